From an optimization exercise on the open Yosys and OpenROAD flow, aimed at small area; shortcuts taken in it are not production practice.
RTL that was checked went through simulation tests only; none was proved equivalent to the original.
The runs stand in the order in which they began. Some may have run side by side, so a run need not build on the results above it, and the first need not be the original design.
The series may have gaps, and a smaller design here may also do less where the tests do not look.
For runs 4 to 8, only the layout was checked, not whether the RTL still works.
Power and IR drop assume default switching activity.

$ cat flow/config.mk
export PLATFORM = sky130hd
export DESIGN_NAME = C10LP_TOP
export DESIGN_NICKNAME = C10LP_TOP
export VERILOG_FILES = /design/flow/design.v
export SDC_FILE = /design/flow/constraint.sdc
export NUM_CORES = 4
export LEC_CHECK = 0
export CAP_MARGIN = 20
export CORE_MARGIN = 2
export CORE_UTILIZATION = 40
export SLEW_MARGIN = 20
$ cat flow/constraint.sdc
create_clock -name core_clock -period 20.0 [get_ports {SYS_CLK50M}]
set_input_delay 4.0000 -clock core_clock [delete_from_list [all_inputs] [get_ports {SYS_CLK50M}]]
set_output_delay 4.0000 -clock core_clock [all_outputs]
set_load 0.01 [all_outputs]
$ cat flow/design.v
module debouncer 
(
	input 		noisy,
	input 		clock,
	output reg 	debounced
);
reg [7:0] shiftreg;
always @ (posedge clock) 
begin
	shiftreg[7:0] <= {shiftreg[6:0], noisy};
	if (shiftreg[7:0] == 8'b00000000) 
	begin
		debounced <= 1'b1;
	end 
	else if (shiftreg[7:0] == 8'b11111111) 
	begin
		debounced <= 1'b0;
	end 
	else 
	begin
		debounced <= debounced;
	end
end
endmodule
module RXMajority3Filter
(
	input clockIN,
	input rxIN,
	output wire rxOUT
);
reg [2:0] rxLock;
assign rxOUT = (rxLock[0] & rxLock[1]) | (rxLock[0] & rxLock[2]) | (rxLock[1] & rxLock[2]);
always @(posedge clockIN)
begin
	rxLock <= {rxIN, rxLock[2:1]};
end
endmodule
module UART_RX
#(
	parameter CLOCK_FREQUENCY = 50_000_000,
	parameter BAUD_RATE       = 9600
)
(
	input  clockIN,
	input  RxResetIN,
	input  rxIN, 
	output wire rxIdleOUT,
	output wire rxReadyOUT,
	output wire [7:0] rxDataOUT
);
localparam HALF_BAUD_CLK_REG_VALUE = (CLOCK_FREQUENCY / BAUD_RATE / 2 - 1);
localparam HALF_BAUD_CLK_REG_SIZE  = $clog2(HALF_BAUD_CLK_REG_VALUE);
reg [HALF_BAUD_CLK_REG_SIZE-1:0] rxClkCounter;
reg rxBaudClk;
reg [9:0] rxReg;
wire rx;
wire rxBaudTick = ~(rx & rxIdleOUT) & (rxClkCounter == 0) & ~rxBaudClk;
assign rxIdleOUT      = ~rxReg[0];
assign rxReadyOUT     = rxReg[9] & rxIdleOUT;
assign rxDataOUT[7:0] = rxReg[8:1];
RXMajority3Filter rxFilter
(
	.clockIN(clockIN),
	.rxIN(rxIN),
	.rxOUT(rx)
);
always @(posedge clockIN) 
begin : rx_clock_generate
	if(rx & rxIdleOUT) 
	begin
		rxClkCounter <= HALF_BAUD_CLK_REG_VALUE;
		rxBaudClk    <= 0;
	end
	else if(rxClkCounter == 0) 
	begin
		rxClkCounter <= HALF_BAUD_CLK_REG_VALUE;
		rxBaudClk    <= ~rxBaudClk;
	end
	else 
	begin
		rxClkCounter <= rxClkCounter - 1'b1;
	end
end
always @(posedge clockIN) 
begin : rx_receive
	if(RxResetIN) begin
		rxReg <= 10'h000;
	end
	else if(rxBaudTick) begin
		if(~rxIdleOUT) begin
			rxReg <= {rx, rxReg[9:1]};
		end
		else if(~rx) begin
			rxReg <= 10'h1FF;
		end
	end
end
endmodule
module LedDataSelector
(
	input wire clock,
	input wire reset,
	input wire [7:0] UART_Rx,
	input wire UART_RxReady,
	output reg [31:0] LED0_Data,
	output reg [31:0] LED0_Addr,
	output reg LED0_Write,
	output reg [31:0] LED1_Data,
	output reg [31:0] LED1_Addr,
	output reg LED1_Write
);
localparam STATE_RX_0_BYTE   = 3'd0;
localparam STATE_RX_OTHER	= 3'd1;
reg [2:0] current_state;
reg [4:0] current_byte;
reg UART_RxReady_q;
wire UART_RxFire = UART_RxReady & ~UART_RxReady_q;
always @(posedge clock)
	UART_RxReady_q <= UART_RxReady;
reg [31:0] LED_Data;
reg [31:0] LED_Addr;
always @(posedge clock)
begin
	if(reset) 
	begin
		LED0_Data <= 32'd0;
		LED0_Addr <= 32'd0;
		LED1_Data <= 32'd0;
		LED1_Addr <= 32'd0;
		LED0_Write <= 1'b0;
		LED1_Write <= 1'b0;
		current_state <= STATE_RX_0_BYTE;
	end
	else if(UART_RxFire)
	begin
		case (current_state)	
		STATE_RX_0_BYTE:
		begin
			current_byte <= 1;
			LED0_Write <= 1'b0;
			LED1_Write <= 1'b0;
			LED_Addr <= {24'd0, UART_Rx[7:0]};
			current_state <= STATE_RX_OTHER;	
		end
		STATE_RX_OTHER:
		begin
			if(UART_RxReady)
			begin
				case (current_byte)
				1:
					LED_Addr <= {16'd0, UART_Rx[7:0], LED_Addr[7:0]};
				2:
					LED_Addr <= {8'd0, UART_Rx[7:0], LED_Addr[15:0]};
				3:
					LED_Addr <= {UART_Rx[7:0], LED_Addr[23:0]};
				4:
					LED_Data <= {24'd0, UART_Rx[7:0]};
				5:
					LED_Data <= {16'd0, UART_Rx[7:0], LED_Data[7:0]};
				6:
					LED_Data <= {8'd0, UART_Rx[7:0], LED_Data[15:0]};
				7:
				begin
					LED_Data = {UART_Rx[7:0], LED_Data[23:0]};
					if(LED_Addr[31] == 1'b1)
					begin
						LED_Addr[31] = 1'b0;
						LED1_Data <= LED_Data;
						LED1_Addr <= LED_Addr;
						LED1_Write <= 1'b1;
					end
					else
					begin
						LED0_Data <= LED_Data;
						LED0_Addr <= LED_Addr;
						LED0_Write <= 1'b1;
					end
					current_state <= STATE_RX_0_BYTE;					
				end
				endcase  
				current_byte <= current_byte + 1;
			end
		end
		endcase  
	end
end
endmodule
module RAM_2P
#(
	parameter ADDR_WIDTH = 32,  
	parameter DATA_WIDTH = 32 	 
)
(
	input [DATA_WIDTH-1:0] data_a, data_b,
	input [$clog2(ADDR_WIDTH):0] addr_a, addr_b,  
	input we_a, we_b, 
	input clock,
	output reg [DATA_WIDTH-1:0] rd_a, rd_b
);
localparam integer ADDR_POINTER_WIDTH = $clog2(ADDR_WIDTH);
reg [DATA_WIDTH-1:0] ram[ADDR_WIDTH-1:0];
always @ (posedge clock)
begin
	if (we_a) 
	begin
		ram[addr_a] <= data_a;
		rd_a <= data_a;
	end
	else 
	begin
		rd_a <= ram[addr_a];
	end
end
always @ (posedge clock)
begin
	if (we_b)
	begin
		ram[addr_b] <= data_b;
		rd_b <= data_b;
	end
	else
	begin
		rd_b <= ram[addr_b];
	end
end
endmodule
module WS2812
#(
	parameter LEDS_NUM = 3,  
	parameter PREPARE_LATCH_DELAY = 10,  
	parameter CLOCK_FRQ = 50_000_000   
)
(
	input wire clock,
	input wire reset,
	input wire [31:0] color_rgb,  
	output reg new_data_req,
	output reg [LED_ADDR_WIDTH-1:0] current_ledN,
	output reg ws_data
);
localparam integer CLOCK_CYCLE_COUNT 	= CLOCK_FRQ / 800_000;
localparam integer T0H_CYCLE_COUNT     = (CLOCK_CYCLE_COUNT * 35 + 50) / 100;  
localparam integer T1H_CYCLE_COUNT     = (CLOCK_CYCLE_COUNT * 90 + 50) / 100;  
localparam integer RESET_CYCLE_COUNT   = 600 * CLOCK_CYCLE_COUNT;  
localparam integer LED_ADDR_WIDTH 		= $clog2(LEDS_NUM);
localparam integer CLK_COUNTER_WIDTH 	= $clog2(RESET_CYCLE_COUNT);
localparam STATE_RESET    = 3'd0;
localparam STATE_PREPARE_LATCH = 3'd1;
localparam STATE_LATCH    = 3'd2;
localparam STATE_PREPARE_TRANSMIT = 3'd3;
localparam STATE_TRANSMIT = 3'd4;
localparam STATE_SEND_RESET   = 3'd5;
reg [CLK_COUNTER_WIDTH-1:0] clk_counter;
reg [2:0] current_state;
reg [1:0] current_color;
reg [2:0] current_bit;
reg [7:0] led_red;
reg [7:0] led_green;
reg [7:0] led_blue;
reg [7:0] led_current_color;
always @ (posedge clock)
begin
	if (reset) 
	begin
		ws_data <= 0;
		current_state <= STATE_RESET;
	end
	else 
	begin
		case (current_state)	
		STATE_RESET:
		begin
			ws_data <= 0;
			clk_counter <= 0;
			current_ledN <= 0;
			current_state <= STATE_PREPARE_LATCH;
		end
		STATE_PREPARE_LATCH:
		begin
			new_data_req <= 1;
			if(clk_counter >= PREPARE_LATCH_DELAY)
				current_state <= STATE_LATCH;
			else
				clk_counter <= clk_counter + 1'b1;
		end
		STATE_LATCH:
		begin
			new_data_req <= 0;
			led_red <= color_rgb[7:0];
			led_green <= color_rgb[15:8];
			led_blue <= color_rgb[23:16];
			current_color <= 0;  
			current_state <= STATE_PREPARE_TRANSMIT;
		end
		STATE_PREPARE_TRANSMIT:
		begin
			clk_counter <= 0;
			current_bit <= 3'd7;
			if(current_color == 2'd0)  
				led_current_color <= led_green;
			else if(current_color == 2'd1)  
				led_current_color <= led_red;
			else if(current_color == 2'd2)  
				led_current_color <= led_blue;
			current_state <= STATE_TRANSMIT;
		end
		STATE_TRANSMIT:		
		begin		
			if(led_current_color[current_bit] == 1'b1 && clk_counter >= T1H_CYCLE_COUNT)
				ws_data <= 0;
			else if(led_current_color[current_bit] == 1'b0 && clk_counter >= T0H_CYCLE_COUNT)
				ws_data <= 0;	
			else
				ws_data <= 1;
			if(clk_counter >= CLOCK_CYCLE_COUNT)
			begin
				clk_counter <= 0;
				if(current_bit == 3'd0)
				begin
					if(current_color == 2)
					begin
						if(current_ledN == LEDS_NUM)
							current_state <= STATE_SEND_RESET;
						else
						begin  
							current_ledN <= current_ledN + 1'd1;
							current_color <= 0;  
							clk_counter <= 0;
							current_state <= STATE_PREPARE_LATCH;
						end
					end
					else
					begin
						current_color <= current_color + 1'b1;
						current_state <= STATE_PREPARE_TRANSMIT;
					end
				end
				else
					current_bit <= current_bit - 1'b1;
			end
			else
				clk_counter <= clk_counter + 1'b1;
		end
		STATE_SEND_RESET:
		begin
			if(clk_counter < RESET_CYCLE_COUNT)
			begin
				clk_counter <= clk_counter + 1'b1;
				ws_data <= 0;
			end
			else
				current_state <= STATE_RESET;
		end
		endcase  
	end
end
endmodule
module SK6812RGBW
#(
	parameter LEDS_NUM = 3,  
	parameter PREPARE_LATCH_DELAY = 10,  
	parameter CLOCK_FRQ = 50_000_000   
)
(
	input wire clock,
	input wire reset,
	input wire [31:0] color_rgbw,  
	output reg new_data_req,
	output reg [LED_ADDR_WIDTH-1:0] current_ledN,
	output reg ws_data
);
localparam integer CLOCK_CYCLE_COUNT 	= CLOCK_FRQ / 800_000;
localparam integer T0H_CYCLE_COUNT     = (CLOCK_CYCLE_COUNT * 35 + 50) / 100;  
localparam integer T1H_CYCLE_COUNT     = (CLOCK_CYCLE_COUNT * 90 + 50) / 100;  
localparam integer RESET_CYCLE_COUNT   = 600 * CLOCK_CYCLE_COUNT;  
localparam integer LED_ADDR_WIDTH 		= $clog2(LEDS_NUM);
localparam integer CLK_COUNTER_WIDTH 	= $clog2(RESET_CYCLE_COUNT);
localparam STATE_RESET    = 3'd0;
localparam STATE_PREPARE_LATCH = 3'd1;
localparam STATE_LATCH    = 3'd2;
localparam STATE_PREPARE_TRANSMIT = 3'd3;
localparam STATE_TRANSMIT = 3'd4;
localparam STATE_SEND_RESET   = 3'd5;
reg [CLK_COUNTER_WIDTH-1:0] clk_counter;
reg [2:0] current_state;
reg [2:0] current_color;
reg [2:0] current_bit;
reg [7:0] led_red;
reg [7:0] led_green;
reg [7:0] led_blue;
reg [7:0] led_white;
reg [7:0] led_current_color;
always @ (posedge clock)
begin
	if (reset) 
	begin
		ws_data <= 0;
		current_state <= STATE_RESET;
	end
	else 
	begin
		case (current_state)	
		STATE_RESET:
		begin
			ws_data <= 0;
			clk_counter <= 0;
			current_ledN <= 0;
			current_state <= STATE_PREPARE_LATCH;
		end
		STATE_PREPARE_LATCH:
		begin
			new_data_req <= 1;
			if(clk_counter >= PREPARE_LATCH_DELAY)
				current_state <= STATE_LATCH;
			else
				clk_counter <= clk_counter + 1'b1;
		end
		STATE_LATCH:
		begin
			new_data_req <= 0;
			led_red <= color_rgbw[7:0];
			led_green <= color_rgbw[15:8];
			led_blue <= color_rgbw[23:16];
			led_white <= color_rgbw[31:24];
			current_color <= 0;  
			current_state <= STATE_PREPARE_TRANSMIT;
		end
		STATE_PREPARE_TRANSMIT:
		begin
			clk_counter <= 0;
			current_bit <= 3'd7;
			if(current_color == 2'd0)  
				led_current_color <= led_green;
			else if(current_color == 2'd1)  
				led_current_color <= led_red;
			else if(current_color == 2'd2)  
				led_current_color <= led_blue;
			else if(current_color == 2'd3)  
				led_current_color <= led_white;
			current_state <= STATE_TRANSMIT;
		end
		STATE_TRANSMIT:		
		begin		
			if(led_current_color[current_bit] == 1'b1 && clk_counter >= T1H_CYCLE_COUNT)
				ws_data <= 0;
			else if(led_current_color[current_bit] == 1'b0 && clk_counter >= T0H_CYCLE_COUNT)
				ws_data <= 0;	
			else
				ws_data <= 1;
			if(clk_counter >= CLOCK_CYCLE_COUNT)
			begin
				clk_counter <= 0;
				if(current_bit == 3'd0)
				begin
					if(current_color == 2'd3)
					begin
						if(current_ledN == LEDS_NUM)
							current_state <= STATE_SEND_RESET;
						else
						begin  
							current_ledN <= current_ledN + 1'd1;
							current_color <= 0;  
							clk_counter <= 0;
							current_state <= STATE_PREPARE_LATCH;
						end
					end
					else
					begin
						current_color <= current_color + 1'b1;
						current_state <= STATE_PREPARE_TRANSMIT;
					end
				end
				else
					current_bit <= current_bit - 1'b1;
			end
			else
				clk_counter <= clk_counter + 1'b1;
		end
		STATE_SEND_RESET:
		begin
			if(clk_counter < RESET_CYCLE_COUNT)
			begin
				clk_counter <= clk_counter + 1'b1;
				ws_data <= 0;
			end
			else
				current_state <= STATE_RESET;
		end
		endcase  
	end
end
endmodule
module C10LP_TOP
(
	input SYS_CLK50M,
	input USER_PB0,
	input GPIO1,
	output ARDUINO_IO12,
	output ARDUINO_IO13
);
wire reset;
wire [31:0] ws_led_color;
wire [1:0] ws_led_addr;  
wire [31:0] sk_led_color;
wire [1:0] sk_led_addr;
wire [31:0] ws_led_color_new;
wire [31:0] ws_led_addr_new;
wire ws_led_write_new;
wire [31:0] sk_led_color_new;
wire [31:0] sk_led_addr_new;
wire sk_led_write_new;
wire [7:0] uart_rx;
wire uart_rx_ready;
wire uart_rx_idle;
wire ws_new_data_req;
wire sk_new_data_req;
debouncer db
(
	.noisy(USER_PB0),
	.clock(SYS_CLK50M),
	.debounced(reset)
);
WS2812
#(
	.LEDS_NUM(3),
	.CLOCK_FRQ(50_000_000)
) ws
(
	.clock(SYS_CLK50M),
	.reset(reset),
	.color_rgb(ws_led_color),
	.current_ledN(ws_led_addr),
	.new_data_req(ws_new_data_req),
	.ws_data(ARDUINO_IO12)
);
SK6812RGBW
#(
	.LEDS_NUM(3),
	.CLOCK_FRQ(50_000_000)
) sk
(
	.clock(SYS_CLK50M),
	.reset(reset),
	.color_rgbw(sk_led_color),
	.current_ledN(sk_led_addr),
	.new_data_req(sk_new_data_req),
	.ws_data(ARDUINO_IO13)
);
RAM_2P ram_ws
(
	.clock(SYS_CLK50M),
	.rd_a(),
	.rd_b(ws_led_color),
	.addr_b({4'd0, ws_led_addr}),
	.data_a(ws_led_color_new),
	.data_b(32'd0),
	.addr_a({3'd0, ws_led_addr_new[2:0]}),
	.we_a(ws_led_write_new),
	.we_b(1'b0)
);
RAM_2P ram_sk
(
	.clock(SYS_CLK50M),
	.rd_a(),
	.rd_b(sk_led_color),
	.addr_b({4'd0, sk_led_addr}),
	.data_a(sk_led_color_new),
	.data_b(32'd0),
	.addr_a({3'd0, sk_led_addr_new[2:0]}),
	.we_a(sk_led_write_new),
	.we_b(1'b0)
);
UART_RX
#(
	.BAUD_RATE(921600),
	.CLOCK_FREQUENCY(50_000_000)
) uart_rx_i
(
	.clockIN(SYS_CLK50M),
	.RxResetIN(reset),
	.rxIN(GPIO1),
	.rxIdleOUT(uart_rx_idle),
	.rxReadyOUT(uart_rx_ready),
	.rxDataOUT(uart_rx)
);
LedDataSelector lds
(
	.clock(SYS_CLK50M),
	.reset(reset),
	.UART_Rx(uart_rx),
	.UART_RxReady(uart_rx_ready),
	.LED0_Data(ws_led_color_new),
	.LED0_Addr(ws_led_addr_new),
	.LED0_Write(ws_led_write_new),
	.LED1_Data(sk_led_color_new),
	.LED1_Addr(sk_led_addr_new),
	.LED1_Write(sk_led_write_new)
);
endmodule
$ cat flow/run.sh
#!/bin/bash
# synth_recipe.tcl (not shown) runs the flow's synth.tcl, then flattens the netlist and writes it again
# the make line also repeats each setting of config.mk as NAME=value (left out here)
make -C /OpenROAD-flow-scripts/flow DESIGN_CONFIG=/design/flow/config.mk WORK_HOME=/design/flow/orfs CLKGATE_MAP_FILE= SYNTH_SCRIPT=/design/flow/synth_recipe.tcl finish
==> results of run 1 <==
-- layout make-up --
| cell class | count | area (um^2) | share of cell area, % |
|---|---|---|---|
| flip-flops and latches | 534 | 14460 | 63.57 |
| multi-input cells | 731 | 5215 | 22.93 |
| clock buffers | 66 | 1468 | 6.453 |
| well taps | 664 | 830.8 | 3.653 |
| clock inverters | 36 | 424.2 | 1.865 |
| repair buffers | 26 | 205.2 | 0.9022 |
| inverters | 38 | 142.6 | 0.6272 |
-- metal layers --
layer	wire length, um	track usage (%)
met1	17270	20.31
met2	17760	24.25
met3	1130	2.340
met4	746	4.512
met5	0	0
-- layout by cell type (no fill, tap or decap), types with 4 or more instances in the layout --
cell / n
o21ai_0: 29
nand2_1: 184
inv_1: 37
o22ai_1: 9
edfxtp_1: 376
clkdlybuf4s50_1: 4
nand2b_1: 5
ha_1: 28
xnor2_1: 21
nor2b_1: 10
o22a_1: 8
clkbuf_16: 55
or4_1: 5
buf_4: 22
a211oi_1: 4
clkbuf_1: 6
mux2i_1: 10
o31ai_1: 5
clkbuf_8: 5
clkinv_2: 15
nand3_1: 20
nor2_1: 82
nor3_1: 14
o31a_1: 4
nor4_1: 5
and2_1: 17
a21oi_1: 97
nand4_1: 7
nor3b_1: 7
clkinv_1: 7
dfxtp_1: 157
and3_1: 27
xor2_1: 15
mux4_2: 60
bufinv_16: 8
-- per-stage QoR --
| stage | instance area [um^2] | utilization (%) | setup WS (ns) | hold WS, ns | instances |
|---|---|---|---|---|---|
| 2_1_floorplan | 20020 | - | 15.64 | 0.3259 | 1370 |
| 3_3_place_gp | 20840 | 42.39 | 15.13 | 0.3307 | 1993 |
| 3_5_place_dp | 20840 | 42.40 | 15.13 | 0.3427 | 1993 |
| 4_1_cts | 22730 | 46.25 | 14.47 | 0.3556 | 2095 |
| 5_1_grt | 22740 | 46.27 | 14.46 | 0.3664 | 2095 |
| 6_report | 22740 | 46.27 | 14.52 | 0.3495 | 2095 |
-- logic make-up (layout without fill, tap and decap cells) --
logic type | count (synthesis) | in the layout
adders and majority gates | 29 | 29
AOI/OAI and AO/OA | 186 | 186
and+or+nand+nor | 410 | 410
buffers and inverters | 105 | 166
DFF | 534 | 534
xor gates and xnor gates | 36 | 36
muxes | 70 | 70
-- how the worst max path moves through the flow --
stage          startpoint      endpoint  slack [ns]  cells after the start
6_report       ws.ws_data  ARDUINO_IO12       14.52                      1
5_1_grt        ws.ws_data  ARDUINO_IO12       14.46                      1
4_1_cts        ws.ws_data  ARDUINO_IO12       14.47                      1
3_5_place_dp   ws.ws_data  ARDUINO_IO12       15.13                      1
3_3_place_gp   ws.ws_data  ARDUINO_IO12       15.13                      1
2_1_floorplan  ws.ws_data  ARDUINO_IO12       15.64                      0
-- state kept, by name, summed over array words and instances (netlist names), 4 cells and up --
| name | count |
|---|---|
| sk.clk_counter | 16 |
| db.shiftreg | 8 |
| ws.led_red | 8 |
| sk.led_white | 8 |
| uart_rx_i.rxClkCounter | 5 |
| ws.led_blue | 8 |
| sk.led_current_color | 8 |
| sk.led_blue | 8 |
| ram_ws.rd_b | 24 |
| lds.LED_Data | 24 |
| ws.led_current_color | 8 |
| lds.LED_Addr | 4 |
| ram_sk.ram | 128 |
| lds.LED0_Data | 24 |
| ws.clk_counter | 16 |
| sk.led_red | 8 |
| sk.led_green | 8 |
| uart_rx_i.rxReg | 10 |
| ram_sk.rd_b | 32 |
| lds.current_byte | 5 |
| lds.LED1_Data | 32 |
| ram_ws.ram | 96 |
| ws.led_green | 8 |
==> run summary, run 1 <==
- I/O pins: 5
- Worst-path clk slew: 0.06 ns
- Tcrit/Tclk final: 27.38%
- # nets final: 1416
- Synth Area in Simple Gates: 9.658%
- FMAX: 182.6 MHz
- Vias post-DR: 10580
- Hold Path Depth: 0
- Mean Syn Cell Area: 14.61 um^2
- CTS tree: built
- Worst R2R Path Depth: 6
- Synth Area in XOR/XNOR: 1.575%
- Crit Path Class: flip-flop to primary output
- Reg-to-Reg Start: sk.current_color[1]
- Longest Clk Path Bufs: 3
- Critical path, cell by cell: clkdlybuf4s50_1
- Top Family by Delay on Critical Path: buffers and inverters
- Compound-Gate Fraction of Synth Area: 5.495%
- Clock skew: 0.03358 ns
- Port Buf Inserts: 4
- Worst skew pair latency: 0.60 ns
- ANT nets after route: 0
- Starting Density: 40.72%
- Synth cell count leaders: edfxtp_1 (376), nand2_1 (184), dfxtp_1 (158)
- Yosys Warn Count: 7
- Final Routed Wirelength: 36910 um
- Largest area contributor in the netlist: edfxtp_1
- Critical Path AT: 1.48 ns
- Synth Area in Adders: 1.800%
- Routability Congestion: 0.8078
- Post-synthesis cell count: 1370
- Worst Path Required: 16.00 ns
- CTS hold repair buffers: 0
- Initial drt markers: 695
- Hold Path Origin: db.shiftreg[5]
- Async S/R FF share, synth: 0%
- Hold crit path type: flip-flop to flip-flop
- Max-Cap Viols: 0
- Global route overflow: 0
- Global-route wire length before repair: 59310 um
- Drt wl/cell: 17.62 um
- Run status: no timing/DRC/antenna violations
- Initial antenna violation count: 1
- Mux cell area share after synthesis: 7.251%
- Ys flop type: edfxtp_1
- Clock sink count: 534
- Reg2reg end: sk.led_current_color[1]
- Count leader, synth: edfxtp_1
- Root Driver: clkbuf_16
- Worst Hold End: db.shiftreg[6]
- DPL Wire Length: 21820 um
- Post-synth net total: 1401
- Critical Path End Type: primary output
- Number of H-tree levels: 2
- Worst setup SP type: flip-flop
- RSZ-0062 raised after global routing: false
- Die height: 227.7 um
- Setup TNS: 0 ns
- Drt drc: 0
- Full die area: 0.05185 mm^2
- GRT Resource Usage Total: 14.77%
- Placement row count: 81
- TritonCTS buffer count: 54
- Filler Cells Inserted: 4301
- Endpoints failing setup: 0
- Number of global-route vias before repair: 10760
- Largest net degree at the start of global routing: 69
- Yosys reg bits: 534
- Worst-path fanout max: 3
- Core area: 0.04915 mm^2
- Postcts setup bufs: 0
- Slew Limit Fails: 0
- Post-synth EDFFs: 376
- Synth cell types: 63
- CTS resizes: 0
- Proportion of layout cells with a drive suffix above 1: 13.63%
- Max_slew headroom: 33.32%
- Area grow syn2layout: 13.63%
- Minimum clock period: 5.476 ns
- Largest cells by area after synthesis: edfxtp_1 (56%), dfxtp_1 (16%), mux4_2 (6.8%)
- Slew @ Worst Pin: 0.9926 ns
- DIE WIDTH: 227.7 um
- Worst path bufs/invs: 1
- Routed vias/inst: 5.048
- Top-area cell type share of the netlist area: 56.41%
- Final hold violation count: 0
- Max incr delay on CP: 0.54 ns
- Diode count: 0
- Sequential area share after synthesis: 72.21%
- FF-to-FF setup slack: 17.16 ns
- Drt pass-1 iters: 5
- Synthesized area: 0.02002 mm^2
- Largest family of logic cells by synthesized area: simple AND/OR/NAND/NOR gates
- Crit-path slowest cell: clkdlybuf4s50_1
Power of run 1 is not shown: the default activity estimate is doubtful for this run.
==> inputs of run 2 (changes only) <==
==> flow/design.v (replaced) <==
module debouncer
(
	input 		noisy,
	input 		clock,
	output reg 	debounced
);
reg       last;
reg [2:0] run;    
always @ (posedge clock)
begin
	last <= noisy;
	if (noisy != last)
		run <= 3'd0;
	else if (run != 3'd7)
		run <= run + 3'd1;
	if (run == 3'd7)
		debounced <= ~last;
end
endmodule
module RXMajority3Filter
(
	input clockIN,
	input rxIN,
	output wire rxOUT
);
reg [2:0] rxLock;
assign rxOUT = (rxLock[0] & rxLock[1]) | (rxLock[0] & rxLock[2]) | (rxLock[1] & rxLock[2]);
always @(posedge clockIN)
begin
	rxLock <= {rxIN, rxLock[2:1]};
end
endmodule
module UART_RX
#(
	parameter CLOCK_FREQUENCY = 50_000_000,
	parameter BAUD_RATE       = 921600
)
(
	input  clockIN,
	input  RxResetIN,
	input  rxIN,
	output wire rxFireOUT,
	output wire [7:0] rxDataOUT
);
localparam HALF_BAUD_CLK_REG_VALUE = (CLOCK_FREQUENCY / BAUD_RATE / 2 - 1);
localparam HALF_BAUD_CLK_REG_SIZE  = $clog2(HALF_BAUD_CLK_REG_VALUE);
reg [HALF_BAUD_CLK_REG_SIZE-1:0] rxClkCounter;
reg rxBaudClk;
reg [9:0] rxReg;
wire rx;
wire rxIdle = ~rxReg[0];
wire rxBaudTick = ~(rx & rxIdle) & (rxClkCounter == 0) & ~rxBaudClk;
assign rxFireOUT = rxReg[9] & rxIdle & rxBaudClk & (rxClkCounter == HALF_BAUD_CLK_REG_VALUE);
assign rxDataOUT = rxReg[8:1];
RXMajority3Filter rxFilter
(
	.clockIN(clockIN),
	.rxIN(rxIN),
	.rxOUT(rx)
);
always @(posedge clockIN)
begin
	if(rx & rxIdle)
	begin
		rxClkCounter <= HALF_BAUD_CLK_REG_VALUE;
		rxBaudClk    <= 0;
	end
	else if(rxClkCounter == 0)
	begin
		rxClkCounter <= HALF_BAUD_CLK_REG_VALUE;
		rxBaudClk    <= ~rxBaudClk;
	end
	else
		rxClkCounter <= rxClkCounter - 1'b1;
end
always @(posedge clockIN)
begin
	if(RxResetIN)
		rxReg <= 10'h000;
	else if(rxBaudTick)
	begin
		if(~rxIdle)
			rxReg <= {rx, rxReg[9:1]};
		else if(~rx)
			rxReg <= 10'h1FF;
	end
end
endmodule
module LedDataSelector
(
	input wire clock,
	input wire reset,
	input wire [7:0] UART_Rx,
	input wire UART_RxFire,
	output reg        wr,
	output reg        addr31,
	output reg [2:0]  addr,
	output reg [7:0]  red,
	output reg [7:0]  green,
	output reg [7:0]  blue,
	output reg [7:0]  white
);
reg [2:0] byte_idx;
always @(posedge clock)
begin
	wr <= UART_RxFire & (byte_idx == 3'd7) & ~reset;
	if (reset)
		byte_idx <= 3'd0;
	else if (UART_RxFire)
	begin
		byte_idx <= byte_idx + 3'd1;
		case (byte_idx)
		3'd0: addr   <= UART_Rx[2:0];
		3'd3: addr31 <= UART_Rx[7];
		3'd4: red    <= UART_Rx;
		3'd5: green  <= UART_Rx;
		3'd6: blue   <= UART_Rx;
		3'd7: white  <= UART_Rx;
		default: ;
		endcase
	end
end
endmodule
module RAM_2P
#(
	parameter WIDTH = 32
)
(
	input clock,
	input reset,
	input we,                     
	input [1:0] waddr,
	input [WIDTH-1:0] wdata,      
	input [1:0] rd_led,           
	input [4:0] rd_idx,           
	input win,                    
	input led_end,                
	output rd_bit
);
reg [WIDTH-1:0] ram [0:3];
reg pend;
wire blk    = we & win & ~led_end & ~reset & (waddr == rd_led);
wire commit = pend & (~win | led_end | reset);
always @(posedge clock)
	pend <= blk | (pend & ~commit);
genvar k;
generate
for (k = 0; k < 4; k = k + 1) begin : g_ent
	always @(posedge clock)
		if ((we & ~blk & (waddr == k)) | (commit & (rd_led == k)))
			ram[k] <= wdata;
end
endgenerate
wire [WIDTH-1:0] cur = ram[rd_led];
assign rd_bit = cur[rd_idx];
endmodule
module WS2812
#(
	parameter NBITS = 24,
	parameter [5:0] T_CNT = 6'd35,   
	parameter [4:0] T_IDX = 5'd8,
	parameter [1:0] T_LED = 2'd0,
	parameter [2:0] T_EXT = 3'd6
)
(
	input wire clock,
	input wire reset,
	input wire bit_val,
	output reg [1:0] led,
	output reg [4:0] idx,
	output wire win,
	output wire led_end,
	output reg ws_data
);
reg gap, pre;
reg [5:0] cnt;
reg [2:0] ext;
wire bit_end = ~pre & (cnt == 6'd62);
wire col_end = bit_end & (idx[2:0] == 3'd7);
wire led_last = col_end & (idx == NBITS - 1);
wire term = gap & ~pre & (cnt == T_CNT) & (idx == T_IDX) & (led == T_LED) & (ext == T_EXT);
assign win = ~gap & (~pre | (cnt >= 6'd61));
assign led_end = led_last & ~gap;
always @(posedge clock)
begin
	if (reset)
	begin
		ws_data <= 1'b0;
		gap <= 1'b0;
		pre <= 1'b1;
		cnt <= 6'd50;
		idx <= 5'd0;
		led <= 2'd0;
	end
	else
	begin
		ws_data <= ~gap & ~pre & (bit_val ? (cnt < 6'd56) : (cnt < 6'd22));
		if (term)
		begin
			gap <= 1'b0;
			pre <= 1'b1;
			cnt <= 6'd51;
			idx <= 5'd0;
			led <= 2'd0;
		end
		else if (pre)
		begin
			cnt <= cnt + 6'd1;
			if (cnt == 6'd62)
				pre <= 1'b0;
		end
		else if (led_last)
		begin
			idx <= 5'd0;
			led <= led + 2'd1;
			pre <= 1'b1;
			cnt <= 6'd51;
			if (led == 2'd3)
			begin
				gap <= 1'b1;
				ext <= gap ? ext + 3'd1 : 3'd0;
			end
		end
		else if (col_end)
		begin
			idx <= idx + 5'd1;
			cnt <= 6'd63;
		end
		else if (bit_end)
		begin
			idx <= idx + 5'd1;
			cnt <= 6'd0;
		end
		else
			cnt <= cnt + 6'd1;
	end
end
endmodule
module SK6812RGBW
(
	input wire clock,
	input wire reset,
	input wire bit_val,
	output wire [1:0] led,
	output wire [4:0] idx,
	output wire win,
	output wire led_end,
	output wire ws_data
);
WS2812 #(.NBITS(32), .T_CNT(6'd44), .T_IDX(5'd9), .T_LED(2'd2), .T_EXT(3'd4)) ser
(
	.clock(clock),
	.reset(reset),
	.bit_val(bit_val),
	.led(led),
	.idx(idx),
	.win(win),
	.led_end(led_end),
	.ws_data(ws_data)
);
endmodule
module C10LP_TOP
(
	input SYS_CLK50M,
	input USER_PB0,
	input GPIO1,
	output ARDUINO_IO12,
	output ARDUINO_IO13
);
wire reset;
wire [7:0] uart_rx;
wire uart_rx_fire;
wire wr, addr31;
wire [2:0] addr;
wire [7:0] red, green, blue, white;
wire [31:0] grbw = {green, red, blue, white};
wire [31:0] tx_data;
genvar i;
generate
for (i = 0; i < 32; i = i + 1) begin : g_rev
	assign tx_data[i] = grbw[31 - i];
end
endgenerate
wire [1:0] ws_led, sk_led;
wire [4:0] ws_idx, sk_idx;
wire ws_win, sk_win, ws_led_end, sk_led_end, ws_bit, sk_bit;
debouncer db
(
	.noisy(USER_PB0),
	.clock(SYS_CLK50M),
	.debounced(reset)
);
UART_RX uart_rx_i
(
	.clockIN(SYS_CLK50M),
	.RxResetIN(reset),
	.rxIN(GPIO1),
	.rxFireOUT(uart_rx_fire),
	.rxDataOUT(uart_rx)
);
LedDataSelector lds
(
	.clock(SYS_CLK50M),
	.reset(reset),
	.UART_Rx(uart_rx),
	.UART_RxFire(uart_rx_fire),
	.wr(wr),
	.addr31(addr31),
	.addr(addr),
	.red(red),
	.green(green),
	.blue(blue),
	.white(white)
);
RAM_2P #(.WIDTH(24)) ram_ws
(
	.clock(SYS_CLK50M),
	.reset(reset),
	.we(wr & ~addr31 & ~addr[2]),
	.waddr(addr[1:0]),
	.wdata(tx_data[23:0]),
	.rd_led(ws_led),
	.rd_idx(ws_idx),
	.win(ws_win),
	.led_end(ws_led_end),
	.rd_bit(ws_bit)
);
RAM_2P #(.WIDTH(32)) ram_sk
(
	.clock(SYS_CLK50M),
	.reset(reset),
	.we(wr & addr31 & ~addr[2]),
	.waddr(addr[1:0]),
	.wdata(tx_data),
	.rd_led(sk_led),
	.rd_idx(sk_idx),
	.win(sk_win),
	.led_end(sk_led_end),
	.rd_bit(sk_bit)
);
WS2812 ws
(
	.clock(SYS_CLK50M),
	.reset(reset),
	.bit_val(ws_bit),
	.led(ws_led),
	.idx(ws_idx),
	.win(ws_win),
	.led_end(ws_led_end),
	.ws_data(ARDUINO_IO12)
);
SK6812RGBW sk
(
	.clock(SYS_CLK50M),
	.reset(reset),
	.bit_val(sk_bit),
	.led(sk_led),
	.idx(sk_idx),
	.win(sk_win),
	.led_end(sk_led_end),
	.ws_data(ARDUINO_IO13)
);
endmodule
==> run 2 against run 1 <==
Compared with the run above: cell area decreased by 35%; non-clock buffer count decreased by 7; highest routed layer unchanged; cell count decreased by 35%; sequential cell count down 206; routed wire length down 25%; utilization shrank 0.26 points; synthesized cell count is 36% lower; worst setup slack better by 0.12 ns; first-iteration DRC count is 11% higher; still clean; sequential share of layout area down 1.5 points; clock-buffer cell count decreased by 19; critical path depth unchanged.
==> run summary, run 2 <==
- Top-area cell type share of the netlist area: 61.19% (+4.8 points)
- Port Buf Inserts: 4 (unchanged)
- Top Family by Delay on Critical Path: buffers and inverters
- Starting Density: 40.48% (-0.24 points)
- Synth Area in XOR/XNOR: 1.671% (+0.096 points)
- Final hold violation count: 0 (unchanged)
- FF-to-FF setup slack: 16.52 ns (-0.64 ns)
- Crit Path Class: flip-flop to primary output
- Filler Cells Inserted: 2845 (-34%)
- Synthesized area: 0.01310 mm^2 (-35%)
- Compound-Gate Fraction of Synth Area: 8.451% (+3.0 points)
- CTS resizes: 0 (unchanged)
- Setup TNS: 0 ns (unchanged)
- FMAX: 186.7 MHz (+2.2%)
- Area grow syn2layout: 13.67% (about the same)
- Full die area: 0.03422 mm^2 (-34%)
- Proportion of layout cells with a drive suffix above 1: 10.72% (-2.9 points)
- Longest Clk Path Bufs: 3 (unchanged)
- Die height: 185.0 um (-19%)
- Critical Path End Type: primary output
- DIE WIDTH: 185.0 um (-19%)
- Count leader, synth: edfxtp_1
- Synth Area in Simple Gates: 9.110% (-0.55 points)
- Global route overflow: 0 (unchanged)
- Critical Path AT: 1.36 ns (-0.12 ns)
- Peak supply drop: 0.06573 mV
- Root Driver: clkbuf_16
- Post-synth net total: 923 (-34%)
- Largest family of logic cells by synthesized area: simple AND/OR/NAND/NOR gates
- Number of global-route vias before repair: 7430 (-31%)
- # placed instances: 1291 (-35%)
- Post-synth EDFFs: 267 (-29%)
- Hold Path Depth: 0 (unchanged)
- Worst Hold End: uart_rx_i.rxFilter.rxLock[0]
- Worst path bufs/invs: 1 (unchanged)
- Largest net degree at the start of global routing: 34 (-51%)
- CTS tree: built
- GRT Resource Usage Total: 16.62% (+1.9 points)
- Minimum clock period: 5.356 ns (-0.1196 ns)
- Critical path, cell by cell: clkdlybuf4s50_1
- Initial drt markers: 769 (+11%)
- Initial antenna violation count: 0 (-1)
- Largest area contributor in the netlist: edfxtp_1
- Post-synthesis cell count: 880 (-36%)
- Global-route wire length before repair: 43630 um (-26%)
- Cell area power density: 94.14 mW/mm^2
- Tcrit/Tclk final: 26.78% (-0.60 points)
- Routability Congestion: 0.7852 (-2.8%)
- Most flops, register: ram_sk.ram
- Area after DPL: 0.01364 mm^2 (-35%)
- Most common cell after layout, fill and taps aside: edfxtp_1
- I/O pins: 5 (unchanged)
- ANT nets after route: 0 (unchanged)
- Worst setup margin: 14.64 ns (+0.1196 ns)
- Commonest non-fill, non-tap cells in the layout: edfxtp_1 (267), dfxtp_1 (61), nor2_1 (59)
- Max reg flops: 128 (unchanged)
- Number of H-tree levels: 2 (unchanged)
- Worst setup SP type: flip-flop
- CTS hold repair buffers: 0 (unchanged)
- Reg-to-Reg Start: sk.ser.idx[1]
- Yosys reg bits: 328 (-39%)
- Core area: 0.03237 mm^2 (-34%)
- Vias post-DR: 7420 (-30%)
- Ys flop type: edfxtp_1
- Largest regs: ram_sk.ram x128, ram_ws.ram x96, uart_rx_i.rxReg x10
- Drt pass-1 iters: 8 (+3)
- Slew @ Worst Pin: 1.214 ns (+0.2213 ns)
- Final Routed Wirelength: 27560 um (-25%)
- Synth Area in Adders: 3.896% (+2.1 points)
- Postcts setup bufs: 0 (unchanged)
- Worst-path fanout max: 1 (-2)
- Drt wl/cell: 20.33 um (+15%)
- Clock sink count: 328 (-39%)
- Yosys Warn Count: 10 (+3)
- Routed vias/inst: 5.472 (+8.4%)
- Post-Layout Cell Count: 1356 (-35%)
- Hold crit path type: flip-flop to flip-flop
- DPL Wire Length: 16880 um (-23%)
- Async S/R FF share, synth: 0% (unchanged)
- Hold Path Origin: uart_rx_i.rxFilter.rxLock[1]
- Synth cell count leaders: edfxtp_1 (267), dfxtp_1 (61), nor2_1 (59)
- Diode count: 0 (unchanged)
- Worst R2R Path Depth: 9 (+3)
- Endpoints failing setup: 0 (unchanged)
- Max-Cap Viols: 0 (unchanged)
- Design Area, Final: 0.01489 mm^2 (-35%)
- Sequential area share after synthesis: 70.51% (-1.7 points)
- Largest cells by area after synthesis: edfxtp_1 (61%), dfxtp_1 (9.3%), ha_1 (3.8%)
- RSZ-0062 raised after global routing: false
- Crit-path slowest cell: clkdlybuf4s50_1
- Synth cell types: 63 (unchanged)
- Worst-path clk slew: 0.06 ns (about the same)
- Max incr delay on CP: 0.53 ns (about the same)
- Reg2reg end: ram_sk.ram[3][0]
- Clock skew: 0.01726 ns (-0.01632 ns)
- Run status: no timing/DRC/antenna violations
- Slew Limit Fails: 0 (unchanged)
- Worst skew pair latency: 0.51 ns (-0.09 ns)
- Placement row count: 66 (-19%)
- DP Worst Slack: 15.05 ns (-0.08880 ns)
- Mux cell area share after synthesis: 3.715% (-3.5 points)
- Finished Core Util: 46.01% (-0.26 points)
- Mean Syn Cell Area: 14.89 um^2 (+1.9%)
- Worst Path Required: 16.00 ns (about the same)
- Leakage: 0.004843 uW
- TritonCTS buffer count: 34 (-37%)
- # nets final: 931 (-34%)
- Drt drc: 0 (unchanged)
- Max_slew headroom: 18.38% (-15 points)
[run 2: changes by cell type after synthesis, moves of 38 or more]
cell / previous run / this run
a21oi_1: 97 / 25
a222oi_1: 0 / 40
clkbuf_1: 53 / 15
dfxtp_1: 158 / 61
edfxtp_1: 376 / 267
mux4_2: 60 / 14
nand2_1: 184 / 56
[run 2: logic make-up (layout without fill, tap and decap cells)]
kind of cell    after synthesis  count (layout)
buf+inv                      73             107
compound gates              142             142
flops                       328             328
fa+ha+maj                    41              41
xor+xnor                     25              25
mux                          31              31
simple gates                240             240
[run 2: where the power goes]
part / internal (uW) / total (uW) / switching, uW
Combinational: 5.17 / 10.4 / 5.21
Clock: 400 / 658 / 258
Sequential: 731 / 734 / 2.90
[run 2: area by class of cell]
cell class / count / area [um^2] / share of cell area, %
timing repair buffer: 19 / 212.7 / 1.428
clock inverter: 15 / 178.9 / 1.201
inverter: 26 / 97.59 / 0.6552
clock buffer: 47 / 993.5 / 6.670
tap: 442 / 553.0 / 3.713
multi-input combinational: 479 / 3620 / 24.30
sequential: 328 / 9239 / 62.03
[run 2: worst max-delay path by stage]
| stage | from | endpoint | slack (ns) | depth (start not counted) |
|---|---|---|---|---|
| finish | sk.ser.ws_data | ARDUINO_IO13 | 14.64 | 1 |
| CTS | sk.ser.ws_data | ARDUINO_IO13 | 14.62 | 1 |
| global route | sk.ser.ws_data | ARDUINO_IO13 | 14.60 | 1 |
| floorplan | USER_PB0 | db.run[0] | 15.63 | 2 |
| detailed placement | USER_PB0 | db.run[2] | 15.05 | 3 |
| global placement | USER_PB0 | db.run[1] | 15.08 | 3 |
[run 2: stage by stage]
stage,hold WS [ns],total power (uW)
final,0.3577,1402
after detailed placement,0.3435,758.9
after floorplan,0.3344,756.2
after global placement,0.3398,758.5
after CTS,0.3579,1413
after global routing,0.3608,1441
[run 2: layer usage]
layer,part of all wire (%),up-vias,track usage (%)
li1,-,3429,-
met5,0,-,0
met1,45,3780,23.38
met2,48,168,26.95
met3,4.5,43,2.261
met4,2.1,0,5.048
[run 2: worst reg2reg max path, delay by kind of cell, from the launching register on]
kind,cells,cell delay (ns)
and+or+nand+nor,3,0.49
adders and majority gates,2,0.46
buffers and inverters,2,0.51
AOI/OAI and AO/OA,2,1.47
DFF,1,0.29
==> inputs of run 3 (changes only) <==
==> flow/design.v (replaced) <==
module debouncer
(
	input 		noisy,
	input 		clock,
	output reg 	debounced
);
reg       last;
reg [2:0] run;    
always @ (posedge clock)
begin
	last <= noisy;
	if (noisy != last)
		run <= 3'd0;
	else if (run != 3'd7)
		run <= run + 3'd1;
	if (run == 3'd7)
		debounced <= ~last;
end
endmodule
module RXMajority3Filter
(
	input clockIN,
	input rxIN,
	output wire rxOUT
);
reg [2:0] rxLock;
assign rxOUT = (rxLock[0] & rxLock[1]) | (rxLock[0] & rxLock[2]) | (rxLock[1] & rxLock[2]);
always @(posedge clockIN)
begin
	rxLock <= {rxIN, rxLock[2:1]};
end
endmodule
module UART_RX
#(
	parameter CLOCK_FREQUENCY = 50_000_000,
	parameter BAUD_RATE       = 921600
)
(
	input  clockIN,
	input  RxResetIN,
	input  rxIN,
	output reg  rxFireOUT,
	output reg  rxBitOUT,
	output reg  [3:0] rxBitsOUT
);
localparam HALF_BAUD_CLK_REG_VALUE = (CLOCK_FREQUENCY / BAUD_RATE / 2 - 1);
localparam HALF_BAUD_CLK_REG_SIZE  = $clog2(HALF_BAUD_CLK_REG_VALUE);
reg [HALF_BAUD_CLK_REG_SIZE-1:0] rxClkCounter;
reg rxBaudClk;
wire rx;
wire rxIdle = (rxBitsOUT == 4'd15);
wire rxBaudTick = ~(rx & rxIdle) & (rxClkCounter == 0) & ~rxBaudClk;
RXMajority3Filter rxFilter
(
	.clockIN(clockIN),
	.rxIN(rxIN),
	.rxOUT(rx)
);
always @(posedge clockIN)
begin
	if(rx & rxIdle)
	begin
		rxClkCounter <= HALF_BAUD_CLK_REG_VALUE;
		rxBaudClk    <= 0;
	end
	else if(rxClkCounter == 0)
	begin
		rxClkCounter <= HALF_BAUD_CLK_REG_VALUE;
		rxBaudClk    <= ~rxBaudClk;
	end
	else
		rxClkCounter <= rxClkCounter - 1'b1;
end
always @(posedge clockIN)
begin
	rxFireOUT <= rxBaudTick & (rxBitsOUT == 4'd0) & rx & ~RxResetIN;
	if(RxResetIN)
		rxBitsOUT <= 4'd15;
	else if(rxBaudTick)
	begin
		rxBitOUT <= rx;
		if(rxIdle)
			rxBitsOUT <= 4'd8;
		else
			rxBitsOUT <= rxBitsOUT - 4'd1;
	end
end
endmodule
module LedDataSelector
(
	input wire clock,
	input wire reset,
	input wire [4:0] phase,
	input wire UART_RxFire,
	input wire UART_RxBit,
	input wire [3:0] UART_RxBits,
	input wire [1:0] ws_led,
	input wire ws_win,
	input wire ws_led_end,
	input wire [1:0] sk_led,
	input wire sk_win,
	input wire sk_led_end,
	output wire [3:0] wd,        
	output wire [3:0] ws_we,     
	output wire [3:0] sk_we
);
reg [2:0] byte_idx;
reg [2:0] addr;
reg addr31;
reg wr;
reg [7:0] cb [0:3];
wire rx_data = ~UART_RxBits[3];            
wire slot_now = (phase[2:0] == UART_RxBits[2:0]);
genvar c;
generate
for (c = 0; c < 4; c = c + 1) begin : g_cb
	localparam [2:0] BYTE = (c == 0) ? 3'd5 : (c == 1) ? 3'd4 : (c == 2) ? 3'd6 : 3'd7;
	wire ins = rx_data & slot_now & (byte_idx == BYTE);
	always @(posedge clock)
		cb[c] <= {cb[c][0], cb[c][7:2], ins ? UART_RxBit : cb[c][1]};
	assign wd[c] = cb[c][1];
end
endgenerate
always @(posedge clock)
begin
	wr <= UART_RxFire & (byte_idx == 3'd7) & ~reset;
	if (reset)
		byte_idx <= 3'd0;
	else if (UART_RxFire)
		byte_idx <= byte_idx + 3'd1;
	if (byte_idx == 3'd0 && UART_RxBits == 4'd7) addr[0] <= UART_RxBit;
	if (byte_idx == 3'd0 && UART_RxBits == 4'd6) addr[1] <= UART_RxBit;
	if (byte_idx == 3'd0 && UART_RxBits == 4'd5) addr[2] <= UART_RxBit;
	if (byte_idx == 3'd3 && UART_RxBits == 4'd0) addr31 <= UART_RxBit;
end
reg pend, ch, sw_on, sw_half;
reg [1:0] tgt;
wire wr_ok   = wr & ~addr[2];    
wire a_win   = addr31 ? sk_win : ws_win;
wire a_end   = addr31 ? sk_led_end : ws_led_end;
wire [1:0] a_led = addr31 ? sk_led : ws_led;
wire blk     = wr_ok & a_win & ~a_end & ~reset & (a_led == addr[1:0]);
wire c_win   = ch ? sk_win : ws_win;
wire c_end   = ch ? sk_led_end : ws_led_end;
wire commit  = pend & (~c_win | c_end | reset);
wire start   = (wr_ok & ~blk) | commit;
always @(posedge clock)
begin
	if (wr_ok)
	begin
		tgt <= addr[1:0];
		ch <= addr31;
	end
	pend <= blk | (pend & ~commit);
	if (start)
	begin
		sw_on <= 1'b1;
		sw_half <= 1'b0;
	end
	else if (sw_on && phase[2:0] == 3'd7)
	begin
		if (sw_half)
			sw_on <= 1'b0;
		sw_half <= 1'b1;
	end
end
wire [1:0] wtap = tgt - phase[4:3];
wire [3:0] tap_sel = 4'd1 << wtap;
assign ws_we = (sw_on & ~ch) ? tap_sel : 4'd0;
assign sk_we = (sw_on & ch) ? tap_sel : 4'd0;
endmodule
module RAM_2P
(
	input clock,
	input [3:0] we,       
	input wd,
	output [3:0] tap
);
reg [31:0] q;
wire [31:0] nxt = {q[0], q[31:1]};
genvar t;
generate
for (t = 0; t < 4; t = t + 1) begin : g_tap
	assign tap[t] = we[t] ? wd : nxt[8*t];
end
endgenerate
always @(posedge clock)
	q <= {nxt[31:25], tap[3], nxt[23:17], tap[2], nxt[15:9], tap[1], nxt[7:1], tap[0]};
endmodule
module WS2812
#(
	parameter NCOL = 3,
	parameter NBITS = 8 * NCOL,
	parameter [5:0] T_CNT = 6'd35,   
	parameter [4:0] T_IDX = 5'd8,
	parameter [1:0] T_LED = 2'd0,
	parameter [2:0] T_EXT = 3'd6
)
(
	input wire clock,
	input wire reset,
	input wire [4:0] phase,
	input wire [4*NCOL-1:0] taps,    
	output reg [1:0] led,
	output reg [4:0] idx,
	output wire win,
	output wire led_end,
	output reg ws_data
);
reg gap, pre;
reg bit_val;    
wire [1:0] rtap = led - phase[4:3];
wire [3:0] col_taps = taps[4*idx[4:3] +: 4];
always @(posedge clock)
	if (phase[2:0] == idx[2:0])
		bit_val <= col_taps[rtap];
reg [5:0] cnt;
reg [2:0] ext;
wire bit_end = ~pre & (cnt == 6'd62);
wire col_end = bit_end & (idx[2:0] == 3'd7);
wire led_last = col_end & (idx == NBITS - 1);
wire term = gap & ~pre & (cnt == T_CNT) & (idx == T_IDX) & (led == T_LED) & (ext == T_EXT);
assign win = ~gap & (~pre | (cnt >= 6'd61));
assign led_end = led_last & ~gap;
always @(posedge clock)
begin
	if (reset)
	begin
		ws_data <= 1'b0;
		gap <= 1'b0;
		pre <= 1'b1;
		cnt <= 6'd50;
		idx <= 5'd0;
		led <= 2'd0;
	end
	else
	begin
		ws_data <= ~gap & ~pre & (bit_val ? (cnt < 6'd56) : (cnt < 6'd22));
		if (term)
		begin
			gap <= 1'b0;
			pre <= 1'b1;
			cnt <= 6'd51;
			idx <= 5'd0;
			led <= 2'd0;
		end
		else if (pre)
		begin
			cnt <= cnt + 6'd1;
			if (cnt == 6'd62)
				pre <= 1'b0;
		end
		else if (led_last)
		begin
			idx <= 5'd0;
			led <= led + 2'd1;
			pre <= 1'b1;
			cnt <= 6'd51;
			if (led == 2'd3)
			begin
				gap <= 1'b1;
				ext <= gap ? ext + 3'd1 : 3'd0;
			end
		end
		else if (col_end)
		begin
			idx <= idx + 5'd1;
			cnt <= 6'd63;
		end
		else if (bit_end)
		begin
			idx <= idx + 5'd1;
			cnt <= 6'd0;
		end
		else
			cnt <= cnt + 6'd1;
	end
end
endmodule
module SK6812RGBW
(
	input wire clock,
	input wire reset,
	input wire [4:0] phase,
	input wire [15:0] taps,
	output wire [1:0] led,
	output wire win,
	output wire led_end,
	output wire ws_data
);
WS2812 #(.NCOL(4), .T_CNT(6'd44), .T_IDX(5'd9), .T_LED(2'd2), .T_EXT(3'd4)) ser
(
	.clock(clock),
	.reset(reset),
	.phase(phase),
	.taps(taps),
	.led(led),
	.idx(),
	.win(win),
	.led_end(led_end),
	.ws_data(ws_data)
);
endmodule
module C10LP_TOP
(
	input SYS_CLK50M,
	input USER_PB0,
	input GPIO1,
	output ARDUINO_IO12,
	output ARDUINO_IO13
);
wire reset;
reg [4:0] phase;
always @(posedge SYS_CLK50M)
	phase <= phase + 5'd1;
wire rx_fire, rx_bit;
wire [3:0] rx_bits;
wire [3:0] wd, ws_we, sk_we;
wire [1:0] ws_led, sk_led;
wire ws_win, sk_win, ws_led_end, sk_led_end;
wire [11:0] ws_taps;
wire [15:0] sk_taps;
debouncer db
(
	.noisy(USER_PB0),
	.clock(SYS_CLK50M),
	.debounced(reset)
);
UART_RX uart_rx_i
(
	.clockIN(SYS_CLK50M),
	.RxResetIN(reset),
	.rxIN(GPIO1),
	.rxFireOUT(rx_fire),
	.rxBitOUT(rx_bit),
	.rxBitsOUT(rx_bits)
);
LedDataSelector lds
(
	.clock(SYS_CLK50M),
	.reset(reset),
	.phase(phase),
	.UART_RxFire(rx_fire),
	.UART_RxBit(rx_bit),
	.UART_RxBits(rx_bits),
	.ws_led(ws_led),
	.ws_win(ws_win),
	.ws_led_end(ws_led_end),
	.sk_led(sk_led),
	.sk_win(sk_win),
	.sk_led_end(sk_led_end),
	.wd(wd),
	.ws_we(ws_we),
	.sk_we(sk_we)
);
genvar c;
generate
for (c = 0; c < 3; c = c + 1) begin : g_ws
	RAM_2P ram (.clock(SYS_CLK50M), .we(ws_we), .wd(wd[c]), .tap(ws_taps[4*c +: 4]));
end
for (c = 0; c < 4; c = c + 1) begin : g_sk
	RAM_2P ram (.clock(SYS_CLK50M), .we(sk_we), .wd(wd[c]), .tap(sk_taps[4*c +: 4]));
end
endgenerate
WS2812 ws
(
	.clock(SYS_CLK50M),
	.reset(reset),
	.phase(phase),
	.taps(ws_taps),
	.led(ws_led),
	.idx(),
	.win(ws_win),
	.led_end(ws_led_end),
	.ws_data(ARDUINO_IO12)
);
SK6812RGBW sk
(
	.clock(SYS_CLK50M),
	.reset(reset),
	.phase(phase),
	.taps(sk_taps),
	.led(sk_led),
	.win(sk_win),
	.led_end(sk_led_end),
	.ws_data(ARDUINO_IO13)
);
endmodule
==> run 3 against run 2 <==
Compared with the run above: clock skew about the same; routed wire length decreased by 46%; power decreased by 6.3%; still clean on timing, DRC and antenna; non-clock buffer count decreased by 15; synthesized cell count decreased by 13%; clock power decreased by 5.2%; die area decreased by 23%; sequential cell count increased by 7; cell area decreased by 23%.
==> run summary, run 3 <==
- Run status: no timing/DRC/antenna violations
- Longest Clk Path Bufs: 3 (unchanged)
- Async S/R FF share, synth: 0% (unchanged)
- # nets final: 827 (-11%)
- Clock network power share: 47.5% (+0.6 points)
- ANT nets after route: 0 (unchanged)
- DIE WIDTH: 162.2 um (-12%)
- Critical path, cell by cell: clkdlybuf4s50_1
- Drt wl/cell: 13.10 um (-36%)
- Area after DPL: 0.01038 mm^2 (-24%)
- Global-route wire length before repair: 24380 um (-44%)
- Area grow syn2layout: 15.26%
- Diode count: 0 (unchanged)
- Full die area: 0.02630 mm^2 (-23%)
- Worst skew pair latency: 0.50 ns (about the same)
- Routed vias/inst: 4.459 (-19%)
- Placement row count: 57 (-14%)
- Root Driver: clkbuf_16
- Cell area power density: 113.9 mW/mm^2 (+21%)
- Top-area cell type share of the netlist area: 63.61% (+2.4 points)
- Max incr delay on CP: 0.52 ns (about the same)
- Critical Path AT: 1.32 ns (-0.04 ns)
- Core area: 0.02446 mm^2 (-24%)
- Initial antenna violation count: 0 (unchanged)
- Tcrit/Tclk final: 26.61% (-0.17 points)
- Yosys Warn Count: 9 (-1)
- Worst-path clk slew: 0.06 ns (about the same)
- RSZ-0062 raised after global routing: false
- Endpoints failing setup: 0 (unchanged)
- Sequential area share after synthesis: 68.71% (-1.8 points)
- FMAX: 187.9 MHz (+0.66%)
- Psw: 254.6 uW (-4.3%)
- Global route overflow: 0 (unchanged)
- Setup TNS: 0 ns (unchanged)
- Max-Cap Viols: 0 (unchanged)
- Post-synth EDFFs: 17 (-94%)
- Final hold slack: 0.3107 ns (-0.04699 ns)
- Yosys reg bits: 335 (+2.1%)
- Vias post-DR: 5061 (-32%)
- Largest area contributor in the netlist: dfxtp_1
- Post-synthesis cell count: 763 (-13%)
- Max_slew headroom: 47.63% (+29 points)
- TritonCTS buffer count: 34 (unchanged)
- CTS hold repair buffers: 0 (unchanged)
- Port Buf Inserts: 4 (unchanged)
- Synth cell types: 66 (+4.8%)
- Synthesized area: 0.01001 mm^2 (-24%)
- Initial drt markers: 297 (-61%)
- Drt pass-1 iters: 4 (-4)
- Most flops, register: g_sk.ram.q
- Largest regs: g_sk.ram.q x128, g_ws.ram.q x96, lds.cb x32
- Sw frac: 19.38% (+0.40 points)
- Filler Cells Inserted: 2139 (-25%)
- Crit-path slowest cell: clkdlybuf4s50_1
- Number of H-tree levels: 2 (unchanged)
- Worst-path fanout max: 1 (unchanged)
- Starting Density: 40.91% (+0.44 points)
- Most common cell after layout, fill and taps aside: dfxtp_1
- Largest net degree at the start of global routing: 21 (-38%)
- Synth cell count leaders: dfxtp_1 (318), nand2_1 (43), nor2_1 (42)
- CTS resizes: 0 (unchanged)
- Postcts setup bufs: 0 (unchanged)
- Largest cells by area after synthesis: dfxtp_1 (64%), edfxtp_1 (5.1%), ha_1 (4.8%)
- Count leader, synth: dfxtp_1
- Max reg flops: 128 (unchanged)
- Crit Path Class: flip-flop to primary output
- Drt drc: 0 (unchanged)
- DPL Wire Length: 9659 um (-43%)
- FF-to-FF setup slack: 17.28 ns (+0.76 ns)
- Slew @ Worst Pin: 0.7856 ns (-0.4283 ns)
- Post-synth net total: 804 (-13%)
- Worst path bufs/invs: 1 (unchanged)
- Minimum clock period: 5.321 ns (-0.03500 ns)
- Die height: 162.2 um (-12%)
- Clock skew: 0.01762 ns (+0.0003610 ns)
- Routability Congestion: 0.7970 (+1.5%)
- Peak supply drop: 0.05434 mV (-17%)
- GRT Resource Usage Total: 11.69% (-4.9 points)
- Slew Limit Fails: 0 (unchanged)
- Top Family by Delay on Critical Path: buffers and inverters
- P_int: 1059 uW (-6.8%)
- Critical Path End Type: primary output
- Design Area, Final: 0.01154 mm^2 (-23%)
- Seq pwr share: 51.7% (-0.6 points)
- CTS tree: built
- Mean Syn Cell Area: 13.12 um^2 (-12%)
- Gate power share: 0.8% (about the same)
- Commonest non-fill, non-tap cells in the layout: dfxtp_1 (318), nand2_1 (43), nor2_1 (42)
- Ys flop type: dfxtp_1
- Final Routed Wirelength: 14870 um (-46%)
- Leakage: 0.004623 uW (-4.5%)
- Worst setup SP type: flip-flop
- Proportion of layout cells with a drive suffix above 1: 12.70% (+2.0 points)
- Number of global-route vias before repair: 4816 (-35%)
- Worst Path Required: 16.00 ns (about the same)
- I/O pins: 5 (unchanged)
- Final hold violation count: 0 (unchanged)
- Clock sink count: 335 (+2.1%)
- Hold crit path type: flip-flop to flip-flop
run 3: per-layer routing:
metal | wire length [um] | vias up | global-route usage (%)
met5 | 0 | - | 0
met4 | 368 | 0 | 5.189
met3 | 507 | 29 | 2.809
met2 | 6048 | 61 | 16.19
met1 | 7947 | 2343 | 17.23
li1 | - | 2628 | -
run 3: cell families after synthesis:
| logic type | synth area share [%] |
|---|---|
| mux | 6.688 |
| compound gates | 3.651 |
| buf+inv | 1.888 |
| fa+ha+maj | 4.851 |
| flops | 68.71 |
| simple gates | 10.00 |
| xor+xnor | 4.213 |
run 3: layout make-up:
cell class / instances / area, um^2 / share of cell area, %
multi-input cells: 380 / 2943 / 25.51
well taps: 324 / 405.4 / 3.514
clock inverters: 10 / 67.56 / 0.5857
repair buffers: 4 / 40.04 / 0.3471
inverters: 31 / 116.4 / 1.009
clock buffers: 51 / 1087 / 9.425
flip-flops and latches: 335 / 6877 / 59.61
run 3: stage by stage:
step / total power [uW] / worst slack [ns] / util [%] / cells
2_1_floorplan: 702.5 / 15.63 / - / 763
3_3_place_gp: 704.7 / 15.10 / 42.44 / 1074
3_5_place_dp: 705.2 / 15.09 / 42.44 / 1074
4_1_cts: 1332 / 14.66 / 47.16 / 1135
5_1_grt: 1360 / 14.64 / 47.16 / 1135
6_report: 1314 / 14.68 / 47.16 / 1135
run 3: power groups by stage:
stage / logic (uW) / registers [uW] / clock network (uW)
2_1_floorplan: 8.91 / 694 / 0
3_3_place_gp: 10.2 / 695 / 0
3_5_place_dp: 10.6 / 695 / 0
4_1_cts: 10.6 / 680 / 641
5_1_grt: 12.3 / 680 / 668
6_report: 10.4 / 680 / 624
run 3: path summary, 6_finish.rpt:
check        cells after the start             start                to
max                              1        ws.ws_data      ARDUINO_IO12
min                              0  g_ws[2].ram.q[2]  g_ws[2].ram.q[1]
max reg2reg                      8         ws.led[0]        ws.bit_val
min reg2reg                      0  g_ws[2].ram.q[2]  g_ws[2].ram.q[1]
==> inputs of run 4 (changes only) <==
--- a/flow/design.v
+++ b/flow/design.v
@@ -102,6 +102,9 @@
 	input wire sk_led_end,
 	output wire [3:0] wd,        
-	output wire [3:0] ws_we,     
-	output wire [3:0] sk_we
+	output wire ws_we,           
+	output wire sk_we,
+	output wire ws_by,           
+	output wire sk_by,
+	output wire [1:0] by_led
 );
 reg [2:0] byte_idx;
@@ -145,4 +148,5 @@
 wire commit  = pend & (~c_win | c_end | reset);
 wire start   = (wr_ok & ~blk) | commit;
+wire at_last = (phase == {tgt, 3'd7});
 always @(posedge clock)
 begin
@@ -158,5 +162,5 @@
 		sw_half <= 1'b0;
 	end
-	else if (sw_on && phase[2:0] == 3'd7)
+	else if (sw_on && at_last)
 	begin
 		if (sw_half)
@@ -165,26 +169,24 @@
 	end
 end
-wire [1:0] wtap = tgt - phase[4:3];
-wire [3:0] tap_sel = 4'd1 << wtap;
-assign ws_we = (sw_on & ~ch) ? tap_sel : 4'd0;
-assign sk_we = (sw_on & ch) ? tap_sel : 4'd0;
+wire sw_here = sw_on & (phase[4:3] == tgt);
+assign ws_we = sw_here & ~ch;
+assign sk_we = sw_here & ch;
+assign ws_by = sw_on & ~ch;
+assign sk_by = sw_on & ch;
+assign by_led = tgt;
 endmodule
 module RAM_2P
 (
 	input clock,
-	input [3:0] we,       
+	input we,
 	input wd,
-	output [3:0] tap
+	output tap0,
+	output tap2
 );
 reg [31:0] q;
-wire [31:0] nxt = {q[0], q[31:1]};
-genvar t;
-generate
-for (t = 0; t < 4; t = t + 1) begin : g_tap
-	assign tap[t] = we[t] ? wd : nxt[8*t];
-end
-endgenerate
+assign tap0 = we ? wd : q[1];
+assign tap2 = q[17];
 always @(posedge clock)
-	q <= {nxt[31:25], tap[3], nxt[23:17], tap[2], nxt[15:9], tap[1], nxt[7:1], tap[0]};
+	q <= {q[0], q[31:2], tap0};
 endmodule
 module WS2812
@@ -201,5 +203,8 @@
 	input wire reset,
 	input wire [4:0] phase,
-	input wire [4*NCOL-1:0] taps,    
+	input wire [2*NCOL-1:0] taps,    
+	input wire [NCOL-1:0] wd,        
+	input wire by,                   
+	input wire [1:0] by_led,
 	output reg [1:0] led,
 	output reg [4:0] idx,
@@ -210,9 +215,8 @@
 reg gap, pre;
 reg bit_val;    
-wire [1:0] rtap = led - phase[4:3];
-wire [3:0] col_taps = taps[4*idx[4:3] +: 4];
+wire [1:0] col_taps = taps[2*idx[4:3] +: 2];
 always @(posedge clock)
-	if (phase[2:0] == idx[2:0])
-		bit_val <= col_taps[rtap];
+	if (phase[3:0] == {led[0], idx[2:0]})
+		bit_val <= (by && by_led == led) ? wd[idx[4:3]] : col_taps[phase[4] ^ led[1]];
 reg [5:0] cnt;
 reg [2:0] ext;
@@ -283,5 +287,8 @@
 	input wire reset,
 	input wire [4:0] phase,
-	input wire [15:0] taps,
+	input wire [7:0] taps,
+	input wire [3:0] wd,
+	input wire by,
+	input wire [1:0] by_led,
 	output wire [1:0] led,
 	output wire win,
@@ -295,4 +302,7 @@
 	.phase(phase),
 	.taps(taps),
+	.wd(wd),
+	.by(by),
+	.by_led(by_led),
 	.led(led),
 	.idx(),
@@ -316,9 +326,11 @@
 wire rx_fire, rx_bit;
 wire [3:0] rx_bits;
-wire [3:0] wd, ws_we, sk_we;
+wire [3:0] wd;
+wire ws_we, sk_we, ws_by, sk_by;
+wire [1:0] by_led;
 wire [1:0] ws_led, sk_led;
 wire ws_win, sk_win, ws_led_end, sk_led_end;
-wire [11:0] ws_taps;
-wire [15:0] sk_taps;
+wire [5:0] ws_taps;
+wire [7:0] sk_taps;
 debouncer db
 (
@@ -352,13 +364,16 @@
 	.wd(wd),
 	.ws_we(ws_we),
-	.sk_we(sk_we)
+	.sk_we(sk_we),
+	.ws_by(ws_by),
+	.sk_by(sk_by),
+	.by_led(by_led)
 );
 genvar c;
 generate
 for (c = 0; c < 3; c = c + 1) begin : g_ws
-	RAM_2P ram (.clock(SYS_CLK50M), .we(ws_we), .wd(wd[c]), .tap(ws_taps[4*c +: 4]));
+	RAM_2P ram (.clock(SYS_CLK50M), .we(ws_we), .wd(wd[c]), .tap0(ws_taps[2*c]), .tap2(ws_taps[2*c+1]));
 end
 for (c = 0; c < 4; c = c + 1) begin : g_sk
-	RAM_2P ram (.clock(SYS_CLK50M), .we(sk_we), .wd(wd[c]), .tap(sk_taps[4*c +: 4]));
+	RAM_2P ram (.clock(SYS_CLK50M), .we(sk_we), .wd(wd[c]), .tap0(sk_taps[2*c]), .tap2(sk_taps[2*c+1]));
 end
 endgenerate
@@ -369,4 +384,7 @@
 	.phase(phase),
 	.taps(ws_taps),
+	.wd(wd[2:0]),
+	.by(ws_by),
+	.by_led(by_led),
 	.led(ws_led),
 	.idx(),
@@ -381,4 +399,7 @@
 	.phase(phase),
 	.taps(sk_taps),
+	.wd(wd),
+	.by(sk_by),
+	.by_led(by_led),
 	.led(sk_led),
 	.win(sk_win),
--- a/flow/config.mk
+++ b/flow/config.mk
@@ -9,3 +9,5 @@
 export CORE_MARGIN = 2
 export CORE_UTILIZATION = 40
+export CTS_BUF_LIST = sky130_fd_sc_hd__clkbuf_4
+export CTS_CLUSTER_SIZE = 30
 export SLEW_MARGIN = 20
==> run 4 against run 3 <==
Compared with the run above: sequential share of layout area increased by 4.3 points; sequential power about the same; clock power decreased by 19%; register-to-register slack better by 0.25 ns; still clean on timing, DRC and antenna; sequential cell count did not move; global-route usage is 0.18 points higher.
==> run summary, run 4 <==
- Run status: no timing/DRC/antenna violations
- Worst-path clk slew: 0.07 ns (about the same)
- Hold Path Depth: 0 (unchanged)
- Setup TNS: 0 ns (unchanged)
- Max_slew headroom: 42.95% (-4.7 points)
- Crit-path slowest cell: clkdlybuf4s50_1
- CTS tree: built
- Final hold slack: 0.3042 ns (-0.006542 ns)
- Worst setup margin: 14.52 ns (-0.1552 ns)
- Number of H-tree levels: 3 (+1)
- I/O pins: 5 (unchanged)
- Max-Cap Viols: 0 (unchanged)
- Clock sink count: 335 (unchanged)
- Critical Path End Type: primary output
- Yosys Warn Count: 9 (unchanged)
- DPL Wire Length: 8895 um (-7.9%)
- Slew Limit Fails: 0 (unchanged)
- Full die area: 0.02495 mm^2 (-5.1%)
- Proportion of layout cells with a drive suffix above 1: 17.53% (+4.8 points)
- Synth Area in XOR/XNOR: 4.065% (-0.15 points)
- Minimum clock period: 5.476 ns (+0.1552 ns)
- Post-synthesis cell count: 709 (-7.1%)
- Reg-to-Reg Start: sk.ser.idx[0]
- Placement row count: 56 (-1.8%)
- Largest family of logic cells by synthesized area: simple AND/OR/NAND/NOR gates
- Worst-path fanout max: 1 (unchanged)
- Post-Layout Cell Count: 1147 (+1.1%)
- Worst setup SP type: flip-flop
- Final Routed Wirelength: 13970 um (-6.1%)
- Count leader, synth: dfxtp_1
- GRT Resource Usage Total: 11.87% (+0.18 points)
- Die height: 158.0 um (-2.6%)
- Max reg flops: 128 (unchanged)
- Worst Path Required: 16.00 ns (about the same)
- WP depth: 1 (unchanged)
- Post-synth EDFFs: 17 (unchanged)
- Leakage: 0.004428 uW (-4.2%)
- Slew @ Worst Pin: 0.8487 ns (+0.06311 ns)
- Worst R2R Path Depth: 7 (-1)
- Tcrit/Tclk final: 27.38% (+0.78 points)
- CTS resizes: 0 (unchanged)
- Most flops, register: g_sk.ram.q
- Mean Syn Cell Area: 13.37 um^2 (+1.9%)
- Critical Path AT: 1.48 ns (+0.16 ns)
- Compound-Gate Fraction of Synth Area: 4.184% (+0.53 points)
- Commonest non-fill, non-tap cells in the layout: dfxtp_1 (318), clkbuf_4 (116), nor2_1 (40)
- Initial antenna violation count: 1 (+1)
- Drt wl/cell: 12.18 um (-7.0%)
- Top-area cell type share of the netlist area: 67.15% (+3.5 points)
- Postcts setup bufs: 0 (unchanged)
- Initial drt markers: 208 (-30%)
- Cell area power density: 110.6 mW/mm^2 (-2.9%)
- TritonCTS buffer count: 82 (+140%)
- Post-synth net total: 746 (-7.2%)
- FF-to-FF setup slack: 17.53 ns (+0.25 ns)
- Port Buf Inserts: 4 (unchanged)
- Max incr delay on CP: 0.53 ns (about the same)
- # nets final: 816 (-1.3%)
- Routed vias/inst: 4.407 (-1.2%)
- Largest net degree at the start of global routing: 16 (-24%)
- Critical Path Start: ws.ws_data
- Yosys reg bits: 335 (unchanged)
- Async S/R FF share, synth: 0% (unchanged)
- Most common cell after layout, fill and taps aside: dfxtp_1
- Largest area contributor in the netlist: dfxtp_1
- Endpoints failing setup: 0 (unchanged)
- Global route overflow: 0 (unchanged)
- Synth cell count leaders: dfxtp_1 (318), nor2_1 (40), ha_1 (34)
- Synth Area in Adders: 4.593% (-0.26 points)
- Number of global-route vias before repair: 5119 (+6.3%)
- Routability Congestion: 0.8108 (+1.7%)
- Clock skew: 0.03039 ns (+0.01277 ns)
- Crit Path Class: flip-flop to primary output
- Drt pass-1 iters: 4 (unchanged)
- Ys flop type: dfxtp_1
- Largest cells by area after synthesis: dfxtp_1 (67%), edfxtp_1 (5.4%), ha_1 (4.5%)
- ANT nets after route: 0 (unchanged)
- DP Worst Slack: 15.08 ns (-0.007200 ns)
- Longest Clk Path Bufs: 3 (unchanged)
- CTS hold repair buffers: 0 (unchanged)
- Starting Density: 40.51% (-0.40 points)
- Largest regs: g_sk.ram.q x128, g_ws.ram.q x96, lds.cb x32
- Finished Core Util: 46.00% (-1.2 points)
- Global-route wire length before repair: 23300 um (-4.4%)
- FF/Latch Area: 0.006877 mm^2 (unchanged)
- FMAX: 182.6 MHz (-2.8%)
- Drt drc: 0 (unchanged)
- Area grow syn2layout: 13.54%
- Synth Area in Simple Gates: 9.225% (-0.78 points)
- Final hold violation count: 0 (unchanged)
- Reg2reg end: sk.ser.ext[2]
- DIE WIDTH: 158.0 um (-2.6%)
- Core area: 0.02340 mm^2 (-4.3%)
- Vias post-DR: 5055 (-0.12%)
- Multi-input gate area: 0.002396 mm^2 (-19%)
- Filler Cells Inserted: 2156 (+0.79%)
- Peak supply drop: 0.03924 mV (-28%)
- Root Driver: clkbuf_4
- Sequential area share after synthesis: 72.54% (+3.8 points)
- Synthesized area: 0.009480 mm^2 (-5.3%)
- RSZ-0062 raised after global routing: false
- # placed instances: 1014 (-5.6%)
- Worst path bufs/invs: 1 (unchanged)
- Worst skew pair latency: 0.64 ns (+0.14 ns)
- Hold crit path type: flip-flop to flip-flop
- Top Family by Delay on Critical Path: buffers and inverters
- Critical path, cell by cell: clkdlybuf4s50_1
- CP Capture Point: ARDUINO_IO12
- Mux cell area share after synthesis: 3.207% (-3.5 points)
- Synth cell types: 57 (-14%)
[run 4: cell types whose count changed in the layout (fill, tap and decap cells not counted), sizes merged, moves of 6 or more]
| cell | delta |
|---|---|
| a21oi | -7 |
| clkbuf | +65 |
| mux2 | -18 |
| nand2 | -11 |
| nor2 | -6 |
| nor3 | -7 |
| xor2 | +6 |
[run 4: cell families after synthesis]
family,count (synthesis)
DFF,335
and+or+nand+nor,162
AOI/OAI and AO/OA,63
buffers and inverters,46
xor gates and xnor gates,44
adders and majority gates,35
muxes,24
[run 4: area by class of cell]
cell class              count  share of cell area [%]
flip-flops and latches    335                   63.88
multi-input cells         328                   22.26
clock buffers             116                   8.090
well taps                 319                   3.708
inverters                  28                  0.9764
clock inverters            16                  0.6858
repair buffers              4                  0.3720
diodes                      1                 0.02325
[run 4: where the power goes]
group | internal [uW] | switching [uW] | total (uW) | leakage [uW]
Sequential | 675 | 2.74 | 678 | 0.00273
Clock | 265 | 239 | 504 | 0.000575
Combinational | 4.57 | 4.41 | 8.98 | 0.00112
[run 4: how the worst min path moves through the flow]
| stage | from | endpoint |
|---|---|---|
| after floorplan | g_sk[0].ram.q[11] | g_sk[0].ram.q[10] |
| after global placement | lds.cb[3][2] | lds.cb[3][1] |
| after detailed placement | g_ws[1].ram.q[6] | g_ws[1].ram.q[5] |
| after CTS | g_sk[0].ram.q[15] | g_sk[0].ram.q[14] |
| after global routing | g_sk[0].ram.q[15] | g_sk[0].ram.q[14] |
| final | g_sk[0].ram.q[15] | g_sk[0].ram.q[14] |
[run 4: metal layers]
metal	GRT usage, %	share of wire [%]
met5	0	0
met4	7.079	2.8
met3	4.626	4.9
met2	17.27	44
met1	14.89	48
[run 4: through the flow]
step | area, um^2 | total power (uW)
floorplan | 9480 | 699.5
global placement | 9817 | 700.7
detailed placement | 9817 | 702.2
CTS | 10760 | 1216
global route | 10760 | 1251
finish | 10760 | 1191
==> inputs of run 5 (changes only) <==
--- a/flow/config.mk
+++ b/flow/config.mk
@@ -9,5 +9,5 @@
 export CORE_MARGIN = 2
 export CORE_UTILIZATION = 40
-export CTS_BUF_LIST = sky130_fd_sc_hd__clkbuf_4
-export CTS_CLUSTER_SIZE = 30
+export CTS_BUF_LIST = sky130_fd_sc_hd__clkbuf_2
+export CTS_CLUSTER_SIZE = 20
 export SLEW_MARGIN = 20
==> run 5 against run 4 <==
Compared with the run above: still clean on timing, DRC and antenna; via count fell by 0.51%; worst setup slack got worse by 0.15 ns; sequential cell count unchanged; critical endpoint is now ARDUINO_IO13.
==> run summary, run 5 <==
- Run status: no timing/DRC/antenna violations
- Sequential area share after synthesis: 72.54% (unchanged)
- I/O pins: 5 (unchanged)
- FMAX: 177.8 MHz (-2.6%)
- Drt drc: 0 (unchanged)
- Worst setup SP type: flip-flop
- Global route overflow: 0 (unchanged)
- Initial antenna violation count: 1 (unchanged)
- Cell area power density: 106.4 mW/mm^2 (-3.9%)
- Synth cell count leaders: dfxtp_1 (318), nor2_1 (40), ha_1 (34)
- RSZ-0062 raised after global routing: false
- Area grow syn2layout: 11.44%
- Ys flop type: dfxtp_1
- Minimum clock period: 5.623 ns (+0.1466 ns)
- Worst Path Required: 16.00 ns (about the same)
- Critical path, cell by cell: clkdlybuf4s50_1
- Worst path bufs/invs: 1 (unchanged)
- Async S/R FF share, synth: 0% (unchanged)
- Max reg flops: 128 (unchanged)
- Tcrit/Tclk final: 28.11% (+0.73 points)
- Global-route wire length before repair: 23650 um (+1.5%)
- ANT nets after route: 0 (unchanged)
- Endpoints failing setup: 0 (unchanged)
- Most flops, register: g_sk.ram.q
- Placement row count: 56 (unchanged)
- Top Family by Delay on Critical Path: buffers and inverters
- Max-Cap Viols: 0 (unchanged)
- Clock sink count: 335 (unchanged)
- Mean Syn Cell Area: 13.37 um^2 (unchanged)
- Root Driver: clkbuf_2
- Critical Path End Type: primary output
- Slew Limit Fails: 0 (unchanged)
- Largest net degree at the start of global routing: 16 (unchanged)
- Yosys Warn Count: 9 (unchanged)
- Full die area: 0.02495 mm^2 (unchanged)
- Final Routed Wirelength: 14240 um (+1.9%)
- Longest Clk Path Bufs: 3 (unchanged)
- Slew @ Worst Pin: 0.8592 ns (+0.01046 ns)
- Routability Congestion: 0.8108 (unchanged)
- Largest regs: g_sk.ram.q x128, g_ws.ram.q x96, lds.cb x32
- Die height: 158.0 um (unchanged)
- Largest cells by area after synthesis: dfxtp_1 (67%), edfxtp_1 (5.4%), ha_1 (4.5%)
- Commonest non-fill, non-tap cells in the layout: dfxtp_1 (318), clkbuf_2 (115), nor2_1 (40)
- Peak supply drop: 0.03625 mV (-7.6%)
- Synthesized area: 0.009480 mm^2 (unchanged)
- # nets final: 813 (-0.37%)
- Core area: 0.02340 mm^2 (unchanged)
- Number of H-tree levels: 3 (unchanged)
- Synth Area in XOR/XNOR: 4.065% (unchanged)
- Starting Density: 40.51% (unchanged)
- Crit-path slowest cell: clkdlybuf4s50_1
- Worst-path clk slew: 0.11 ns (+0.04 ns)
- Setup TNS: 0 ns (unchanged)
- Routed vias/inst: 4.369 (-0.86%)
- Post-synth net total: 746 (unchanged)
- Largest family of logic cells by synthesized area: simple AND/OR/NAND/NOR gates
- Clock skew: 0.03343 ns (+0.003038 ns)
- Crit Path Class: flip-flop to primary output
- Max incr delay on CP: 0.53 ns (about the same)
- Final hold violation count: 0 (unchanged)
- Finished Core Util: 45.15% (-0.85 points)
- Post-synthesis cell count: 709 (unchanged)
- Worst skew pair latency: 0.79 ns (+0.15 ns)
- CTS resizes: 0 (unchanged)
- TritonCTS buffer count: 79 (-3.7%)
- Initial drt markers: 174 (-16%)
- Hold crit path type: flip-flop to flip-flop
- Leakage: 0.004413 uW (-0.35%)
- Synth Area in Simple Gates: 9.225% (unchanged)
- GRT Resource Usage Total: 12.06% (+0.19 points)
- Synth Area in Adders: 4.593% (unchanged)
- Mux cell area share after synthesis: 3.207% (unchanged)
- Postcts setup bufs: 0 (unchanged)
- DPL Wire Length: 8895 um (unchanged)
- CTS tree: built
- Number of global-route vias before repair: 5146 (+0.53%)
- Worst-path fanout max: 1 (unchanged)
- DIE WIDTH: 158.0 um (unchanged)
- Filler Cells Inserted: 2179 (+1.1%)
- Top-area cell type share of the netlist area: 67.15% (unchanged)
- Yosys reg bits: 335 (unchanged)
- Port Buf Inserts: 4 (unchanged)
- Drt wl/cell: 12.37 um (+1.6%)
- Drt pass-1 iters: 4 (unchanged)
- Most common cell after layout, fill and taps aside: dfxtp_1
- Vias post-DR: 5029 (-0.51%)
- CTS hold repair buffers: 0 (unchanged)
- Count leader, synth: dfxtp_1
- Max_slew headroom: 42.72% (-0.23 points)
- Post-synth EDFFs: 17 (unchanged)
- Critical Path AT: 1.62 ns (+0.14 ns)
- Synth cell types: 57 (unchanged)
- Proportion of layout cells with a drive suffix above 1: 17.45% (-0.084 points)
- Largest area contributor in the netlist: dfxtp_1
- Final hold slack: 0.3100 ns (+0.005826 ns)
- Compound-Gate Fraction of Synth Area: 4.184% (unchanged)
[run 5: cell count changes in the layout (fill, tap and decap cells not counted), sizes merged]
cell / previous run / this run
clkbuf: 116 / 115
inv: 30 / 29
clkinv: 13 / 16
bufinv: 0 / 3
[run 5: area by class of cell]
cell class              instances  area [um^2]  area share, %
well taps                     319        399.1          3.778
inverters                      28        105.1         0.9948
multi-input cells             328         2396          22.68
clock buffers                 115        575.6          5.448
flip-flops and latches        335         6877          65.09
diodes                          1        2.502        0.02369
repair buffers                  4        40.04         0.3790
clock inverters                21        170.2          1.611
[run 5: final timing paths]
check,depth (start not counted),from,slack (ns),end
setup reg to reg,7,sk.ser.idx[0],17.53,sk.ser.ext[2]
hold reg to reg,0,g_sk[2].ram.q[15],0.31,g_sk[2].ram.q[14]
setup / recovery,1,sk.ser.ws_data,14.38,ARDUINO_IO13
hold / removal,0,g_sk[2].ram.q[15],0.31,g_sk[2].ram.q[14]
[run 5: kinds of logic after synthesis]
| group | after synthesis |
|---|---|
| multiplexers | 24 |
| AND/OR/NAND/NOR | 162 |
| buffers and inverters | 46 |
| AO/OA/AOI/OAI | 63 |
| adder cells (fa/ha/maj) | 35 |
| flip-flops | 335 |
| XOR/XNOR | 44 |
[run 5: metrics by stage]
step	worst slack, ns	total power [uW]	instances	cell area [um^2]
2_1_floorplan	15.63	699.5	709	9480
3_3_place_gp	15.10	700.7	1014	9817
3_5_place_dp	15.08	702.2	1014	9817
4_1_cts	14.24	1147	1150	10560
5_1_grt	14.19	1183	1151	10570
6_report	14.38	1124	1151	10570
[run 5: per-layer routing]
| layer | part of all wire, % | up-vias | global-route usage [%] |
|---|---|---|---|
| li1 | - | 2549 | - |
| met4 | 3.0 | 0 | 7.465 |
| met3 | 4.9 | 38 | 4.353 |
| met5 | 0 | - | 0 |
| met2 | 44 | 87 | 17.70 |
| met1 | 48 | 2355 | 15.11 |
[run 5: report_power, final]
group	internal (uW)	switching, uW	total [uW]
sequential	675	2.75	678
clock	192	245	437
combinational	4.57	4.41	8.98
==> inputs of run 6 (changes only) <==
--- a/flow/design.v
+++ b/flow/design.v
@@ -193,7 +193,6 @@
 #(
 	parameter NCOL = 3,
-	parameter NBITS = 8 * NCOL,
-	parameter [5:0] T_CNT = 6'd35,   
-	parameter [4:0] T_IDX = 5'd8,
+	parameter [5:0] T_CNT = 6'd35,
+	parameter [4:0] T_IDX = 5'd8,    
 	parameter [1:0] T_LED = 2'd0,
 	parameter [2:0] T_EXT = 3'd6
@@ -203,36 +202,36 @@
 	input wire reset,
 	input wire [4:0] phase,
-	input wire [2*NCOL-1:0] taps,    
-	input wire [NCOL-1:0] wd,        
-	input wire by,                   
+	input wire [2*NCOL-1:0] taps,
+	input wire [NCOL-1:0] wd,
+	input wire by,
 	input wire [1:0] by_led,
 	output reg [1:0] led,
-	output reg [4:0] idx,
 	output wire win,
 	output wire led_end,
-	output reg ws_data
+	output wire ws_data
 );
-reg gap, pre;
-reg bit_val;    
+reg gap, pre, bit_val;
+reg [5:0] cnt;
+reg [4:0] idx;
+reg [2:0] ext;
 wire [1:0] col_taps = taps[2*idx[4:3] +: 2];
 always @(posedge clock)
 	if (phase[3:0] == {led[0], idx[2:0]})
 		bit_val <= (by && by_led == led) ? wd[idx[4:3]] : col_taps[phase[4] ^ led[1]];
-reg [5:0] cnt;
-reg [2:0] ext;
-wire bit_end = ~pre & (cnt == 6'd62);
+wire e62 = (cnt == 6'd62);
+wire bit_end = ~pre & e62;
 wire col_end = bit_end & (idx[2:0] == 3'd7);
-wire led_last = col_end & (idx == NBITS - 1);
-wire term = gap & ~pre & (cnt == T_CNT) & (idx == T_IDX) & (led == T_LED) & (ext == T_EXT);
-assign win = ~gap & (~pre | (cnt >= 6'd61));
+wire led_last = col_end & (idx[4:3] == NCOL - 1);
+wire term = gap & ~pre & (cnt == T_CNT) & ((idx & T_IDX) == T_IDX) & ((led & T_LED) == T_LED) & ((ext & T_EXT) == T_EXT);
+assign win = ~gap & (~pre | (cnt == 6'd61) | e62);
 assign led_end = led_last & ~gap;
+assign ws_data = ~gap & ~pre & (((cnt != 6'd0) & (cnt <= 6'd22)) | (bit_val & (cnt >= 6'd23) & (cnt <= 6'd56)));
 always @(posedge clock)
 begin
-	if (reset)
+	if (reset | term)
 	begin
-		ws_data <= 1'b0;
 		gap <= 1'b0;
 		pre <= 1'b1;
-		cnt <= 6'd50;
+		cnt <= {5'b11001, ~reset};
 		idx <= 5'd0;
 		led <= 2'd0;
@@ -240,25 +239,10 @@
 	else
 	begin
-		ws_data <= ~gap & ~pre & (bit_val ? (cnt < 6'd56) : (cnt < 6'd22));
-		if (term)
+		if (led_last)
 		begin
-			gap <= 1'b0;
 			pre <= 1'b1;
 			cnt <= 6'd51;
 			idx <= 5'd0;
-			led <= 2'd0;
-		end
-		else if (pre)
-		begin
-			cnt <= cnt + 6'd1;
-			if (cnt == 6'd62)
-				pre <= 1'b0;
-		end
-		else if (led_last)
-		begin
-			idx <= 5'd0;
 			led <= led + 2'd1;
-			pre <= 1'b1;
-			cnt <= 6'd51;
 			if (led == 2'd3)
 			begin
@@ -267,16 +251,12 @@
 			end
 		end
-		else if (col_end)
-		begin
-			idx <= idx + 5'd1;
-			cnt <= 6'd63;
-		end
-		else if (bit_end)
+		else
 		begin
-			idx <= idx + 5'd1;
-			cnt <= 6'd0;
+			if (pre & e62)
+				pre <= 1'b0;
+			cnt <= (bit_end & ~col_end) ? 6'd0 : cnt + 6'd1;
+			if (bit_end)
+				idx <= idx + 5'd1;
 		end
-		else
-			cnt <= cnt + 6'd1;
 	end
 end
@@ -306,5 +286,4 @@
 	.by_led(by_led),
 	.led(led),
-	.idx(),
 	.win(win),
 	.led_end(led_end),
@@ -388,5 +367,4 @@
 	.by_led(by_led),
 	.led(ws_led),
-	.idx(),
 	.win(ws_win),
 	.led_end(ws_led_end),
--- a/flow/config.mk
+++ b/flow/config.mk
@@ -9,5 +9,6 @@
 export CORE_MARGIN = 2
 export CORE_UTILIZATION = 40
-export CTS_BUF_LIST = sky130_fd_sc_hd__clkbuf_2
+export CTS_BUF_LIST = sky130_fd_sc_hd__clkbuf_8
+export CTS_CLUSTER_DIAMETER = 80
 export CTS_CLUSTER_SIZE = 20
 export SLEW_MARGIN = 20
==> run 6 against run 5 <==
Compared with the run above: still clean on timing, DRC and antenna; utilization down 1.3 points; worst hold slack lost 0.0092 ns; clock skew grew 0.00080 ns; sequential share of layout area increased by 3.6 points; sequential cell count fell by 2; register-to-register slack gained 0.32 ns; area after synthesis is 1.9% lower; critical path type unchanged; critical endpoint unchanged; highest routed layer unchanged.
==> run summary, run 6 <==
- Run status: no timing/DRC/antenna violations
- Root Driver: clkbuf_8
- Slew Limit Fails: 0 (unchanged)
- Mux cell area share after synthesis: 3.915% (+0.71 points)
- Initial drt markers: 324 (+86%)
- Clock network power share: 29.2% (-9.7 points)
- Commonest non-fill, non-tap cells in the layout: dfxtp_1 (316), nor2_1 (42), xor2_1 (28)
- Max_slew headroom: 42.26% (-0.46 points)
- Count leader, synth: dfxtp_1
- Area after DPL: 0.009628 mm^2 (-1.9%)
- Max-Cap Viols: 0 (unchanged)
- Post-synthesis cell count: 678 (-4.4%)
- Hold crit path type: flip-flop to flip-flop
- # nets final: 718 (-12%)
- Psw: 192.1 uW (-24%)
- Routed vias/inst: 4.661 (+6.7%)
- Synth Area in XOR/XNOR: 4.507% (+0.44 points)
- Largest regs: g_sk.ram.q x128, g_ws.ram.q x96, lds.cb x32
- Slew @ Worst Pin: 0.8581 ns (-0.001043 ns)
- Starting Density: 40.95% (+0.44 points)
- Synthesized area: 0.009300 mm^2 (-1.9%)
- GRT Resource Usage Total: 11.06% (-1.0 points)
- Diode count: 0 (-1)
- Leakage: 0.003937 uW (-11%)
- Clock skew: 0.03423 ns (+0.0007957 ns)
- Drt drc: 0 (unchanged)
- Initial antenna violation count: 0 (-1)
- Critical Path AT: 2.88 ns (+1.26 ns)
- Post-synth EDFFs: 17 (unchanged)
- Crit Path Class: flip-flop to primary output
- Postcts setup bufs: 0 (unchanged)
- Synth cell count leaders: dfxtp_1 (316), nor2_1 (42), xor2_1 (28)
- TritonCTS buffer count: 20 (-75%)
- CTS tree: built
- Number of H-tree levels: 1 (-2)
- Placement row count: 55 (-1.8%)
- Top-area cell type share of the netlist area: 68.02% (+0.87 points)
- Yosys Warn Count: 9 (unchanged)
- Worst path bufs/invs: 2 (+1)
- Sequential area share after synthesis: 73.51% (+0.97 points)
- Most flops, register: g_sk.ram.q
- Routability Congestion: 0.8207 (+1.2%)
- DPL Wire Length: 8533 um (-4.1%)
- Synth cell types: 66 (+16%)
- DIE WIDTH: 156.5 um (-0.93%)
- Minimum clock period: 6.885 ns (+1.262 ns)
- Largest area contributor in the netlist: dfxtp_1
- Max reg flops: 128 (unchanged)
- Proportion of layout cells with a drive suffix above 1: 7.061% (-10 points)
- Longest Clk Path Bufs: 3 (unchanged)
- Final hold slack: 0.3008 ns (-0.009217 ns)
- Largest cells by area after synthesis: dfxtp_1 (68%), edfxtp_1 (5.5%), ha_1 (3.5%)
- Yosys reg bits: 333 (-0.60%)
- Full die area: 0.02449 mm^2 (-1.9%)
- Core area: 0.02271 mm^2 (-3.0%)
- Critical Path End Type: primary output
- Ys flop type: dfxtp_1
- Setup TNS: 0 ns (unchanged)
- Die height: 156.5 um (-0.93%)
- Port Buf Inserts: 4 (unchanged)
- Global route overflow: 0 (unchanged)
- Drt pass-1 iters: 5 (+1)
- Max incr delay on CP: 0.61 ns (+0.08 ns)
- Crit-path slowest cell: clkdlybuf4s50_1
- I/O pins: 5 (unchanged)
- CTS resizes: 0 (unchanged)
- Most common cell after layout, fill and taps aside: dfxtp_1
- Post-synth net total: 707 (-5.2%)
- Design Area, Final: 0.009947 mm^2 (-5.9%)
- FMAX: 145.2 MHz (-18%)
- Sw frac: 19.90% (-2.5 points)
- Multi-input gate area: 0.002316 mm^2 (-3.3%)
- Filler Cells Inserted: 2051 (-5.9%)
- Global-route wire length before repair: 22080 um (-6.6%)
- Worst-path fanout max: 6 (+5)
- Worst Path Required: 16.00 ns (about the same)
- Tcrit/Tclk final: 34.43% (+6.3 points)
- Top Family by Delay on Critical Path: buffers and inverters
- Critical path, cell by cell: inv_1 > ha_1 > nor2b_1 > nand2b_1 > a21oi_1 > or3_1 > a211oi_1 > clkdlybuf4s50_1
- Final Routed Wirelength: 13050 um (-8.4%)
- Worst-path clk slew: 0.13 ns (+0.02 ns)
- Cell area power density: 97.04 mW/mm^2 (-8.8%)
- RSZ-0062 raised after global routing: false
- Compound-Gate Fraction of Synth Area: 3.565% (-0.62 points)
- Area grow syn2layout: 6.955%
- Endpoints failing setup: 0 (unchanged)
- Total Power: 965.3 uW (-14%)
- Peak supply drop: 0.06192 mV (+71%)
- Mean Syn Cell Area: 13.72 um^2 (+2.6%)
- Largest net degree at the start of global routing: 22 (+6)
- Synth Area in Adders: 3.606% (-0.99 points)
- CTS hold repair buffers: 0 (unchanged)
- Seq pwr share: 69.8% (+9.5 points)
- ANT nets after route: 0 (unchanged)
- Number of global-route vias before repair: 4566 (-11%)
- Async S/R FF share, synth: 0% (unchanged)
- Vias post-DR: 4563 (-9.3%)
- Largest family of logic cells by synthesized area: simple AND/OR/NAND/NOR gates
- Clock sink count: 333 (-0.60%)
- Worst skew pair latency: 0.55 ns (-0.24 ns)
- Drt wl/cell: 13.33 um (+7.8%)
- P_int: 773.2 uW (-11%)
- FF/Latch Area: 0.006837 mm^2 (-0.58%)
- Worst setup SP type: flip-flop
- Gate power share: 1.0% (+0.2 points)
- Final hold violation count: 0 (unchanged)
- Synth Area in Simple Gates: 9.310% (+0.085 points)
## run 6: kinds of logic (layout without fill, tap and decap cells)
kind of cell,Yosys count,after routing
flip-flops,333,333
AO/OA/AOI/OAI,50,50
XOR/XNOR,47,47
buffers and inverters,36,52
multiplexers,28,28
adder cells (fa/ha/maj),27,27
AND/OR/NAND/NOR,157,157
## run 6: final timing paths
check,startpoint,cells after the start,slack [ns],end
worst max register to register,sk.ser.cnt[0],7,17.85,sk.ser.ext[1]
worst max-delay path,sk.ser.cnt[0],8,13.12,ARDUINO_IO13
worst min register to register,g_sk[1].ram.q[7],0,0.30,g_sk[1].ram.q[6]
worst min-delay path,g_sk[1].ram.q[7],0,0.30,g_sk[1].ram.q[6]
## run 6: layout make-up
cell class              instances  share of cell area [%]
clock buffers                  21                   2.906
flip-flops and latches        333                   68.73
clock inverters                 6                  0.3019
inverters                      21                  0.7925
repair buffers                  4                  0.4025
multi-input cells             309                   23.28
well taps                     285                   3.585
## run 6: power by group through the flow
stage	clock, uW	combinational [uW]	sequential [uW]
6_report	282	9.39	674
5_1_grt	319	10.5	675
4_1_cts	298	9.47	674
3_5_place_dp	0	9.37	689
3_3_place_gp	0	8.03	688
2_1_floorplan	0	7.31	688
## run 6: through the flow
stage	std cells	utilization, %	worst slack (ns)
after floorplan	678	-	14.32
after global placement	952	42.40	13.79
after detailed placement	952	42.40	13.70
after CTS	979	43.80	13.04
after global routing	979	43.80	12.91
final	979	43.80	13.12
## run 6: routing by layer
metal	part of all wire, %	wire (um)	track usage, %
met1	48	6216	14.40
met2	46	5985	18.33
met3	3.7	487	2.326
met4	2.8	359	3.801
met5	0	0	0
==> inputs of run 7 (changes only) <==
--- a/flow/config.mk
+++ b/flow/config.mk
@@ -10,5 +10,5 @@
 export CORE_UTILIZATION = 40
 export CTS_BUF_LIST = sky130_fd_sc_hd__clkbuf_8
-export CTS_CLUSTER_DIAMETER = 80
-export CTS_CLUSTER_SIZE = 20
+export CTS_CLUSTER_DIAMETER = 60
+export CTS_CLUSTER_SIZE = 16
 export SLEW_MARGIN = 20
==> run 7 against run 6 <==
Compared with the run above: worst hold slack improved by 0.019 ns; power increased by 4.4%; still clean; non-clock buffer count unchanged; sequential power about the same; sequential cell count unchanged.
==> run summary, run 7 <==
- I/O pins: 5 (unchanged)
- Sequential area share after synthesis: 73.51% (unchanged)
- Max incr delay on CP: 0.61 ns (about the same)
- # nets final: 724 (+0.84%)
- Filler Cells Inserted: 2034 (-0.83%)
- Worst Path Required: 16.00 ns (about the same)
- Critical Path AT: 2.89 ns (about the same)
- Area grow syn2layout: 8.207%
- Mean Syn Cell Area: 13.72 um^2 (unchanged)
- Root Driver: clkbuf_8
- Hold crit path type: flip-flop to flip-flop
- TritonCTS buffer count: 26 (+30%)
- Largest net degree at the start of global routing: 18 (-18%)
- Most common cell after layout, fill and taps aside: dfxtp_1
- Multi-input gate area: 0.002316 mm^2 (unchanged)
- Clock skew: 0.03103 ns (-0.003200 ns)
- Longest Clk Path Bufs: 3 (unchanged)
- Max-Cap Viols: 0 (unchanged)
- Max reg flops: 128 (unchanged)
- Finished Core Util: 44.31% (+0.51 points)
- CTS hold repair buffers: 0 (unchanged)
- Commonest non-fill, non-tap cells in the layout: dfxtp_1 (316), nor2_1 (42), xor2_1 (28)
- DPL Wire Length: 8533 um (unchanged)
- Clock network power share: 32.3% (+3.1 points)
- Max_slew headroom: 33.44% (-8.8 points)
- FF/Latch Area: 0.006837 mm^2 (unchanged)
- Most flops, register: g_sk.ram.q
- Gate power share: 0.9% (about the same)
- P_int: 802.1 uW (+3.7%)
- Worst path bufs/invs: 2 (unchanged)
- CTS tree: built
- Full die area: 0.02449 mm^2 (unchanged)
- Count leader, synth: dfxtp_1
- Worst setup SP type: flip-flop
- Hold Path Origin: g_sk[0].ram.q[3]
- Port Buf Inserts: 4 (unchanged)
- Total Power: 1008 uW (+4.4%)
- Sw frac: 20.42% (+0.52 points)
- Drt wl/cell: 13.35 um (+0.19%)
- Slew Limit Fails: 0 (unchanged)
- Reg-to-Reg Start: sk.ser.idx[0]
- Top-area cell type share of the netlist area: 68.02% (unchanged)
- Synthesized area: 0.009300 mm^2 (unchanged)
- Post-synth net total: 707 (unchanged)
- Run status: no timing/DRC/antenna violations
- Largest regs: g_sk.ram.q x128, g_ws.ram.q x96, lds.cb x32
- Leakage: 0.003996 uW (+1.5%)
- Top Family by Delay on Critical Path: buffers and inverters
- Vias post-DR: 4607 (+0.96%)
- Critical Path End Type: primary output
- Number of H-tree levels: 1 (unchanged)
- Diode count: 0 (unchanged)
- Post-synth EDFFs: 17 (unchanged)
- Drt drc: 0 (unchanged)
- Postcts setup bufs: 0 (unchanged)
- Core area: 0.02271 mm^2 (unchanged)
- DIE WIDTH: 156.5 um (unchanged)
- Number of global-route vias before repair: 4612 (+1.0%)
- Setup TNS: 0 ns (unchanged)
- Tcrit/Tclk final: 34.44% (about the same)
- Routed vias/inst: 4.658 (about the same)
- RSZ-0062 raised after global routing: false
- Drt pass-1 iters: 7 (+2)
- Minimum clock period: 6.887 ns (+0.002200 ns)
- Placement row count: 55 (unchanged)
- Final hold violation count: 0 (unchanged)
- Initial antenna violation count: 0 (unchanged)
- Worst-path clk slew: 0.10 ns (-0.03 ns)
- Yosys reg bits: 333 (unchanged)
- Worst skew pair latency: 0.56 ns (about the same)
- Cell area power density: 100.2 mW/mm^2 (+3.2%)
- ANT nets after route: 0 (unchanged)
- Clock sink count: 333 (unchanged)
- Synth cell count leaders: dfxtp_1 (316), nor2_1 (42), xor2_1 (28)
- Critical path, cell by cell: inv_1 > ha_1 > nor2b_1 > nand2b_1 > a21oi_1 > or3_1 > a211oi_1 > clkdlybuf4s50_1
- Initial drt markers: 301 (-7.1%)
- CTS resizes: 0 (unchanged)
- Global-route wire length before repair: 22310 um (+1.0%)
- Proportion of layout cells with a drive suffix above 1: 8.523% (+1.5 points)
- Ys flop type: dfxtp_1
- Final Routed Wirelength: 13210 um (+1.2%)
- Routability Congestion: 0.8207 (unchanged)
- Starting Density: 40.95% (unchanged)
- Async S/R FF share, synth: 0% (unchanged)
- Psw: 205.8 uW (+7.2%)
- Synth cell types: 66 (unchanged)
- Crit Path Class: flip-flop to primary output
- Largest area contributor in the netlist: dfxtp_1
- Die height: 156.5 um (unchanged)
- GRT Resource Usage Total: 11.21% (+0.15 points)
- Worst-path fanout max: 6 (unchanged)
- Slew @ Worst Pin: 0.9893 ns (+0.1311 ns)
- Largest cells by area after synthesis: dfxtp_1 (68%), edfxtp_1 (5.5%), ha_1 (3.5%)
- Global route overflow: 0 (unchanged)
- Yosys Warn Count: 9 (unchanged)
- Seq pwr share: 66.8% (-3.0 points)
- Crit-path slowest cell: clkdlybuf4s50_1
- FF-to-FF setup slack: 17.81 ns (-0.04 ns)
- Critical Path Start: sk.ser.cnt[0]
- FMAX: 145.2 MHz (about the same)
- Post-synthesis cell count: 678 (unchanged)
- Peak supply drop: 0.06265 mV (+1.2%)
- Endpoints failing setup: 0 (unchanged)
run 7: logic make-up (layout without fill, tap and decap cells):
family / after synthesis / after routing / synth area share [%]
simple gates: 157 / 157 / 9.310
fa+ha+maj: 27 / 27 / 3.606
flops: 333 / 333 / 73.51
mux: 28 / 28 / 3.915
compound gates: 50 / 50 / 3.565
xor+xnor: 47 / 47 / 4.507
buf+inv: 36 / 62 / 1.588
run 7: layout make-up:
cell class	count	share of cell area [%]
inverters	21	0.7833
well taps	285	3.543
repair buffers	4	0.3979
clock buffers	27	3.693
flip-flops and latches	333	67.93
multi-input cells	309	23.01
clock inverters	10	0.6341
run 7: power by group through the flow:
stage / logic, uW / registers (uW) / clock network, uW
floorplan: 7.31 / 688 / 0
global placement: 8.03 / 688 / 0
detailed placement: 9.37 / 689 / 0
CTS: 9.52 / 673 / 341
global route: 10.6 / 674 / 364
finish: 9.45 / 673 / 325
run 7: path summary, 6_finish.rpt:
check / to / depth (start not counted)
min: g_sk[0].ram.q[2] / 0
max reg2reg: sk.ser.cnt[0] / 6
max: ARDUINO_IO13 / 8
min reg2reg: g_sk[0].ram.q[2] / 0
run 7: metal layers:
metal	track usage, %	up-vias	share of wire (%)
met1	14.41	2192	47
met3	2.492	34	4.1
met2	18.65	87	46
met5	0	-	0
li1	-	2294	-
met4	3.976	0	2.7
run 7: worst register-to-register path: cells and delay by family (launching register included):
family	cells	cell delay, ns
fa+ha+maj	2	0.49
simple gates	4	1.18
flops	1	0.40
run 7: metrics by stage:
stage | instance area [um^2] | hold WS [ns] | setup WS [ns] | std cells
2_1_floorplan | 9300 | 0.3096 | 14.32 | 678
3_3_place_gp | 9628 | 0.3103 | 13.79 | 952
3_5_place_dp | 9628 | 0.3121 | 13.70 | 952
4_1_cts | 10060 | 0.3275 | 13.06 | 989
5_1_grt | 10060 | 0.3334 | 12.95 | 989
6_report | 10060 | 0.3201 | 13.11 | 989
==> inputs of run 8 (changes only) <==
--- a/flow/config.mk
+++ b/flow/config.mk
@@ -9,6 +9,6 @@
 export CORE_MARGIN = 2
 export CORE_UTILIZATION = 40
-export CTS_BUF_LIST = sky130_fd_sc_hd__clkbuf_8
-export CTS_CLUSTER_DIAMETER = 60
-export CTS_CLUSTER_SIZE = 16
+export CTS_BUF_LIST = sky130_fd_sc_hd__clkbuf_16
+export CTS_CLUSTER_DIAMETER = 80
+export CTS_CLUSTER_SIZE = 30
 export SLEW_MARGIN = 20
==> run 8 against run 7 <==
Compared with the run above: clock-buffer cell count decreased by 12; cell count fell by 1.4%; via count shrank 1.0%; routed wire length fell by 2.1%; critical endpoint unchanged; area after synthesis did not move; sequential cell count unchanged; worst setup slack improved by 0.067 ns; largest cell class unchanged; cell area about the same.
==> run summary, run 8 <==
- Run status: no timing/DRC/antenna violations
- CTS tree: built
- Slew Limit Fails: 0 (unchanged)
- Worst setup SP type: flip-flop
- Worst-path clk slew: 0.10 ns (about the same)
- Post-Layout Cell Count: 975 (-1.4%)
- Crit Path Class: flip-flop to primary output
- Top Family by Delay on Critical Path: buffers and inverters
- Largest regs: g_sk.ram.q x128, g_ws.ram.q x96, lds.cb x32
- RSZ-0062 raised after global routing: false
- Max_slew headroom: 41.71% (+8.3 points)
- Critical Path AT: 2.82 ns (-0.07 ns)
- Commonest non-fill, non-tap cells in the layout: dfxtp_1 (316), nor2_1 (42), xor2_1 (28)
- Full die area: 0.02449 mm^2 (unchanged)
- Drt drc: 0 (unchanged)
- CTS resizes: 0 (unchanged)
- DPL Wire Length: 8533 um (unchanged)
- Final hold slack: 0.3280 ns (+0.007860 ns)
- Root Driver: clkbuf_16
- Post-synthesis cell count: 678 (unchanged)
- Cell area power density: 101.1 mW/mm^2 (+0.96%)
- Ys flop type: dfxtp_1
- ANT nets after route: 0 (unchanged)
- # nets final: 713 (-1.5%)
- Slew @ Worst Pin: 0.8663 ns (-0.1229 ns)
- Worst Path Required: 16.00 ns (about the same)
- Async S/R FF share, synth: 0% (unchanged)
- Synthesized area: 0.009300 mm^2 (unchanged)
- Proportion of layout cells with a drive suffix above 1: 6.377% (-2.1 points)
- DP Worst Slack: 13.70 ns (unchanged)
- Drt pass-1 iters: 4 (-3)
- Setup TNS: 0 ns (unchanged)
- Yosys reg bits: 333 (unchanged)
- Global-route wire length before repair: 21820 um (-2.2%)
- Max-Cap Viols: 0 (unchanged)
- Critical Path End Type: primary output
- Top-area cell type share of the netlist area: 68.02% (unchanged)
- Met1 wire length: 6207 um (-0.39%)
- Routed vias/inst: 4.676 (+0.38%)
- Initial drt markers: 279 (-7.3%)
- Core area: 0.02271 mm^2 (unchanged)
- Endpoints failing setup: 0 (unchanged)
- Largest area contributor in the netlist: dfxtp_1
- Yosys Warn Count: 9 (unchanged)
- Vias post-DR: 4559 (-1.0%)
- Synth cell types: 66 (unchanged)
- Diode count: 0 (unchanged)
- Final hold violation count: 0 (unchanged)
- Critical path, cell by cell: inv_1 > ha_1 > nor2b_1 > nand2b_1 > a21oi_1 > or3_1 > a211oi_1 > clkdlybuf4s50_1
- Peak supply drop: 0.06196 mV (-1.1%)
- GRT Resource Usage Total: 10.97% (-0.24 points)
- Number of H-tree levels: 1 (unchanged)
- Tcrit/Tclk final: 34.10% (-0.33 points)
- Postcts setup bufs: 0 (unchanged)
- Final Routed Wirelength: 12920 um (-2.1%)
- Largest cells by area after synthesis: dfxtp_1 (68%), edfxtp_1 (5.5%), ha_1 (3.5%)
- FMAX: 146.6 MHz (+0.98%)
- CTS hold repair buffers: 0 (unchanged)
- Max reg flops: 128 (unchanged)
- Crit-path slowest cell: clkdlybuf4s50_1
- Leakage: 0.003986 uW (-0.27%)
- Most flops, register: g_sk.ram.q
- Initial antenna violation count: 0 (unchanged)
- Minimum clock period: 6.820 ns (-0.06670 ns)
- Met3 wire len: 455 um (-16%)
- Worst path bufs/invs: 2 (unchanged)
- Post-synth net total: 707 (unchanged)
- Port Buf Inserts: 4 (unchanged)
- Number of global-route vias before repair: 4512 (-2.2%)
- Mean Syn Cell Area: 13.72 um^2 (unchanged)
- Post-synth EDFFs: 17 (unchanged)
- Placement row count: 55 (unchanged)
- Starting Density: 40.95% (unchanged)
- Die height: 156.5 um (unchanged)
- Routability Congestion: 0.8207 (unchanged)
- # placed instances: 952 (unchanged)
- Longest Clk Path Bufs: 3 (unchanged)
- Worst setup margin: 13.18 ns (+0.06670 ns)
- TritonCTS buffer count: 15 (-42%)
- Worst skew pair latency: 0.51 ns (-0.05 ns)
- Worst-path fanout max: 6 (unchanged)
- Area grow syn2layout: 8.153% (about the same)
- Drt wl/cell: 13.26 um (-0.74%)
- Largest net degree at the start of global routing: 32 (+14)
- Count leader, synth: dfxtp_1
- DIE WIDTH: 156.5 um (unchanged)
- Clock sink count: 333 (unchanged)
- Hold crit path type: flip-flop to flip-flop
- I/O pins: 5 (unchanged)
- Most common cell after layout, fill and taps aside: dfxtp_1
- Max incr delay on CP: 0.61 ns (about the same)
- Synth cell count leaders: dfxtp_1 (316), nor2_1 (42), xor2_1 (28)
- Met2 Routed Length: 5915 um (-2.6%)
- Clock skew: 0.03035 ns (-0.0006771 ns)
- Global route overflow: 0 (unchanged)
- Sequential area share after synthesis: 73.51% (unchanged)
- Max layer used: met4
==> run 8: area by class of cell <==
type                    count  area (um^2)
fillers                  2030        12650
flip-flops and latches    333         6837
clock buffers              15        375.4
repair buffers              4        40.04
multi-input cells         309         2316
well taps                 285        356.6
clock inverters             8        55.05
inverters                  21        78.83
==> run 8: through the flow <==
stage	util [%]	area (um^2)	power, uW
CTS	44.29	10060	1032
global route	44.29	10060	1056
detailed placement	42.40	9628	698.3
global placement	42.40	9628	696.5
finish	44.29	10060	1017
floorplan	-	9300	695.3
==> run 8: path summary, 6_finish.rpt <==
kind	cells after the start	startpoint	endpoint	slack [ns]
setup reg to reg	5	lds.tgt[1]	sk.ser.bit_val	17.86
hold reg to reg	0	g_sk[3].ram.q[2]	g_sk[3].ram.q[1]	0.33
hold / removal	0	g_sk[3].ram.q[2]	g_sk[3].ram.q[1]	0.33
setup / recovery	8	sk.ser.cnt[0]	ARDUINO_IO13	13.18
==> run 8: report_power, final <==
part	leakage [uW]	switching, uW	total (uW)	internal (uW)
logic	0.00105	4.82	9.35	4.52
clock network	0.000229	192	334	142
registers	0.00271	2.72	674	671
total	0.00399	200	1020	817
==> run 8: cell families (layout without fill, tap and decap cells) <==
group                      Yosys count  in the layout  synth area share [%]
AOI/OAI and AO/OA                   50             50                 3.565
muxes                               28             28                 3.915
xor gates and xnor gates            47             47                 4.507
and+or+nand+nor                    157            157                 9.310
adders and majority gates           27             27                 3.606
DFF                                333            333                 73.51
buffers and inverters               36             48                 1.588
==> run 8: metal layers <==
| metal | GRT usage (%) | vias up |
|---|---|---|
| met3 | 2.215 | 30 |
| li1 | - | 2277 |
| met1 | 14.13 | 2189 |
| met2 | 18.40 | 63 |
| met4 | 3.844 | 0 |
| met5 | 0 | - |
==> inputs of run 9 (changes only) <==
--- a/flow/design.v
+++ b/flow/design.v
@@ -95,10 +95,6 @@
 	input wire UART_RxBit,
 	input wire [3:0] UART_RxBits,
-	input wire [1:0] ws_led,
 	input wire ws_win,
-	input wire ws_led_end,
-	input wire [1:0] sk_led,
 	input wire sk_win,
-	input wire sk_led_end,
 	output wire [3:0] wd,        
 	output wire ws_we,           
@@ -140,13 +136,7 @@
 reg [1:0] tgt;
 wire wr_ok   = wr & ~addr[2];    
-wire a_win   = addr31 ? sk_win : ws_win;
-wire a_end   = addr31 ? sk_led_end : ws_led_end;
-wire [1:0] a_led = addr31 ? sk_led : ws_led;
-wire blk     = wr_ok & a_win & ~a_end & ~reset & (a_led == addr[1:0]);
-wire c_win   = ch ? sk_win : ws_win;
-wire c_end   = ch ? sk_led_end : ws_led_end;
-wire commit  = pend & (~c_win | c_end | reset);
+wire blk     = wr_ok & (addr31 ? sk_win : ws_win);
+wire commit  = pend & ~(ch ? sk_win : ws_win);
 wire start   = (wr_ok & ~blk) | commit;
-wire at_last = (phase == {tgt, 3'd7});
 always @(posedge clock)
 begin
@@ -162,5 +152,5 @@
 		sw_half <= 1'b0;
 	end
-	else if (sw_on && at_last)
+	else if (sw_on && phase == 5'd31)
 	begin
 		if (sw_half)
@@ -193,8 +183,8 @@
 #(
 	parameter NCOL = 3,
-	parameter [5:0] T_CNT = 6'd35,
-	parameter [4:0] T_IDX = 5'd8,    
-	parameter [1:0] T_LED = 2'd0,
-	parameter [2:0] T_EXT = 3'd6
+	parameter [5:0] T_CNT = 6'd35,   
+	parameter [4:0] T_IDX = 5'b10000,   
+	parameter [1:0] T_LED = 2'b00,      
+	parameter [2:0] T_EXT = 3'b111
 )
 (
@@ -202,17 +192,18 @@
 	input wire reset,
 	input wire [4:0] phase,
-	input wire [2*NCOL-1:0] taps,
-	input wire [NCOL-1:0] wd,
+	input wire [7:0] taps,
+	input wire [3:0] wd,
 	input wire by,
 	input wire [1:0] by_led,
 	output reg [1:0] led,
 	output wire win,
-	output wire led_end,
 	output wire ws_data
 );
-reg gap, pre, bit_val;
+localparam [4:0] IDX0 = (NCOL == 3) ? 5'd8 : 5'd0;
+reg pre, bit_val;
 reg [5:0] cnt;
 reg [4:0] idx;
 reg [2:0] ext;
+wire gap = |ext;
 wire [1:0] col_taps = taps[2*idx[4:3] +: 2];
 always @(posedge clock)
@@ -222,8 +213,7 @@
 wire bit_end = ~pre & e62;
 wire col_end = bit_end & (idx[2:0] == 3'd7);
-wire led_last = col_end & (idx[4:3] == NCOL - 1);
-wire term = gap & ~pre & (cnt == T_CNT) & ((idx & T_IDX) == T_IDX) & ((led & T_LED) == T_LED) & ((ext & T_EXT) == T_EXT);
+wire led_last = bit_end & (idx == 5'd31);
+wire term = ~pre & (cnt == T_CNT) & ((idx & T_IDX) == T_IDX) & ((led & T_LED) == T_LED) & ((ext & T_EXT) == T_EXT);
 assign win = ~gap & (~pre | (cnt == 6'd61) | e62);
-assign led_end = led_last & ~gap;
 assign ws_data = ~gap & ~pre & (((cnt != 6'd0) & (cnt <= 6'd22)) | (bit_val & (cnt >= 6'd23) & (cnt <= 6'd56)));
 always @(posedge clock)
@@ -231,32 +221,25 @@
 	if (reset | term)
 	begin
-		gap <= 1'b0;
 		pre <= 1'b1;
 		cnt <= {5'b11001, ~reset};
-		idx <= 5'd0;
-		led <= 2'd0;
+		{ext, led, idx} <= {5'd0, IDX0};
 	end
 	else
 	begin
+		if (led_last | (pre & e62))
+			pre <= ~pre;
 		if (led_last)
-		begin
-			pre <= 1'b1;
 			cnt <= 6'd51;
-			idx <= 5'd0;
-			led <= led + 2'd1;
-			if (led == 2'd3)
-			begin
-				gap <= 1'b1;
-				ext <= gap ? ext + 3'd1 : 3'd0;
-			end
-		end
+		else if (bit_end & ~col_end)
+			cnt <= 6'd0;
 		else
+			cnt <= cnt + 6'd1;
+		if (led_last)
 		begin
-			if (pre & e62)
-				pre <= 1'b0;
-			cnt <= (bit_end & ~col_end) ? 6'd0 : cnt + 6'd1;
-			if (bit_end)
-				idx <= idx + 5'd1;
+			idx <= IDX0;
+			{ext, led} <= {ext, led} + 5'd1;
 		end
+		else if (bit_end)
+			idx <= idx + 5'd1;
 	end
 end
@@ -267,5 +250,5 @@
 	input wire reset,
 	input wire [4:0] phase,
-	input wire [7:0] taps,
+	input wire [7:0] taps,     
 	input wire [3:0] wd,
 	input wire by,
@@ -273,8 +256,7 @@
 	output wire [1:0] led,
 	output wire win,
-	output wire led_end,
 	output wire ws_data
 );
-WS2812 #(.NCOL(4), .T_CNT(6'd44), .T_IDX(5'd9), .T_LED(2'd2), .T_EXT(3'd4)) ser
+WS2812 #(.NCOL(4), .T_CNT(6'd44), .T_IDX(5'b01001), .T_LED(2'b10), .T_EXT(3'b101)) ser
 (
 	.clock(clock),
@@ -287,5 +269,4 @@
 	.led(led),
 	.win(win),
-	.led_end(led_end),
 	.ws_data(ws_data)
 );
@@ -309,6 +290,6 @@
 wire [1:0] by_led;
 wire [1:0] ws_led, sk_led;
-wire ws_win, sk_win, ws_led_end, sk_led_end;
-wire [5:0] ws_taps;
+wire ws_win, sk_win;
+wire [7:0] ws_taps;    
 wire [7:0] sk_taps;
 debouncer db
@@ -335,10 +316,6 @@
 	.UART_RxBit(rx_bit),
 	.UART_RxBits(rx_bits),
-	.ws_led(ws_led),
 	.ws_win(ws_win),
-	.ws_led_end(ws_led_end),
-	.sk_led(sk_led),
 	.sk_win(sk_win),
-	.sk_led_end(sk_led_end),
 	.wd(wd),
 	.ws_we(ws_we),
@@ -351,5 +328,5 @@
 generate
 for (c = 0; c < 3; c = c + 1) begin : g_ws
-	RAM_2P ram (.clock(SYS_CLK50M), .we(ws_we), .wd(wd[c]), .tap0(ws_taps[2*c]), .tap2(ws_taps[2*c+1]));
+	RAM_2P ram (.clock(SYS_CLK50M), .we(ws_we), .wd(wd[c]), .tap0(ws_taps[2*c+2]), .tap2(ws_taps[2*c+3]));
 end
 for (c = 0; c < 4; c = c + 1) begin : g_sk
@@ -363,10 +340,9 @@
 	.phase(phase),
 	.taps(ws_taps),
-	.wd(wd[2:0]),
+	.wd({wd[2:0], 1'b0}),
 	.by(ws_by),
 	.by_led(by_led),
 	.led(ws_led),
 	.win(ws_win),
-	.led_end(ws_led_end),
 	.ws_data(ARDUINO_IO12)
 );
@@ -382,5 +358,4 @@
 	.led(sk_led),
 	.win(sk_win),
-	.led_end(sk_led_end),
 	.ws_data(ARDUINO_IO13)
 );
--- a/flow/config.mk
+++ b/flow/config.mk
@@ -9,6 +9,6 @@
 export CORE_MARGIN = 2
 export CORE_UTILIZATION = 40
-export CTS_BUF_LIST = sky130_fd_sc_hd__clkbuf_16
-export CTS_CLUSTER_DIAMETER = 80
-export CTS_CLUSTER_SIZE = 30
+export CTS_BUF_LIST = sky130_fd_sc_hd__clkbuf_8
+export CTS_CLUSTER_DIAMETER = 60
+export CTS_CLUSTER_SIZE = 16
 export SLEW_MARGIN = 20
==> run 9 against run 8 <==
Compared with the run above: largest cell class unchanged; area after synthesis shrank 1.2%; worst setup slack gained 0.085 ns; non-clock buffer count unchanged; first-iteration DRC count decreased by 24%.
==> run summary, run 9 <==
- Run status: no timing/DRC/antenna violations
- Hold Path Origin: g_ws[0].ram.q[16]
- Hold Path Depth: 0 (unchanged)
- Finished Core Util: 44.20% (-0.090 points)
- Mux cell area share after synthesis: 3.773% (-0.14 points)
- Critical Path AT: 2.74 ns (-0.08 ns)
- Peak supply drop: 0.04480 mV (-28%)
- Number of global-route vias before repair: 4492 (-0.44%)
- Root Driver: clkbuf_8
- Post-synthesis cell count: 679 (+0.15%)
- Clock skew: 0.03249 ns (+0.002138 ns)
- Worst-path clk slew: 0.09 ns (about the same)
- Initial antenna violation count: 0 (unchanged)
- Gate power share: 1.0% (about the same)
- CTS tree: built
- Async S/R FF share, synth: 0% (unchanged)
- Synth cell count leaders: dfxtp_1 (320), nor2_1 (43), nand2_1 (40)
- Sequential area share after synthesis: 73.33% (-0.18 points)
- Sw frac: 20.13% (+0.48 points)
- Starting Density: 40.70% (-0.25 points)
- Synth cell types: 59 (-11%)
- Mean Syn Cell Area: 13.53 um^2 (-1.4%)
- Post-synth EDFFs: 11 (-6)
- Longest Clk Path Bufs: 3 (unchanged)
- Most flops, register: g_sk.ram.q
- Met1 usage: 15.27% (+1.1 points)
- Met3 Usage GRT: 2.417% (+0.20 points)
- Psw: 204.9 uW (+2.6%)
- Worst skew pair latency: 0.56 ns (+0.05 ns)
- Placement row count: 55 (unchanged)
- Number of H-tree levels: 1 (unchanged)
- Gr busiest metal: met2
- Worst Path Required: 16.00 ns (about the same)
- Reg2reg end: ws.bit_val
- Leakage: 0.003974 uW (-0.28%)
- FMAX: 148.5 MHz (+1.3%)
- GR Util met2: 18.44% (+0.039 points)
- Endpoints failing setup: 0 (unchanged)
- Worst setup SP type: flip-flop
- Global-route wire length before repair: 22440 um (+2.8%)
- Global route overflow: 0 (unchanged)
- Post-synth net total: 710 (+0.42%)
- # nets final: 724 (+1.5%)
- Synthesized area: 0.009186 mm^2 (-1.2%)
- Die height: 155.5 um (-0.60%)
- Ys flop type: dfxtp_1
- Worst-path fanout max: 5 (-1)
- ANT nets after route: 0 (unchanged)
- Setup TNS: 0 ns (unchanged)
- Routed vias/inst: 4.553 (-2.6%)
- Largest net degree at the start of global routing: 18 (-44%)
- Core area: 0.02257 mm^2 (-0.61%)
- Final Routed Wirelength: 13110 um (+1.4%)
- Synth Area in Adders: 3.923% (+0.32 points)
- DIE WIDTH: 155.5 um (-0.60%)
- Synth Area in Simple Gates: 8.921% (-0.39 points)
- P_int: 813.2 uW (-0.51%)
- CTS hold repair buffers: 0 (unchanged)
- Slew @ Worst Pin: 0.5859 ns (-0.2804 ns)
- Crit Path Class: flip-flop to primary output
- Total Power: 1018 uW (about the same)
- Slew Limit Fails: 0 (unchanged)
- DPL Wire Length: 8416 um (-1.4%)
- Vias post-DR: 4489 (-1.5%)
- Clock sink count: 331 (-0.60%)
- Largest family of logic cells by synthesized area: simple AND/OR/NAND/NOR gates
- Drt wl/cell: 13.29 um (+0.28%)
- Reg-to-Reg Start: lds.tgt[1]
- Clock network power share: 33.3% (+0.4 points)
- Count leader, synth: dfxtp_1
- FF-to-FF setup slack: 17.73 ns (-0.13 ns)
- Diode count: 0 (unchanged)
- Seq pwr share: 65.6% (-0.6 points)
- Cell area power density: 102.0 mW/mm^2 (+0.91%)
- Most common cell after layout, fill and taps aside: dfxtp_1
- Largest area contributor in the netlist: dfxtp_1
- Drt drc: 0 (unchanged)
- Tcrit/Tclk final: 33.68% (-0.42 points)
- Worst R2R Path Depth: 5 (unchanged)
- Port Buf Inserts: 4 (unchanged)
- Area grow syn2layout: 8.608%
- GRT Resource Usage Total: 11.40% (+0.43 points)
- Proportion of layout cells with a drive suffix above 1: 7.989% (+1.6 points)
- Drt pass-1 iters: 4 (unchanged)
- TritonCTS buffer count: 26 (+11)
- Yosys Warn Count: 11 (+2)
- Full die area: 0.02419 mm^2 (-1.2%)
- CTS resizes: 0 (unchanged)
- I/O pins: 5 (unchanged)
- Final hold violation count: 0 (unchanged)
- Largest cells by area after synthesis: dfxtp_1 (70%), ha_1 (3.8%), edfxtp_1 (3.6%)
- Hold crit path type: flip-flop to flip-flop
- Max reg flops: 128 (unchanged)
- Top-area cell type share of the netlist area: 69.74% (+1.7 points)
- Commonest non-fill, non-tap cells in the layout: dfxtp_1 (320), nor2_1 (43), nand2_1 (40)
- Worst Hold End: g_ws[0].ram.q[15]
- Largest regs: g_sk.ram.q x128, g_ws.ram.q x96, lds.cb x32
- RSZ-0062 raised after global routing: false
- Critical Path End Type: primary output
- Minimum clock period: 6.736 ns (-0.08490 ns)
- Yosys reg bits: 331 (-0.60%)
- Max-Cap Viols: 0 (unchanged)
- Compound-Gate Fraction of Synth Area: 3.432% (-0.13 points)
- Max_slew headroom: 60.62% (+19 points)
- Initial drt markers: 212 (-24%)
- Filler Cells Inserted: 2048 (+0.89%)
- Synth Area in XOR/XNOR: 4.931% (+0.42 points)
- Routability Congestion: 0.7989 (-2.7%)
- Postcts setup bufs: 0 (unchanged)
## run 9: cell types whose count changed in the layout (fill, tap and decap cells not counted), sizes merged, moves of 5 or more
cell    before  now
xor2        29   36
nand2b       6    1
edfxtp      17   11
nand2       26   40
clkbuf      15   28
and2        12    3
## run 9: cell type report
| class | count | area [um^2] | area share, % |
|---|---|---|---|
| Sequential cell | 331 | 6736 | 67.52 |
| Multi-Input combinational cell | 308 | 2295 | 23.00 |
| Clock buffer | 28 | 385.4 | 3.863 |
| Clock inverter | 8 | 81.33 | 0.8151 |
| Tap cell | 285 | 356.6 | 3.574 |
| Timing Repair Buffer | 4 | 40.04 | 0.4013 |
| Inverter | 22 | 82.58 | 0.8277 |
## run 9: metal layers
layer  vias to the layer above  part of all wire [%]
li1                       2266                     -
met1                      2140                    49
met2                        57                    45
met3                        26                   3.6
met4                         0                   2.4
met5                         -                     0
## run 9: worst max path at each step
| stage | startpoint | endpoint | slack [ns] | cells past startpoint |
|---|---|---|---|---|
| 5_1_grt | ws.cnt[0] | ARDUINO_IO12 | 12.91 | 8 |
| 2_1_floorplan | ws.cnt[0] | ARDUINO_IO12 | 14.32 | 7 |
| 3_3_place_gp | ws.cnt[0] | ARDUINO_IO12 | 13.86 | 8 |
| 4_1_cts | ws.cnt[0] | ARDUINO_IO12 | 13.15 | 8 |
| 3_5_place_dp | ws.cnt[0] | ARDUINO_IO12 | 13.80 | 8 |
| 6_report | ws.cnt[0] | ARDUINO_IO12 | 13.26 | 8 |
## run 9: power by group through the flow
stage,combinational [uW],sequential [uW],clock [uW]
6_report,10.4,668,339
2_1_floorplan,8.41,683,0
5_1_grt,11.8,669,381
3_5_place_dp,10.6,684,0
3_3_place_gp,9.12,683,0
4_1_cts,10.6,668,355
## run 9: worst max-delay path: stages, from the launching register on
cell and delay (ns):
dfxtp_1 0.36, inv_1 0.09, ha_1 0.18, inv_1 0.05, o21ai_0 0.13, nand2_1 0.07, a22o_1 0.23, a2111oi_0 0.46
clkdlybuf4s50_1 0.62
## run 9: kinds of logic (layout without fill, tap and decap cells)
group,after synthesis,in the layout
adders and majority gates,29,29
AOI/OAI and AO/OA,47,47
buffers and inverters,40,62
DFF,331,331
and+or+nand+nor,153,153
xor gates and xnor gates,50,50
muxes,29,29
## run 9: metrics by stage
stage,instances,hold WS (ns),instance area (um^2),setup WS [ns]
floorplan,679,0.3096,9186,14.32
global placement,950,0.3100,9510,13.86
detailed placement,950,0.3121,9510,13.80
CTS,986,0.3154,9977,13.15
global route,986,0.3360,9977,12.91
finish,986,0.3219,9977,13.26
==> inputs of run 10 (changes only) <==
--- a/flow/config.mk
+++ b/flow/config.mk
@@ -9,6 +9,6 @@
 export CORE_MARGIN = 2
 export CORE_UTILIZATION = 40
-export CTS_BUF_LIST = sky130_fd_sc_hd__clkbuf_8
-export CTS_CLUSTER_DIAMETER = 60
-export CTS_CLUSTER_SIZE = 16
+export CTS_BUF_LIST = sky130_fd_sc_hd__clkbuf_16
+export CTS_CLUSTER_DIAMETER = 80
+export CTS_CLUSTER_SIZE = 30
 export SLEW_MARGIN = 20
==> run 10 against run 9 <==
Compared with the run above: die area stayed put; synthesized cell count stayed put; sequential cell count did not move; routed wire length fell by 0.74%.
==> run summary, run 10 <==
- # placed instances: 950 (unchanged)
- Port Buf Inserts: 4 (unchanged)
- Core area: 0.02257 mm^2 (unchanged)
- Critical path's most frequent cell: inv_1
- Drt pass-1 iters: 5 (+1)
- Routed vias/inst: 4.560 (+0.16%)
- Max_slew headroom: 61.03% (+0.41 points)
- Critical path, cell by cell: inv_1 > ha_1 > inv_1 > o21ai_0 > nand2_1 > a22o_1 > a2111oi_0 > clkdlybuf4s50_1
- Root Driver: clkbuf_16
- Slew Limit Fails: 0 (unchanged)
- FF/Latch Area: 0.006736 mm^2 (unchanged)
- Critical Path End Type: primary output
- Max reg flops: 128 (unchanged)
- Starting Density: 40.70% (unchanged)
- Worst Path Required: 16.00 ns (about the same)
- Leakage: 0.003948 uW (-0.67%)
- Proportion of layout cells with a drive suffix above 1: 5.831% (-2.2 points)
- Top-area cell type share of the netlist area: 69.74% (unchanged)
- RSZ-0062 raised after global routing: false
- Crit-path slowest cell: clkdlybuf4s50_1
- Global-route wire length before repair: 22180 um (-1.1%)
- Peak supply drop: 0.06040 mV (+35%)
- Area grow syn2layout: 8.336%
- Multi-input gate area: 0.002295 mm^2 (unchanged)
- Initial antenna violation count: 0 (unchanged)
- Placement row count: 55 (unchanged)
- DPL Wire Length: 8416 um (unchanged)
- Final hold violation count: 0 (unchanged)
- Crit Path Class: flip-flop to primary output
- Initial drt markers: 159 (-25%)
- Tcrit/Tclk final: 33.52% (-0.16 points)
- Synth cell count leaders: dfxtp_1 (320), nor2_1 (43), nand2_1 (40)
- Most flops, register: g_sk.ram.q
- Clock skew: 0.01575 ns (-0.01674 ns)
- # nets final: 713 (-1.5%)
- Sequential area share after synthesis: 73.33% (unchanged)
- Drt drc: 0 (unchanged)
- Most common cell after layout, fill and taps aside: dfxtp_1
- Yosys Warn Count: 11 (unchanged)
- Routability Congestion: 0.7989 (unchanged)
- Commonest non-fill, non-tap cells in the layout: dfxtp_1 (320), nor2_1 (43), nand2_1 (40)
- Drt wl/cell: 13.40 um (+0.79%)
- Global route overflow: 0 (unchanged)
- Final Routed Wirelength: 13010 um (-0.74%)
- Postcts setup bufs: 0 (unchanged)
- Mean Syn Cell Area: 13.53 um^2 (unchanged)
- Post-Layout Cell Count: 971 (-1.5%)
- Slew @ Worst Pin: 0.5797 ns (-0.006171 ns)
- Synth cell types: 59 (unchanged)
- ANT nets after route: 0 (unchanged)
- Setup TNS: 0 ns (unchanged)
- Async S/R FF share, synth: 0% (unchanged)
- Count leader, synth: dfxtp_1
- Largest net degree at the start of global routing: 32 (+14)
- Clock sink count: 331 (unchanged)
- GRT Resource Usage Total: 11.30% (-0.10 points)
- Post-synthesis cell count: 679 (unchanged)
- FMAX: 149.2 MHz (+0.48%)
- Critical Path AT: 2.70 ns (-0.04 ns)
- Largest cells by area after synthesis: dfxtp_1 (70%), ha_1 (3.8%), edfxtp_1 (3.6%)
- Post-synth EDFFs: 11 (unchanged)
- Worst-path fanout max: 5 (unchanged)
- Vias post-DR: 4428 (-1.4%)
- Finished Core Util: 44.09% (-0.11 points)
- CTS tree: built
- Synthesized area: 0.009186 mm^2 (unchanged)
- Worst setup SP type: flip-flop
- Cell area power density: 102.7 mW/mm^2 (+0.69%)
- Worst skew pair latency: 0.50 ns (-0.06 ns)
- DIE WIDTH: 155.5 um (unchanged)
- Longest Clk Path Bufs: 3 (unchanged)
- Hold crit path type: flip-flop to flip-flop
- Diode count: 0 (unchanged)
- Largest regs: g_sk.ram.q x128, g_ws.ram.q x96, lds.cb x32
- CTS hold repair buffers: 0 (unchanged)
- Largest area contributor in the netlist: dfxtp_1
- Yosys reg bits: 331 (unchanged)
- Max incr delay on CP: 0.62 ns (about the same)
- Die height: 155.5 um (unchanged)
- Run status: no timing/DRC/antenna violations
- Number of H-tree levels: 1 (unchanged)
- Ys flop type: dfxtp_1
- Worst-path clk slew: 0.10 ns (about the same)
- Minimum clock period: 6.703 ns (-0.03250 ns)
- Number of global-route vias before repair: 4387 (-2.3%)
- Full die area: 0.02419 mm^2 (unchanged)
- Max-Cap Viols: 0 (unchanged)
- Filler Cells Inserted: 2030 (-0.88%)
- Total Power: 1023 uW (+0.44%)
- Post-synth net total: 710 (unchanged)
- TritonCTS buffer count: 15 (-42%)
- CTS resizes: 0 (unchanged)
- I/O pins: 5 (unchanged)
- Endpoints failing setup: 0 (unchanged)
-- run 10: logic make-up after synthesis --
family,count (synthesis),share of synthesized area (%)
flops,331,73.33
simple gates,153,8.921
xor+xnor,50,4.931
compound gates,47,3.432
buf+inv,40,1.689
mux,29,3.773
fa+ha+maj,29,3.923
-- run 10: final cells by class --
cell class                      instances  share of cell area (%)
Sequential cell                       331                   67.69
Multi-Input combinational cell        308                   23.06
Clock buffer                           15                   3.772
Tap cell                              285                   3.583
Inverter                               22                  0.8298
Clock inverter                          6                  0.6663
Timing Repair Buffer                    4                  0.4023
-- run 10: worst paths after layout --
kind	startpoint	end	slack, ns	depth (start not counted)
setup reg to reg	lds.tgt[1]	ws.bit_val	17.74	5
hold / removal	g_sk[0].ram.q[4]	g_sk[0].ram.q[3]	0.33	0
hold reg to reg	g_sk[0].ram.q[4]	g_sk[0].ram.q[3]	0.33	0
setup / recovery	ws.cnt[0]	ARDUINO_IO12	13.30	8
-- run 10: power breakdown --
part	internal, uW	switching [uW]	leakage [uW]	total [uW]
Clock	153	190	0.000223	344
Combinational	5.10	5.34	0.00104	10.4
Sequential	665	3.15	0.00269	669
-- run 10: per-layer routing --
layer	vias up	wire length [um]	share of wire, %	GRT usage (%)
met5	-	0	0	0
met4	0	257	2.0	3.539
met3	22	519	4.0	2.139
met2	42	5819	45	18.29
met1	2116	6414	49	15.42
li1	2248	-	-	-
-- run 10: critical path: cells and delay by family, from the launching register on --
| kind | cells | cell delay (ns) |
|---|---|---|
| DFF | 1 | 0.36 |
| and+or+nand+nor | 1 | 0.07 |
| adders and majority gates | 1 | 0.19 |
| AOI/OAI and AO/OA | 3 | 0.84 |
| buffers and inverters | 3 | 0.76 |
-- run 10: metrics by stage --
step,setup slack [ns],cell area (um^2),hold slack (ns)
3_5_place_dp,13.80,9510,0.3121
3_3_place_gp,13.86,9510,0.3100
6_report,13.30,9952,0.3268
2_1_floorplan,14.32,9186,0.3096
4_1_cts,13.23,9952,0.3299
5_1_grt,12.98,9952,0.3370
==> inputs of run 11 (changes only) <==
--- a/flow/design.v
+++ b/flow/design.v
@@ -6,13 +6,19 @@
 );
 reg       last;
-reg [2:0] run;    
+reg [2:0] run;
+reg fb;
+always @(*)
+	case (run)
+	3'b000, 3'b010, 3'b011, 3'b101, 3'b111: fb = 1'b1;
+	default: fb = 1'b0;
+	endcase
 always @ (posedge clock)
 begin
 	last <= noisy;
 	if (noisy != last)
-		run <= 3'd0;
-	else if (run != 3'd7)
-		run <= run + 3'd1;
-	if (run == 3'd7)
+		run <= 3'b110;
+	else
+		run <= {run[1:0], fb};
+	if (run == 3'b111)
 		debounced <= ~last;
 end
@@ -44,11 +50,18 @@
 	output reg  [3:0] rxBitsOUT
 );
-localparam HALF_BAUD_CLK_REG_VALUE = (CLOCK_FREQUENCY / BAUD_RATE / 2 - 1);
-localparam HALF_BAUD_CLK_REG_SIZE  = $clog2(HALF_BAUD_CLK_REG_VALUE);
-reg [HALF_BAUD_CLK_REG_SIZE-1:0] rxClkCounter;
-reg rxBaudClk;
+localparam integer BIT_CYCLES = CLOCK_FREQUENCY / BAUD_RATE / 2 * 2;    
+function [5:0] lf(input integer k);
+	integer j;
+	begin
+		lf = 6'd1;
+		for (j = 0; j < k; j = j + 1)
+			lf = {lf[4:0], lf[5] ^ lf[4]};
+	end
+endfunction
+localparam [5:0] T_START = lf(0), T_TICK = lf(BIT_CYCLES / 2 - 1), T_LAST = lf(BIT_CYCLES - 1);
+reg [5:0] rxTimer;
 wire rx;
 wire rxIdle = (rxBitsOUT == 4'd15);
-wire rxBaudTick = ~(rx & rxIdle) & (rxClkCounter == 0) & ~rxBaudClk;
+wire rxBaudTick = ~(rx & rxIdle) & (rxTimer == T_TICK);
 RXMajority3Filter rxFilter
 (
@@ -58,18 +71,8 @@
 );
 always @(posedge clockIN)
-begin
-	if(rx & rxIdle)
-	begin
-		rxClkCounter <= HALF_BAUD_CLK_REG_VALUE;
-		rxBaudClk    <= 0;
-	end
-	else if(rxClkCounter == 0)
-	begin
-		rxClkCounter <= HALF_BAUD_CLK_REG_VALUE;
-		rxBaudClk    <= ~rxBaudClk;
-	end
+	if ((rx & rxIdle) | (rxTimer == T_LAST))
+		rxTimer <= T_START;
 	else
-		rxClkCounter <= rxClkCounter - 1'b1;
-end
+		rxTimer <= {rxTimer[4:0], rxTimer[5] ^ rxTimer[4]};
 always @(posedge clockIN)
 begin
@@ -201,5 +204,14 @@
 );
 localparam [4:0] IDX0 = (NCOL == 3) ? 5'd8 : 5'd0;
-reg pre, bit_val;
+function [5:0] lf(input integer k);
+	integer j;
+	begin
+		lf = 6'd1;
+		for (j = 0; j < k; j = j + 1)
+			lf = {lf[4:0], lf[5] ^ lf[4]};
+	end
+endfunction
+localparam [5:0] C0 = lf(0), C22 = lf(22), C50 = lf(50), C51 = lf(51), C56 = lf(56), C61 = lf(61), C62 = lf(62), CT = lf(T_CNT);
+reg pre, bit_val, out;
 reg [5:0] cnt;
 reg [4:0] idx;
@@ -210,17 +222,18 @@
 	if (phase[3:0] == {led[0], idx[2:0]})
 		bit_val <= (by && by_led == led) ? wd[idx[4:3]] : col_taps[phase[4] ^ led[1]];
-wire e62 = (cnt == 6'd62);
+wire e62 = (cnt == C62);
 wire bit_end = ~pre & e62;
 wire col_end = bit_end & (idx[2:0] == 3'd7);
 wire led_last = bit_end & (idx == 5'd31);
-wire term = ~pre & (cnt == T_CNT) & ((idx & T_IDX) == T_IDX) & ((led & T_LED) == T_LED) & ((ext & T_EXT) == T_EXT);
-assign win = ~gap & (~pre | (cnt == 6'd61) | e62);
-assign ws_data = ~gap & ~pre & (((cnt != 6'd0) & (cnt <= 6'd22)) | (bit_val & (cnt >= 6'd23) & (cnt <= 6'd56)));
+wire term = ~pre & (cnt == CT) & ((idx & T_IDX) == T_IDX) & ((led & T_LED) == T_LED) & ((ext & T_EXT) == T_EXT);
+assign win = ~gap & (~pre | (cnt == C61) | e62);
+assign ws_data = out;
 always @(posedge clock)
 begin
+	out <= ~reset & ~gap & ~pre & ((cnt == C0) | (out & ~((cnt == C22) & ~bit_val) & ~(cnt == C56)));
 	if (reset | term)
 	begin
 		pre <= 1'b1;
-		cnt <= {5'b11001, ~reset};
+		cnt <= reset ? C50 : C51;
 		{ext, led, idx} <= {5'd0, IDX0};
 	end
@@ -230,9 +243,7 @@
 			pre <= ~pre;
 		if (led_last)
-			cnt <= 6'd51;
-		else if (bit_end & ~col_end)
-			cnt <= 6'd0;
+			cnt <= C51;
 		else
-			cnt <= cnt + 6'd1;
+			cnt <= {cnt[4:0], cnt[5] ^ cnt[4] ^ (cnt[4:0] == 5'd0) | (bit_end & ~col_end)};
 		if (led_last)
 		begin
==> run 11 against run 10 <==
Compared with the run above: clock power shrank 4%; utilization rose by 0.45 points; sequential power increased by 1%; routed wire length decreased by 6.9%; worst hold slack lost 0.012 ns; critical endpoint is now ARDUINO_IO13; fmax up 24%; critical path depth down 7; clock-buffer cell count is the same; critical path type unchanged; synthesized cell count decreased by 3.5%; largest cell class unchanged; first-iteration DRC count down 3.1%; still clean on timing, DRC and antenna; cell count fell by 2.3%.
==> run summary, run 11 <==
- Synth cell count leaders: dfxtp_1 (322), nand2_1 (41), nor2_1 (40)
- Most flops, register: g_sk.ram.q
- Critical Path AT: 1.39 ns (-1.31 ns)
- Worst path bufs/invs: 1 (-2)
- Initial antenna violation count: 0 (unchanged)
- Clock skew: 0.02832 ns (+0.01257 ns)
- Cell area power density: 104.5 mW/mm^2 (+1.7%)
- CTS resizes: 0 (unchanged)
- Critical Path Start: sk.ser.out
- Hold crit path type: flip-flop to flip-flop
- Full die area: 0.02377 mm^2 (-1.8%)
- CTS tree: built
- TritonCTS buffer count: 15 (unchanged)
- DPL Wire Length: 7986 um (-5.1%)
- Finished Core Util: 44.54% (+0.45 points)
- Routed vias/inst: 4.571 (+0.24%)
- Mean Syn Cell Area: 13.77 um^2 (+1.8%)
- Largest area contributor in the netlist: dfxtp_1
- P_int: 818.7 uW (-0.61%)
- Sequential area share after synthesis: 75.13% (+1.8 points)
- Top Family by Delay on Critical Path: buffers and inverters
- Psw: 203.5 uW (+2.4%)
- CTS hold repair buffers: 0 (unchanged)
- Post-synthesis cell count: 655 (-3.5%)
- Critical path, cell by cell: clkdlybuf4s50_1
- Sw frac: 19.90% (+0.47 points)
- Max reg flops: 128 (unchanged)
- Port Buf Inserts: 4 (unchanged)
- Reg-to-Reg Start: lds.tgt[1]
- Setup TNS: 0 ns (unchanged)
- Worst R2R Path Depth: 5 (unchanged)
- Count leader, synth: dfxtp_1
- Largest regs: g_sk.ram.q x128, g_ws.ram.q x96, lds.cb x32
- Filler Cells Inserted: 1924 (-5.2%)
- Drt wl/cell: 12.76 um (-4.7%)
- Minimum clock period: 5.386 ns (-1.317 ns)
- Die height: 154.2 um (-0.89%)
- Most common cell after layout, fill and taps aside: dfxtp_1
- Crit Path Class: flip-flop to primary output
- Final hold violation count: 0 (unchanged)
- Synthesized area: 0.009020 mm^2 (-1.8%)
- # nets final: 695 (-2.5%)
- Endpoints failing setup: 0 (unchanged)
- Async S/R FF share, synth: 0% (unchanged)
- Drt drc: 0 (unchanged)
- Reg2reg end: sk.ser.bit_val
- Diode count: 0 (unchanged)
- Number of H-tree levels: 1 (unchanged)
- DIE WIDTH: 154.2 um (-0.89%)
- Yosys reg bits: 333 (+0.60%)
- Vias post-DR: 4338 (-2.0%)
- Worst skew pair latency: 0.49 ns (about the same)
- FF-to-FF setup slack: 17.94 ns (+0.20 ns)
- RSZ-0062 raised after global routing: false
- I/O pins: 5 (unchanged)
- Yosys Warn Count: 11 (unchanged)
- CP Capture Point: ARDUINO_IO13
- GRT Resource Usage Total: 10.53% (-0.77 points)
- Routability Congestion: 0.7826 (-2.0%)
- Global route overflow: 0 (unchanged)
- Slew Limit Fails: 0 (unchanged)
- Core area: 0.02196 mm^2 (-2.7%)
- Post-synth net total: 684 (-3.7%)
- Peak supply drop: 0.06046 mV (+0.11%)
- Worst-path clk slew: 0.10 ns (about the same)
- Starting Density: 41.08% (+0.38 points)
- Clock network power share: 32.2% (-1.4 points)
- Worst-path fanout max: 3 (-2)
- Max-Cap Viols: 0 (unchanged)
- Final Routed Wirelength: 12110 um (-6.9%)
- FMAX: 185.7 MHz (+24%)
- WP depth: 1 (-7)
- Top-area cell type share of the netlist area: 71.47% (+1.7 points)
- Drt pass-1 iters: 4 (-1)
- Final hold slack: 0.3148 ns (-0.01203 ns)
- Initial drt markers: 154 (-3.1%)
- Worst Path Required: 16.00 ns (about the same)
- Commonest non-fill, non-tap cells in the layout: dfxtp_1 (322), nand2_1 (41), nor2_1 (40)
- Synth cell types: 59 (unchanged)
- Seq pwr share: 66.3% (+0.9 points)
- Slew @ Worst Pin: 0.6153 ns (+0.03559 ns)
- Root Driver: clkbuf_16
- Placement row count: 54 (-1.8%)
- Area grow syn2layout: 8.434% (about the same)
- Longest Clk Path Bufs: 3 (unchanged)
- Clock sink count: 333 (+0.60%)
- Run status: no timing/DRC/antenna violations
- Crit-path slowest cell: clkdlybuf4s50_1
- Worst setup SP type: flip-flop
- Postcts setup bufs: 0 (unchanged)
- Largest net degree at the start of global routing: 32 (unchanged)
- Largest cells by area after synthesis: dfxtp_1 (71%), edfxtp_1 (3.7%), ha_1 (3.6%)
- ANT nets after route: 0 (unchanged)
- Area after DPL: 0.009366 mm^2 (-1.5%)
- Ys flop type: dfxtp_1
- Max_slew headroom: 58.53% (-2.5 points)
- Max incr delay on CP: 0.55 ns (-0.07 ns)
- Global-route wire length before repair: 20750 um (-6.5%)
- Gate power share: 1.5% (+0.5 points)
- Critical Path End Type: primary output
- Tcrit/Tclk final: 26.93% (-6.6 points)
- Proportion of layout cells with a drive suffix above 1: 7.623% (+1.8 points)
- Post-synth EDFFs: 11 (unchanged)
- Number of global-route vias before repair: 4308 (-1.8%)
- Design Area, Final: 0.009781 mm^2 (-1.7%)
- Leakage: 0.003950 uW (about the same)
-- run 11: cell count changes after synthesis, moves of 6 or more --
cell | previous run | this run
mux2_1 | 9 | 0
clkbuf_1 | 14 | 7
xor2_1 | 34 | 28
o21ai_1 | 11 | 2
mux2_2 | 6 | 16
-- run 11: how the worst min path moves through the flow --
| stage | start | to | slack (ns) | cells past startpoint |
|---|---|---|---|---|
| 4_1_cts | g_sk[1].ram.q[26] | g_sk[1].ram.q[25] | 0.32 | 0 |
| 3_5_place_dp | g_sk[0].ram.q[12] | g_sk[0].ram.q[11] | 0.31 | 0 |
| 5_1_grt | g_sk[1].ram.q[26] | g_sk[1].ram.q[25] | 0.33 | 0 |
| 6_report | g_sk[1].ram.q[26] | g_sk[1].ram.q[25] | 0.31 | 0 |
| 2_1_floorplan | g_sk[0].ram.q[11] | g_sk[0].ram.q[10] | 0.31 | 0 |
| 3_3_place_gp | g_ws[2].ram.q[0] | g_ws[2].ram.q[31] | 0.31 | 0 |
-- run 11: logic make-up after synthesis --
family | Yosys count | synth area share [%]
flip-flops | 333 | 75.13
AND/OR/NAND/NOR | 158 | 9.391
AO/OA/AOI/OAI | 42 | 3.191
XOR/XNOR | 37 | 3.593
multiplexers | 30 | 3.745
buffers and inverters | 28 | 1.235
adder cells (fa/ha/maj) | 27 | 3.718
-- run 11: cell type report --
type	instances	area (um^2)	share of cell area [%]
Clock buffer	15	375.4	3.838
Clock inverter	5	38.79	0.3966
Inverter	18	67.56	0.6908
Multi-Input combinational cell	294	2132	21.80
Sequential cell	333	6777	69.28
Tap cell	280	350.3	3.582
Timing Repair Buffer	4	40.04	0.4094
-- run 11: layer usage --
metal	GRT usage [%]	vias to the layer above	wire length, um
met5	0	-	0
met2	16.34	58	5268
li1	-	2190	-
met1	14.60	2063	6093
met3	2.170	27	430
met4	3.827	0	320
-- run 11: metrics by stage --
| step | power (uW) | setup slack (ns) | std cells |
|---|---|---|---|
| final | 1022 | 14.61 | 949 |
| after global routing | 1064 | 14.56 | 949 |
| after floorplan | 703.7 | 15.55 | 655 |
| after detailed placement | 708.4 | 15.00 | 929 |
| after global placement | 707.0 | 15.06 | 929 |
| after CTS | 1039 | 14.58 | 949 |
-- run 11: power groups by stage --
stage          Clock (uW)  Combinational (uW)  Sequential [uW]
5_1_grt               367                17.3              679
3_3_place_gp            0                14.3              693
6_report              329                15.1              678
4_1_cts               345                15.2              678
3_5_place_dp            0                15.2              693
2_1_floorplan           0                13.2              690
==> inputs of run 12 (changes only) <==
--- a/flow/config.mk
+++ b/flow/config.mk
@@ -9,6 +9,6 @@
 export CORE_MARGIN = 2
 export CORE_UTILIZATION = 40
-export CTS_BUF_LIST = sky130_fd_sc_hd__clkbuf_16
-export CTS_CLUSTER_DIAMETER = 80
-export CTS_CLUSTER_SIZE = 30
+export CTS_BUF_LIST = sky130_fd_sc_hd__clkbuf_8
+export CTS_CLUSTER_DIAMETER = 60
+export CTS_CLUSTER_SIZE = 16
 export SLEW_MARGIN = 20
==> run 12 against run 11 <==
Compared with the run above: critical path type unchanged; largest cell class unchanged; register-to-register slack barely moved; sequential cell count stayed put; cell area stayed put.
==> run summary, run 12 <==
- Run status: no timing/DRC/antenna violations
- Setup TNS: 0 ns (unchanged)
- Count leader, synth: dfxtp_1
- Post-synth EDFFs: 11 (unchanged)
- Post-synth net total: 684 (unchanged)
- Yosys Warn Count: 11 (unchanged)
- Area grow syn2layout: 8.434% (unchanged)
- Drt pass-1 iters: 4 (unchanged)
- Synth cell types: 59 (unchanged)
- Ys flop type: dfxtp_1
- Max reg flops: 128 (unchanged)
- Critical Path AT: 1.43 ns (+0.04 ns)
- Synthesized area: 0.009020 mm^2 (unchanged)
- Sequential area share after synthesis: 75.13% (unchanged)
- Synth cell count leaders: dfxtp_1 (322), nand2_1 (41), nor2_1 (40)
- Endpoints failing setup: 0 (unchanged)
- Clock skew: 0.03246 ns (+0.004143 ns)
- Clock sink count: 333 (unchanged)
- Leakage: 0.003967 uW (+0.43%)
- Placement row count: 54 (unchanged)
- Slew Limit Fails: 0 (unchanged)
- GR Util met2: 16.29% (-0.043 points)
- Vias post-DR: 4352 (+0.32%)
- DPL Wire Length: 7986 um (unchanged)
- Critical path, cell by cell: clkdlybuf4s50_1
- Postcts setup bufs: 0 (unchanged)
- Design Area, Final: 0.009781 mm^2 (unchanged)
- Core area: 0.02196 mm^2 (unchanged)
- CTS tree: built
- ANT nets after route: 0 (unchanged)
- Met1 usage: 14.79% (+0.19 points)
- Worst setup SP type: flip-flop
- Yosys reg bits: 333 (unchanged)
- Peak supply drop: 0.05619 mV (-7.1%)
- Final Routed Wirelength: 12220 um (+0.91%)
- TritonCTS buffer count: 25 (+10)
- Number of H-tree levels: 1 (unchanged)
- Root Driver: clkbuf_8
- Max-Cap Viols: 0 (unchanged)
- Total Power: 1011 uW (-1.1%)
- Routability Congestion: 0.7826 (unchanged)
- Worst setup margin: 14.57 ns (-0.04810 ns)
- Gr busiest metal: met2
- Full die area: 0.02377 mm^2 (unchanged)
- Async S/R FF share, synth: 0% (unchanged)
- Port Buf Inserts: 4 (unchanged)
- Initial drt markers: 175 (+14%)
- Most common cell after layout, fill and taps aside: dfxtp_1
- Global route overflow: 0 (unchanged)
- Commonest non-fill, non-tap cells in the layout: dfxtp_1 (322), nand2_1 (41), nor2_1 (40)
- Critical Path End Type: primary output
- Max incr delay on CP: 0.55 ns (about the same)
- Mean Syn Cell Area: 13.77 um^2 (unchanged)
- FMAX: 184.0 MHz (-0.88%)
- Worst path bufs/invs: 1 (unchanged)
- Drt drc: 0 (unchanged)
- Initial antenna violation count: 0 (unchanged)
- Worst-path clk slew: 0.09 ns (about the same)
- Crit Path Class: flip-flop to primary output
- Filler Cells Inserted: 1915 (-0.47%)
- Worst-path fanout max: 3 (unchanged)
- I/O pins: 5 (unchanged)
- Largest net degree at the start of global routing: 18 (-44%)
- Worst skew pair latency: 0.55 ns (+0.06 ns)
- Final hold violation count: 0 (unchanged)
- Area after DPL: 0.009366 mm^2 (unchanged)
- Worst Path Required: 16.00 ns (about the same)
- Tcrit/Tclk final: 27.17% (+0.24 points)
- Minimum clock period: 5.434 ns (+0.04810 ns)
- Longest Clk Path Bufs: 3 (unchanged)
- Largest area contributor in the netlist: dfxtp_1
- Drt wl/cell: 12.69 um (-0.56%)
- CTS resizes: 0 (unchanged)
- Proportion of layout cells with a drive suffix above 1: 9.078% (+1.5 points)
- Number of global-route vias before repair: 4374 (+1.5%)
- Starting Density: 41.08% (unchanged)
- Slew @ Worst Pin: 0.6127 ns (-0.002626 ns)
- Top Family by Delay on Critical Path: buffers and inverters
- CTS hold repair buffers: 0 (unchanged)
- Routed vias/inst: 4.519 (-1.1%)
- Crit-path slowest cell: clkdlybuf4s50_1
- # nets final: 705 (+1.4%)
- Met3 Usage GRT: 2.565% (+0.39 points)
- Top-area cell type share of the netlist area: 71.47% (unchanged)
- Cell area power density: 103.4 mW/mm^2 (-1.1%)
- Global-route wire length before repair: 20890 um (+0.70%)
- DIE WIDTH: 154.2 um (unchanged)
- GRT Resource Usage Total: 10.66% (+0.13 points)
- Die height: 154.2 um (unchanged)
- Post-synthesis cell count: 655 (unchanged)
- Diode count: 0 (unchanged)
- Most flops, register: g_sk.ram.q
- Largest regs: g_sk.ram.q x128, g_ws.ram.q x96, lds.cb x32
- Hold crit path type: flip-flop to flip-flop
- DP Worst Slack: 15.00 ns (unchanged)
- Max_slew headroom: 58.71% (+0.18 points)
- RSZ-0062 raised after global routing: false
- Largest cells by area after synthesis: dfxtp_1 (71%), edfxtp_1 (3.7%), ha_1 (3.6%)
## run 12: cell types whose count changed in the layout (fill, tap and decap cells not counted)
cell	delta
clkbuf_8	+25
clkbuf_16	-15
inv_1	+3
bufinv_16	+1
clkinv_2	+1
clkinv_4	+1
clkinvlp_4	+1
inv_12	-1
inv_4	-1
inv_6	-1
## run 12: final timing paths
kind                     start                end  slack [ns]  cells after the start
max                 sk.ser.out       ARDUINO_IO13       14.57                      1
min          g_sk[1].ram.q[26]  g_sk[1].ram.q[25]        0.31                      0
min reg2reg  g_sk[1].ram.q[26]  g_sk[1].ram.q[25]        0.31                      0
max reg2reg         lds.tgt[1]     sk.ser.bit_val       17.93                      5
## run 12: kinds of logic after synthesis
logic type / after synthesis / share of synthesized area, %
AOI/OAI and AO/OA: 42 / 3.191
xor gates and xnor gates: 37 / 3.593
adders and majority gates: 27 / 3.718
buffers and inverters: 28 / 1.235
DFF: 333 / 75.13
muxes: 30 / 3.745
and+or+nand+nor: 158 / 9.391
## run 12: final cells by class
class | count | area [um^2] | area share, %
multi-input combinational | 294 | 2132 | 21.80
sequential | 333 | 6777 | 69.28
tap | 280 | 350.3 | 3.582
timing repair buffer | 4 | 40.04 | 0.4094
clock inverter | 9 | 70.07 | 0.7164
inverter | 18 | 67.56 | 0.6908
clock buffer | 25 | 344.1 | 3.518
## run 12: stage by stage
step	utilization (%)	hold WS, ns	std cells
final	44.54	0.3094	963
after floorplan	-	0.3096	655
after CTS	44.54	0.3169	963
after global placement	42.66	0.3104	929
after global routing	44.54	0.3272	963
after detailed placement	42.66	0.3121	929
## run 12: routing by layer
| metal | vias up | share of wire (%) |
|---|---|---|
| met5 | - | 0 |
| met4 | 0 | 2.3 |
| met3 | 24 | 3.9 |
| met1 | 2067 | 51 |
| li1 | 2204 | - |
| met2 | 57 | 43 |
## run 12: where the power goes
group	total [uW]	internal, uW	switching (uW)
sequential	678	671	6.64
combinational	15.0	6.82	8.21
clock	318	129	190
==> inputs of run 13 (changes only) <==
--- a/flow/config.mk
+++ b/flow/config.mk
@@ -8,7 +8,8 @@
 export CAP_MARGIN = 20
 export CORE_MARGIN = 2
-export CORE_UTILIZATION = 40
-export CTS_BUF_LIST = sky130_fd_sc_hd__clkbuf_8
-export CTS_CLUSTER_DIAMETER = 60
-export CTS_CLUSTER_SIZE = 16
+export CORE_UTILIZATION = 60
+export CTS_BUF_LIST = sky130_fd_sc_hd__clkbuf_16
+export CTS_CLUSTER_DIAMETER = 80
+export CTS_CLUSTER_SIZE = 30
+export PLACE_DENSITY = 0.75
 export SLEW_MARGIN = 20
==> run 13 against run 12 <==
Compared with the run above: sequential power about the same; global-route usage increased by 5.4 points; via count about the same; power increased by 1.1%; clock-buffer cell count decreased by 10; clock power increased by 3%; worst setup slack improved by 0.067 ns; critical endpoint unchanged; register-to-register slack about the same; worst hold slack improved by 0.019 ns; first-iteration DRC count increased by 16%.
==> run summary, run 13 <==
- Max reg flops: 128 (unchanged)
- Async S/R FF share, synth: 0% (unchanged)
- Leakage: 0.003955 uW (-0.30%)
- Gate power share: 1.5% (about the same)
- Drt drc: 0 (unchanged)
- TritonCTS buffer count: 15 (-40%)
- Mean Syn Cell Area: 13.77 um^2 (unchanged)
- Largest cells by area after synthesis: dfxtp_1 (71%), edfxtp_1 (3.7%), ha_1 (3.6%)
- Global-route wire length before repair: 21170 um (+1.3%)
- Hold crit path type: flip-flop to flip-flop
- Routed vias/inst: 5.103 (+13%)
- ANT nets after route: 0 (unchanged)
- Count leader, synth: dfxtp_1
- Diode count: 0 (unchanged)
- CTS tree: built
- Psw: 203.0 uW (-0.69%)
- Most flops, register: g_sk.ram.q
- Max_slew headroom: 56.90% (-1.8 points)
- Setup TNS: 0 ns (unchanged)
- Run status: no timing/DRC/antenna violations
- Post-synth EDFFs: 11 (unchanged)
- Top-area cell type share of the netlist area: 71.47% (unchanged)
- Root Driver: clkbuf_16
- Number of H-tree levels: 1 (unchanged)
- # nets final: 695 (-1.4%)
- Critical path, cell by cell: clkdlybuf4s50_1
- Synth cell count leaders: dfxtp_1 (322), nand2_1 (41), nor2_1 (40)
- Number of global-route vias before repair: 4403 (+0.66%)
- Seq pwr share: 66.3% (-0.7 points)
- Yosys Warn Count: 11 (unchanged)
- Synthesized area: 0.009020 mm^2 (unchanged)
- Yosys reg bits: 333 (unchanged)
- Tcrit/Tclk final: 26.83% (-0.34 points)
- P_int: 819.3 uW (+1.6%)
- Drt wl/cell: 14.31 um (+13%)
- Clock sink count: 333 (unchanged)
- Final hold violation count: 0 (unchanged)
- Initial antenna violation count: 0 (unchanged)
- I/O pins: 5 (unchanged)
- Routability Congestion: 0.8027 (+2.6%)
- CTS hold repair buffers: 0 (unchanged)
- Area grow syn2layout: 7.144%
- Placement row count: 44 (-19%)
- Sw frac: 19.86% (-0.36 points)
- Worst-path clk slew: 0.11 ns (+0.02 ns)
- Core area: 0.01459 mm^2 (-34%)
- Max incr delay on CP: 0.54 ns (about the same)
- Post-synthesis cell count: 655 (unchanged)
- Longest Clk Path Bufs: 3 (unchanged)
- Max-Cap Viols: 0 (unchanged)
- FMAX: 186.3 MHz (+1.3%)
- Slew @ Worst Pin: 0.6395 ns (+0.02686 ns)
- GRT Resource Usage Total: 16.05% (+5.4 points)
- CTS resizes: 0 (unchanged)
- Total Power: 1022 uW (+1.1%)
- Slew Limit Fails: 0 (unchanged)
- Worst path bufs/invs: 1 (unchanged)
- Proportion of layout cells with a drive suffix above 1: 7.474% (-1.6 points)
- DIE WIDTH: 126.6 um (-18%)
- Clock skew: 0.01434 ns (-0.01811 ns)
- Largest area contributor in the netlist: dfxtp_1
- Final Routed Wirelength: 12210 um (-0.13%)
- Initial drt markers: 203 (+16%)
- Peak supply drop: 0.08474 mV (+51%)
- Largest regs: g_sk.ram.q x128, g_ws.ram.q x96, lds.cb x32
- Top Family by Delay on Critical Path: buffers and inverters
- DPL Wire Length: 8088 um (+1.3%)
- Commonest non-fill, non-tap cells in the layout: dfxtp_1 (322), nand2_1 (41), nor2_1 (40)
- Critical Path End Type: primary output
- Synth cell types: 59 (unchanged)
- Postcts setup bufs: 0 (unchanged)
- Cell area power density: 105.8 mW/mm^2 (+2.3%)
- Starting Density: 61.83% (+21 points)
- Die height: 126.6 um (-18%)
- Global route overflow: 0 (unchanged)
- Drt pass-1 iters: 4 (unchanged)
- Crit-path slowest cell: clkdlybuf4s50_1
- Endpoints failing setup: 0 (unchanged)
- Area after DPL: 0.009246 mm^2 (-1.3%)
- Clock network power share: 32.1% (+0.6 points)
- Minimum clock period: 5.367 ns (-0.06730 ns)
- Worst-path fanout max: 3 (unchanged)
- Ys flop type: dfxtp_1
- Full die area: 0.01603 mm^2 (-33%)
- Largest net degree at the start of global routing: 32 (+14)
- Filler Cells Inserted: 1035 (-46%)
- RSZ-0062 raised after global routing: false
- Sequential area share after synthesis: 75.13% (unchanged)
- Most common cell after layout, fill and taps aside: dfxtp_1
- Vias post-DR: 4353 (+0.023%)
- Post-synth net total: 684 (unchanged)
- Worst setup SP type: flip-flop
- Crit Path Class: flip-flop to primary output
- Worst skew pair latency: 0.48 ns (-0.07 ns)
- Worst Path Required: 16.00 ns (about the same)
- Final hold slack: 0.3287 ns (+0.01935 ns)
- Critical Path AT: 1.37 ns (-0.06 ns)
- Port Buf Inserts: 4 (unchanged)
- Design Area, Final: 0.009664 mm^2 (-1.2%)
==> run 13: cell counts after synthesis <==
Identical to the previous run, type by type.
==> run 13: final timing paths <==
path / slack (ns) / from / cells past startpoint / end
hold reg to reg: 0.33 / g_ws[2].ram.q[30] / 0 / g_ws[2].ram.q[29]
setup reg to reg: 17.92 / lds.tgt[1] / 5 / sk.ser.bit_val
setup / recovery: 14.63 / sk.ser.out / 1 / ARDUINO_IO13
hold / removal: 0.33 / g_ws[2].ram.q[30] / 0 / g_ws[2].ram.q[29]
==> run 13: power by group through the flow <==
stage	sequential (uW)	clock, uW	combinational, uW
5_1_grt	680	361	17.7
3_5_place_dp	693	0	15.4
6_report	678	329	15.5
4_1_cts	678	339	15.6
2_1_floorplan	690	0	13.2
3_3_place_gp	693	0	14.4
==> run 13: stage by stage <==
step                cells  worst slack, ns  utilization (%)
floorplan             655            15.55                -
global placement      833            15.06            63.38
detailed placement    833            14.98            63.38
CTS                   853            14.61            66.24
global route          853            14.58            66.24
finish                853            14.63            66.24
==> run 13: layout make-up <==
| class | count | area (um^2) | area share, % |
|---|---|---|---|
| clock inverters | 5 | 42.54 | 0.4402 |
| repair buffers | 4 | 40.04 | 0.4143 |
| flip-flops and latches | 333 | 6777 | 70.12 |
| clock buffers | 15 | 375.4 | 3.884 |
| inverters | 18 | 67.56 | 0.6991 |
| multi-input cells | 294 | 2132 | 22.06 |
| well taps | 184 | 230.2 | 2.382 |
==> run 13: per-layer routing <==
metal  share of wire [%]  wire length, um  global-route usage, %  vias to the layer above
met5                   0                0                      0                        -
met4                 1.7              210                  3.685                        0
met3                 3.6              436                  3.121                       16
met2                  46             5653                  25.86                       63
met1                  48             5906                  22.73                     2077
li1                    -                -                      -                     2197
==> run 13: cells by family (layout without fill, tap and decap cells) <==
| kind of cell | Yosys count | after routing | synth area share [%] |
|---|---|---|---|
| simple gates | 158 | 158 | 9.391 |
| compound gates | 42 | 42 | 3.191 |
| fa+ha+maj | 27 | 27 | 3.718 |
| buf+inv | 28 | 42 | 1.235 |
| mux | 30 | 30 | 3.745 |
| flops | 333 | 333 | 75.13 |
| xor+xnor | 37 | 37 | 3.593 |
==> inputs of run 14 (changes only) <==
--- a/flow/config.mk
+++ b/flow/config.mk
@@ -8,8 +8,7 @@
 export CAP_MARGIN = 20
 export CORE_MARGIN = 2
-export CORE_UTILIZATION = 60
+export CORE_UTILIZATION = 40
 export CTS_BUF_LIST = sky130_fd_sc_hd__clkbuf_16
-export CTS_CLUSTER_DIAMETER = 80
-export CTS_CLUSTER_SIZE = 30
-export PLACE_DENSITY = 0.75
+export CTS_CLUSTER_DIAMETER = 100
+export CTS_CLUSTER_SIZE = 36
 export SLEW_MARGIN = 20
==> run 14 against run 13 <==
Compared with the run above: sequential cell count unchanged; global-route usage down 5.6 points; clock-buffer cell count decreased by 2.
==> run summary, run 14 <==
- Run status: no timing/DRC/antenna violations
- Global route overflow: 0 (unchanged)
- Max_slew headroom: 58.53% (+1.6 points)
- Most common cell after layout, fill and taps aside: dfxtp_1
- Drt drc: 0 (unchanged)
- Mean Syn Cell Area: 13.77 um^2 (unchanged)
- Hold crit path type: flip-flop to flip-flop
- Clock sink count: 333 (unchanged)
- Initial drt markers: 183 (-9.9%)
- P_int: 801.5 uW (-2.2%)
- Yosys reg bits: 333 (unchanged)
- Slew Limit Fails: 0 (unchanged)
- I/O pins: 5 (unchanged)
- Clock skew: 0.03092 ns (+0.01658 ns)
- Drt wl/cell: 12.75 um (-11%)
- Largest cells by area after synthesis: dfxtp_1 (71%), edfxtp_1 (3.7%), ha_1 (3.6%)
- Sw frac: 19.91% (+0.048 points)
- Top Family by Delay on Critical Path: buffers and inverters
- Number of H-tree levels: 1 (unchanged)
- Routed vias/inst: 4.535 (-11%)
- Gate power share: 1.5% (about the same)
- RSZ-0062 raised after global routing: false
- Psw: 199.2 uW (-1.9%)
- CTS hold repair buffers: 0 (unchanged)
- Sequential area share after synthesis: 75.13% (unchanged)
- Slew @ Worst Pin: 0.6153 ns (-0.02424 ns)
- Critical Path AT: 1.39 ns (+0.02 ns)
- GRT Resource Usage Total: 10.40% (-5.6 points)
- Starting Density: 41.08% (-21 points)
- Worst setup SP type: flip-flop
- Cell area power density: 102.8 mW/mm^2 (-2.8%)
- Global-route wire length before repair: 20440 um (-3.5%)
- Leakage: 0.003925 uW (-0.77%)
- Top-area cell type share of the netlist area: 71.47% (unchanged)
- Max-Cap Viols: 0 (unchanged)
- DIE WIDTH: 154.2 um (+22%)
- Max incr delay on CP: 0.55 ns (about the same)
- Placement row count: 54 (+23%)
- Vias post-DR: 4290 (-1.4%)
- Worst path bufs/invs: 1 (unchanged)
- Synth Area in Adders: 3.718% (unchanged)
- Seq pwr share: 67.8% (+1.5 points)
- Synthesized area: 0.009020 mm^2 (unchanged)
- Peak supply drop: 0.06942 mV (-18%)
- Synth cell types: 59 (unchanged)
- Mux cell area share after synthesis: 3.745% (unchanged)
- # nets final: 693 (-0.29%)
- Port Buf Inserts: 4 (unchanged)
- Routability Congestion: 0.7826 (-2.5%)
- Critical path, cell by cell: clkdlybuf4s50_1
- Longest Clk Path Bufs: 3 (unchanged)
- Finished Core Util: 44.33% (-22 points)
- Post-synth net total: 684 (unchanged)
- Compound-Gate Fraction of Synth Area: 3.190% (unchanged)
- Post-synthesis cell count: 655 (unchanged)
- DPL Wire Length: 7986 um (-1.3%)
- Ys flop type: dfxtp_1
- Die height: 154.2 um (+22%)
- Worst-path clk slew: 0.13 ns (+0.02 ns)
- Max reg flops: 128 (unchanged)
- Commonest non-fill, non-tap cells in the layout: dfxtp_1 (322), nand2_1 (41), nor2_1 (40)
- Setup TNS: 0 ns (unchanged)
- Number of global-route vias before repair: 4264 (-3.2%)
- Final Routed Wirelength: 12070 um (-1.2%)
- Diode count: 0 (unchanged)
- CTS tree: built
- Crit Path Class: flip-flop to primary output
- Largest net degree at the start of global routing: 38 (+19%)
- Synth Area in XOR/XNOR: 3.593% (unchanged)
- Minimum clock period: 5.387 ns (+0.02050 ns)
- Worst skew pair latency: 0.49 ns (about the same)
- Yosys Warn Count: 11 (unchanged)
- Drt pass-1 iters: 4 (unchanged)
- Async S/R FF share, synth: 0% (unchanged)
- Synth Area in Simple Gates: 9.391% (unchanged)
- Crit-path slowest cell: clkdlybuf4s50_1
- FMAX: 185.6 MHz (-0.38%)
- CTS resizes: 0 (unchanged)
- Postcts setup bufs: 0 (unchanged)
- Post-synth EDFFs: 11 (unchanged)
- Critical Path End Type: primary output
- Tcrit/Tclk final: 26.94% (+0.10 points)
- Clock network power share: 30.7% (-1.4 points)
- Proportion of layout cells with a drive suffix above 1: 7.207% (-0.27 points)
- Synth cell count leaders: dfxtp_1 (322), nand2_1 (41), nor2_1 (40)
- DP Worst Slack: 15.00 ns (+0.02610 ns)
- ANT nets after route: 0 (unchanged)
- Endpoints failing setup: 0 (unchanged)
- Worst Path Required: 16.00 ns (about the same)
- Largest family of logic cells by synthesized area: simple AND/OR/NAND/NOR gates
- Count leader, synth: dfxtp_1
- Root Driver: clkbuf_16
- Worst-path fanout max: 3 (unchanged)
- Worst setup margin: 14.61 ns (-0.02050 ns)
- Largest area contributor in the netlist: dfxtp_1
- Final hold violation count: 0 (unchanged)
- Initial antenna violation count: 0 (unchanged)
- Most flops, register: g_sk.ram.q
- Largest regs: g_sk.ram.q x128, g_ws.ram.q x96, lds.cb x32
- TritonCTS buffer count: 13 (-2)
- Core area: 0.02196 mm^2 (+51%)
- Full die area: 0.02377 mm^2 (+48%)
- Area grow syn2layout: 7.921%
-- run 14: logic make-up (layout without fill, tap and decap cells) --
kind of cell | Yosys count | count (layout)
DFF | 333 | 333
and+or+nand+nor | 158 | 158
AOI/OAI and AO/OA | 42 | 42
buffers and inverters | 28 | 39
xor gates and xnor gates | 37 | 37
muxes | 30 | 30
adders and majority gates | 27 | 27
-- run 14: area by class of cell --
| cell class | instances | area, um^2 |
|---|---|---|
| tap | 280 | 350.3 |
| clock inverter | 4 | 42.54 |
| multi-input combinational | 294 | 2132 |
| clock buffer | 13 | 325.3 |
| sequential | 333 | 6777 |
| inverter | 18 | 67.56 |
| timing repair buffer | 4 | 40.04 |
| fill | 1920 | 12220 |
-- run 14: path summary, 6_finish.rpt --
path | slack, ns | to | cells past startpoint | from
worst max-delay path | 14.61 | ARDUINO_IO13 | 1 | sk.ser.out
worst min-delay path | 0.32 | lds.cb[3][1] | 0 | lds.cb[3][2]
worst max register to register | 17.92 | sk.ser.bit_val | 5 | lds.tgt[1]
worst min register to register | 0.32 | lds.cb[3][1] | 0 | lds.cb[3][2]
-- run 14: metrics by stage --
step / std cells / total power [uW] / hold slack (ns) / area [um^2]
final: 946 / 1001 / 0.3229 / 9734
after global routing: 946 / 1040 / 0.3287 / 9734
after CTS: 946 / 1015 / 0.3251 / 9734
after detailed placement: 929 / 708.4 / 0.3121 / 9366
after global placement: 929 / 707.0 / 0.3104 / 9366
after floorplan: 655 / 703.7 / 0.3096 / 9020
-- run 14: per-layer routing --
metal | wire length (um) | GRT usage (%) | up-vias
met1 | 6243 | 14.72 | 2048
met3 | 319 | 1.945 | 23
met2 | 5204 | 16.08 | 44
met4 | 296 | 3.516 | 0
li1 | - | - | 2175
met5 | 0 | 0 | -
-- run 14: power by group through the flow --
stage	clock [uW]	sequential (uW)	combinational, uW
CTS	321	678	15.2
floorplan	0	690	13.2
global route	344	680	17.3
finish	307	678	15.1
global placement	0	693	14.3
detailed placement	0	693	15.2
==> inputs of run 15 (changes only) <==
--- a/flow/config.mk
+++ b/flow/config.mk
@@ -8,7 +8,8 @@
 export CAP_MARGIN = 20
 export CORE_MARGIN = 2
-export CORE_UTILIZATION = 40
+export CORE_UTILIZATION = 60
 export CTS_BUF_LIST = sky130_fd_sc_hd__clkbuf_16
-export CTS_CLUSTER_DIAMETER = 100
-export CTS_CLUSTER_SIZE = 36
+export CTS_CLUSTER_DIAMETER = 60
+export CTS_CLUSTER_SIZE = 34
+export PLACE_DENSITY = 0.9
 export SLEW_MARGIN = 20
==> run 15 against run 14 <==
Compared with the run above: still clean; cell area decreased by 0.27%; routed wire length increased by 11%; sequential share of layout area increased by 0.19 points; first-iteration DRC count increased by 45%; cell count decreased by 9.3%; synthesized cell count unchanged; register-to-register slack got worse by 0.08 ns; via count increased by 3.9%; global-route usage increased by 6.5 points; area after synthesis unchanged; power increased by 4.2%; die area decreased by 33%; largest power group unchanged; highest routed layer unchanged.
==> run summary, run 15 <==
- Worst Path Required: 16.00 ns (about the same)
- FMAX: 185.2 MHz (-0.20%)
- CTS tree: built
- Tcrit/Tclk final: 26.99% (+0.055 points)
- ANT nets after route: 0 (unchanged)
- Cell area power density: 107.4 mW/mm^2 (+4.5%)
- Largest net degree at the start of global routing: 36 (-5.3%)
- # nets final: 695 (+0.29%)
- Leakage: 0.003975 uW (+1.3%)
- Hold crit path type: flip-flop to flip-flop
- Filler Cells Inserted: 970 (-49%)
- Top-area cell type share of the netlist area: 71.47% (unchanged)
- Multi-input gate area: 0.002132 mm^2 (unchanged)
- Max_slew headroom: 58.68% (+0.14 points)
- Postcts setup bufs: 0 (unchanged)
- Largest cells by area after synthesis: dfxtp_1 (71%), edfxtp_1 (3.7%), ha_1 (3.6%)
- Diode count: 0 (unchanged)
- Vias post-DR: 4457 (+3.9%)
- Critical Path AT: 1.40 ns (about the same)
- Global route overflow: 0 (unchanged)
- Max incr delay on CP: 0.55 ns (about the same)
- Synth cell count leaders: dfxtp_1 (322), nand2_1 (41), nor2_1 (40)
- Max reg flops: 128 (unchanged)
- Peak supply drop: 0.06371 mV (-8.2%)
- Sequential area share after synthesis: 75.13% (unchanged)
- Post-synthesis cell count: 655 (unchanged)
- Drt drc: 0 (unchanged)
- CTS hold repair buffers: 0 (unchanged)
- Core area: 0.01459 mm^2 (-34%)
- CTS resizes: 0 (unchanged)
- Initial antenna violation count: 0 (unchanged)
- Full die area: 0.01603 mm^2 (-33%)
- Routability Congestion: 0.8633 (+10%)
- Global-route wire length before repair: 22090 um (+8.1%)
- Final Routed Wirelength: 13370 um (+11%)
- Run status: no timing/DRC/antenna violations
- Routed vias/inst: 5.195 (+15%)
- Commonest non-fill, non-tap cells in the layout: dfxtp_1 (322), nand2_1 (41), nor2_1 (40)
- Mean Syn Cell Area: 13.77 um^2 (unchanged)
- I/O pins: 5 (unchanged)
- GRT Resource Usage Total: 16.91% (+6.5 points)
- DIE WIDTH: 126.6 um (-18%)
- TritonCTS buffer count: 15 (+2)
- Yosys Warn Count: 11 (unchanged)
- Minimum clock period: 5.398 ns (+0.01100 ns)
- Number of global-route vias before repair: 4584 (+7.5%)
- Most flops, register: g_sk.ram.q
- Endpoints failing setup: 0 (unchanged)
- Placement row count: 44 (-19%)
- Async S/R FF share, synth: 0% (unchanged)
- Critical path, cell by cell: clkdlybuf4s50_1
- Setup TNS: 0 ns (unchanged)
- Final hold slack: 0.3336 ns (+0.01068 ns)
- Port Buf Inserts: 4 (unchanged)
- FF/Latch Area: 0.006777 mm^2 (unchanged)
- Post-synth net total: 684 (unchanged)
- Initial drt markers: 265 (+45%)
- Clock skew: 0.01017 ns (-0.02075 ns)
- Longest Clk Path Bufs: 3 (unchanged)
- Root Driver: clkbuf_16
- Worst path bufs/invs: 1 (unchanged)
- Slew @ Worst Pin: 0.6131 ns (-0.002144 ns)
- Final hold violation count: 0 (unchanged)
- Largest area contributor in the netlist: dfxtp_1
- Clock sink count: 333 (unchanged)
- Worst-path clk slew: 0.11 ns (-0.02 ns)
- Proportion of layout cells with a drive suffix above 1: 8.160% (+0.95 points)
- DPL Wire Length: 8708 um (+9.0%)
- Count leader, synth: dfxtp_1
- Yosys reg bits: 333 (unchanged)
- Top Family by Delay on Critical Path: buffers and inverters
- Worst skew pair latency: 0.49 ns (about the same)
- Number of H-tree levels: 1 (unchanged)
- Synth cell types: 59 (unchanged)
- Finished Core Util: 66.54% (+22 points)
- Starting Density: 61.83% (+21 points)
- Ys flop type: dfxtp_1
- Worst-path fanout max: 3 (unchanged)
- Crit Path Class: flip-flop to primary output
- RSZ-0062 raised after global routing: false
- Post-Layout Cell Count: 858 (-9.3%)
- Worst setup SP type: flip-flop
- Most common cell after layout, fill and taps aside: dfxtp_1
- Die height: 126.6 um (-18%)
- Drt wl/cell: 15.58 um (+22%)
- Crit-path slowest cell: clkdlybuf4s50_1
- Post-synth EDFFs: 11 (unchanged)
- Area grow syn2layout: 7.629%
- Drt pass-1 iters: 4 (unchanged)
- # placed instances: 833 (-10%)
- Synthesized area: 0.009020 mm^2 (unchanged)
- Max-Cap Viols: 0 (unchanged)
- Slew Limit Fails: 0 (unchanged)
- Largest regs: g_sk.ram.q x128, g_ws.ram.q x96, lds.cb x32
- Critical Path End Type: primary output
## run 15: cell counts after synthesis
No cell type changed its count.
## run 15: layout make-up
cell class / count / share of cell area, %
clock buffer: 15 / 3.866
clock inverter: 10 / 0.8893
inverter: 18 / 0.6960
multi-input combinational: 294 / 21.96
sequential: 333 / 69.80
tap: 184 / 2.371
timing repair buffer: 4 / 0.4124
## run 15: power breakdown
group          internal (uW)  switching [uW]  total, uW
logic                   6.93            9.38       16.3
registers                672            6.91        679
clock network            146             202        348
## run 15: logic make-up after synthesis
group,synth area share [%]
buffers and inverters,1.235
AO/OA/AOI/OAI,3.191
XOR/XNOR,3.593
flip-flops,75.13
AND/OR/NAND/NOR,9.391
multiplexers,3.745
adder cells (fa/ha/maj),3.718
## run 15: final timing paths
| check | cells after the start | end | slack [ns] | start |
|---|---|---|---|---|
| setup / recovery | 1 | ARDUINO_IO12 | 14.60 | ws.out |
| hold / removal | 0 | g_sk[2].ram.q[24] | 0.33 | g_sk[2].ram.q[25] |
| setup reg to reg | 5 | sk.ser.bit_val | 17.84 | lds.tgt[1] |
| hold reg to reg | 0 | g_sk[2].ram.q[24] | 0.33 | g_sk[2].ram.q[25] |
## run 15: layer usage
metal  track usage (%)  vias to the layer above  wire [um]
li1                  -                     2201          -
met1             22.07                     2137       6149
met2             28.85                       88       6424
met3             2.868                       31        535
met4             5.559                        0        261
met5                 0                        -          0
## run 15: through the flow
step / setup slack, ns / power, uW / area, um^2
floorplan: 15.55 / 703.7 / 9020
global placement: 15.07 / 706.7 / 9246
detailed placement: 15.03 / 709.4 / 9246
CTS: 14.58 / 1048 / 9708
global route: 14.55 / 1075 / 9708
finish: 14.60 / 1043 / 9708
==> inputs of run 16 (changes only) <==
--- a/flow/design.v
+++ b/flow/design.v
@@ -46,5 +46,5 @@
 	input  RxResetIN,
 	input  rxIN,
-	output reg  rxFireOUT,
+	output wire rxFireOUT,
 	output reg  rxBitOUT,
 	output reg  [3:0] rxBitsOUT
@@ -59,9 +59,10 @@
 	end
 endfunction
-localparam [5:0] T_START = lf(0), T_TICK = lf(BIT_CYCLES / 2 - 1), T_LAST = lf(BIT_CYCLES - 1);
+localparam [5:0] T_START = lf(0), T_TICK = lf(BIT_CYCLES / 2 - 1), T_AFTER = lf(BIT_CYCLES / 2), T_LAST = lf(BIT_CYCLES - 1);
 reg [5:0] rxTimer;
 wire rx;
 wire rxIdle = (rxBitsOUT == 4'd15);
 wire rxBaudTick = ~(rx & rxIdle) & (rxTimer == T_TICK);
+assign rxFireOUT = (rxTimer == T_AFTER) & rxIdle & rxBitOUT;
 RXMajority3Filter rxFilter
 (
@@ -77,7 +78,9 @@
 always @(posedge clockIN)
 begin
-	rxFireOUT <= rxBaudTick & (rxBitsOUT == 4'd0) & rx & ~RxResetIN;
 	if(RxResetIN)
+	begin
 		rxBitsOUT <= 4'd15;
+		rxBitOUT <= 1'b0;
+	end
 	else if(rxBaudTick)
 	begin
--- a/flow/config.mk
+++ b/flow/config.mk
@@ -8,8 +8,7 @@
 export CAP_MARGIN = 20
 export CORE_MARGIN = 2
-export CORE_UTILIZATION = 60
-export CTS_BUF_LIST = sky130_fd_sc_hd__clkbuf_16
+export CORE_UTILIZATION = 40
+export CTS_BUF_LIST = sky130_fd_sc_hd__clkbuf_8
 export CTS_CLUSTER_DIAMETER = 60
-export CTS_CLUSTER_SIZE = 34
-export PLACE_DENSITY = 0.9
+export CTS_CLUSTER_SIZE = 16
 export SLEW_MARGIN = 20
==> run 16 against run 15 <==
Compared with the run above: synthesized cell count up 0.31%; utilization down 22 points; global-route usage down 6.1 points; routed wire length down 5.8%; worst setup slack worse by 0.044 ns; cell area down 0.13%; die area up 48%; clock-buffer cell count up 10; via count down 1.1%; power down 5.0%; largest cell class unchanged; fmax down 0.81%; highest routed layer unchanged; first-iteration DRC count down 6.4%.
==> run summary, run 16 <==
- TritonCTS buffer count: 25 (+10)
- Global route overflow: 0 (unchanged)
- Reg2reg end: sk.ser.cnt[0]
- Most flops, register: g_sk.ram.q
- Routability Congestion: 0.7898 (-8.5%)
- Die height: 153.8 um (+21%)
- DIE WIDTH: 153.8 um (+21%)
- Critical path, cell by cell: clkdlybuf4s50_1
- Ys flop type: dfxtp_1
- Hold crit path type: flip-flop to flip-flop
- Setup TNS: 0 ns (unchanged)
- FF-to-FF setup slack: 17.90 ns (+0.06 ns)
- Post-synthesis cell count: 657 (+0.31%)
- Commonest non-fill, non-tap cells in the layout: dfxtp_1 (322), nor2_1 (42), nand2_1 (42)
- ANT nets after route: 0 (unchanged)
- Minimum clock period: 5.442 ns (+0.04400 ns)
- Peak supply drop: 0.06779 mV (+6.4%)
- Worst Path Required: 16.00 ns (about the same)
- Root Driver: clkbuf_8
- Routed vias/inst: 4.597 (-11%)
- Yosys Warn Count: 11 (unchanged)
- Clock sink count: 332 (-0.30%)
- # placed instances: 928 (+11%)
- Endpoints failing setup: 0 (unchanged)
- Top-area cell type share of the netlist area: 71.83% (+0.37 points)
- Final hold violation count: 0 (unchanged)
- Filler Cells Inserted: 1986 (+100%)
- Mean Syn Cell Area: 13.66 um^2 (-0.82%)
- Initial drt markers: 248 (-6.4%)
- Port Buf Inserts: 4 (unchanged)
- Clock skew: 0.02282 ns (+0.01264 ns)
- Most common cell after layout, fill and taps aside: dfxtp_1
- Largest area contributor in the netlist: dfxtp_1
- CTS hold repair buffers: 0 (unchanged)
- Longest Clk Path Bufs: 3 (unchanged)
- CTS tree: built
- Hold Path Origin: lds.cb[2][5]
- Sequential area share after synthesis: 75.18% (about the same)
- Leakage: 0.003916 uW (-1.5%)
- Max-Cap Viols: 0 (unchanged)
- Initial antenna violation count: 0 (unchanged)
- Slew Limit Fails: 0 (unchanged)
- Max reg flops: 128 (unchanged)
- Number of global-route vias before repair: 4444 (-3.1%)
- Worst skew pair latency: 0.54 ns (+0.05 ns)
- Worst R2R Path Depth: 7 (+2)
- Reg-to-Reg Start: sk.ser.cnt[4]
- Worst Hold End: lds.cb[2][4]
- Number of H-tree levels: 1 (unchanged)
- FMAX: 183.7 MHz (-0.81%)
- Diode count: 0 (unchanged)
- Largest net degree at the start of global routing: 18 (-50%)
- CTS resizes: 0 (unchanged)
- Vias post-DR: 4409 (-1.1%)
- Max incr delay on CP: 0.55 ns (about the same)
- RSZ-0062 raised after global routing: false
- Critical Path AT: 1.44 ns (+0.04 ns)
- Synth cell types: 53 (-10%)
- Crit-path slowest cell: clkdlybuf4s50_1
- Tcrit/Tclk final: 27.21% (+0.22 points)
- I/O pins: 5 (unchanged)
- Drt wl/cell: 13.13 um (-16%)
- Worst-path clk slew: 0.10 ns (about the same)
- Worst path bufs/invs: 1 (unchanged)
- Worst setup SP type: flip-flop
- Core area: 0.02189 mm^2 (+50%)
- Final Routed Wirelength: 12590 um (-5.8%)
- Crit Path Class: flip-flop to primary output
- Proportion of layout cells with a drive suffix above 1: 7.953% (-0.21 points)
- Worst-path fanout max: 3 (unchanged)
- Design Area, Final: 0.009696 mm^2 (-0.13%)
- Hold Path Depth: 0 (unchanged)
- Synth cell count leaders: dfxtp_1 (322), nand2_1 (42), nor2_1 (42)
- Post-synth net total: 686 (+0.29%)
- Post-synth EDFFs: 10 (-1)
- Count leader, synth: dfxtp_1
- Drt drc: 0 (unchanged)
- Largest cells by area after synthesis: dfxtp_1 (72%), ha_1 (3.6%), edfxtp_1 (3.3%)
- Slew @ Worst Pin: 0.6179 ns (+0.004722 ns)
- Yosys reg bits: 332 (-0.30%)
- Critical Path End Type: primary output
- Top Family by Delay on Critical Path: buffers and inverters
- # nets final: 704 (+1.3%)
- Area grow syn2layout: 8.045%
- Starting Density: 40.99% (-21 points)
- Post-Layout Cell Count: 959 (+12%)
- Area after DPL: 0.009311 mm^2 (+0.70%)
- Async S/R FF share, synth: 0% (unchanged)
- Cell area power density: 102.1 mW/mm^2 (-4.9%)
- Drt pass-1 iters: 4 (unchanged)
- Synthesized area: 0.008974 mm^2 (-0.51%)
- GRT Resource Usage Total: 10.78% (-6.1 points)
- Run status: no timing/DRC/antenna violations
- Full die area: 0.02365 mm^2 (+48%)
- DPL Wire Length: 8187 um (-6.0%)
- Placement row count: 54 (+23%)
- Global-route wire length before repair: 21160 um (-4.2%)
- Largest regs: g_sk.ram.q x128, g_ws.ram.q x96, lds.cb x32
- Postcts setup bufs: 0 (unchanged)
- Max_slew headroom: 58.36% (-0.32 points)
[run 16: worst max path at each step]
| stage | end | slack, ns | start | cells after the start |
|---|---|---|---|---|
| 2_1_floorplan | db.run[0] | 15.55 | USER_PB0 | 3 |
| 3_3_place_gp | db.run[0] | 15.05 | USER_PB0 | 4 |
| 3_5_place_dp | db.run[0] | 15.02 | USER_PB0 | 4 |
| 4_1_cts | ARDUINO_IO13 | 14.51 | sk.ser.out | 1 |
| 5_1_grt | ARDUINO_IO13 | 14.49 | sk.ser.out | 1 |
| 6_report | ARDUINO_IO13 | 14.56 | sk.ser.out | 1 |
[run 16: worst reg2reg max path, stage by stage, from the launching register on]
cell and delay [ns]:
dfxtp_1 0.36, inv_1 0.12, ha_1 0.21, nand2b_1 0.18, nor4_1 0.55, nor2_1 0.19
nand2_1 0.22, o21ai_0 0.12
[run 16: metrics by stage]
stage / setup WS, ns / util (%) / hold slack, ns / total power [uW]
after floorplan: 15.55 / - / 0.3096 / 695.7
after global placement: 15.05 / 42.54 / 0.3100 / 699.0
after detailed placement: 15.02 / 42.54 / 0.3121 / 700.0
after CTS: 14.51 / 44.29 / 0.3182 / 1005
after global routing: 14.49 / 44.29 / 0.3325 / 1033
final: 14.56 / 44.29 / 0.3203 / 990.3
[run 16: kinds of logic after synthesis]
group                    synth area share (%)
AND/OR/NAND/NOR                         9.398
adder cells (fa/ha/maj)                 3.737
AO/OA/AOI/OAI                           2.775
buffers and inverters                   1.255
XOR/XNOR                                3.709
flip-flops                              75.18
multiplexers                            3.946
[run 16: metal layers]
| metal | up-vias | share of wire (%) | GRT usage, % |
|---|---|---|---|
| met5 | - | 0 | 0 |
| met4 | 0 | 2.7 | 4.325 |
| met3 | 27 | 3.5 | 2.424 |
| met2 | 65 | 45 | 17.02 |
| met1 | 2113 | 49 | 14.43 |
| li1 | 2204 | - | - |
[run 16: layout make-up]
class	instances	area (um^2)	area share, %
multi-input combinational	296	2115	21.81
sequential	332	6746	69.58
inverter	16	60.06	0.6194
clock inverter	6	40.04	0.4130
tap	280	350.3	3.613
timing repair buffer	4	40.04	0.4130
clock buffer	25	344.1	3.549
[run 16: power breakdown]
group | total (uW) | internal (uW) | switching (uW)
clock | 306 | 116 | 190
combinational | 12.2 | 5.14 | 7.09
sequential | 672 | 668 | 4.79
total | 990 | 789 | 202

[afterwards: timing with drivers on the ports]
The results above use ideal ports. As a check the final layouts listed here were re-extracted and re-timed, cells and wires unchanged.
Step 1: set_driving_cell puts a clkbuf_16 on SYS_CLK50M and a buf_2 on each other input, an assumption about the parent block.
Step 2 moves the port delays by t, midway between the first and last clock arrival at a register: inputs arrive t later, outputs are due t later. That takes back most of the time a late clock gives input paths.
Slacks: ideal ports / drivers / drivers and shift; pairs: ideal ports / drivers.
run | t, ns | setup WS [ns] | worst slew at a driven data input, ns
run 1 | 0.637 | 14.524 / 14.468 / 15.106 | 0.03
run 2 | 0.554 | 14.644 / 14.593 / 15.031 | 0.03
run 3 | 0.540 | 14.679 / 14.635 / 15.085 | 0.03
run 4 | 0.657 | 14.524 / 14.489 / 15.085 | 0.03
run 5 | 0.806 | 14.377 / 14.342 / 15.093 | 0.03
run 6 | 0.574 | 13.115 / 13.076 / 13.649 | 0.03
run 7 | 0.581 | 13.113 / 13.073 / 13.654 | 0.03
run 8 | 0.534 | 13.180 / 13.137 / 13.671 | 0.03
run 9 | 0.579 | 13.264 / 13.225 / 13.804 | 0.03
run 10 | 0.530 | 13.297 / 13.253 / 13.783 | 0.03
run 11 | 0.523 | 14.614 / 14.571 / 15.006 | 0.03
run 12 | 0.568 | 14.566 / 14.529 / 15.006 | 0.03
run 13 | 0.516 | 14.633 / 14.591 / 14.985 | 0.03
run 14 | 0.521 | 14.613 / 14.570 / 14.983 | 0.03
run 15 | 0.519 | 14.602 / 14.563 / 15.034 | 0.03
run 16 | 0.570 | 14.558 / 14.518 / 15.034 | 0.03
After both steps every run listed still meets setup and hold.
